This design comes from an exercise in tuning for small area on the open sky130 flow, not from production work. RTL that was checked went through simulation tests only; none was proved equivalent to the original. Order is by start time. A run may have started before the one above it ended, and the first run may already hold edits. Some runs may be left out. An edit can pass the tests and still lose a function that they never use. The RTL of runs 4 to 8 was laid out without a check of its function. The clock cells of run 18 come from the design's own scripts or RTL, not from TritonCTS. The clock input has no modelled driver; a real chip could not lean on it and would need a root buffer or a full tree. No activity file was given, so power comes from the tool's default toggle rates.

$ cat design/flow/design.v
module SEQ0(
    input [3:0] address,
    output reg [3:0] output_reg
);
always @(address) begin
    case (address)
        4'b0000: output_reg = 4'b0001;
        4'b0001: output_reg = 4'b0001;
        4'b0010: output_reg = 4'b0001;
        4'b0011: output_reg = 4'b0001;
        4'b0100: output_reg = 4'b0001;
        4'b0101: output_reg = 4'b0001;
        4'b0110: output_reg = 4'b0001;
        4'b0111: output_reg = 4'b0001;
        4'b1000: output_reg = 4'b0001;
        4'b1001: output_reg = 4'b0001;
        4'b1010: output_reg = 4'b0001;
        4'b1011: output_reg = 4'b0001;
        4'b1100: output_reg = 4'b0001;
        4'b1101: output_reg = 4'b0001;
        4'b1110: output_reg = 4'b0001;
        4'b1111: output_reg = 4'b0001;
        default: output_reg = 4'b0000;   
    endcase
end
endmodule
module SEQ1(
    input [3:0] address,
    output reg [3:0] output_reg
);
always @(address) begin
    case (address)
        4'b0000: output_reg = 4'b0001;
        4'b0001: output_reg = 4'b0100;
        4'b0010: output_reg = 4'b0001;
        4'b0011: output_reg = 4'b1000;
        4'b0100: output_reg = 4'b0010;
        4'b0101: output_reg = 4'b0001;
        4'b0110: output_reg = 4'b1000;
        4'b0111: output_reg = 4'b0100;
        4'b1000: output_reg = 4'b0001;
        4'b1001: output_reg = 4'b0010;
        4'b1010: output_reg = 4'b0001;
        4'b1011: output_reg = 4'b1000;
        4'b1100: output_reg = 4'b0100;
        4'b1101: output_reg = 4'b0010;
        4'b1110: output_reg = 4'b1000;
        4'b1111: output_reg = 4'b0001;
        default: output_reg = 4'b0000;   
    endcase
end
endmodule
module SEQ2(
    input [3:0] address,
    output reg [3:0] output_reg
);
always @(address) begin
    case (address)
        4'b0000: output_reg = 4'b0001;
        4'b0001: output_reg = 4'b0100;
        4'b0010: output_reg = 4'b0010;
        4'b0011: output_reg = 4'b1000;
        4'b0100: output_reg = 4'b0001;
        4'b0101: output_reg = 4'b1000;
        4'b0110: output_reg = 4'b0100;
        4'b0111: output_reg = 4'b1000;
        4'b1000: output_reg = 4'b0010;
        4'b1001: output_reg = 4'b1000;
        4'b1010: output_reg = 4'b0001;
        4'b1011: output_reg = 4'b0010;
        4'b1100: output_reg = 4'b1000;
        4'b1101: output_reg = 4'b0001;
        4'b1110: output_reg = 4'b0100;
        4'b1111: output_reg = 4'b0010;
        default: output_reg = 4'b0000;   
    endcase
end
endmodule
module SEQ3(
    input [3:0] address,
    output reg [3:0] output_reg
);
always @(address) begin
    case (address)
        4'b0000: output_reg = 4'b0001;
        4'b0001: output_reg = 4'b1000;
        4'b0010: output_reg = 4'b0100;
        4'b0011: output_reg = 4'b1000;
        4'b0100: output_reg = 4'b0001;
        4'b0101: output_reg = 4'b0010;
        4'b0110: output_reg = 4'b0100;
        4'b0111: output_reg = 4'b1000;
        4'b1000: output_reg = 4'b0001;
        4'b1001: output_reg = 4'b0010;
        4'b1010: output_reg = 4'b1000;
        4'b1011: output_reg = 4'b0010;
        4'b1100: output_reg = 4'b0001;
        4'b1101: output_reg = 4'b1000;
        4'b1110: output_reg = 4'b0100;
        4'b1111: output_reg = 4'b0010;
        default: output_reg = 4'b0000;   
    endcase
end
endmodule
module dec7seg
(
bcd_i,
seg_o
);
localparam BCD_SIZE = 4;
localparam SEG_SIZE = 7;
input wire [BCD_SIZE - 1:0] bcd_i;
output reg [SEG_SIZE - 1:0] seg_o;
always @(bcd_i) begin
	case (bcd_i)
		4'h0 : seg_o = ~7'b011_1111;
		4'h1 : seg_o = ~7'b000_0110;
		4'h2 : seg_o = ~7'b110_1101;
		4'h3 : seg_o = ~7'b111_1001;
		4'h4 : seg_o = ~7'b011_0011;
		4'h5 : seg_o = ~7'b110_1101;
		4'h6 : seg_o = ~7'b111_1101;
		4'h7 : seg_o = ~7'b000_0111;
		4'h8 : seg_o = ~7'b111_1111;
		4'h9 : seg_o = ~7'b111_1011;
		4'hA : seg_o = ~7'b111_0111;
		4'hB : seg_o = ~7'b001_1111;
		4'hC : seg_o = ~7'b100_1110;
		4'hD : seg_o = ~7'b011_1101;
		4'hE : seg_o = ~7'b100_1111;
		4'hF : seg_o = ~7'b100_0111;
	endcase	
	end
endmodule 
module mux2x1
(
	a,
	b,
	sel,
	q
);
	input [6:0]a, b;
	input sel;
	output reg [6:0] q;
	always @(a or b or sel)
	begin
		if (sel==1'b1)
			q <= a;
		else
			q <= b;
	end
endmodule 
module MUX4X1
(
	level,
	CL1,
	CL2,
	CL3,
	CL4,
	CLKHZ
);
	localparam P_level = 2;
	input wire [P_level-1:0] level;
	input wire CL1;
	input wire CL2;
	input wire CL3;
	input wire CL4;
	output reg CLKHZ;
	always @(*) begin
		case (level)
			2'b00: CLKHZ = CL1;
			2'b01: CLKHZ = CL2;
			2'b10: CLKHZ = CL3;
			default: CLKHZ = CL4;
		endcase
	end
endmodule
module MUX4x1_4bits
(
	SEL,
	ENT0,
	ENT1,
	ENT2,
	ENT3,
	out
);
	localparam P_SEL = 2;
	localparam P_ENT = 4;
	localparam P_OUT = 4;
	input wire [P_SEL-1:0] SEL;
	input wire [P_ENT-1:0] ENT0;
	input wire [P_ENT-1:0] ENT1;
	input wire [P_ENT-1:0] ENT2;
	input wire [P_ENT-1:0] ENT3;
	output reg [P_OUT-1:0] out;
	always @(*) begin
		case (SEL)
			2'b00: out = ENT0;
			2'b01: out = ENT1;
			2'b10: out = ENT2;
			default: out = ENT3;
		endcase
	end
endmodule
module LOGICA (
    input wire [1:0] REG_SetupLEVEL,  
    input wire [3:0] ROUND,           
    input wire [1:0] REG_SetupMAPA,   
    output reg [7:0] POINTS          
);
    always @* begin
        POINTS = REG_SetupLEVEL * ROUND;
    end
endmodule
module buttonSync (
    input wire clk,
    input wire key,  
    output reg btn  
);
    parameter EsperaApertar = 2'b00;
    parameter SaidaAtiva = 2'b01;
    parameter EsperaSoltar = 2'b10;
    reg [1:0] current_state, next_state;
    always @(posedge clk) begin
        current_state <= next_state;
    end
    always @(*) begin
        case (current_state)
            EsperaApertar: begin
                if (key == 1'b0) 
                    next_state = SaidaAtiva;
                else 
                    next_state = EsperaApertar;
                btn = 1'b0;  
            end
            SaidaAtiva: begin
                if (key == 1'b0) 
                    next_state = EsperaSoltar;
                else 
                    next_state = EsperaApertar;
                btn = 1'b1;  
            end
            EsperaSoltar: begin
                if (key == 1'b0) 
                    next_state = EsperaSoltar;
                else 
                    next_state = EsperaApertar;
                btn = 1'b0;  
            end
            default: begin
                next_state = EsperaApertar;
                btn = 1'b0;  
            end
        endcase
    end
endmodule
module FMS_CLOCK (
    input wire clk,          
    input wire reset,        
    output reg clk_025Hz,    
    output reg clk_05Hz,     
    output reg clk_1Hz,      
    output reg clk_2Hz       
);
reg [15:0] c025;  
reg [14:0] c05;   
reg [13:0] c1;    
reg [12:0] c2;    
localparam C025_MAX = 65_535;
localparam C05_MAX  = 32_767;
localparam C1_MAX   = 16_383;
localparam C2_MAX   = 8_191;
always @(posedge clk) begin
    if (reset) begin
        c025 <= 0;
        c05 <= 0;
        c1 <= 0;
        c2 <= 0;
        clk_025Hz <= 0;
        clk_05Hz <= 0;
        clk_1Hz <= 0;
        clk_2Hz <= 0;
    end else begin
        if (c025 == C025_MAX) begin
            c025 <= 0;
            clk_025Hz <= ~clk_025Hz;
        end else begin
            c025 <= c025 + 1'b1;
        end
        if (c05 == C05_MAX) begin
            c05 <= 0;
            clk_05Hz <= ~clk_05Hz;
        end else begin
            c05 <= c05 + 1'b1;
        end
        if (c1 == C1_MAX) begin
            c1 <= 0;
            clk_1Hz <= ~clk_1Hz;
        end else begin
            c1 <= c1 + 1'b1;
        end
        if (c2 == C2_MAX) begin
            c2 <= 0;
            clk_2Hz <= ~clk_2Hz;
        end else begin
            c2 <= c2 + 1'b1;
        end
    end
end
endmodule
module counter_time
(
	CLKT, R, E,
	TEMPO, end_time
);
	input wire CLKT, R, E;
	output reg [3:0] TEMPO;
	output wire end_time;
	reg r_end_time;
	always @(posedge CLKT)
	begin
		if (R == 1'b1) begin
			TEMPO <= 4'h0;
			r_end_time <= 1'b0;
		end
		else begin
			if (E == 1'b1) begin
				if (TEMPO == 4'b1000) begin
					TEMPO <= 4'h0;
					r_end_time <= 1'b1;
				end
				else begin
					TEMPO <= TEMPO + 1'b1;
					r_end_time <= 1'b0;
				end
			end
		end
	end
	assign end_time = r_end_time;
endmodule
module counter_round (
    input wire [3:0] data,
    input wire clk,
    input wire R,
    input wire E,
    output reg tc,
    output reg [3:0] ROUND
);
reg [3:0] total;
always @(posedge clk) begin
    if (R) begin
        total <= 4'b0000;
        tc <= 1'b0;
    end else if (E) begin
        total <= total + 1'b1;
        if (total == data) begin
            tc <= 1'b1;
        end
    end
    ROUND <= total;
end
endmodule
module counter_FPGA (
    input wire clk,
    input wire R,
    input wire E,
    input wire [3:0] data,
    output reg tc,
    output reg [3:0] SEQFPGA
);
    reg [3:0] total;
    always @(posedge clk) begin
        if (R) begin
            total <= 4'b0000;
            tc <= 1'b0;
        end else if (E) begin
            total <= total + 4'b0001;
            if (total == data) begin
                tc <= 1'b1;
            end else begin
                tc <= 1'b0;
            end
        end
    end
    always @(*) begin
        SEQFPGA = total;
    end
endmodule
module counter_User (
    input wire clk,
    input wire R,
    input wire E,
    input wire [3:0] data,
    output reg tc
);
    reg [3:0] cnt;
    always @(posedge clk) begin
        if (R) begin
            cnt <= 4'b0000;
            tc <= 0;
        end else if (E) begin
            cnt <= cnt + 4'b0001;
            if (cnt == data) begin
                tc <= 1;
            end else begin
                tc <= 0;
            end
        end
    end
endmodule
module REG_Setup (
    input wire CLK,         
    input wire R,           
    input wire E,           
    input wire [7:0] SW,    
    output reg [7:0] setup  
);
    always @(posedge CLK) begin
        if (R) begin
            setup <= 8'b0;
        end else if (E) begin
            setup <= SW;
        end
    end
endmodule
module REG_FPGA (
    input wire CLK,           
    input wire R,             
    input wire E,             
    input wire [63:0] data,   
    output reg [63:4] q,      
    output reg [3:0] q3       
);
    always @(posedge CLK) begin
        if (R) begin
            q <= 60'b0;
            q3 <= 4'b0;
        end else if (E) begin
            q <= data[63:4];
            q3 <= data[3:0];
        end
    end
endmodule
module REG_USER (
    input wire CLK,           
    input wire R,             
    input wire E,             
    input wire [63:0] data,   
    output reg [63:4] q,      
    output reg [3:0] q3       
);
    always @(posedge CLK) begin
        if (R) begin
            q <= 60'b0;
            q3 <= 4'b0;
        end else if (E) begin
            q <= data[63:4];
            q3 <= data[3:0];
        end
    end
endmodule
	module datapath
(
	CLOCK_50,
	KEY,
	SWITCH,
	R1,
	R2,
	E1,
	E2,
	E3,
	E4,
	SEL,
	hex0,
	hex1,
	hex2,
	hex3,
	hex4,
	hex5,
	leds,
	ledr,
	end_FPGA,
	end_User,
	end_time,
	win,
	match	
	);
	localparam P_KEY		=4;
	localparam P_SWITCH	=8;
	localparam P_HEX		=7;
	localparam P_LEDS		=4;
	input wire CLOCK_50;
	input wire [P_KEY-1:0]KEY;
	input wire [P_SWITCH-1:0]SWITCH;
	input wire R1;
	input wire R2;
	input wire E1;
	input wire E2;
	input wire E3;
	input wire E4;
	input wire SEL;
	output wire [P_HEX-1:0]hex0;
	output wire [P_HEX-1:0]hex1;
	output wire [P_HEX-1:0]hex2;
	output wire [P_HEX-1:0]hex3;
	output wire [P_HEX-1:0]hex4;
	output wire [P_HEX-1:0]hex5;
	output wire [P_LEDS-1:0]leds;
	output wire [P_LEDS-1:0]ledr;
	output wire end_FPGA;
	output wire end_User;
	output wire end_time;
	output wire win;
	output wire match;
	wire [3:0] TIME;
	wire tick_1Hz;
	wire tick_HZ;
	counter_time U0_CT
	(
	.CLKT(CLOCK_50), .R(R2), .E(E2 & tick_1Hz),
	.TEMPO(TIME), .end_time(end_time)
	);
wire w_win;
assign w_win=win;
wire [6:0] w_mux0_mux1;
mux2x1 MUX0
(
	.a(7'b1000_111),  
	.b(7'b1011_011),  
	.sel(w_win),
	.q	(w_mux0_mux1)
);
mux2x1 MUX1
(
	.a(w_mux0_mux1),  
	.b(7'b0001_110),  
	.sel(SEL),
	.q	(hex5)
);
wire [7:0] SETUP;
wire [6:0] w_dec0_mux3;
wire [6:0] w_mux2_mux3;
dec7seg DEC0
(
	.bcd_i({2'b00,SETUP[7:6]}),
	.seg_o(w_dec0_mux3)
);
mux2x1 MUX2
(
	.a(7'b1011_011),  
	.b(7'b1100_111),  
	.sel(w_win),
	.q	(w_mux2_mux3)
);
mux2x1 MUX3
(
	.a(w_mux2_mux3),  
	.b(w_dec0_mux3),  
	.sel(SEL),
	.q	(hex4)
);
wire [6:0] w_mux4_mux5;
mux2x1 MUX4
(
	.a(7'b1001_111),  
	.b(7'b1111_011),  
	.sel(w_win),
	.q	(w_mux4_mux5)
);
mux2x1 MUX5
(
	.a(w_mux4_mux5),  
	.b(7'b0001_111),  
	.sel(SEL),
	.q	(hex3)
);
wire [6:0] w_dec1_mux7;
dec7seg DEC1
(
	.bcd_i(TIME),
	.seg_o(w_dec1_mux7)
);
wire [6:0] w_mux6_mux7;
mux2x1 MUX6
(
	.a(7'b1011_011),  
	.b(7'b1100_111),  
	.sel(w_win),
	.q	(w_mux6_mux7)
);
mux2x1 MUX7
(
	.a(w_mux6_mux7),  
	.b(w_dec1_mux7),  
	.sel(SEL),
	.q	(hex2)
);
wire [7:0] POINTS;
wire [6:0] w_dec2_mux8;
dec7seg DEC2
(
	.bcd_i(POINTS[7:4]),
	.seg_o(w_dec2_mux8)
);
mux2x1 MUX8
(
	.a(w_dec2_mux8),  
	.b(7'b1011_011),  
	.sel(SEL),
	.q	(hex1)
);
wire [3:0] ROUND;
wire [6:0] w_dec3_mux9;
dec7seg DEC3
(
	.bcd_i(ROUND),
	.seg_o(w_dec3_mux9)
);
wire [6:0] w_dec4_mux9;
dec7seg DEC4
(
	.bcd_i(POINTS[3:0]),
	.seg_o(w_dec4_mux9)
);
mux2x1 MUX9
(
	.a(w_dec4_mux9),  
	.b(w_dec3_mux9),  
	.sel(SEL),
	.q	(hex0)
);
counter_round CR1
(
	.data(SETUP[3:0]),
	.clk(CLOCK_50),
	.R(R1),														 
	.E(E4),
	.tc(win),
	.ROUND(ROUND)
);
wire clk_025Hz;
wire clk_05Hz;
wire clk_1Hz;
wire clk_2Hz;
wire CLKZ;
FMS_CLOCK fms01
(
	.clk(CLOCK_50),
	.reset(R1),
	.clk_025Hz(clk_025Hz), 	 
	.clk_05Hz(clk_05Hz),  	 
	.clk_1Hz(clk_1Hz),	  	 
	.clk_2Hz(clk_2Hz)			 
);
MUX4X1 MUX10 (
    .level(SETUP[7:6]),
    .CL1(clk_025Hz),
    .CL2(clk_05Hz),
    .CL3(clk_1Hz),
    .CL4(clk_2Hz),
    .CLKHZ(CLKZ)
);
reg r_CLKZ, r_clk_1Hz;
always @(posedge CLOCK_50) begin
	if (R1) begin
		r_CLKZ <= 1'b0;
		r_clk_1Hz <= 1'b0;
	end else begin
		r_CLKZ <= CLKZ;
		r_clk_1Hz <= clk_1Hz;
	end
end
assign tick_HZ  = CLKZ & ~r_CLKZ;
assign tick_1Hz = clk_1Hz & ~r_clk_1Hz;
wire [3:0]w_SEQFPGA;
counter_FPGA counter_fpga1 (
	.data(ROUND[3:0]),
	.clk(CLOCK_50),
	.R(R2),
	.E(E3 & tick_HZ),
	.tc(end_FPGA),
	.SEQFPGA(w_SEQFPGA[3:0])
);
wire [3:0] w_seq0_mux;
SEQ0 seq0 (
	.address(w_SEQFPGA[3:0]),            
   .output_reg(w_seq0_mux)
);
wire [3:0] w_seq1_mux;
SEQ1 seq1 (
	.address(w_SEQFPGA[3:0]),
   .output_reg(w_seq1_mux)
);
wire [3:0] w_seq2_mux;
SEQ2 seq2 (
	.address(w_SEQFPGA[3:0]),
   .output_reg(w_seq2_mux)
);
wire [3:0] w_seq3_mux;
SEQ3 seq3 (
	.address(w_SEQFPGA[3:0]),
   .output_reg(w_seq3_mux)
);
wire [3:0] SEQ_FPGA;
MUX4x1_4bits MUX11 (
    .SEL(SETUP[5:4]),
    .ENT0(w_seq0_mux),
    .ENT1(w_seq1_mux),
    .ENT2(w_seq2_mux),
    .ENT3(w_seq3_mux),
    .out(SEQ_FPGA)
);
    wire btn0, btn1, btn2, btn3;
    buttonSync sync0 (.clk(CLOCK_50), .key(~KEY[0]), .btn(btn0));
    buttonSync sync1 (.clk(CLOCK_50), .key(~KEY[1]), .btn(btn1));
    buttonSync sync2 (.clk(CLOCK_50), .key(~KEY[2]), .btn(btn2));
    buttonSync sync3 (.clk(CLOCK_50), .key(~KEY[3]), .btn(btn3));
    wire or_output;
    assign or_output = btn0 | btn1 | btn2 | btn3;
    wire counter_enable;
    assign counter_enable = or_output & E2;
    counter_User counter_user01 (
        .clk(CLOCK_50),
        .R(R2),
        .E(counter_enable),
        .data(ROUND),
        .tc(end_User)
    );
    LOGICA logica_inst (
        .REG_SetupLEVEL(SETUP[7:6]),   
        .ROUND(ROUND),                 
        .REG_SetupMAPA(SETUP[5:4]),   
        .POINTS(POINTS)                
    );
    REG_Setup reg_setup_inst (
        .CLK(CLOCK_50),                
        .R(R1),                       
        .E(E1),                       
        .SW(SWITCH),                  
        .setup(SETUP)       			 
    );
	 wire [63:4] q_output_regfpga;
    wire [3:0] q3_output_regfpga;
	 wire [63:0] OUT_FPGA;
    wire [63:0] and_output_regfpga;
	 assign and_output_regfpga = {SEQ_FPGA, q_output_regfpga};
	 assign OUT_FPGA = {q_output_regfpga, q3_output_regfpga};
    REG_FPGA reg_fpga_inst (
        .CLK(CLOCK_50),
        .R(R2),
        .E(E3 & tick_HZ),
        .data(and_output_regfpga),     
        .q(q_output_regfpga),          
        .q3(q3_output_regfpga)         
    );
	 wire [3:0] NBTN;
	 wire [63:4] q_output_reguser;
    wire [3:0] q3_output_reguser;
	 wire [63:0] OUT_User;
	 wire [63:0] and_NBTN_q_output;
	 assign NBTN = {btn3, btn2, btn1, btn0};
	 assign and_NBTN_q_output = {NBTN, q_output_reguser};
	 assign OUT_User = {q_output_reguser, q3_output_reguser};
    REG_USER reg_user_inst (
        .CLK(CLOCK_50),
        .R(R2),
        .E(counter_enable),
        .data(and_NBTN_q_output),     
        .q(q_output_reguser),          
        .q3(q3_output_reguser)         
    );
	assign ledr = OUT_FPGA[63:60];
	assign match = (OUT_User == OUT_FPGA);
	assign leds = ~KEY[3:0];
endmodule
module controle
(
	CLOCK, enter, reset,
	end_FPGA, end_User, end_time,
	win, match,
	R1, R2, E1, E2, E3, E4, SEL
);
	input wire CLOCK, enter, reset, end_FPGA, end_User, end_time, win, match;
	output reg R1, R2, E1, E2, E3, E4, SEL;
	localparam N_ESTADOS = 3;
	localparam [N_ESTADOS-1:0] Init       = 3'b000,  
	                           Setup      = 3'b001,  
	                           Play_FPGA  = 3'd2,    
	                           Play_User  = 3'h3,    
	                           Check      = 3'b100,  
	                           Next_Round = 3'b101,  
	                           Result     = 3'b110;  
	reg [N_ESTADOS-1:0] state, next_state;
	always @(posedge CLOCK) begin
		if (reset)
			state <= Init;
		else
			state <= next_state;
	end
	always @(*) begin
		next_state = state;
		case (state)
			Init: next_state = Setup;
			Setup: if (enter == 1'b1) next_state = Play_FPGA;
			Play_FPGA: if (end_FPGA == 1'b1) next_state = Play_User;
			Play_User:
			begin
				if (end_time == 1'b1) next_state = Result;
				else if (end_User == 1'b1) next_state = Check;
			end
			Check:
			begin
				if (match == 1'b1) next_state = Next_Round;
				else next_state = Result;
			end
			Next_Round:
			begin
				if (win == 1'b1) next_state = Result;
				else next_state = Play_FPGA;
			end
			Result: next_state = Result;
			default: next_state = state;
		endcase
	end
	always @(*) begin
		R1 = 1'b0; R2 = 1'b0;
		E1 = 1'b0; E2 = 1'b0; E3 = 1'b0; E4 = 1'b0;
		SEL = 1'b0;
		case (state)
			Init: begin
				R1 = 1'b1; R2 = 1'b1;
			end
			Setup:      E1 = 1'b1;
			Play_FPGA:  E3 = 1'b1;
			Play_User:  E2 = 1'b1;
			Check:      E4 = 1'b1;
			Next_Round: R2 = 1'b1;
			Result:     SEL = 1'b1;
			default: ;
		endcase
	end
endmodule
module Topo
(
	CLOCK_50, KEY, SW,
	LEDR, LEDS,
	HEX0, HEX1, HEX2, HEX3, HEX4, HEX5
);
	localparam P_KEY  = 4;
	localparam P_SW   = 10;
	localparam P_LEDR = 10;
	localparam P_HEX  = 7;
	input CLOCK_50;
	input wire [P_KEY-1:0] KEY;
	input wire [P_SW-1:0] SW;
	output wire [3:0] LEDR;
	output wire [9:6] LEDS;
	output wire [P_HEX-1:0] HEX0;
	output wire [P_HEX-1:0] HEX1;
	output wire [P_HEX-1:0] HEX2;
	output wire [P_HEX-1:0] HEX3;
	output wire [P_HEX-1:0] HEX4;
	output wire [P_HEX-1:0] HEX5;
	wire w_R1, w_R2, w_E1, w_E2, w_E3, w_E4, w_end_FPGA, w_end_User, w_end_time, w_win, w_match, w_SEL;
	datapath U0_DP
	(
		.CLOCK_50(CLOCK_50),
		.KEY(KEY),
		.SWITCH(SW[9:2]),
		.R1(w_R1), .R2(w_R2), .E1(w_E1), .E2(w_E2), .E3(w_E3), .E4(w_E4), .SEL(w_SEL),
		.hex0(HEX0), .hex1(HEX1), .hex2(HEX2), .hex3(HEX3), .hex4(HEX4), .hex5(HEX5),
		.ledr(LEDR[3:0]), .leds(LEDS[9:6]),
		.end_FPGA(w_end_FPGA), .end_User(w_end_User), .end_time(w_end_time), .win(w_win), .match(w_match)
	);
	controle U1_FSM
	(
		.CLOCK(CLOCK_50), .enter(SW[0]), .reset(SW[1]),
		.end_FPGA(w_end_FPGA), .end_User(w_end_User), .end_time(w_end_time),
		.win(w_win), .match(w_match),
		.R1(w_R1), .R2(w_R2), .E1(w_E1), .E2(w_E2), .E3(w_E3), .E4(w_E4), .SEL(w_SEL)
	);
endmodule
$ cat design/flow/run.sh
#!/bin/bash
# synth_recipe.tcl (not shown) runs the flow's synth.tcl, then flattens the netlist and writes it again
# the make line also repeats each setting of config.mk as NAME=value (left out here)
make -C /OpenROAD-flow-scripts/flow DESIGN_CONFIG=/design/flow/config.mk WORK_HOME=/design/flow/orfs CLKGATE_MAP_FILE= SYNTH_SCRIPT=/design/flow/synth_recipe.tcl finish
$ cat design/flow/config.mk
export PLATFORM = sky130hd
export DESIGN_NAME = Topo
export DESIGN_NICKNAME = Topo
export VERILOG_FILES = /design/flow/design.v
export SDC_FILE = /design/flow/constraint.sdc
export NUM_CORES = 4
export LEC_CHECK = 0
export CAP_MARGIN = 20
export CORE_MARGIN = 2
export CORE_UTILIZATION = 40
export PLACE_DENSITY = 0.6
export SLEW_MARGIN = 20
$ cat design/flow/constraint.sdc
create_clock -name core_clock -period 10.0 [get_ports {CLOCK_50}]
set_input_delay 2.0000 -clock core_clock [delete_from_list [all_inputs] [get_ports {CLOCK_50}]]
set_output_delay 2.0000 -clock core_clock [all_outputs]
set_load 0.01 [all_outputs]
==> impl_metrics.yaml, run 1 <==
status:
  outcome: "complete, no violations"
critical_path:
  crit_buf_inv: 2
  cp-end-kind: "output pin"
  critPathMaxFanout: 9
  worst_path_largest_cell_delay_ns: 0.58
  path_cells: "and2_1 -> ha_1 -> inv_1 -> fa_1 -> xor2_1 -> mux4_2 -> nand2_1 -> nand2_1 -> clkdlybuf4s50_1"
  cp_top_family: "adder cells"
  slowest_stage: "mux4_2"
  worstPathRequired_ns: 8.00
  arrival_ns: 3.54
  timing.critical_path.mode_cell: "nand2_1"
  crit_type: "reg -> out"
  startpoint_type: "register"
synthesis:
  synth_warnings: 20
  ys_seq_elements: 266
  netlist_top_cells_area: "dfxtp_1 44%, nand2_1 11%, xor2_1 7.7%, a21oi_1 6.3%, ha_1 4.3%"
  synth_async_sr_flop_share_pct: 0
  synthDistinctLibCells: 67
  synth_top_cell_by_area: "dfxtp_1"
  syn-cell-area_mm2: 0.0121
  synth_top_flop_cell: "dfxtp_1"
  ys_seq_area_share_pct: 43.9
  synth_edf_count: 0
  synth_top_area_share_pct: 43.9
  synthCells: 1462
  syn_avg_cell_area_um2: 8.29
clock_network:
  cts-buffers-inserted: 29
  cts_resized: 0
  post_cts_buffers: 0
  cts_tree: "built"
  clockBufferDepth: 3
  clk_pin_slew_ns: 0.06
  h-tree-depth: 1
  ctsHoldBuffers: 0
  clk_latency_ns: 0.54
  root_buffer: "clkbuf_16"
  cts.sinks: 266
layout:
  multi_input_area_mm2: 0.00616
  fin_nets: 1531
  final_cell_count_no_fill: 1883
  fill_cells: 2888
  drive_gt1_share_pct: 5.49
  final_core_util_pct: 46.5
  diodes: 0
  areaGrowthSynthToFinish_pct: 13.9
  register_area_mm2: 0.00533
sta:
  fin_skew_ns: 0.0153
  fin_setup_tns_ns: 0
  rsz0062_at_grt: "false"
  layout_min_cycle_time_ns: 5.54
  post-route-period-util_pct: 55.4
  slew_violations: 0
  worst_pin_slew_ns: 0.906
  slew_headroom_pct: 39.6
  finalSetupViolCount: 0
  fmax_ghz: 0.180
  hold_viol: 0
die:
  rows: 63
  start_util_pct: 40.8
  core_area_mm2: 0.0297
  die_x_um: 178
  die-area_mm2: 0.0317
  ios: 65
  die_h_um: 178
global_route:
  grt_use_total_pct: 16.4
  gr-total-overflow: 0
  antenna_found_initial: 0
  grt_pass1_vias: 8743
  grt_max_degree: 87
  grt_pass1_wl_um: 43300
route:
  num_vias: 9302
  drc: 0
  wl_um: 26100
  drt_iter0_drc: 605
  drtAntennaViolNets: 0
  vias_per_cell: 4.94
  wl_per_cell_um: 13.8
  detail_route.first_pass.iterations: 5
placement:
  dp_hpwl_um: 17300
  gp_congestion: 0.769
  dp.cells: 1832
  numPortBuffers: 59
power_and_ir_drop:
  p_per_area_mw_per_mm2: 174
  p_leak_nw: 5.45
  irDropWorstVdd_mv: 0.160
run:
  drv_cap: 0
hold_path:
  hold_path_class: "reg -> reg"
stage by stage:
step	power, mW	hold slack (ns)	setup slack, ns	instance area [µm²]
2_1_floorplan	1.28	0.329	5.67	12100
3_3_place_gp	1.34	0.441	4.97	12800
3_5_place_dp	1.34	0.450	4.97	12800
4_1_cts	2.44	0.462	4.41	13800
5_1_grt	2.51	0.484	4.18	13800
6_report	2.40	0.461	4.46	13800
cell usage after synthesis, types with 27 or more instances:
master and number:
a21oi_1 152, buf_4 27, clkbuf_1 35, dfxtp_1 266
ha_1 42, inv_1 50, nand2_1 347, nand3_1 29
nor2_1 97, o21ai_0 37, xnor2_1 34, xor2_1 107
worst register-to-register path: stages, from the launching register on:
cell	delay [ns]
dfxtp_1	0.43
mux4_2	0.72
nand2_2	0.11
buf_4	0.61
nand2_1	0.17
a21oi_1	0.34
ha_1	0.44
nor2b_1	0.18
o2111ai_1	0.15
nand2_1	0.16
a21oi_1	0.07
o31ai_1	0.27
cell families (layout without fill, tap and decap cells):
group / count (synthesis) / after routing / share of synthesized area, %
and+or+nand+nor: 604 / 604 / 22.1
xor gates and xnor gates: 141 / 141 / 10.2
DFF: 266 / 266 / 43.9
muxes: 23 / 23 / 2.26
adders and majority gates: 43 / 43 / 4.50
AOI/OAI and AO/OA: 242 / 242 / 11.4
buffers and inverters: 141 / 169 / 5.46
other: 2 / 5 / 0.0620
cells in the final DEF (no fill, tap or decap), types with 6 or more instances in the layout:
cell type / netlist / routed
and3_1: 22 / 22
a21o_1: 6 / 6
xor2_1: 107 / 107
dfxtp_1: 266 / 266
nor4_1: 19 / 19
ha_1: 42 / 42
nand3_1: 29 / 29
nor2_1: 97 / 97
o21ai_0: 37 / 37
nand2b_1: 16 / 16
clkdlybuf4s50_1: 0 / 59
a221oi_1: 6 / 6
nor3b_1: 10 / 10
nor3_1: 15 / 15
mux2i_1: 15 / 15
xnor2_1: 34 / 34
clkbuf_8: 0 / 8
a21oi_1: 152 / 151
nand2_1: 347 / 345
and2_1: 10 / 9
buf_4: 27 / 8
inv_1: 50 / 50
clkbuf_16: 0 / 29
nand4_1: 15 / 15
power by group:
part           switching [mW]  total, mW  internal (mW)
sequential             0.0303       1.12           1.09
clock                   0.425       1.09          0.666
combinational           0.124      0.190         0.0651
cell type report:
cell class	count	area share, %
clock buffers	42	6.19
clock inverters	9	0.933
inverters	51	1.42
multi-input cells	1058	44.6
flip-flops and latches	266	38.6
well taps	390	3.53
repair buffers	67	4.71
metal layers:
metal / wire [µm] / vias to the layer above / share of wire, % / track usage (%)
met2: 12300 / 100 / 47 / 27.6
met5: 0 / - / 0 / 0
met3: 800 / 34 / 3.1 / 2.24
li1: - / 4834 / - / -
met4: 383 / 0 / 1.5 / 3.52
met1: 12600 / 4334 / 48 / 22.5
sequential cells by signal, indices dropped and copies added, names as in the netlist, 3 cells and up:
| register | cells |
|---|---|
| U0_DP.counter_user01.cnt | 4 |
| U0_DP.CR1.ROUND | 4 |
| U0_DP.MUX3.b | 5 |
| U0_DP.MUX11.ENT1 | 4 |
| U0_DP.reg_user_inst.q | 60 |
| U0_DP.counter_fpga1.total | 4 |
| U0_DP.CR1.total | 4 |
| U0_DP.MUX11.ENT3 | 4 |
| U0_DP.reg_setup_inst.setup | 8 |
| U0_DP.fms01.c1 | 14 |
| U0_DP.reg_fpga_inst.q | 60 |
| U0_DP.MUX7.b | 7 |
| U0_DP.U0_CT.TEMPO | 4 |
| U1_FSM.state | 3 |
| U0_DP.reg_fpga_inst.q3 | 4 |
| U0_DP.fms01.c2 | 13 |
| U0_DP.reg_user_inst.q3 | 4 |
| U0_DP.MUX11.ENT2 | 4 |
| U0_DP.fms01.c025 | 16 |
| U0_DP.fms01.c05 | 15 |
| U0_DP.MUX9.b | 7 |
worst paths after layout:
| check | start | endpoint | slack, ns | cells past startpoint |
|---|---|---|---|---|
| setup reg to reg | U0_DP.reg_setup_inst.setup[7] | U0_DP.MUX11.ENT1[0] | 6.27 | 11 |
| hold reg to reg | U0_DP.fms01.c1[0] | U0_DP.fms01.c1[0] | 0.46 | 1 |
| hold / removal | U0_DP.fms01.c1[0] | U0_DP.fms01.c1[0] | 0.46 | 1 |
| setup / recovery | U0_DP.reg_setup_inst.setup[7] | HEX0[6] | 4.46 | 9 |
==> inputs of run 2 (changes only) <==
==> design/flow/design.v (replaced) <==
module Topo
(
	CLOCK_50, KEY, SW,
	LEDR, LEDS,
	HEX0, HEX1, HEX2, HEX3, HEX4, HEX5
);
	input CLOCK_50;
	input wire [3:0] KEY;
	input wire [9:0] SW;
	output wire [3:0] LEDR;
	output wire [9:6] LEDS;
	output wire [6:0] HEX0;
	output wire [6:0] HEX1;
	output wire [6:0] HEX2;
	output wire [6:0] HEX3;
	output wire [6:0] HEX4;
	output wire [6:0] HEX5;
	localparam [2:0] S_INIT   = 3'd0,
	                 S_SETUP  = 3'd1,
	                 S_FPGA   = 3'd2,
	                 S_USER   = 3'd3,
	                 S_CHECK  = 3'd4,
	                 S_NEXT   = 3'd5,
	                 S_RESULT = 3'd6;
	reg [2:0] state;
	wire R1  = (state == S_INIT);
	wire R2  = (state == S_INIT) | (state == S_NEXT);
	wire E1  = (state == S_SETUP);
	wire E2  = (state == S_USER);
	wire E3  = (state == S_FPGA);
	wire E4  = (state == S_CHECK);
	wire SEL = (state == S_RESULT);
	reg [1:0] level;      
	reg [1:0] map;        
	reg [3:0] last;       
	always @(posedge CLOCK_50) begin
		if (R1)
			level <= 2'd0;
		else if (E1)
			level <= SW[9:8];
		if (E1) begin
			map  <= SW[7:6];
			last <= SW[5:2];
		end
	end
	reg [16:0] presc;
	always @(posedge CLOCK_50) begin
		if (R1)
			presc <= 17'd0;
		else
			presc <= presc + 17'd1;
	end
	reg clkz;
	always @(*) begin
		case (level)
			2'd0: clkz = presc[16];
			2'd1: clkz = presc[15];
			2'd2: clkz = presc[14];
			default: clkz = presc[13];
		endcase
	end
	reg r_clkz, r_clk1;
	always @(posedge CLOCK_50) begin
		r_clkz <= clkz;
		r_clk1 <= presc[14];
	end
	wire tick_z = clkz & ~r_clkz;
	wire tick_1 = presc[14] & ~r_clk1;
	reg [3:0] key_d1, key_d2;
	always @(posedge CLOCK_50) begin
		key_d1 <= KEY;
		key_d2 <= key_d1;
	end
	wire [3:0] btn = key_d1 & ~key_d2;
	wire press = E2 & (|btn);
	reg [3:0] total;
	reg [3:0] round;
	reg       win;
	always @(posedge CLOCK_50) begin
		if (R1) begin
			total <= 4'd0;
			win   <= 1'b0;
		end else if (E4) begin
			total <= total + 4'd1;
			if (total == last)
				win <= 1'b1;
		end
		round <= total;
	end
	reg [3:0] tempo;
	always @(posedge CLOCK_50) begin
		if (R2)
			tempo <= 4'd0;
		else if (E2 & tick_1)
			tempo <= tempo + 4'd1;
	end
	wire end_time = tempo[3] & tempo[0];
	reg [3:0] cnt;
	reg       tc;
	wire show = E3 & tick_z;
	always @(posedge CLOCK_50) begin
		if (R2 | (E3 & tc)) begin
			cnt <= 4'd0;
			tc  <= 1'b0;
		end else if (show | press) begin
			cnt <= cnt + 4'd1;
			tc  <= (cnt == round);
		end
	end
	localparam [127:0] SEQ_TAB = 128'h6c74e4ec634decd836c4b1c800000000;
	wire [1:0] seq = SEQ_TAB[{map, cnt, 1'b0} +: 2];
	wire [3:0] seq_oh = 4'd1 << seq;
	reg       led_v;
	reg [1:0] led_i;
	always @(posedge CLOCK_50) begin
		if (R2)
			led_v <= 1'b0;
		else if (show)
			led_v <= 1'b1;
		if (show)
			led_i <= seq;
	end
	assign LEDR = led_v ? (4'd1 << led_i) : 4'd0;
	reg       okA, okB;
	reg [1:0] prev;
	wire first = ~(|cnt) & ~tc;
	always @(posedge CLOCK_50) begin
		if (R2) begin
			okA <= 1'b1;
			okB <= 1'b1;
		end else if (press) begin
			okA <= okA & (btn == seq_oh);
			okB <= okB & (first | (btn == (4'd1 << prev)));
		end
		if (press)
			prev <= seq;
	end
	wire match = tc ? okA : (okB & (&round));
	always @(posedge CLOCK_50) begin
		if (SW[1])
			state <= S_INIT;
		else begin
			case (state)
				S_INIT:   state <= S_SETUP;
				S_SETUP:  if (SW[0]) state <= S_FPGA;
				S_FPGA:   if (tc) state <= S_USER;
				S_USER:   if (end_time) state <= S_RESULT;
				          else if (tc) state <= S_CHECK;
				S_CHECK:  state <= match ? S_NEXT : S_RESULT;
				S_NEXT:   state <= win ? S_RESULT : S_FPGA;
				default:  state <= state;
			endcase
		end
	end
	localparam [111:0] SEG_TAB = 112'h70c2131c020200f00894c0c4bcc0;
	wire [7:0] points = level * round;
	wire [3:0] time_shown = end_time ? 4'd0 : tempo;
	assign HEX5 = SEL ? (win ? 7'b1000_111 : 7'b1011_011) : 7'b0001_110;
	assign HEX4 = SEL ? (win ? 7'b1011_011 : 7'b1100_111) : SEG_TAB[7*level +: 7];
	assign HEX3 = SEL ? (win ? 7'b1001_111 : 7'b1111_011) : 7'b0001_111;
	assign HEX2 = SEL ? (win ? 7'b1011_011 : 7'b1100_111) : SEG_TAB[7*time_shown +: 7];
	wire [3:0] hex0_v = SEL ? points[3:0] : round;
	assign HEX1 = SEL ? SEG_TAB[7*points[7:4] +: 7] : 7'b1011_011;
	assign HEX0 = SEG_TAB[7*hex0_v +: 7];
	assign LEDS = ~KEY;
endmodule
==> run 2 against run 1 <==
Effect of this change:
- non-clock buffer count decreased by 7
- via count shrank 66%
- clock skew shrank 0.0097 ns
- routed wire length is 68% lower
- synthesized area decreased by 68%
- critical path depth decreased by 1
- power down 66%
- worst hold slack got worse by 0.11 ns
- setup slack better by 0.016 ns
- fmax increased by 0.29%
- final cell count is 66% lower
- critical path type unchanged
- critical endpoint unchanged
- largest cell class unchanged
- largest power group unchanged
==> impl_metrics.yaml, run 2 <==
route:
  num_vias: 3208
  wl_met2_um: 3950
  top_layer_used: "met4"
  drt_iter0_drc: 88
  wl_per_cell_um: 13.2
  vias_per_cell: 5.05
  drtAntennaViolNets: 0
  met1_length_um: 4060
  wl_met3_um: 269
  detail_route.first_pass.iterations: 5
  wl_um: 8360
  drc: 0
synthesis:
  synth_top_area_share_pct: 27.5
  ys_seq_elements: 63
  synthDistinctLibCells: 58
  synth_edf_count: 10
  synth_warnings: 1
  netlist_top_cells_area: "dfxtp_1 28%, ha_1 8.4%, edfxtp_1 7.8%, nor2_1 5.6%, xor2_1 4.8%"
  synthCells: 456
  synth_top_flop_cell: "dfxtp_1"
  synth.most_common_cell: "nor2_1"
  ys_seq_area_share_pct: 35.3
  syn_avg_cell_area_um2: 8.45
  synth_top_cell_by_area: "dfxtp_1"
  synth_commonest_cells: "58 x nor2_1, 53 x dfxtp_1, 41 x nand2_1"
  synth_async_sr_flop_share_pct: 0
  syn-cell-area_mm2: 0.00385
layout:
  largest_reg_flops: 17
  areaGrowthSynthToFinish_pct: 21.3
  fin_nets: 543
  drive_gt1_share_pct: 5.73
  diodes: 0
  final_cell_mix: "59 x clkdlybuf4s50_1, 58 x nor2_1, 53 x dfxtp_1"
  top_register: "presc"
  final_core_util_pct: 50.4
  final_common_cell: "clkdlybuf4s50_1"
die:
  ios: 65
  die_h_um: 102
  die-area_mm2: 0.0104
  rows: 35
  die_x_um: 102
  start_util_pct: 41.5
  core_area_mm2: 0.00928
critical_path:
  startpoint_type: "register"
  cp-end-kind: "output pin"
  path_cells: "nand3b_1 -> o21ai_0 -> inv_1 -> ha_1 -> nor2b_1 -> a211oi_1 -> a21oi_1 -> clkdlybuf4s50_1"
  worstPathRequired_ns: 8.00
  slowest_stage: "dfxtp_1"
  critPathMaxFanout: 18
  worst_path_largest_cell_delay_ns: 0.67
  crit_type: "reg -> out"
  arrival_ns: 3.53
clock_network:
  post_cts_buffers: 0
  cts_tree: "built"
  clk_latency_ns: 0.34
  clockBufferDepth: 2
  clk_pin_slew_ns: 0.07
  h-tree-depth: 3
  cts-buffers-inserted: 9
  ctsHoldBuffers: 0
  cts_resized: 0
  cts.sinks: 63
  root_buffer: "clkbuf_8"
sta:
  worst_pin_slew_ns: 0.901
  post-route-period-util_pct: 55.3
  slew_headroom_pct: 40.0
  rsz0062_at_grt: "false"
  fin_setup_tns_ns: 0
  fin_skew_ns: 0.00557
  hold_viol: 0
  slew_violations: 0
  finalSetupViolCount: 0
  layout_min_cycle_time_ns: 5.53
  fmax_ghz: 0.181
power_and_ir_drop:
  clkPwrFrac_pct: 29.9
  comb_power_share_pct: 29.3
  p_leak_nw: 1.91
  irDropWorstVdd_mv: 0.148
  p_switching_uw: 286
  seqPwrFrac_pct: 40.8
  internal_power_uw: 535
  p_per_area_mw_per_mm2: 175
  switching_share_pct: 34.8
status:
  outcome: "complete, no violations"
global_route:
  grt_pass1_wl_um: 14000
  antenna_found_initial: 0
  grt_pass1_vias: 3000
  grt_use_total_pct: 16.9
  grt_max_degree: 21
  gr-total-overflow: 0
placement:
  numPortBuffers: 59
  dp_hpwl_um: 6280
  gp_congestion: 0.806
hold_path:
  hold_path_class: "reg -> reg"
run:
  drv_cap: 0
-- run 2: power groups by stage --
stage | Combinational (mW) | Clock, mW | Sequential [mW]
2_1_floorplan | 0.175 | 0 | 0.316
3_3_place_gp | 0.237 | 0 | 0.339
3_5_place_dp | 0.240 | 0 | 0.340
4_1_cts | 0.243 | 0.249 | 0.335
5_1_grt | 0.271 | 0.261 | 0.342
6_report | 0.240 | 0.245 | 0.335
-- run 2: path summary, 6_finish.rpt --
path	startpoint	endpoint	slack, ns	cells past startpoint
setup / recovery	state[2]	HEX0[6]	4.47	8
hold / removal	key_d1[0]	key_d2[0]	0.35	0
setup reg to reg	state[1]	cnt[3]	7.59	6
hold reg to reg	key_d1[0]	key_d2[0]	0.35	0
-- run 2: cell type report --
type                            count  area, µm²
Timing Repair Buffer               60        598
Multi-Input combinational cell    344       2250
Inverter                           23       86.3
Clock buffer                        9        124
Sequential cell                    63       1360
Fill cell                         906       4610
Tap cell                          129        161
Clock inverter                      7       96.3
-- run 2: cells by family (layout without fill, tap and decap cells) --
logic type      after synthesis  in the layout  share of synthesized area, %
compound gates               84             84                          14.1
xor+xnor                     32             32                          7.27
fa+ha+maj                    27             27                          8.96
buf+inv                      52             99                          6.62
flops                        63             63                          35.3
mux                          10             10                          3.05
other cells                   2              5                         0.195
simple gates                186            186                          24.5
-- run 2: routing by layer --
layer | up-vias | global-route usage [%]
li1 | 1637 | -
met3 | 9 | 3.56
met4 | 0 | 4.92
met5 | - | 0
met2 | 51 | 28.1
met1 | 1511 | 22.1
-- run 2: worst max-delay path: cells and delay by family (launching register included) --
| family | cells | cell delay, ns |
|---|---|---|
| buffers and inverters | 2 | 0.67 |
| adder cells (fa/ha/maj) | 1 | 0.25 |
| flip-flops | 1 | 0.67 |
| AO/OA/AOI/OAI | 3 | 0.86 |
| AND/OR/NAND/NOR | 2 | 0.74 |
-- run 2: through the flow --
step                std cells  total power, mW  instance area [µm²]  hold slack, ns  setup WS, ns
finish                    635            0.821                 4680           0.348          4.47
global route              635            0.874                 4680           0.361          4.03
CTS                       635            0.827                 4680           0.352          4.45
detailed placement        619            0.581                 4460           0.336          4.83
global placement          619            0.576                 4460           0.335          4.96
floorplan                 459            0.491                 3870           0.324          5.76
==> inputs of run 3 (changes only) <==
==> design/flow/flow/run.sh (new file) <==
#!/bin/bash
# Standard layout, with the port buffers made of the smallest buffer cell.
set -euo pipefail
export BUFFER_PORTS_ARGS="-buffer_cell sky130_fd_sc_hd__buf_1"
bash standard.sh > standard_flow.log 2>&1
==> design/flow/standard.sh (new file) <==
#!/bin/bash
# synth_recipe.tcl (not shown) runs the flow's synth.tcl, then flattens the netlist and writes it again
# the make line also repeats each setting of config.mk as NAME=value (left out here)
make -C /OpenROAD-flow-scripts/flow DESIGN_CONFIG=/design/flow/config.mk WORK_HOME=/design/flow/orfs CLKGATE_MAP_FILE= SYNTH_SCRIPT=/design/flow/synth_recipe.tcl "${@:-finish}"
removed: design/flow/run.sh
==> run 3 against run 2 <==
Effect of this change:
- still clean
- count of clock-buffer cells in the layout unchanged
- non-clock buffer count unchanged
- critical path depth unchanged
- clock skew rose by 0.0038 ns
- first-iteration DRC count grew 49%
- sequential share of layout area rose by 2.5 points
- global-route usage decreased by 0.55 points
- critical path type unchanged
==> impl_metrics.yaml, run 3 <==
die:
  ios: 65
  die_x_um: 102
  core_area_mm2: 0.00928
  die_h_um: 102
  rows: 35
  die-area_mm2: 0.0104
  start_util_pct: 41.5
critical_path:
  rr_startpoint: "state[1]"
  cp_num_cells: 8
  arrival_ns: 3.19
  cp-end-kind: "output pin"
  ff2ff_path_depth: 6
  path_cells: "nand3b_1 -> o21ai_0 -> inv_1 -> ha_1 -> nor2b_1 -> a211oi_1 -> a21oi_1 -> buf_1"
  crit_type: "reg -> out"
  r2r-end: "cnt[2]"
  rrSetupSlack_ns: 7.60
  worstPathRequired_ns: 8.00
  worst_path_largest_cell_delay_ns: 0.67
  cp_top_family: "compound AO/OA/AOI/OAI gates"
  startpoint_type: "register"
  crit_buf_inv: 2
  slowest_stage: "dfxtp_1"
  critPathMaxFanout: 18
placement:
  dp_hpwl_um: 6110
  dpl_worst_slack_ns: 5.19
  place_area_mm2: 0.00409
  dp.cells: 619
  numPortBuffers: 59
  gp_congestion: 0.862
clock_network:
  h-tree-depth: 3
  cts_tree: "built"
  clockBufferDepth: 2
  post_cts_buffers: 0
  clk_latency_ns: 0.34
  cts.sinks: 63
  root_buffer: "clkbuf_8"
  cts-buffers-inserted: 9
  ctsHoldBuffers: 0
  clk_pin_slew_ns: 0.08
  cts_resized: 0
sta:
  slew_headroom_pct: 41.3
  finalSetupViolCount: 0
  fin_skew_ns: 0.00933
  rsz0062_at_grt: "false"
  fmax_ghz: 0.193
  hold_viol: 0
  worst_pin_slew_ns: 0.881
  worst_slack_ns: 4.81
  layout_min_cycle_time_ns: 5.19
  fin_setup_tns_ns: 0
  whs_ns: 0.351
  slew_violations: 0
  post-route-period-util_pct: 51.9
run:
  drv_cap: 0
synthesis:
  synth_commonest_cells: "58 x nor2_1, 53 x dfxtp_1, 41 x nand2_1"
  synth_top_flop_cell: "dfxtp_1"
  synthCells: 456
  ys_seq_area_share_pct: 35.3
  syn-cell-area_mm2: 0.00385
  synth.most_common_cell: "nor2_1"
  synthDistinctLibCells: 58
  synth_warnings: 1
  ys_seq_elements: 63
  synth_top_area_share_pct: 27.5
  synth_edf_count: 10
  syn_avg_cell_area_um2: 8.45
  synth_top_cell_by_area: "dfxtp_1"
  synth_async_sr_flop_share_pct: 0
  netlist_top_cells_area: "dfxtp_1 28%, ha_1 8.4%, edfxtp_1 7.8%, nor2_1 5.6%, xor2_1 4.8%"
route:
  drtAntennaViolNets: 0
  wl_per_cell_um: 12.8
  drt_iter0_drc: 131
  wl_um: 8130
  drc: 0
  detail_route.first_pass.iterations: 6
  num_vias: 3191
  vias_per_cell: 5.03
layout:
  drive_gt1_share_pct: 5.93
  final_design_area_no_fill_mm2: 0.00431
  top_register: "presc"
  largest_reg_flops: 17
  fill_cells: 939
  diodes: 0
  final_core_util_pct: 46.4
  fin_nets: 543
  final_cell_count_no_fill: 635
  final_common_cell: "buf_1"
  areaGrowthSynthToFinish_pct: 11.8
  final_cell_mix: "59 x buf_1, 58 x nor2_1, 53 x dfxtp_1"
global_route:
  grt_use_total_pct: 16.3
  grt_pass1_vias: 2864
  grt_pass1_wl_um: 13400
  antenna_found_initial: 0
  grt_max_degree: 21
  gr-total-overflow: 0
hold_path:
  min_path_cells: 0
  hold_path_class: "reg -> reg"
  whs_endpoint: "key_d2[0]"
  hp-start: "key_d1[0]"
status:
  outcome: "complete, no violations"
power_and_ir_drop:
  p_leak_nw: 1.76
  p_per_area_mw_per_mm2: 183
  power_uw: 788
  irDropWorstVdd_mv: 0.0951
-- run 3: worst max path at each step --
stage / from / to / slack [ns]
global placement: state[2] / HEX0[6] / 5.33
floorplan: level[1] / HEX0[2] / 5.76
CTS: state[2] / HEX0[6] / 4.80
global route: state[2] / HEX0[1] / 4.48
finish: state[2] / HEX0[6] / 4.81
detailed placement: state[2] / HEX0[6] / 5.19
-- run 3: kinds of logic after synthesis --
logic type      Yosys count  synth area share [%]
compound gates           84                  14.1
xor+xnor                 32                  7.27
fa+ha+maj                27                  8.96
buf+inv                  52                  6.62
flops                    63                  35.3
mux                      10                  3.05
other cells               2                 0.195
simple gates            186                  24.5
-- run 3: power by group --
| group | internal [mW] | switching, mW |
|---|---|---|
| Sequential | 0.289 | 0.0455 |
| Clock | 0.140 | 0.103 |
| Combinational | 0.0779 | 0.132 |
| Total | 0.507 | 0.280 |
-- run 3: layout make-up --
class                           instances  area (µm²)  share of cell area, %
Multi-Input combinational cell        344        2250                   52.2
Sequential cell                        63        1360                   31.6
Timing Repair Buffer                   60         229                   5.31
Tap cell                              129         161                   3.75
Clock buffer                            9         124                   2.87
Clock inverter                          7        97.6                   2.26
Inverter                               23        86.3                   2.00
-- run 3: routing by layer --
layer / wire length [µm] / track usage, % / up-vias / share of wire, %
met4: 140 / 6.36 / 0 / 1.7
met2: 3760 / 26.1 / 66 / 46
met1: 3950 / 21.2 / 1472 / 49
met5: 0 / 0 / - / 0
met3: 284 / 4.04 / 14 / 3.5
li1: - / - / 1639 / -
==> inputs of run 4 (changes only) <==
--- a/design/flow/design.v
+++ b/design/flow/design.v
@@ -43,13 +43,33 @@
 			last <= SW[5:2];
 		end
 	end
-	reg [16:0] presc;
+	reg [12:0] q;
+	reg [3:0]  presc_hi;
+	wire nR1 = ~R1;
+	wire s_low0 = ~(q[0] | q[2] | q[4] | q[6] | q[8] | q[10]) &
+	              (q[1] & q[3] & q[5] & q[7] & q[9] & q[11]);    
+	wire s_wrap = s_low0 & ~q[12];                                 
+	wire s_fb   = ~(q[12] ^ q[3] ^ q[2] ^ q[0] ^ s_low0);         
 	always @(posedge CLOCK_50) begin
+		q[0]  <= R1 | s_fb;
+		q[1]  <= ~(nR1 & q[0]);
+		q[2]  <= ~(R1 | q[1]);
+		q[3]  <= ~(nR1 & q[2]);
+		q[4]  <= ~(R1 | q[3]);
+		q[5]  <= ~(nR1 & q[4]);
+		q[6]  <= ~(R1 | q[5]);
+		q[7]  <= ~(nR1 & q[6]);
+		q[8]  <= ~(R1 | q[7]);
+		q[9]  <= ~(nR1 & q[8]);
+		q[10] <= ~(R1 | q[9]);
+		q[11] <= ~(nR1 & q[10]);
+		q[12] <= ~(R1 | q[11]);
 		if (R1)
-			presc <= 17'd0;
+			presc_hi <= 4'd0;
 		else
-			presc <= presc + 17'd1;
+			presc_hi <= presc_hi + {3'd0, s_wrap};
 	end
+	wire [16:13] presc = presc_hi;
 	reg clkz;
 	always @(*) begin
 		case (level)
--- a/design/flow/config.mk
+++ b/design/flow/config.mk
@@ -5,8 +5,10 @@
 export SDC_FILE = /design/flow/constraint.sdc
 export NUM_CORES = 4
 export LEC_CHECK = 0
+export ABC_AREA = 1
 export CAP_MARGIN = 20
 export CORE_MARGIN = 2
 export CORE_UTILIZATION = 40
+export CTS_BUF_LIST = sky130_fd_sc_hd__clkbuf_4
 export PLACE_DENSITY = 0.6
 export SLEW_MARGIN = 20
==> run 4 against run 3 <==
Effect of this change:
- largest power group unchanged
- still clean on timing, DRC and antenna
- cell area shrank 6.7%
- sequential share of layout area grew 2.3 points
- fmax grew 6.8%
- first-iteration DRC count shrank 11%
- synthesized cell count grew 7.2%
- register-to-register slack lost 0.08 ns
- combinational power grew 59%
- die area shrank 6.1%
==> impl_metrics.yaml, run 4 <==
status:
  outcome: "complete, no violations"
critical_path:
  arrival_ns: 2.86
  timing.critical_path.mode_cell: "nand2_1"
  startpoint_type: "register"
  path_cells: "nand2_1 -> nor2_2 -> inv_2 -> o21ai_0 -> inv_1 -> ha_1 -> nand2_1 -> nand2_1 -> inv_1 -> a32oi_1 -> buf_1"
  worst_path_largest_cell_delay_ns: 0.49
  slowest_stage: "dfxtp_1"
  worstPathRequired_ns: 8.00
  crit_type: "reg -> out"
  cp_top_family: "simple AND/OR/NAND/NOR gates"
  cp-end-kind: "output pin"
  critPathMaxFanout: 18
  crit_buf_inv: 4
layout:
  top_register: "q"
  fin_nets: 587
  final_design_area_no_fill_mm2: 0.00402
  areaGrowthSynthToFinish_pct: 11.3
  largest_reg_flops: 13
  fill_cells: 860
  drive_gt1_share_pct: 8.38
  final_common_cell: "nand2_1"
  final_core_util_pct: 46.1
  final_cell_mix: "101 x nand2_1, 72 x inv_1, 59 x buf_1"
  diodes: 0
die:
  rows: 34
  start_util_pct: 41.4
  ios: 65
  die_h_um: 99.0
  core_area_mm2: 0.00872
  die_x_um: 99.0
  die-area_mm2: 0.00980
route:
  wl_per_cell_um: 11.3
  drc: 0
  detail_route.first_pass.iterations: 4
  drt_iter0_drc: 117
  drtAntennaViolNets: 0
  vias_per_cell: 4.80
  wl_um: 7400
  num_vias: 3153
global_route:
  grt_use_total_pct: 16.2
  grt_pass1_vias: 2896
  grt_max_degree: 19
  grt_pass1_wl_um: 12900
  antenna_found_initial: 0
  gr-total-overflow: 0
sta:
  rsz0062_at_grt: "false"
  worst_pin_slew_ns: 0.850
  layout_min_cycle_time_ns: 4.86
  slew_violations: 0
  slew_headroom_pct: 43.1
  hold_viol: 0
  finalSetupViolCount: 0
  fin_skew_ns: 0.0127
  fmax_ghz: 0.206
  fin_setup_tns_ns: 0
  post-route-period-util_pct: 48.6
synthesis:
  ys_seq_elements: 63
  synth_commonest_cells: "101 x nand2_1, 72 x inv_1, 53 x dfxtp_1"
  syn-cell-area_mm2: 0.00361
  netlist_top_cells_area: "dfxtp_1 29%, nand2_1 10%, ha_1 9.4%, edfxtp_1 8.3%, inv_1 7.5%"
  synth.most_common_cell: "nand2_1"
  synth_top_area_share_pct: 29.4
  synth_edf_count: 10
  synthDistinctLibCells: 43
  synth_async_sr_flop_share_pct: 0
  ys_seq_area_share_pct: 37.7
  synth_top_cell_by_area: "dfxtp_1"
  synthCells: 489
  syn_avg_cell_area_um2: 7.38
  synth_warnings: 1
  synth_top_flop_cell: "dfxtp_1"
power_and_ir_drop:
  clkPwrFrac_pct: 22.1
  irDropWorstVdd_mv: 0.117
  power_uw: 882
  p_leak_nw: 1.83
  switching_share_pct: 40.2
  comb_power_share_pct: 37.9
  internal_power_uw: 528
  p_switching_uw: 354
  seqPwrFrac_pct: 40.0
  p_per_area_mw_per_mm2: 219
clock_network:
  clk_latency_ns: 0.39
  root_buffer: "clkbuf_4"
  cts_resized: 0
  cts_tree: "built"
  ctsHoldBuffers: 0
  h-tree-depth: 3
  cts-buffers-inserted: 9
  post_cts_buffers: 0
  clk_pin_slew_ns: 0.09
  cts.sinks: 63
  clockBufferDepth: 2
placement:
  gp_congestion: 0.896
  place_area_mm2: 0.00386
  numPortBuffers: 59
  dp_hpwl_um: 5730
run:
  drv_cap: 0
hold_path:
  hold_path_class: "reg -> reg"
==> run 4: per-layer routing <==
metal	share of wire, %	GRT usage, %	vias to the layer above
met4	1.6	6.85	0
met2	46	25.9	82
li1	-	-	1671
met3	4.4	3.33	9
met1	48	21.1	1391
met5	0	0	-
==> run 4: worst reg2reg max path: stages (launching register included) <==
cell and delay (ns):
dfxtp_1 0.39, nor2_1 0.24, inv_1 0.11, nor2_1 0.66, inv_1 0.42, nand2_1 0.26, inv_1 0.14, o21ai_0 0.11
nor2_1 0.05
==> run 4: cells by family after synthesis <==
group / after synthesis / synth area share [%]
AOI/OAI and AO/OA: 75 / 12.4
xor gates and xnor gates: 11 / 2.67
DFF: 63 / 37.7
adders and majority gates: 28 / 9.91
and+or+nand+nor: 207 / 24.9
other: 2 / 0.208
buffers and inverters: 103 / 12.2
==> run 4: final timing paths <==
| kind | cells past startpoint | slack, ns | endpoint | startpoint |
|---|---|---|---|---|
| max | 11 | 5.14 | HEX0[3] | state[2] |
| min | 0 | 0.36 | key_d2[3] | key_d1[3] |
| max reg2reg | 8 | 7.52 | tempo[1] | state[0] |
| min reg2reg | 0 | 0.36 | key_d2[3] | key_d1[3] |
==> run 4: layout make-up <==
type                       count  area [µm²]  area share, %
multi-input combinational    326        1820           45.3
sequential                    63        1360           33.9
inverter                      85         319           7.94
timing repair buffer          59         221           5.51
tap                          108         135           3.36
clock buffer                  12        90.1           2.24
clock inverter                 4        70.1           1.74
==> run 4: through the flow <==
step           worst slack [ns]  hold WS (ns)  cells
2_1_floorplan              5.93         0.331    492
3_3_place_gp               5.66         0.338    641
3_5_place_dp               5.53         0.341    641
4_1_cts                    5.07         0.360    657
5_1_grt                    4.74         0.372    657
6_report                   5.14         0.357    657
==> run 4: power by group through the flow <==
stage | Sequential (mW) | Clock [mW] | Combinational [mW]
2_1_floorplan | 0.344 | 0 | 0.261
3_3_place_gp | 0.357 | 0 | 0.333
3_5_place_dp | 0.359 | 0 | 0.334
4_1_cts | 0.353 | 0.203 | 0.337
5_1_grt | 0.359 | 0.215 | 0.385
6_report | 0.353 | 0.195 | 0.334
==> inputs of run 5 (changes only) <==
--- a/design/flow/design.v
+++ b/design/flow/design.v
@@ -174,11 +174,11 @@
 	end
 	localparam [111:0] SEG_TAB = 112'h70c2131c020200f00894c0c4bcc0;
 	wire [7:0] points = level * round;
-	wire [3:0] time_shown = end_time ? 4'd0 : tempo;
+	localparam [111:0] TIME_TAB = 112'h80020008002000f00894c0c4bcc0;
 	assign HEX5 = SEL ? (win ? 7'b1000_111 : 7'b1011_011) : 7'b0001_110;
 	assign HEX4 = SEL ? (win ? 7'b1011_011 : 7'b1100_111) : SEG_TAB[7*level +: 7];
 	assign HEX3 = SEL ? (win ? 7'b1001_111 : 7'b1111_011) : 7'b0001_111;
-	assign HEX2 = SEL ? (win ? 7'b1011_011 : 7'b1100_111) : SEG_TAB[7*time_shown +: 7];
+	assign HEX2 = SEL ? (win ? 7'b1011_011 : 7'b1100_111) : TIME_TAB[7*tempo +: 7];
 	wire [3:0] hex0_v = SEL ? points[3:0] : round;
 	assign HEX1 = SEL ? SEG_TAB[7*points[7:4] +: 7] : 7'b1011_011;
 	assign HEX0 = SEG_TAB[7*hex0_v +: 7];
==> design/flow/flow/run.sh (replaced) <==
#!/bin/bash
# Standard layout, with the port buffers made of the smallest buffer cell
# and the buffers Yosys put on ports that share a net removed before placement.
set -euo pipefail
export BUFFER_PORTS_ARGS="-buffer_cell sky130_fd_sc_hd__buf_1"
export REMOVE_ABC_BUFFERS=1
bash standard.sh > standard_flow.log 2>&1
--- a/design/flow/config.mk
+++ b/design/flow/config.mk
@@ -8,7 +8,7 @@
 export ABC_AREA = 1
 export CAP_MARGIN = 20
 export CORE_MARGIN = 2
-export CORE_UTILIZATION = 40
+export CORE_UTILIZATION = 65
 export CTS_BUF_LIST = sky130_fd_sc_hd__clkbuf_4
-export PLACE_DENSITY = 0.6
+export PLACE_DENSITY = 0.75
 export SLEW_MARGIN = 20
==> run 5 against run 4 <==
Effect of this change:
- core utilization is 30 points higher
- via count is 1.9% lower
- synthesized area is 2.3% lower
- critical path depth is 2 lower
- critical path type unchanged
- largest power group unchanged
- highest routed layer unchanged
==> impl_metrics.yaml, run 5 <==
clock_network:
  clk_latency_ns: 0.40
  root_buffer: "clkbuf_4"
  cts.sinks: 63
  cts_resized: 0
  h-tree-depth: 3
  clockBufferDepth: 2
  ctsHoldBuffers: 0
  post_cts_buffers: 0
  cts_tree: "built"
  clk_pin_slew_ns: 0.12
  cts-buffers-inserted: 9
synthesis:
  netlist_top_cells_area: "dfxtp_1 30%, nand2_1 12%, ha_1 9.2%, edfxtp_1 8.5%, inv_1 7.0%"
  synth_top_cell_by_area: "dfxtp_1"
  syn-cell-area_mm2: 0.00353
  synth_async_sr_flop_share_pct: 0
  synth_commonest_cells: "109 x nand2_1, 66 x inv_1, 53 x dfxtp_1"
  synth_warnings: 1
  synthCells: 476
  synth.most_common_cell: "nand2_1"
  ys_seq_area_share_pct: 38.6
  synthDistinctLibCells: 39
  synth_top_flop_cell: "dfxtp_1"
  synth_edf_count: 10
  ys_seq_elements: 63
  syn_avg_cell_area_um2: 7.41
  synth_top_area_share_pct: 30.1
global_route:
  grt_pass1_wl_um: 12600
  grt_use_total_pct: 25.6
  grt_pass1_vias: 2946
  antenna_found_initial: 0
  gr-total-overflow: 0
  grt_max_degree: 18
die:
  rows: 26
  ios: 65
  die-area_mm2: 0.00603
  core_area_mm2: 0.00517
  start_util_pct: 68.2
  die_x_um: 77.7
  die_h_um: 77.7
layout:
  largest_reg_flops: 13
  fin_nets: 572
  diodes: 0
  top_register: "q"
  final_cell_count_no_fill: 605
  areaGrowthSynthToFinish_pct: 11.0
  final_common_cell: "nand2_1"
  final_cell_mix: "109 x nand2_1, 66 x inv_1, 59 x buf_1"
  drive_gt1_share_pct: 8.60
  final_design_area_no_fill_mm2: 0.00392
sta:
  fin_skew_ns: 0.0174
  worst_pin_slew_ns: 0.792
  slew_violations: 0
  finalSetupViolCount: 0
  post-route-period-util_pct: 47.5
  rsz0062_at_grt: "false"
  hold_viol: 0
  fmax_ghz: 0.211
  whs_ns: 0.362
  fin_setup_tns_ns: 0
  slew_headroom_pct: 47.0
  layout_min_cycle_time_ns: 4.75
critical_path:
  worst_path_largest_cell_delay_ns: 0.46
  rrSetupSlack_ns: 7.82
  crit_buf_inv: 2
  slowest_stage: "dfxtp_1"
  path_cells: "nand2_1 -> nor2_2 -> inv_2 -> o21ai_1 -> ha_1 -> nand2_1 -> o21ai_1 -> o21ai_1 -> buf_1"
  timing.critical_path.mode_cell: "o21ai_1"
  crit_type: "reg -> out"
  arrival_ns: 2.75
  worstPathRequired_ns: 8.00
  cp-end-kind: "output pin"
  startpoint_type: "register"
  cp_top_family: "simple AND/OR/NAND/NOR gates"
  critPathMaxFanout: 17
power_and_ir_drop:
  irDropWorstVdd_mv: 0.219
  p_per_area_mw_per_mm2: 219
  power_uw: 857
  p_leak_nw: 1.82
placement:
  numPortBuffers: 59
  gp_congestion: 0.866
  place_area_mm2: 0.00373
  dp_hpwl_um: 5510
  dp.cells: 589
run:
  drv_cap: 0
route:
  detail_route.first_pass.iterations: 5
  drc: 0
  drt_iter0_drc: 117
  vias_per_cell: 5.11
  num_vias: 3092
  wl_per_cell_um: 11.8
  drtAntennaViolNets: 0
  wl_um: 7130
hold_path:
  hold_path_class: "reg -> reg"
status:
  outcome: "complete, no violations"
run 5: changes by cell type in the layout (fill, tap and decap cells not counted), sizes merged, moves of 3 or more:
cell	change
a21oi	-3
xor2	+3
clkbuf	-3
nand2	+8
nor2	-7
run 5: metal layers:
metal / GRT usage (%) / part of all wire, %
met5: 0 / 0
met4: 8.57 / 1.0
met3: 4.19 / 4.6
met2: 43.4 / 48
met1: 33.1 / 47
run 5: cell type report:
type / instances / area [µm²]
Timing Repair Buffer: 59 / 221
Clock inverter: 7 / 120
Sequential cell: 63 / 1360
Tap cell: 70 / 87.6
Multi-Input combinational cell: 316 / 1750
Fill cell: 425 / 1260
Inverter: 81 / 304
Clock buffer: 9 / 67.6
run 5: final timing paths:
kind              from  depth (start not counted)   endpoint
max           state[2]                          9    HEX0[1]
min          key_d1[1]                          0  key_d2[1]
max reg2reg   state[0]                          8   tempo[0]
min reg2reg  key_d1[1]                          0  key_d2[1]
run 5: cell families (layout without fill, tap and decap cells):
family | count (synthesis) | after routing | share of synthesized area [%]
fa+ha+maj | 27 | 27 | 9.79
compound gates | 70 | 70 | 12.0
flops | 63 | 63 | 38.6
xor+xnor | 12 | 12 | 2.98
simple gates | 202 | 202 | 24.5
buf+inv | 100 | 156 | 12.0
other cells | 2 | 5 | 0.213
run 5: through the flow:
stage / worst slack, ns / util (%)
2_1_floorplan: 5.79 / -
3_3_place_gp: 5.74 / 72.1
3_5_place_dp: 5.70 / 72.1
4_1_cts: 5.25 / 75.7
5_1_grt: 4.95 / 75.7
6_report: 5.25 / 75.7
run 5: power by group:
group	switching [mW]	leakage [nW]	internal, mW
logic	0.194	1.20	0.102
clock network	0.0928	0.0981	0.127
registers	0.0391	0.526	0.302
total	0.326	1.82	0.531
==> inputs of run 6 (changes only) <==
--- a/design/flow/config.mk
+++ b/design/flow/config.mk
@@ -9,6 +9,6 @@
 export CAP_MARGIN = 20
 export CORE_MARGIN = 2
 export CORE_UTILIZATION = 65
-export CTS_BUF_LIST = sky130_fd_sc_hd__clkbuf_4
+export CTS_BUF_LIST = sky130_fd_sc_hd__clkbuf_2 sky130_fd_sc_hd__clkbuf_4
 export PLACE_DENSITY = 0.75
 export SLEW_MARGIN = 20
==> run 6 against run 5 <==
Effect of this change:
- via count is the same
- clock power about the same
- fmax stayed put
- critical endpoint unchanged
- core utilization is the same
- cell area did not move
- first-iteration DRC count stayed put
- flip-flop and latch count is the same
- combinational power hardly changed
- routed wire length unchanged
- worst hold slack stayed put
- highest routed layer unchanged
- synthesized area did not move
==> impl_metrics.yaml, run 6 <==
status:
  outcome: "complete, no violations"
sta:
  fin_setup_tns_ns: 0
  post-route-period-util_pct: 47.5
  rsz0062_at_grt: "false"
  worst_pin_slew_ns: 0.792
  finalSetupViolCount: 0
  whs_ns: 0.362
  fin_skew_ns: 0.0174
  slew_violations: 0
  fmax_ghz: 0.211
  hold_viol: 0
  slew_headroom_pct: 47.0
  layout_min_cycle_time_ns: 4.75
global_route:
  grt_pass1_wl_um: 12600
  grt_max_degree: 18
  antenna_found_initial: 0
  grt_use_total_pct: 25.6
  grt_pass1_vias: 2946
  gr-total-overflow: 0
layout:
  final_cell_mix: "109 x nand2_1, 66 x inv_1, 59 x buf_1"
  areaGrowthSynthToFinish_pct: 11.0
  fill_cells: 425
  drive_gt1_share_pct: 8.60
  largest_reg_flops: 13
  final_core_util_pct: 75.7
  fin_nets: 572
  final_cell_count_no_fill: 605
  diodes: 0
  final_common_cell: "nand2_1"
  top_register: "q"
synthesis:
  synth_commonest_cells: "109 x nand2_1, 66 x inv_1, 53 x dfxtp_1"
  yosys-mux-area-fraction_pct: 0
  synthDistinctLibCells: 39
  ys_seq_elements: 63
  netlist_top_cells_area: "dfxtp_1 30%, nand2_1 12%, ha_1 9.2%, edfxtp_1 8.5%, inv_1 7.0%"
  synth-simple-area-share_pct: 24.5
  synth-xor-area-share_pct: 2.98
  syn-cell-area_mm2: 0.00353
  synth_adder_area_share_pct: 9.79
  synthCells: 476
  syn_avg_cell_area_um2: 7.41
  synth_warnings: 1
  synth_top_cell_by_area: "dfxtp_1"
  synth_async_sr_flop_share_pct: 0
  synth_edf_count: 10
  synth_top_area_share_pct: 30.1
  synth-compound-area-share_pct: 12.0
  synth.most_common_cell: "nand2_1"
  ys_seq_area_share_pct: 38.6
  synth_top_flop_cell: "dfxtp_1"
  synth_top_family_by_area: "simple AND/OR/NAND/NOR gates"
critical_path:
  timing.critical_path.mode_cell: "o21ai_1"
  startpoint_type: "register"
  worstPathRequired_ns: 8.00
  slowest_stage: "dfxtp_1"
  crit_buf_inv: 2
  critPathMaxFanout: 17
  crit_type: "reg -> out"
  arrival_ns: 2.75
  path_cells: "nand2_1 -> nor2_2 -> inv_2 -> o21ai_1 -> ha_1 -> nand2_1 -> o21ai_1 -> o21ai_1 -> buf_1"
  cp-end-kind: "output pin"
  cp_top_family: "simple AND/OR/NAND/NOR gates"
  worst_path_largest_cell_delay_ns: 0.46
clock_network:
  clk_latency_ns: 0.40
  post_cts_buffers: 0
  cts_tree: "built"
  clockBufferDepth: 2
  cts_resized: 0
  ctsHoldBuffers: 0
  clk_pin_slew_ns: 0.12
  root_buffer: "clkbuf_4"
  cts.sinks: 63
  cts-buffers-inserted: 9
  h-tree-depth: 3
route:
  wl_um: 7130
  detail_route.first_pass.iterations: 5
  drt_iter0_drc: 117
  wl_per_cell_um: 11.8
  vias_per_cell: 5.11
  num_vias: 3092
  drc: 0
  drtAntennaViolNets: 0
hold_path:
  hold_path_class: "reg -> reg"
placement:
  dp_hpwl_um: 5510
  numPortBuffers: 59
  gp_congestion: 0.866
  dp.cells: 589
power_and_ir_drop:
  comb_power_share_pct: 34.5
  clkPwrFrac_pct: 25.7
  internal_power_uw: 531
  power_uw: 857
  irDropWorstVdd_mv: 0.219
  switching_share_pct: 38.0
  p_per_area_mw_per_mm2: 219
  p_switching_uw: 326
  seqPwrFrac_pct: 39.8
  p_leak_nw: 1.82
die:
  core_area_mm2: 0.00517
  die_x_um: 77.7
  die-area_mm2: 0.00603
  ios: 65
  die_h_um: 77.7
  rows: 26
  start_util_pct: 68.2
run:
  drv_cap: 0
==> run 6: worst paths after layout <==
| kind | slack (ns) | cells past startpoint | end | from |
|---|---|---|---|---|
| setup / recovery | 5.25 | 9 | HEX0[1] | state[2] |
| hold / removal | 0.36 | 0 | key_d2[1] | key_d1[1] |
| setup reg to reg | 7.82 | 8 | tempo[0] | state[0] |
| hold reg to reg | 0.36 | 0 | key_d2[1] | key_d1[1] |
==> run 6: final cells by class <==
| type | instances | area, µm² | share of cell area [%] |
|---|---|---|---|
| Clock buffer | 9 | 67.6 | 1.73 |
| Clock inverter | 7 | 120 | 3.07 |
| Inverter | 81 | 304 | 7.76 |
| Multi-Input combinational cell | 316 | 1750 | 44.8 |
| Sequential cell | 63 | 1360 | 34.8 |
| Tap cell | 70 | 87.6 | 2.24 |
| Timing Repair Buffer | 59 | 221 | 5.65 |
==> run 6: stage by stage <==
step	setup WS, ns	area (µm²)
2_1_floorplan	5.79	3420
3_3_place_gp	5.74	3730
3_5_place_dp	5.70	3730
4_1_cts	5.25	3920
5_1_grt	4.95	3920
6_report	5.25	3920
==> run 6: logic make-up (layout without fill, tap and decap cells) <==
group	after synthesis	count (layout)
and+or+nand+nor	202	202
buffers and inverters	100	156
AOI/OAI and AO/OA	70	70
DFF	63	63
adders and majority gates	27	27
xor gates and xnor gates	12	12
other	2	5
==> run 6: power groups by stage <==
stage               clock (mW)  combinational, mW  sequential [mW]
floorplan                    0              0.225            0.335
global placement             0              0.287            0.345
detailed placement           0              0.293            0.346
CTS                      0.224              0.296            0.340
global route             0.235              0.341            0.347
finish                   0.220              0.296            0.341
==> run 6: worst reg2reg max path, delay by kind of cell, from the launching register on <==
family          cells  cell delay (ns)
simple gates        3             1.05
compound gates      2             0.15
buf+inv             3             0.47
flops               1             0.39
==> run 6: metal layers <==
metal	part of all wire, %	wire (µm)	up-vias	GRT usage, %
met5	0	0	-	0
met4	1.0	73	0	8.57
met1	47	3320	1393	33.1
li1	-	-	1616	-
met3	4.6	330	9	4.19
met2	48	3410	74	43.4
==> inputs of run 7 (changes only) <==
==> design/flow/flow/run.sh (replaced) <==
#!/bin/bash
# Standard layout, with: the port buffers made of the smallest buffer cell;
# the buffers Yosys put on ports that share a net removed before placement;
# a clock tree of clkbuf_2 and clkbuf_4 cells without dummy balancing loads.
set -euo pipefail
export BUFFER_PORTS_ARGS="-buffer_cell sky130_fd_sc_hd__buf_1"
export REMOVE_ABC_BUFFERS=1
export CTS_ARGS="-sink_clustering_enable -repair_clock_nets -buf_list {sky130_fd_sc_hd__clkbuf_2 sky130_fd_sc_hd__clkbuf_4} -sink_clustering_size 8 -dont_use_dummy_load"
bash standard.sh > standard_flow.log 2>&1
--- a/design/flow/config.mk
+++ b/design/flow/config.mk
@@ -9,6 +9,5 @@
 export CAP_MARGIN = 20
 export CORE_MARGIN = 2
 export CORE_UTILIZATION = 65
-export CTS_BUF_LIST = sky130_fd_sc_hd__clkbuf_2 sky130_fd_sc_hd__clkbuf_4
 export PLACE_DENSITY = 0.75
 export SLEW_MARGIN = 20
==> run 7 against run 6 <==
Effect of this change:
- still clean
- critical path depth unchanged
- fmax increased by 0.50%
- synthesized cell count did not move
- global-route usage fell by 0.19 points
- largest power group unchanged
- highest routed layer unchanged
==> impl_metrics.yaml, run 7 <==
status:
  outcome: "complete, no violations"
critical_path:
  worstPathRequired_ns: 8.00
  critPathMaxFanout: 17
  path_cells: "nand2_1 -> nor2_2 -> inv_2 -> o21ai_1 -> ha_1 -> nand2_1 -> o21ai_1 -> o21ai_1 -> buf_1"
  timing.critical_path.mode_cell: "o21ai_1"
  arrival_ns: 2.72
  crit_type: "reg -> out"
  cp-end-kind: "output pin"
  worst_path_largest_cell_delay_ns: 0.45
  startpoint_type: "register"
  slowest_stage: "dfxtp_1"
clock_network:
  cts-buffers-inserted: 9
  cts_resized: 0
  h-tree-depth: 3
  clockBufferDepth: 2
  cts.sinks: 63
  root_buffer: "clkbuf_4"
  cts_tree: "built"
  ctsHoldBuffers: 0
  clk_pin_slew_ns: 0.11
  post_cts_buffers: 0
  clk_latency_ns: 0.41
placement:
  dp_hpwl_um: 5510
  gp_congestion: 0.866
  dp.cells: 589
  numPortBuffers: 59
synthesis:
  synthDistinctLibCells: 39
  synth_top_family_by_area: "simple AND/OR/NAND/NOR gates"
  ys_seq_elements: 63
  syn-cell-area_mm2: 0.00353
  synth_top_cell_by_area: "dfxtp_1"
  synth_top_flop_cell: "dfxtp_1"
  syn_avg_cell_area_um2: 7.41
  synth_commonest_cells: "109 x nand2_1, 66 x inv_1, 53 x dfxtp_1"
  synth_async_sr_flop_share_pct: 0
  synth_top_area_share_pct: 30.1
  synth.most_common_cell: "nand2_1"
  synth_warnings: 1
  yosys-mux-area-fraction_pct: 0
  synth-compound-area-share_pct: 12.0
  synth_adder_area_share_pct: 9.79
  synth_edf_count: 10
  synth-simple-area-share_pct: 24.5
  synthCells: 476
  synth-xor-area-share_pct: 2.98
  netlist_top_cells_area: "dfxtp_1 30%, nand2_1 12%, ha_1 9.2%, edfxtp_1 8.5%, inv_1 7.0%"
  ys_seq_area_share_pct: 38.6
route:
  wl_um: 7010
  vias_per_cell: 5.15
  drtAntennaViolNets: 0
  drc: 0
  num_vias: 3078
  drt_iter0_drc: 119
  detail_route.first_pass.iterations: 5
  wl_per_cell_um: 11.7
layout:
  top_register: "q"
  diodes: 0
  final_cell_mix: "109 x nand2_1, 66 x inv_1, 59 x buf_1"
  fin_nets: 572
  drive_gt1_share_pct: 7.58
  largest_reg_flops: 13
  final_common_cell: "nand2_1"
  areaGrowthSynthToFinish_pct: 7.59
  final_cell_count_no_fill: 598
sta:
  slew_headroom_pct: 46.9
  fin_setup_tns_ns: 0
  hold_viol: 0
  post-route-period-util_pct: 47.2
  rsz0062_at_grt: "false"
  finalSetupViolCount: 0
  worst_pin_slew_ns: 0.793
  fin_skew_ns: 0.0390
  slew_violations: 0
  layout_min_cycle_time_ns: 4.72
  fmax_ghz: 0.212
global_route:
  gr-total-overflow: 0
  grt_pass1_vias: 2894
  antenna_found_initial: 0
  grt_pass1_wl_um: 12400
  grt_max_degree: 18
  grt_use_total_pct: 25.4
power_and_ir_drop:
  irDropWorstVdd_mv: 0.146
  p_per_area_mw_per_mm2: 198
  p_leak_nw: 1.77
die:
  die_x_um: 77.7
  start_util_pct: 68.2
  rows: 26
  ios: 65
  die_h_um: 77.7
  core_area_mm2: 0.00517
  die-area_mm2: 0.00603
run:
  drv_cap: 0
hold_path:
  hold_path_class: "reg -> reg"
run 7: cell counts after synthesis:
Identical to the previous run, type by type.
run 7: final timing paths:
check | cells after the start | endpoint | slack, ns | start
hold reg to reg | 0 | key_d2[1] | 0.36 | key_d1[1]
setup / recovery | 9 | HEX0[1] | 5.28 | state[2]
hold / removal | 0 | key_d2[1] | 0.36 | key_d1[1]
setup reg to reg | 8 | tempo[0] | 7.83 | state[0]
run 7: power by group:
part           switching, mW  total [mW]  internal, mW
registers             0.0391       0.341         0.302
clock network         0.0740       0.116        0.0417
logic                  0.193       0.295         0.102
run 7: layer usage:
layer	share of wire (%)	global-route usage, %
met1	48	33.0
met2	47	41.6
met3	4.9	5.58
met4	0.56	8.75
met5	0	0
run 7: kinds of logic (layout without fill, tap and decap cells):
group                      after synthesis  in the layout
buffers and inverters                  100            149
xor gates and xnor gates                12             12
and+or+nand+nor                        202            202
adders and majority gates               27             27
other                                    2              5
AOI/OAI and AO/OA                       70             70
DFF                                     63             63
run 7: worst max-delay path, delay by kind of cell (launching register included):
| kind | cells | cell delay (ns) |
|---|---|---|
| fa+ha+maj | 1 | 0.31 |
| buf+inv | 2 | 0.42 |
| simple gates | 3 | 0.63 |
| compound gates | 3 | 0.54 |
| flops | 1 | 0.45 |
run 7: area by class of cell:
type                            count  area, µm²
Clock buffer                        9       67.6
Multi-Input combinational cell    316       1750
Tap cell                           70       87.6
Fill cell                         446       1380
Inverter                           81        304
Sequential cell                    63       1360
Timing Repair Buffer               59        221
run 7: through the flow:
stage | setup WS, ns | area, µm² | power [mW] | util [%] | hold slack (ns)
6_report | 5.28 | 3800 | 0.752 | 73.4 | 0.361
5_1_grt | 4.95 | 3800 | 0.819 | 73.4 | 0.373
4_1_cts | 5.28 | 3800 | 0.754 | 73.4 | 0.363
3_5_place_dp | 5.70 | 3730 | 0.639 | 72.1 | 0.337
3_3_place_gp | 5.74 | 3730 | 0.632 | 72.1 | 0.336
2_1_floorplan | 5.79 | 3420 | 0.560 | - | 0.331
==> inputs of run 8 (changes only) <==
==> design/flow/flow/run.sh (replaced) <==
#!/bin/bash
# Standard layout, with: the port buffers made of the smallest buffer cell;
# the buffers Yosys put on ports that share a net removed before placement;
# a clock tree of clkbuf_4 cells without dummy balancing loads.
set -euo pipefail
export BUFFER_PORTS_ARGS="-buffer_cell sky130_fd_sc_hd__buf_1"
export REMOVE_ABC_BUFFERS=1
export CTS_ARGS="-sink_clustering_enable -repair_clock_nets -buf_list sky130_fd_sc_hd__clkbuf_4 -dont_use_dummy_load"
bash standard.sh > standard_flow.log 2>&1
==> run 8 against run 7 <==
Effect of this change:
- flip-flop and latch count stayed put
- global-route usage stayed put
- routed wire length stayed put
- synthesized cell count stayed put
- via count stayed put
- non-clock buffer count stayed put
- first-iteration DRC count stayed put
- critical path type unchanged
==> impl_metrics.yaml, run 8 <==
status:
  outcome: "complete, no violations"
route:
  met1_length_um: 3330
  num_vias: 3078
  wl_met2_um: 3300
  wl_per_cell_um: 11.7
  top_layer_used: "met4"
  detail_route.first_pass.iterations: 5
  drc: 0
  drtAntennaViolNets: 0
  vias_per_cell: 5.15
  wl_um: 7010
  drt_iter0_drc: 119
  wl_met3_um: 342
synthesis:
  synth_top_cell_by_area: "dfxtp_1"
  synth-compound-area-share_pct: 12.0
  yosys-mux-area-fraction_pct: 0
  netlist_top_cells_area: "dfxtp_1 30%, nand2_1 12%, ha_1 9.2%, edfxtp_1 8.5%, inv_1 7.0%"
  synth_async_sr_flop_share_pct: 0
  syn-cell-area_mm2: 0.00353
  ys_seq_elements: 63
  synth_top_flop_cell: "dfxtp_1"
  synth-simple-area-share_pct: 24.5
  synthCells: 476
  synth_warnings: 1
  synth_adder_area_share_pct: 9.79
  ys_seq_area_share_pct: 38.6
  synthDistinctLibCells: 39
  synth.most_common_cell: "nand2_1"
  syn_avg_cell_area_um2: 7.41
  synth-xor-area-share_pct: 2.98
  synth_top_area_share_pct: 30.1
  synth_commonest_cells: "109 x nand2_1, 66 x inv_1, 53 x dfxtp_1"
  synth_edf_count: 10
  synth_top_family_by_area: "simple AND/OR/NAND/NOR gates"
sta:
  slew_headroom_pct: 46.9
  rsz0062_at_grt: "false"
  whs_ns: 0.361
  fin_skew_ns: 0.0390
  post-route-period-util_pct: 47.2
  worst_slack_ns: 5.28
  fin_setup_tns_ns: 0
  worst_pin_slew_ns: 0.793
  finalSetupViolCount: 0
  fmax_ghz: 0.212
  layout_min_cycle_time_ns: 4.72
  slew_violations: 0
  hold_viol: 0
clock_network:
  h-tree-depth: 3
  cts.sinks: 63
  clockBufferDepth: 2
  post_cts_buffers: 0
  cts_tree: "built"
  ctsHoldBuffers: 0
  clk_latency_ns: 0.41
  clk_pin_slew_ns: 0.11
  cts-buffers-inserted: 9
  cts_resized: 0
  root_buffer: "clkbuf_4"
layout:
  final_cell_count_no_fill: 598
  fin_nets: 572
  drive_gt1_share_pct: 7.58
  multi_input_area_mm2: 0.00175
  register_area_mm2: 0.00136
  largest_reg_flops: 13
  final_common_cell: "nand2_1"
  fill_cells: 446
  final_cell_mix: "109 x nand2_1, 66 x inv_1, 59 x buf_1"
  top_register: "q"
  diodes: 0
  areaGrowthSynthToFinish_pct: 7.59
critical_path:
  crit_buf_inv: 2
  cp-end-kind: "output pin"
  cp_top_family: "simple AND/OR/NAND/NOR gates"
  worstPathRequired_ns: 8.00
  timing.critical_path.mode_cell: "o21ai_1"
  crit_type: "reg -> out"
  startpoint_type: "register"
  r2r-end: "tempo[0]"
  critPathMaxFanout: 17
  ff2ff_path_depth: 8
  slowest_stage: "dfxtp_1"
  crit_start: "state[2]"
  worst_path_largest_cell_delay_ns: 0.45
  rrSetupSlack_ns: 7.83
  rr_startpoint: "state[0]"
  arrival_ns: 2.72
  path_cells: "nand2_1 -> nor2_2 -> inv_2 -> o21ai_1 -> ha_1 -> nand2_1 -> o21ai_1 -> o21ai_1 -> buf_1"
run:
  drv_cap: 0
power_and_ir_drop:
  p_per_area_mw_per_mm2: 198
  irDropWorstVdd_mv: 0.146
  p_leak_nw: 1.77
global_route:
  gr-total-overflow: 0
  grt_pass1_wl_um: 12400
  grt_pass1_vias: 2894
  antenna_found_initial: 0
  grt_max_degree: 18
  grt_use_total_pct: 25.4
die:
  die-area_mm2: 0.00603
  ios: 65
  core_area_mm2: 0.00517
  rows: 26
  die_x_um: 77.7
  start_util_pct: 68.2
  die_h_um: 77.7
hold_path:
  whs_endpoint: "key_d2[1]"
  min_path_cells: 0
  hold_path_class: "reg -> reg"
  hp-start: "key_d1[1]"
placement:
  numPortBuffers: 59
  dp_hpwl_um: 5510
  dp.cells: 589
  gp_congestion: 0.866
  dpl_worst_slack_ns: 5.70
==> run 8: final cells by class <==
class | count | share of cell area (%)
well taps | 70 | 2.31
inverters | 81 | 8.01
multi-input cells | 316 | 46.2
repair buffers | 59 | 5.83
flip-flops and latches | 63 | 35.9
clock buffers | 9 | 1.78
==> run 8: report_power, final <==
group	total, mW	switching (mW)	internal [mW]
sequential	0.341	0.0391	0.302
clock	0.116	0.0740	0.0417
combinational	0.295	0.193	0.102
total	0.752	0.307	0.445
==> run 8: metal layers <==
layer	global-route usage, %	up-vias
li1	-	1607
met3	5.58	5
met4	8.75	0
met2	41.6	87
met5	0	-
met1	33.0	1379
==> run 8: how the worst max path moves through the flow <==
stage,end,cells after the start
3_3_place_gp,LEDS[7],3
4_1_cts,HEX0[3],11
2_1_floorplan,HEX2[2],6
3_5_place_dp,HEX0[1],9
6_report,HEX0[1],9
5_1_grt,HEX0[3],11
==> run 8: through the flow <==
step                power (mW)  instance area [µm²]  util [%]
global route             0.819                 3800      73.4
global placement         0.632                 3730      72.1
CTS                      0.754                 3800      73.4
detailed placement       0.639                 3730      72.1
finish                   0.752                 3800      73.4
floorplan                0.560                 3420         -
==> run 8: cells by family after synthesis <==
kind of cell	Yosys count
simple gates	202
compound gates	70
fa+ha+maj	27
xor+xnor	12
flops	63
other cells	2
buf+inv	100
==> inputs of run 9 (changes only) <==
--- a/design/flow/design.v
+++ b/design/flow/design.v
@@ -93,19 +93,18 @@
 	end
 	wire [3:0] btn = key_d1 & ~key_d2;
 	wire press = E2 & (|btn);
-	reg [3:0] total;
 	reg [3:0] round;
 	reg       win;
+	reg       was_init, was_check;
+	wire [3:0] total = was_init ? 4'd0 : (round + {3'd0, was_check});
 	always @(posedge CLOCK_50) begin
-		if (R1) begin
-			total <= 4'd0;
-			win   <= 1'b0;
-		end else if (E4) begin
-			total <= total + 4'd1;
-			if (total == last)
-				win <= 1'b1;
-		end
-		round <= total;
+		was_init  <= R1;
+		was_check <= E4;
+		round     <= total;
+		if (R1)
+			win <= 1'b0;
+		else if (E4 & (round == last))
+			win <= 1'b1;
 	end
 	reg [3:0] tempo;
 	always @(posedge CLOCK_50) begin
==> run 9 against run 8 <==
Effect of this change:
- still clean
- first-iteration DRC count increased by 43%
- core utilization decreased by 0.95 points
- fmax increased by 2.5%
- worst hold slack got worse by 0.010 ns
- power decreased by 7.5%
- cell area decreased by 1.9%
- clock skew increased by 0.0074 ns
- routed wire length increased by 0.78%
- register-to-register slack improved by 0.13 ns
- combinational power decreased by 14%
- global-route usage about the same
- largest power group unchanged
==> impl_metrics.yaml, run 9 <==
layout:
  drive_gt1_share_pct: 6.84
  diodes: 0
  multi_input_area_mm2: 0.00173
  largest_reg_flops: 13
  final_common_cell: "nand2_1"
  top_register: "q"
  areaGrowthSynthToFinish_pct: 7.48
  fill_cells: 445
  final_cell_count_no_fill: 582
  final_cell_mix: "101 x nand2_1, 65 x inv_1, 59 x buf_1"
  register_area_mm2: 0.00132
  fin_nets: 556
synthesis:
  synth_warnings: 1
  synth_top_cell_by_area: "dfxtp_1"
  syn-cell-area_mm2: 0.00346
  ys_seq_elements: 61
  synthDistinctLibCells: 41
  synth_edf_count: 10
  syn_avg_cell_area_um2: 7.52
  synth_top_area_share_pct: 29.5
  netlist_top_cells_area: "dfxtp_1 29%, nand2_1 11%, ha_1 9.4%, edfxtp_1 8.7%, inv_1 7.0%"
  synth_async_sr_flop_share_pct: 0
  ys_seq_area_share_pct: 38.1
  synth_commonest_cells: "101 x nand2_1, 65 x inv_1, 51 x dfxtp_1"
  synth_top_flop_cell: "dfxtp_1"
  synth.most_common_cell: "nand2_1"
  synthCells: 461
power_and_ir_drop:
  p_per_area_mw_per_mm2: 187
  irDropWorstVdd_mv: 0.169
  internal_power_uw: 417
  clkPwrFrac_pct: 16.3
  comb_power_share_pct: 36.4
  seqPwrFrac_pct: 47.3
  p_switching_uw: 279
  switching_share_pct: 40.1
  power_uw: 695
  p_leak_nw: 1.71
route:
  vias_per_cell: 5.08
  wl_met2_um: 3350
  detail_route.first_pass.iterations: 5
  wl_met3_um: 268
  num_vias: 2954
  met1_length_um: 3380
  drt_iter0_drc: 170
  wl_per_cell_um: 12.1
  wl_um: 7070
  drc: 0
  drtAntennaViolNets: 0
  top_layer_used: "met4"
run:
  drv_cap: 0
die:
  start_util_pct: 67.4
  ios: 65
  rows: 26
  core_area_mm2: 0.00514
  die-area_mm2: 0.00593
  die_x_um: 77.0
  die_h_um: 77.0
clock_network:
  clk_pin_slew_ns: 0.08
  cts_tree: "built"
  clk_latency_ns: 0.41
  cts_resized: 0
  h-tree-depth: 3
  ctsHoldBuffers: 0
  clockBufferDepth: 2
  root_buffer: "clkbuf_4"
  cts.sinks: 61
  post_cts_buffers: 0
  cts-buffers-inserted: 9
placement:
  dp.cells: 573
  gp_congestion: 0.866
  numPortBuffers: 59
  dpl_worst_slack_ns: 5.73
  dp_hpwl_um: 5480
critical_path:
  worstPathRequired_ns: 8.00
  arrival_ns: 2.61
  cp-end-kind: "output pin"
  critPathMaxFanout: 16
  startpoint_type: "register"
  crit_type: "reg -> out"
global_route:
  grt_pass1_vias: 2701
  grt_use_total_pct: 25.4
  grt_pass1_wl_um: 12200
  grt_max_degree: 17
  gr-total-overflow: 0
  antenna_found_initial: 0
sta:
  fin_skew_ns: 0.0464
  post-route-period-util_pct: 46.1
  worst_pin_slew_ns: 0.697
  fin_setup_tns_ns: 0
  layout_min_cycle_time_ns: 4.61
  slew_violations: 0
  worst_slack_ns: 5.39
  finalSetupViolCount: 0
  hold_viol: 0
  rsz0062_at_grt: "false"
  slew_headroom_pct: 53.4
  fmax_ghz: 0.217
hold_path:
  hold_path_class: "reg -> reg"
status:
  outcome: "complete, no violations"
[run 9: critical path: stages, from the launching register on]
cell and delay, ns:
dfxtp_1 0.54, nand3_4 0.24, inv_2 0.28, or2_1 0.13, o21ai_0 0.15, ha_1 0.37, nand2_2 0.08, o21a_1 0.15
nand2_1 0.06, nand2_1 0.06, buf_1 0.15
[run 9: cell type report]
cell class	count	area share [%]
timing repair buffer	60	6.15
multi-input combinational	306	46.5
clock buffer	9	1.81
inverter	76	7.73
tap	70	2.35
sequential	61	35.5
[run 9: path summary, 6_finish.rpt]
kind          endpoint       from  depth (start not counted)  slack [ns]
max reg2reg        okA     cnt[0]                         14        7.96
max            HEX0[1]   state[2]                         10        5.39
min reg2reg  key_d2[2]  key_d1[2]                          0        0.35
min          key_d2[2]  key_d1[2]                          0        0.35
[run 9: per-layer routing]
layer,up-vias,global-route usage [%]
met4,0,5.89
met2,60,42.7
met5,-,0
li1,1559,-
met1,1328,32.3
met3,7,7.29
[run 9: cell families after synthesis]
| logic type | Yosys count | synth area share, % |
|---|---|---|
| other | 2 | 0.217 |
| AOI/OAI and AO/OA | 71 | 12.4 |
| buffers and inverters | 97 | 12.2 |
| adders and majority gates | 27 | 9.97 |
| and+or+nand+nor | 192 | 24.3 |
| DFF | 61 | 38.1 |
| xor gates and xnor gates | 11 | 2.78 |
[run 9: through the flow]
stage / util [%] / hold WS (ns) / area [µm²]
CTS: 72.4 / 0.353 / 3720
floorplan: - / 0.331 / 3340
detailed placement: 71.1 / 0.339 / 3660
global placement: 71.1 / 0.335 / 3660
global route: 72.4 / 0.362 / 3720
finish: 72.4 / 0.351 / 3720
[run 9: power by group through the flow]
stage | sequential, mW | combinational [mW] | clock (mW)
floorplan | 0.324 | 0.183 | 0
global placement | 0.332 | 0.242 | 0
detailed placement | 0.333 | 0.251 | 0
CTS | 0.328 | 0.251 | 0.119
global route | 0.335 | 0.286 | 0.129
finish | 0.329 | 0.253 | 0.113
==> inputs of run 10 (changes only) <==
==> design/flow/flow/run.sh (replaced) <==
#!/bin/bash
# Standard layout, with: the port buffers made of the smallest buffer cell;
# the buffers Yosys put on ports that share a net removed before placement;
# a clock tree of clkbuf_4 cells without dummy balancing loads;
# cells downsized where timing allows (power recovery).
set -euo pipefail
export BUFFER_PORTS_ARGS="-buffer_cell sky130_fd_sc_hd__buf_1"
export REMOVE_ABC_BUFFERS=1
export CTS_ARGS="-sink_clustering_enable -repair_clock_nets -buf_list sky130_fd_sc_hd__clkbuf_4 -dont_use_dummy_load"
export RECOVER_POWER=100
bash standard.sh > standard_flow.log 2>&1
==> run 10 against run 9 <==
Effect of this change:
- global-route usage unchanged
- largest power group unchanged
- largest cell class unchanged
- cell area decreased by 1.1%
- core utilization decreased by 0.83 points
- still clean on timing, DRC and antenna
==> impl_metrics.yaml, run 10 <==
synthesis:
  synth-compound-area-share_pct: 12.4
  synth_adder_area_share_pct: 9.97
  synth_top_area_share_pct: 29.5
  ys_seq_area_share_pct: 38.1
  synth_commonest_cells: "101 x nand2_1, 65 x inv_1, 51 x dfxtp_1"
  synthDistinctLibCells: 41
  synth-xor-area-share_pct: 2.78
  synth-simple-area-share_pct: 24.3
  synth_warnings: 1
  syn_avg_cell_area_um2: 7.52
  synth_top_flop_cell: "dfxtp_1"
  synth_top_family_by_area: "simple AND/OR/NAND/NOR gates"
  netlist_top_cells_area: "dfxtp_1 29%, nand2_1 11%, ha_1 9.4%, edfxtp_1 8.7%, inv_1 7.0%"
  yosys-mux-area-fraction_pct: 0
  synth.most_common_cell: "nand2_1"
  synth_top_cell_by_area: "dfxtp_1"
  synthCells: 461
  synth_edf_count: 10
  syn-cell-area_mm2: 0.00346
  ys_seq_elements: 61
  synth_async_sr_flop_share_pct: 0
placement:
  numPortBuffers: 59
  dp.cells: 573
  gp_congestion: 0.866
  dp_hpwl_um: 5480
  place_area_mm2: 0.00366
  dpl_worst_slack_ns: 5.73
power_and_ir_drop:
  p_switching_uw: 273
  irDropWorstVdd_mv: 0.169
  switching_share_pct: 39.8
  clkPwrFrac_pct: 16.6
  p_per_area_mw_per_mm2: 186
  p_leak_nw: 1.70
  power_uw: 685
  internal_power_uw: 413
  seqPwrFrac_pct: 47.7
  comb_power_share_pct: 35.7
sta:
  rsz0062_at_grt: "false"
  whs_ns: 0.351
  worst_slack_ns: 4.83
  fin_skew_ns: 0.0461
  hold_viol: 0
  slew_headroom_pct: 53.4
  finalSetupViolCount: 0
  fmax_ghz: 0.194
  post-route-period-util_pct: 51.7
  slew_violations: 0
  worst_pin_slew_ns: 0.696
  layout_min_cycle_time_ns: 5.17
  fin_setup_tns_ns: 0
critical_path:
  startpoint_type: "register"
  critPathMaxFanout: 16
  crit_type: "reg -> out"
  cp-end-kind: "output pin"
  cp_top_family: "simple AND/OR/NAND/NOR gates"
  worst_path_largest_cell_delay_ns: 0.47
  timing.critical_path.mode_cell: "nand2_1"
  worstPathRequired_ns: 8.00
  path_cells: "inv_1 -> nand3_1 -> inv_1 -> or2_1 -> o21ai_0 -> clkinv_1 -> ha_1 -> nand2_1 -> nand2_1 -> nand2_1 -> o211ai_1 -> buf_1"
  arrival_ns: 3.17
  crit_buf_inv: 4
  slowest_stage: "nand3_1"
clock_network:
  cts-buffers-inserted: 9
  clk_latency_ns: 0.41
  cts.sinks: 61
  h-tree-depth: 3
  cts_resized: 0
  root_buffer: "clkbuf_4"
  clk_pin_slew_ns: 0.09
  cts_tree: "built"
  ctsHoldBuffers: 0
  post_cts_buffers: 0
  clockBufferDepth: 2
route:
  drtAntennaViolNets: 0
  wl_per_cell_um: 12.1
  detail_route.first_pass.iterations: 5
  drc: 0
  vias_per_cell: 5.10
  drt_iter0_drc: 172
  num_vias: 2967
  wl_um: 7060
layout:
  final_cell_mix: "102 x nand2_1, 70 x inv_1, 59 x buf_1"
  final_core_util_pct: 71.6
  final_common_cell: "nand2_1"
  largest_reg_flops: 13
  top_register: "q"
  final_design_area_no_fill_mm2: 0.00368
  final_cell_count_no_fill: 582
  drive_gt1_share_pct: 3.91
  fill_cells: 452
  fin_nets: 556
  areaGrowthSynthToFinish_pct: 6.25
  diodes: 0
hold_path:
  hold_path_class: "reg -> reg"
die:
  start_util_pct: 67.4
  rows: 26
  ios: 65
  core_area_mm2: 0.00514
  die_x_um: 77.0
  die_h_um: 77.0
  die-area_mm2: 0.00593
run:
  drv_cap: 0
global_route:
  grt_max_degree: 17
  grt_pass1_vias: 2701
  grt_pass1_wl_um: 12200
  antenna_found_initial: 0
  gr-total-overflow: 0
  grt_use_total_pct: 25.4
status:
  outcome: "complete, no violations"
[run 10: changes by cell type in the layout (fill, tap and decap cells not counted), moves of 2 or more]
| cell | change |
|---|---|
| nor3_2 | -3 |
| nor3_1 | +3 |
| inv_1 | +5 |
| clkinv_1 | +2 |
| inv_2 | -7 |
[run 10: kinds of logic (layout without fill, tap and decap cells)]
| family | count (synthesis) | count (layout) |
|---|---|---|
| and+or+nand+nor | 192 | 192 |
| buffers and inverters | 97 | 145 |
| AOI/OAI and AO/OA | 71 | 71 |
| DFF | 61 | 61 |
| adders and majority gates | 27 | 27 |
| xor gates and xnor gates | 11 | 11 |
| other | 2 | 5 |
[run 10: power groups by stage]
stage | clock network (mW) | logic (mW) | registers (mW)
floorplan | 0 | 0.183 | 0.324
CTS | 0.119 | 0.251 | 0.328
detailed placement | 0 | 0.251 | 0.333
global route | 0.129 | 0.278 | 0.333
global placement | 0 | 0.242 | 0.332
finish | 0.114 | 0.245 | 0.327
[run 10: layer usage]
layer	wire length (µm)	global-route usage, %	part of all wire, %	vias up
li1	-	-	-	1557
met1	3340	32.3	47	1343
met2	3370	42.7	48	60
met3	267	7.29	3.8	7
met4	74	5.89	1.0	0
met5	0	0	0	-
[run 10: path summary, 6_finish.rpt]
check | from | end | slack, ns | cells after the start
worst max-delay path | state[0] | HEX0[3] | 4.83 | 12
worst min-delay path | key_d1[2] | key_d2[2] | 0.35 | 0
worst max register to register | state[0] | cnt[0] | 7.74 | 9
worst min register to register | key_d1[2] | key_d2[2] | 0.35 | 0
[run 10: area by class of cell]
type	count	area, µm²	area share (%)
Clock buffer	9	67.6	1.84
Inverter	76	288	7.82
Multi-Input combinational cell	306	1690	46.0
Sequential cell	61	1320	35.9
Tap cell	70	87.6	2.38
Timing Repair Buffer	60	225	6.12
[run 10: worst reg2reg max path, cell delays in order, from the launching register on]
cell,delay [ns]
dfxtp_1,0.44
inv_1,0.11
nor3_1,0.43
clkinv_1,0.24
a21oi_1,0.37
inv_2,0.04
nand2_1,0.15
inv_1,0.12
o21ai_0,0.17
a21oi_1,0.06
==> inputs of run 11 (changes only) <==
==> design/flow/flow/run.sh (replaced) <==
#!/bin/bash
# Standard layout, with: the port buffers made of the smallest buffer cell;
# the buffers Yosys put on ports that share a net removed before placement;
# a clock tree of clkbuf_8 cells, 16 registers each, without dummy balancing loads;
# cells downsized where timing allows (power recovery).
set -euo pipefail
export BUFFER_PORTS_ARGS="-buffer_cell sky130_fd_sc_hd__buf_1"
export REMOVE_ABC_BUFFERS=1
export CTS_ARGS="-sink_clustering_enable -repair_clock_nets -buf_list sky130_fd_sc_hd__clkbuf_8 -sink_clustering_size 16 -dont_use_dummy_load"
export RECOVER_POWER=100
bash standard.sh > standard_flow.log 2>&1
==> run 11 against run 10 <==
Effect of this change:
- register-to-register slack barely moved
- critical path depth did not move
- cell area rose by 1.5%
- combinational power barely moved
- non-clock buffer count did not move
- global-route usage did not move
- critical path type unchanged
- critical endpoint unchanged
- highest routed layer unchanged
==> impl_metrics.yaml, run 11 <==
layout:
  areaGrowthSynthToFinish_pct: 7.87
  top_register: "q"
  fin_nets: 556
  drive_gt1_share_pct: 3.91
  diodes: 0
  largest_reg_flops: 13
  final_cell_mix: "102 x nand2_1, 70 x inv_1, 59 x buf_1"
  final_common_cell: "nand2_1"
synthesis:
  synth_async_sr_flop_share_pct: 0
  synth_top_area_share_pct: 29.5
  synthCells: 461
  ys_seq_elements: 61
  syn-cell-area_mm2: 0.00346
  synth_commonest_cells: "101 x nand2_1, 65 x inv_1, 51 x dfxtp_1"
  synth_warnings: 1
  synth.most_common_cell: "nand2_1"
  netlist_top_cells_area: "dfxtp_1 29%, nand2_1 11%, ha_1 9.4%, edfxtp_1 8.7%, inv_1 7.0%"
  ys_seq_area_share_pct: 38.1
  synth_top_cell_by_area: "dfxtp_1"
  syn_avg_cell_area_um2: 7.52
  synth_edf_count: 10
  synthDistinctLibCells: 41
  synth_top_flop_cell: "dfxtp_1"
critical_path:
  cp_top_family: "simple AND/OR/NAND/NOR gates"
  slowest_stage: "nand3_1"
  timing.critical_path.mode_cell: "nand2_1"
  crit_type: "reg -> out"
  path_cells: "inv_1 -> nand3_1 -> inv_1 -> or2_1 -> o21ai_0 -> clkinv_1 -> ha_1 -> nand2_1 -> nand2_1 -> nand2_1 -> o211ai_1 -> buf_1"
  critPathMaxFanout: 16
  worstPathRequired_ns: 8.00
  r2r-end: "tc"
  rrSetupSlack_ns: 7.75
  arrival_ns: 3.05
  cp-end-kind: "output pin"
  rr_startpoint: "state[0]"
  crit_buf_inv: 4
  startpoint_type: "register"
  ff2ff_path_depth: 9
  worst_path_largest_cell_delay_ns: 0.46
route:
  wl_um: 7030
  wl_per_cell_um: 12.1
  drtAntennaViolNets: 0
  drt_iter0_drc: 181
  drc: 0
  vias_per_cell: 5.04
  detail_route.first_pass.iterations: 4
  num_vias: 2931
clock_network:
  cts.sinks: 61
  cts-buffers-inserted: 9
  clk_pin_slew_ns: 0.06
  post_cts_buffers: 0
  clk_latency_ns: 0.34
  h-tree-depth: 3
  ctsHoldBuffers: 0
  cts_resized: 0
  cts_tree: "built"
  root_buffer: "clkbuf_8"
  clockBufferDepth: 2
placement:
  gp_congestion: 0.866
  dpl_worst_slack_ns: 5.73
  numPortBuffers: 59
  dp_hpwl_um: 5480
die:
  die_h_um: 77.0
  die_x_um: 77.0
  start_util_pct: 67.4
  die-area_mm2: 0.00593
  rows: 26
  core_area_mm2: 0.00514
  ios: 65
run:
  drv_cap: 0
sta:
  fin_skew_ns: 0.0266
  slew_violations: 0
  worst_slack_ns: 4.95
  fmax_ghz: 0.198
  layout_min_cycle_time_ns: 5.05
  slew_headroom_pct: 52.2
  hold_viol: 0
  worst_pin_slew_ns: 0.714
  post-route-period-util_pct: 50.5
  rsz0062_at_grt: "false"
  finalSetupViolCount: 0
  fin_setup_tns_ns: 0
global_route:
  grt_pass1_wl_um: 12200
  antenna_found_initial: 0
  grt_max_degree: 17
  grt_use_total_pct: 25.4
  gr-total-overflow: 0
  grt_pass1_vias: 2720
power_and_ir_drop:
  p_per_area_mw_per_mm2: 195
  power_uw: 728
  p_leak_nw: 1.73
  irDropWorstVdd_mv: 0.144
hold_path:
  hp-start: "key_d1[2]"
  whs_endpoint: "key_d2[2]"
  min_path_cells: 0
  hold_path_class: "reg -> reg"
status:
  outcome: "complete, no violations"
-- run 11: cell counts after synthesis --
No cell type changed its count.
-- run 11: stage by stage --
step	instance area (µm²)	utilization (%)	cells	hold WS [ns]
2_1_floorplan	3340	-	443	0.331
3_3_place_gp	3660	71.1	573	0.335
3_5_place_dp	3660	71.1	573	0.339
4_1_cts	3780	73.5	582	0.350
5_1_grt	3740	72.7	582	0.358
6_report	3740	72.7	582	0.347
-- run 11: routing by layer --
metal | vias to the layer above | GRT usage [%] | share of wire [%]
met5 | - | 0 | 0
met4 | 0 | 6.79 | 0.30
met3 | 2 | 6.59 | 3.3
met2 | 41 | 42.7 | 49
met1 | 1325 | 32.4 | 47
li1 | 1563 | - | -
-- run 11: area by class of cell --
type                            instances  area, µm²
Sequential cell                        61       1320
Fill cell                             458       1400
Clock buffer                            9        124
Multi-Input combinational cell        306       1690
Timing Repair Buffer                   60        225
Inverter                               76        288
Tap cell                               70       87.6
-- run 11: worst max path at each step --
stage	slack, ns	to	depth (start not counted)	from
floorplan	5.93	LEDS[6]	1	KEY[0]
CTS	5.45	HEX0[1]	10	state[2]
finish	4.95	HEX0[3]	12	state[0]
global placement	5.74	LEDS[6]	3	KEY[0]
global route	4.57	HEX0[3]	12	state[0]
detailed placement	5.73	LEDS[7]	3	KEY[1]
-- run 11: cell families after synthesis --
kind of cell | after synthesis | synth area share (%)
buffers and inverters | 97 | 12.2
flip-flops | 61 | 38.1
XOR/XNOR | 11 | 2.78
adder cells (fa/ha/maj) | 27 | 9.97
AND/OR/NAND/NOR | 192 | 24.3
AO/OA/AOI/OAI | 71 | 12.4
other | 2 | 0.217
-- run 11: report_power, final --
group | total (mW) | switching, mW | internal [mW] | leakage, nW
Sequential | 0.327 | 0.0344 | 0.292 | 0.510
Clock | 0.156 | 0.0759 | 0.0796 | 0.0647
Combinational | 0.245 | 0.166 | 0.0790 | 1.15
==> inputs of run 12 (changes only) <==
==> design/flow/flow/run.sh (replaced) <==
#!/bin/bash
# Standard layout (standard.sh), with these changes:
#  - adders are left to ABC as plain gates (no half/full-adder cells);
#    the registers are the same as the standard synthesis's;
#  - the port buffers are the smallest buffer cell (buf_1);
#  - the buffers Yosys put on ports that share a net are removed before placement;
#  - the clock tree is built of clkbuf_4 cells, without dummy balancing loads;
#  - cells off the critical paths are downsized (power recovery).
set -euo pipefail
export ADDER_MAP_FILE=
export BUFFER_PORTS_ARGS="-buffer_cell sky130_fd_sc_hd__buf_1"
export REMOVE_ABC_BUFFERS=1
export CTS_ARGS="-sink_clustering_enable -repair_clock_nets -buf_list sky130_fd_sc_hd__clkbuf_4 -dont_use_dummy_load"
export RECOVER_POWER=100
bash standard.sh > standard_flow.log 2>&1
==> run 12 against run 11 <==
Effect of this change:
- fmax down 3.6%
- non-clock buffer count shrank 2
- first-iteration DRC count rose by 49%
- critical endpoint unchanged
- clock power shrank 26%
- largest cell class unchanged
- combinational power decreased by 13%
- worst hold slack gained 0.0076 ns
- via count increased by 2.3%
- clock skew down 0.0035 ns
- count of clock-buffer cells in the layout stayed put
==> impl_metrics.yaml, run 12 <==
synthesis:
  synth_async_sr_flop_share_pct: 0
  synth_top_cell_by_area: "dfxtp_1"
  synth_warnings: 1
  netlist_top_cells_area: "dfxtp_1 32%, nand2_1 14%, edfxtp_1 9.3%, inv_1 7.4%, nor2_1 5.5%"
  ys_seq_area_share_pct: 40.8
  ys_seq_elements: 61
  synth.most_common_cell: "nand2_1"
  synth_top_flop_cell: "dfxtp_1"
  synth_commonest_cells: "121 x nand2_1, 64 x inv_1, 51 x dfxtp_1"
  syn-cell-area_mm2: 0.00324
  synth_edf_count: 10
  synthDistinctLibCells: 43
  syn_avg_cell_area_um2: 6.98
  synth_top_area_share_pct: 31.5
  synthCells: 464
placement:
  place_area_mm2: 0.00338
  gp_congestion: 0.861
  dp_hpwl_um: 5170
  numPortBuffers: 58
route:
  detail_route.first_pass.iterations: 5
  wl_per_cell_um: 11.7
  vias_per_cell: 5.21
  drtAntennaViolNets: 0
  wl_um: 6730
  drc: 0
  drt_iter0_drc: 269
  num_vias: 2999
layout:
  areaGrowthSynthToFinish_pct: 5.26
  fill_cells: 440
  final_common_cell: "nand2_1"
  final_design_area_no_fill_mm2: 0.00341
  diodes: 0
  register_area_mm2: 0.00132
  fin_nets: 526
  multi_input_area_mm2: 0.00146
  drive_gt1_share_pct: 3.54
  top_register: "q"
  final_cell_mix: "121 x nand2_1, 64 x inv_1, 58 x buf_1"
  largest_reg_flops: 13
power_and_ir_drop:
  p_per_area_mw_per_mm2: 192
  irDropWorstVdd_mv: 0.158
  power_uw: 655
  p_leak_nw: 1.55
critical_path:
  worstPathRequired_ns: 8.00
  startpoint_type: "register"
  rr_startpoint: "state[0]"
  crit_start: "state[0]"
  cp-end-kind: "output pin"
  cp_top_family: "simple AND/OR/NAND/NOR gates"
  crit_type: "reg -> out"
  path_cells: "clkinvlp_2 -> nand3_1 -> clkinvlp_2 -> nand3_1 -> o21ai_0 -> nor2_1 -> clkinv_1 -> nor2_1 -> inv_1 -> nand2_1 -> nand2_1 -> nand2_1 -> buf_1"
  slowest_stage: "clkinvlp_2"
  worst_path_largest_cell_delay_ns: 0.50
  timing.critical_path.mode_cell: "nand2_1"
  critPathMaxFanout: 14
  crit_buf_inv: 5
  arrival_ns: 3.24
clock_network:
  h-tree-depth: 3
  clk_pin_slew_ns: 0.09
  cts_tree: "built"
  cts_resized: 0
  cts-buffers-inserted: 9
  ctsHoldBuffers: 0
  root_buffer: "clkbuf_4"
  clk_latency_ns: 0.40
  post_cts_buffers: 0
  cts.sinks: 61
  clockBufferDepth: 2
sta:
  post-route-period-util_pct: 52.4
  fin_skew_ns: 0.0231
  rsz0062_at_grt: "false"
  layout_min_cycle_time_ns: 5.24
  fin_setup_tns_ns: 0
  slew_violations: 0
  slew_headroom_pct: 49.0
  worst_pin_slew_ns: 0.762
  whs_ns: 0.355
  fmax_ghz: 0.191
  finalSetupViolCount: 0
  hold_viol: 0
die:
  ios: 65
  core_area_mm2: 0.00475
  start_util_pct: 68.1
  die_x_um: 74.6
  die-area_mm2: 0.00556
  die_h_um: 74.6
  rows: 25
global_route:
  grt_max_degree: 15
  grt_use_total_pct: 25.4
  gr-total-overflow: 0
  antenna_found_initial: 0
  grt_pass1_wl_um: 10800
  grt_pass1_vias: 2573
hold_path:
  hp-start: "key_d1[3]"
  hold_path_class: "reg -> reg"
status:
  outcome: "complete, no violations"
run:
  drv_cap: 0
==> run 12: cell count changes in the layout (fill, tap and decap cells not counted), sizes merged, moves of 4 or more <==
cell,delta
o211ai,-4
a21oi,+4
or2,-5
ha,-26
nor2,+12
nand2,+21
inv,-9
==> run 12: layout make-up <==
| cell class | instances | area share (%) |
|---|---|---|
| Multi-Input combinational cell | 313 | 42.8 |
| Sequential cell | 61 | 38.8 |
| Inverter | 68 | 7.57 |
| Timing Repair Buffer | 58 | 6.39 |
| Tap cell | 67 | 2.46 |
| Clock buffer | 9 | 1.98 |
==> run 12: worst paths after layout <==
check | end | slack, ns | cells past startpoint
worst max-delay path | HEX0[3] | 4.76 | 13
worst min-delay path | key_d2[3] | 0.35 | 0
worst max register to register | cnt[3] | 7.75 | 8
worst min register to register | key_d2[3] | 0.35 | 0
==> run 12: report_power, final <==
part / internal (mW) / total (mW) / switching, mW
Clock: 0.0418 / 0.116 / 0.0738
Sequential: 0.290 / 0.326 / 0.0362
Combinational: 0.0679 / 0.214 / 0.146
==> run 12: logic make-up after synthesis <==
family                    after synthesis  synth area share (%)
xor gates and xnor gates               10                  2.71
AOI/OAI and AO/OA                      71                  12.3
and+or+nand+nor                       226                  30.5
other                                   2                 0.232
DFF                                    61                  40.8
buffers and inverters                  94                  13.5
==> run 12: worst register-to-register path: cells and delay by family (launching register included) <==
family,cells,cell delay [ns]
DFF,1,0.39
buffers and inverters,2,0.45
AOI/OAI and AO/OA,3,0.29
and+or+nand+nor,3,0.97
==> run 12: layer usage <==
| metal | track usage, % | part of all wire, % |
|---|---|---|
| met2 | 41.6 | 48 |
| met5 | 0 | 0 |
| met3 | 5.56 | 5.3 |
| met1 | 32.7 | 46 |
| met4 | 9.92 | 1.2 |
==> run 12: per-stage QoR <==
stage | utilization, % | std cells | setup slack, ns
CTS | 72.5 | 576 | 5.61
finish | 71.7 | 576 | 4.76
detailed placement | 71.1 | 567 | 5.73
global placement | 71.1 | 567 | 5.74
global route | 71.7 | 576 | 4.37
floorplan | - | 442 | 5.93
==> inputs of run 13 (changes only) <==
==> design/flow/flow/run.sh (replaced) <==
#!/bin/bash
# Standard layout (standard.sh), with these changes:
#  - synthesis: adders are left to ABC as plain gates (no half/full-adder
#    cells), and ABC's one mapping call uses flow/abc_deep.script (deeper
#    area optimisation and area-oriented mapping). Everything else in the
#    synthesis is synth_recipe.tcl unchanged, so the registers are the same
#    as the standard synthesis's;
#  - the port buffers are the smallest buffer cell (buf_1);
#  - the buffers Yosys put on ports that share a net are removed before placement;
#  - the clock tree is built of clkbuf_4 cells, without dummy balancing loads;
#  - cells off the critical paths are downsized (power recovery).
set -euo pipefail
here=$(pwd)
{
  echo "proc abc {args} {"
  echo "  set i [lsearch \$args -script]"
  echo "  if {\$i >= 0} { lset args [expr {\$i + 1}] $here/flow/abc_deep.script }"
  echo "  yosys abc {*}\$args"
  echo "}"
  cat synth_recipe.tcl
} > synth_deep.tcl
sed "s#SYNTH_SCRIPT=[^ ]*#SYNTH_SCRIPT=$here/synth_deep.tcl#" standard.sh > standard_deep.sh
grep -q "SYNTH_SCRIPT=$here/synth_deep.tcl" standard_deep.sh
export ADDER_MAP_FILE=
export BUFFER_PORTS_ARGS="-buffer_cell sky130_fd_sc_hd__buf_1"
export REMOVE_ABC_BUFFERS=1
export CTS_ARGS="-sink_clustering_enable -repair_clock_nets -buf_list sky130_fd_sc_hd__clkbuf_4 -dont_use_dummy_load"
export RECOVER_POWER=100
bash standard_deep.sh > standard_flow.log 2>&1
==> design/flow/flow/abc_deep.script (new file) <==
strash
&get -n
&deepsyn -T 30
&put
dch
amap
mfs2
strash
dch
amap
topo
==> run 13 against run 12 <==
Effect of this change:
- still clean on timing, DRC and antenna
- final cell count is 20% lower
- global-route usage is 1.6 points higher
- first-iteration DRC count is 36% lower
- worst hold slack worse by 0.0068 ns
- routed wire length is 11% lower
- critical path type unchanged
- critical endpoint is now HEX0[6]
- largest cell class is now flip-flops and latches
- largest power group unchanged
==> impl_metrics.yaml, run 13 <==
status:
  outcome: "complete, no violations"
power_and_ir_drop:
  p_per_area_mw_per_mm2: 145
  irDropWorstVdd_mv: 0.144
  p_leak_nw: 1.04
  power_uw: 436
synthesis:
  netlist_top_cells_area: "dfxtp_1 37%, edfxtp_1 11%, nor2_1 11%, clkinv_1 7.2%, nand2_1 4.8%"
  synth_top_area_share_pct: 37.2
  synth_commonest_cells: "78 x nor2_1, 53 x clkinv_1, 51 x dfxtp_1"
  ys_seq_area_share_pct: 48.1
  synth_async_sr_flop_share_pct: 0
  syn-cell-area_mm2: 0.00275
  synthDistinctLibCells: 34
  synth_top_flop_cell: "dfxtp_1"
  syn_avg_cell_area_um2: 7.81
  synthCells: 352
  synth_edf_count: 10
  synth_warnings: 1
  ys_seq_elements: 61
  synth.most_common_cell: "nor2_1"
  synth_top_cell_by_area: "dfxtp_1"
route:
  num_vias: 2554
  detail_route.first_pass.iterations: 4
  vias_per_cell: 5.55
  drt_iter0_drc: 172
  wl_um: 5970
  drc: 0
  drtAntennaViolNets: 0
  wl_per_cell_um: 13.0
global_route:
  antenna_found_initial: 0
  grt_pass1_vias: 2418
  grt_pass1_wl_um: 10600
  grt_max_degree: 13
  grt_use_total_pct: 27.0
  gr-total-overflow: 0
critical_path:
  rr_startpoint: "state[1]"
  arrival_ns: 4.60
  critPathMaxFanout: 10
  startpoint_type: "register"
  r2r-end: "tc"
  worstPathRequired_ns: 8.00
  rrSetupSlack_ns: 7.06
  cp-end-kind: "output pin"
  crit_type: "reg -> out"
  ff2ff_path_depth: 8
hold_path:
  min_path_cells: 0
  hold_path_class: "reg -> reg"
  whs_endpoint: "key_d2[1]"
  hp-start: "key_d1[1]"
layout:
  final_common_cell: "nor2_1"
  areaGrowthSynthToFinish_pct: 9.65
  fin_nets: 427
  top_register: "q"
  final_cell_mix: "78 x nor2_1, 58 x buf_1, 53 x clkinv_1"
  largest_reg_flops: 13
  final_cell_count_no_fill: 460
  diodes: 0
  drive_gt1_share_pct: 2.20
clock_network:
  ctsHoldBuffers: 0
  clockBufferDepth: 2
  cts-buffers-inserted: 9
  post_cts_buffers: 0
  root_buffer: "clkbuf_4"
  cts_resized: 0
  cts_tree: "built"
  h-tree-depth: 3
  clk_latency_ns: 0.39
  clk_pin_slew_ns: 0.10
  cts.sinks: 61
sta:
  rsz0062_at_grt: "false"
  slew_violations: 0
  hold_viol: 0
  post-route-period-util_pct: 66.0
  fin_skew_ns: 0.0315
  whs_ns: 0.348
  layout_min_cycle_time_ns: 6.60
  slew_headroom_pct: 40.6
  finalSetupViolCount: 0
  fin_setup_tns_ns: 0
  worst_pin_slew_ns: 0.884
  fmax_ghz: 0.152
  worst_slack_ns: 3.40
die:
  core_area_mm2: 0.00403
  start_util_pct: 68.2
  die-area_mm2: 0.00476
  rows: 23
  ios: 65
  die_x_um: 69.0
  die_h_um: 69.0
placement:
  gp_congestion: 0.859
  dp.cells: 451
  dp_hpwl_um: 4620
  dpl_worst_slack_ns: 3.95
  numPortBuffers: 58
run:
  drv_cap: 0
-- run 13: cell types whose count changed after synthesis, moves of 7 or more --
cell      delta
nand2_1     -86
inv_1       -64
clkinv_1    +53
nor2_1      +31
nand3_1     -29
a21oi_1     -15
nor3_1      +11
o22ai_1      +9
o21ai_0      -8
a211oi_1     +7
buf_2        -7
-- run 13: cells by family (layout without fill, tap and decap cells) --
logic type	count (synthesis)	in the layout	synth area share, %
other	2	6	0.273
flip-flops	61	61	48.1
buffers and inverters	66	120	10.8
AND/OR/NAND/NOR	145	145	22.0
AO/OA/AOI/OAI	78	78	18.9
-- run 13: metal layers --
metal	wire length, µm	GRT usage, %
met5	0	0
met4	86	9.59
met3	318	7.02
met2	2890	45.0
met1	2680	33.8
-- run 13: critical path: stages (launching register included) --
cell and delay (ns):
dfxtp_1 0.44, clkinv_1 0.18, nor3_1 0.70, clkinv_1 0.48, nor2_1 0.25, o21ai_0 0.15, nor2_1 0.16, nor2_1 0.06
a21oi_1 0.34, a21oi_1 0.17, nor2_1 0.20, nor2_1 0.08, o21ai_0 0.12, clkinv_1 0.09, o21ai_0 0.24, o21ai_0 0.20
o22ai_1 0.16, buf_1 0.18
-- run 13: final cells by class --
class                           count  area, µm²
Multi-Input combinational cell    229       1140
Timing Repair Buffer               58        218
Clock buffer                        9       67.6
Inverter                           53        199
Fill cell                         332       1020
Tap cell                           50       62.6
Sequential cell                    61       1320
-- run 13: worst max-delay path by stage --
stage | startpoint | cells after the start | end
after detailed placement | state[2] | 17 | HEX0[6]
after CTS | state[2] | 17 | HEX0[6]
final | state[2] | 17 | HEX0[6]
after floorplan | state[2] | 16 | HEX0[6]
after global placement | state[2] | 17 | HEX0[6]
after global routing | state[2] | 17 | HEX0[6]
-- run 13: stage by stage --
step	area, µm²	utilization, %
6_report	3010	74.8
5_1_grt	3010	74.8
4_1_cts	3010	74.8
3_5_place_dp	2950	73.1
3_3_place_gp	2950	73.1
2_1_floorplan	2670	-
-- run 13: power breakdown --
group | internal, mW | total [mW] | switching [mW]
Sequential | 0.262 | 0.272 | 0.00957
Clock | 0.0417 | 0.116 | 0.0741
Combinational | 0.0159 | 0.0482 | 0.0322
==> inputs of run 14 (changes only) <==
--- a/design/flow/flow/run.sh
+++ b/design/flow/flow/run.sh
@@ -24,6 +24,6 @@
 export ADDER_MAP_FILE=
 export BUFFER_PORTS_ARGS="-buffer_cell sky130_fd_sc_hd__buf_1"
 export REMOVE_ABC_BUFFERS=1
-export CTS_ARGS="-sink_clustering_enable -repair_clock_nets -buf_list sky130_fd_sc_hd__clkbuf_4 -dont_use_dummy_load"
+export CTS_ARGS="-sink_clustering_enable -repair_clock_nets -buf_list sky130_fd_sc_hd__clkbuf_16 -sink_clustering_size 64 -sink_clustering_max_diameter 500 -dont_use_dummy_load"
 export RECOVER_POWER=100
 bash standard_deep.sh > standard_flow.log 2>&1
==> run 14 against run 13 <==
Effect of this change:
- still clean
- routed wire length increased by 8.3%
- synthesized cell count unchanged
- register-to-register slack got worse by 0.04 ns
- clock skew decreased by 0.013 ns
- sequential share of layout area decreased by 2.2 points
- sequential power about the same
- combinational power increased by 2%
- worst hold slack improved by 0.0040 ns
- flip-flop and latch count unchanged
- fmax decreased by 0.23%
- cell area increased by 5.2%
- critical path type unchanged
- critical endpoint unchanged
- highest routed layer unchanged
==> impl_metrics.yaml, run 14 <==
clock_network:
  post_cts_buffers: 0
  clockBufferDepth: 2
  clk_latency_ns: 0.32
  cts-buffers-inserted: 9
  h-tree-depth: 3
  cts_tree: "built"
  root_buffer: "clkbuf_16"
  cts_resized: 0
  clk_pin_slew_ns: 0.05
  ctsHoldBuffers: 0
  cts.sinks: 61
placement:
  gp_congestion: 0.859
  dp_hpwl_um: 4620
  numPortBuffers: 58
layout:
  drive_gt1_share_pct: 2.20
  final_common_cell: "nor2_1"
  register_area_mm2: 0.00132
  multi_input_area_mm2: 0.00114
  top_register: "q"
  fin_nets: 427
  final_cell_mix: "78 x nor2_1, 58 x buf_1, 53 x clkinv_1"
  largest_reg_flops: 13
  final_core_util_pct: 78.7
  fill_cells: 294
  diodes: 0
  areaGrowthSynthToFinish_pct: 15.4
route:
  detail_route.first_pass.iterations: 4
  num_vias: 2672
  wl_per_cell_um: 14.1
  drt_iter0_drc: 167
  drc: 0
  drtAntennaViolNets: 0
  vias_per_cell: 5.81
  wl_um: 6470
critical_path:
  crit_type: "reg -> out"
  worstPathRequired_ns: 8.00
  slowest_stage: "nor3_1"
  startpoint_type: "register"
  path_cells: "clkinv_1 -> nor3_1 -> clkinv_1 -> nor2_1 -> o21ai_0 -> nor2_1 -> nor2_1 -> a21oi_1 -> a21oi_1 -> nor2_1 -> nor2_1 -> o21ai_0 -> clkinv_1 -> o21ai_0 -> o21ai_0 -> o22ai_1 -> buf_1"
  critPathMaxFanout: 10
  timing.critical_path.mode_cell: "nor2_1"
  cp-end-kind: "output pin"
  worst_path_largest_cell_delay_ns: 0.72
  arrival_ns: 4.61
die:
  core_area_mm2: 0.00403
  die_h_um: 69.0
  ios: 65
  die_x_um: 69.0
  die-area_mm2: 0.00476
  rows: 23
  start_util_pct: 68.2
power_and_ir_drop:
  switching_share_pct: 23.7
  comb_power_share_pct: 8.7
  p_leak_nw: 1.11
  internal_power_uw: 435
  clkPwrFrac_pct: 43.6
  irDropWorstVdd_mv: 0.162
  p_per_area_mw_per_mm2: 180
  seqPwrFrac_pct: 47.8
  p_switching_uw: 135
sta:
  fmax_ghz: 0.151
  fin_setup_tns_ns: 0
  post-route-period-util_pct: 66.1
  rsz0062_at_grt: "false"
  layout_min_cycle_time_ns: 6.61
  hold_viol: 0
  fin_skew_ns: 0.0186
  finalSetupViolCount: 0
  slew_violations: 0
  worst_pin_slew_ns: 0.918
  slew_headroom_pct: 38.3
synthesis:
  syn-cell-area_mm2: 0.00275
  synth.most_common_cell: "nor2_1"
  synth_top_flop_cell: "dfxtp_1"
  ys_seq_area_share_pct: 48.1
  synth_edf_count: 10
  synth_commonest_cells: "78 x nor2_1, 53 x clkinv_1, 51 x dfxtp_1"
  synth_top_cell_by_area: "dfxtp_1"
  synth_warnings: 1
  synthDistinctLibCells: 34
  netlist_top_cells_area: "dfxtp_1 37%, edfxtp_1 11%, nor2_1 11%, clkinv_1 7.2%, nand2_1 4.8%"
  syn_avg_cell_area_um2: 7.81
  ys_seq_elements: 61
  synth_top_area_share_pct: 37.2
  synthCells: 352
  synth_async_sr_flop_share_pct: 0
global_route:
  antenna_found_initial: 0
  grt_pass1_wl_um: 11200
  grt_use_total_pct: 29.0
  grt_pass1_vias: 2506
  grt_max_degree: 13
  gr-total-overflow: 0
run:
  drv_cap: 0
status:
  outcome: "complete, no violations"
hold_path:
  hold_path_class: "reg -> reg"
[run 14: power groups by stage]
stage	sequential (mW)	combinational [mW]	clock, mW
after global placement	0.277	0.0465	0
after floorplan	0.274	0.0344	0
after detailed placement	0.277	0.0479	0
after CTS	0.272	0.0489	0.251
after global routing	0.274	0.0555	0.260
final	0.273	0.0494	0.249
[run 14: final cells by class]
cell class	instances	share of cell area, %
sequential	61	41.7
inverter	53	6.27
multi-input combinational	229	36.1
timing repair buffer	58	6.87
tap	50	1.97
clock buffer	9	7.10
[run 14: final timing paths]
check	slack, ns	to	depth (start not counted)	start
worst min-delay path	0.35	key_d2[1]	0	key_d1[1]
worst max-delay path	3.39	HEX0[6]	17	state[2]
worst min register to register	0.35	key_d2[1]	0	key_d1[1]
worst max register to register	7.02	tc	8	state[1]
[run 14: logic make-up (layout without fill, tap and decap cells)]
logic type | count (synthesis) | after routing | synth area share [%]
simple gates | 145 | 145 | 22.0
other cells | 2 | 6 | 0.273
compound gates | 78 | 78 | 18.9
flops | 61 | 61 | 48.1
buf+inv | 66 | 120 | 10.8
[run 14: stage by stage]
step                total power [mW]  cell area [µm²]  hold WS, ns  cells  setup slack (ns)
floorplan                      0.308             2670        0.338    343              3.74
global placement               0.323             2950        0.340    451              4.26
detailed placement             0.325             2950        0.348    451              3.95
CTS                            0.572             3170        0.350    460              3.58
global route                   0.589             3170        0.363    460              2.94
finish                         0.571             3170        0.352    460              3.39
[run 14: layer usage]
layer | global-route usage, % | up-vias | wire length (µm)
met5 | 0 | - | 0
met4 | 14.8 | 0 | 138
met3 | 5.85 | 15 | 391
met2 | 49.4 | 104 | 3260
met1 | 34.6 | 1240 | 2680
li1 | - | 1313 | -
[run 14: worst max-delay path, delay by kind of cell, from the launching register on]
| kind | cells | cell delay [ns] |
|---|---|---|
| AOI/OAI and AO/OA | 7 | 1.42 |
| and+or+nand+nor | 6 | 1.47 |
| buffers and inverters | 4 | 0.94 |
| DFF | 1 | 0.45 |
==> inputs of run 15 (changes only) <==
--- a/design/flow/flow/run.sh
+++ b/design/flow/flow/run.sh
@@ -24,6 +24,6 @@
 export ADDER_MAP_FILE=
 export BUFFER_PORTS_ARGS="-buffer_cell sky130_fd_sc_hd__buf_1"
 export REMOVE_ABC_BUFFERS=1
-export CTS_ARGS="-sink_clustering_enable -repair_clock_nets -buf_list sky130_fd_sc_hd__clkbuf_16 -sink_clustering_size 64 -sink_clustering_max_diameter 500 -dont_use_dummy_load"
+export CTS_ARGS="-sink_clustering_enable -repair_clock_nets -buf_list sky130_fd_sc_hd__clkbuf_8 -sink_clustering_size 32 -sink_clustering_max_diameter 500 -dont_use_dummy_load"
 export RECOVER_POWER=100
 bash standard_deep.sh > standard_flow.log 2>&1
==> run 15 against run 14 <==
Effect of this change:
- first-iteration DRC count down 9.6%
- synthesized area did not move
- setup slack gained 0.098 ns
- non-clock buffer count unchanged
- sequential power is essentially flat
- fmax grew 1.5%
- core utilization fell by 2.5 points
- sequential share of layout area up 1.4 points
- critical endpoint unchanged
==> impl_metrics.yaml, run 15 <==
sta:
  finalSetupViolCount: 0
  post-route-period-util_pct: 65.1
  layout_min_cycle_time_ns: 6.51
  fmax_ghz: 0.154
  fin_setup_tns_ns: 0
  rsz0062_at_grt: "false"
  slew_violations: 0
  worst_pin_slew_ns: 0.839
  slew_headroom_pct: 43.6
  fin_skew_ns: 0.0207
  worst_slack_ns: 3.49
  hold_viol: 0
die:
  ios: 65
  die-area_mm2: 0.00476
  start_util_pct: 68.2
  die_h_um: 69.0
  rows: 23
  core_area_mm2: 0.00403
  die_x_um: 69.0
route:
  drtAntennaViolNets: 0
  met1_length_um: 2690
  vias_per_cell: 5.68
  top_layer_used: "met4"
  wl_um: 6120
  drt_iter0_drc: 151
  wl_met3_um: 306
  detail_route.first_pass.iterations: 4
  wl_met2_um: 3000
  drc: 0
  num_vias: 2611
  wl_per_cell_um: 13.3
hold_path:
  min_path_cells: 0
  hold_path_class: "reg -> reg"
  hp-start: "key_d1[1]"
synthesis:
  synthDistinctLibCells: 34
  synth_edf_count: 10
  synth_top_area_share_pct: 37.2
  synth_top_cell_by_area: "dfxtp_1"
  ys_seq_elements: 61
  synth_top_flop_cell: "dfxtp_1"
  netlist_top_cells_area: "dfxtp_1 37%, edfxtp_1 11%, nor2_1 11%, clkinv_1 7.2%, nand2_1 4.8%"
  synth_async_sr_flop_share_pct: 0
  syn_avg_cell_area_um2: 7.81
  syn-cell-area_mm2: 0.00275
  synth_commonest_cells: "78 x nor2_1, 53 x clkinv_1, 51 x dfxtp_1"
  synthCells: 352
  synth_warnings: 1
  ys_seq_area_share_pct: 48.1
  synth.most_common_cell: "nor2_1"
critical_path:
  rrSetupSlack_ns: 7.06
  crit_buf_inv: 4
  cp_num_cells: 17
  ff2ff_path_depth: 8
  r2r-end: "tc"
  crit_type: "reg -> out"
  startpoint_type: "register"
  path_cells: "clkinv_1 -> nor3_1 -> clkinv_1 -> nor2_1 -> o21ai_0 -> nor2_1 -> nor2_1 -> a21oi_1 -> a21oi_1 -> nor2_1 -> nor2_1 -> o21ai_0 -> clkinv_1 -> o21ai_0 -> o21ai_0 -> o22ai_1 -> buf_1"
  crit_end: "HEX0[6]"
  worstPathRequired_ns: 8.00
  arrival_ns: 4.51
  rr_startpoint: "state[1]"
  critPathMaxFanout: 10
  crit_start: "state[2]"
  cp_top_family: "simple AND/OR/NAND/NOR gates"
  slowest_stage: "nor3_1"
  timing.critical_path.mode_cell: "nor2_1"
  cp-end-kind: "output pin"
  worst_path_largest_cell_delay_ns: 0.67
layout:
  final_cell_mix: "78 x nor2_1, 58 x buf_1, 53 x clkinv_1"
  drive_gt1_share_pct: 2.20
  final_common_cell: "nor2_1"
  diodes: 0
  fin_nets: 427
  fill_cells: 327
  areaGrowthSynthToFinish_pct: 11.7
  largest_reg_flops: 13
  final_core_util_pct: 76.2
  top_register: "q"
power_and_ir_drop:
  switching_share_pct: 25.7
  internal_power_uw: 358
  comb_power_share_pct: 10.1
  irDropWorstVdd_mv: 0.166
  p_leak_nw: 1.07
  seqPwrFrac_pct: 56.5
  p_per_area_mw_per_mm2: 157
  p_switching_uw: 124
  clkPwrFrac_pct: 33.5
global_route:
  gr-total-overflow: 0
  grt_pass1_wl_um: 10700
  grt_max_degree: 13
  antenna_found_initial: 0
  grt_pass1_vias: 2431
  grt_use_total_pct: 27.4
placement:
  numPortBuffers: 58
  dpl_worst_slack_ns: 3.95
  dp_hpwl_um: 4620
  gp_congestion: 0.859
clock_network:
  clk_pin_slew_ns: 0.07
  clockBufferDepth: 2
  cts.sinks: 61
  ctsHoldBuffers: 0
  root_buffer: "clkbuf_8"
  cts-buffers-inserted: 9
  cts_tree: "built"
  h-tree-depth: 3
  post_cts_buffers: 0
  clk_latency_ns: 0.33
  cts_resized: 0
status:
  outcome: "complete, no violations"
run:
  drv_cap: 0
## run 15: power groups by stage
stage | logic (mW) | registers [mW] | clock network (mW)
global placement | 0.0465 | 0.277 | 0
detailed placement | 0.0479 | 0.277 | 0
finish | 0.0484 | 0.272 | 0.161
CTS | 0.0483 | 0.272 | 0.163
floorplan | 0.0344 | 0.274 | 0
global route | 0.0546 | 0.273 | 0.174
## run 15: worst reg2reg max path, stage by stage (launching register included)
cell	delay (ns)
dfxtp_1	0.33
clkinv_1	0.10
nand2_1	0.12
nor2_1	0.66
clkinv_1	0.47
o21ai_0	0.39
clkinv_1	0.30
o21ai_0	0.33
a211oi_1	0.10
## run 15: kinds of logic after synthesis
kind of cell / count (synthesis) / share of synthesized area [%]
simple gates: 145 / 22.0
other cells: 2 / 0.273
compound gates: 78 / 18.9
flops: 61 / 48.1
buf+inv: 66 / 10.8
## run 15: final cells by class
| class | instances | area (µm²) | share of cell area (%) |
|---|---|---|---|
| multi-input cells | 229 | 1140 | 37.3 |
| flip-flops and latches | 61 | 1320 | 43.0 |
| repair buffers | 58 | 218 | 7.09 |
| inverters | 53 | 199 | 6.48 |
| clock buffers | 9 | 124 | 4.04 |
| well taps | 50 | 62.6 | 2.04 |
## run 15: worst min-delay path by stage
stage,to,slack (ns)
finish,key_d2[1],0.35
global route,key_d2[0],0.36
CTS,key_d2[1],0.35
detailed placement,key_d2[1],0.35
global placement,r_clk1,0.34
floorplan,key_d2[0],0.34
## run 15: per-layer routing
| layer | track usage [%] | vias up |
|---|---|---|
| met3 | 5.70 | 11 |
| met1 | 33.9 | 1214 |
| met5 | 0 | - |
| met4 | 12.6 | 0 |
| li1 | - | 1308 |
| met2 | 45.7 | 78 |
## run 15: metrics by stage
stage          total power [mW]  hold WS, ns  cells  area, µm²
2_1_floorplan             0.308        0.338    343       2670
3_3_place_gp              0.323        0.340    451       2950
5_1_grt                   0.502        0.357    460       3070
3_5_place_dp              0.325        0.348    451       2950
4_1_cts                   0.483        0.348    460       3070
6_report                  0.482        0.350    460       3070
==> inputs of run 16 (changes only) <==
--- a/design/flow/flow/run.sh
+++ b/design/flow/flow/run.sh
@@ -24,6 +24,6 @@
 export ADDER_MAP_FILE=
 export BUFFER_PORTS_ARGS="-buffer_cell sky130_fd_sc_hd__buf_1"
 export REMOVE_ABC_BUFFERS=1
-export CTS_ARGS="-sink_clustering_enable -repair_clock_nets -buf_list sky130_fd_sc_hd__clkbuf_8 -sink_clustering_size 32 -sink_clustering_max_diameter 500 -dont_use_dummy_load"
+export CTS_ARGS="-sink_clustering_enable -repair_clock_nets -buf_list sky130_fd_sc_hd__clkbuf_4 -dont_use_dummy_load"
 export RECOVER_POWER=100
 bash standard_deep.sh > standard_flow.log 2>&1
--- a/design/flow/config.mk
+++ b/design/flow/config.mk
@@ -8,6 +8,6 @@
 export ABC_AREA = 1
 export CAP_MARGIN = 20
 export CORE_MARGIN = 2
-export CORE_UTILIZATION = 65
-export PLACE_DENSITY = 0.75
+export CORE_UTILIZATION = 85
+export PLACE_DENSITY = 0.92
 export SLEW_MARGIN = 20
==> run 16 against run 15 <==
Effect of this change:
- the run now fails in global placement without I/O
- synthesized cell count is the same
- synthesized area is the same
==> impl_metrics.yaml, run 16 <==
status:
  outcome: "stopped before the end"
  stop_stage: "global placement without I/O"
  error: "[ERROR GPL-0301] Utilization 100.392 % exceeds 100%."
synthesis:
  synth_top_cell_by_area: "dfxtp_1"
  synth_commonest_cells: "78 x nor2_1, 53 x clkinv_1, 51 x dfxtp_1"
  synthDistinctLibCells: 34
  ys_seq_elements: 61
  synth_top_area_share_pct: 37.2
  syn_avg_cell_area_um2: 7.81
  synth_top_flop_cell: "dfxtp_1"
  synth_edf_count: 10
  syn-cell-area_mm2: 0.00275
  synth.most_common_cell: "nor2_1"
  synth_async_sr_flop_share_pct: 0
  synthCells: 352
  ys_seq_area_share_pct: 48.1
  synth_warnings: 1
  netlist_top_cells_area: "dfxtp_1 37%, edfxtp_1 11%, nor2_1 11%, clkinv_1 7.2%, nand2_1 4.8%"
die:
  start_util_pct: 90.0
  die_h_um: 60.9
  rows: 20
  die_x_um: 60.9
## run 16: cell counts after synthesis
Identical to the previous run, type by type.
## run 16: logic make-up after synthesis
kind of cell / after synthesis / share of synthesized area [%]
other: 2 / 0.273
DFF: 61 / 48.1
buffers and inverters: 66 / 10.8
and+or+nand+nor: 145 / 22.0
AOI/OAI and AO/OA: 78 / 18.9
==> inputs of run 17 (changes only) <==
--- a/design/flow/flow/run.sh
+++ b/design/flow/flow/run.sh
@@ -6,6 +6,7 @@
 #    synthesis is synth_recipe.tcl unchanged, so the registers are the same
 #    as the standard synthesis's;
 #  - the port buffers are the smallest buffer cell (buf_1);
+#  - the synthesis's tie cells are kept (no separate tie cell per load);
 #  - the buffers Yosys put on ports that share a net are removed before placement;
 #  - the clock tree is built of clkbuf_4 cells, without dummy balancing loads;
 #  - cells off the critical paths are downsized (power recovery).
@@ -24,6 +25,7 @@
 export ADDER_MAP_FILE=
 export BUFFER_PORTS_ARGS="-buffer_cell sky130_fd_sc_hd__buf_1"
 export REMOVE_ABC_BUFFERS=1
+export SKIP_REPAIR_TIE_FANOUT=1
 export CTS_ARGS="-sink_clustering_enable -repair_clock_nets -buf_list sky130_fd_sc_hd__clkbuf_4 -dont_use_dummy_load"
 export RECOVER_POWER=100
 bash standard_deep.sh > standard_flow.log 2>&1
--- a/design/flow/config.mk
+++ b/design/flow/config.mk
@@ -8,6 +8,6 @@
 export ABC_AREA = 1
 export CAP_MARGIN = 20
 export CORE_MARGIN = 2
-export CORE_UTILIZATION = 85
-export PLACE_DENSITY = 0.92
+export CORE_UTILIZATION = 65
+export PLACE_DENSITY = 0.75
 export SLEW_MARGIN = 20
==> run 17 against run 16 <==
Effect of this change:
- now clean on timing, DRC and antenna
- synthesized cell count stayed put
- synthesized area did not move
==> impl_metrics.yaml, run 17 <==
status:
  outcome: "complete, no violations"
die:
  start_util_pct: 68.2
  die_x_um: 69.0
  ios: 65
  die_h_um: 69.0
  core_area_mm2: 0.00403
  die-area_mm2: 0.00476
  rows: 23
hold_path:
  hold_path_class: "reg -> reg"
  whs_endpoint: "key_d2[0]"
  hp-start: "key_d1[0]"
  min_path_cells: 0
route:
  detail_route.first_pass.iterations: 5
  top_layer_used: "met4"
  drtAntennaViolNets: 0
  num_vias: 2511
  drc: 0
  wl_met3_um: 353
  drt_iter0_drc: 119
  wl_met2_um: 2740
  vias_per_cell: 5.51
  wl_per_cell_um: 13.1
  wl_um: 5990
  met1_length_um: 2810
power_and_ir_drop:
  p_per_area_mw_per_mm2: 146
  irDropWorstVdd_mv: 0.143
  p_leak_nw: 1.03
clock_network:
  clockBufferDepth: 2
  ctsHoldBuffers: 0
  cts_tree: "built"
  clk_pin_slew_ns: 0.11
  cts_resized: 0
  h-tree-depth: 3
  post_cts_buffers: 0
  clk_latency_ns: 0.40
  root_buffer: "clkbuf_4"
  cts-buffers-inserted: 9
  cts.sinks: 61
synthesis:
  synth_top_cell_by_area: "dfxtp_1"
  syn_avg_cell_area_um2: 7.81
  ys_seq_area_share_pct: 48.1
  synth_commonest_cells: "78 x nor2_1, 53 x clkinv_1, 51 x dfxtp_1"
  synth_edf_count: 10
  synth_top_flop_cell: "dfxtp_1"
  netlist_top_cells_area: "dfxtp_1 37%, edfxtp_1 11%, nor2_1 11%, clkinv_1 7.2%, nand2_1 4.8%"
  synthCells: 352
  synth_top_area_share_pct: 37.2
  synth_async_sr_flop_share_pct: 0
  synthDistinctLibCells: 34
  synth.most_common_cell: "nor2_1"
  synth_warnings: 1
  ys_seq_elements: 61
  syn-cell-area_mm2: 0.00275
sta:
  slew_headroom_pct: 45.2
  fin_setup_tns_ns: 0
  post-route-period-util_pct: 64.9
  worst_pin_slew_ns: 0.819
  fin_skew_ns: 0.0291
  layout_min_cycle_time_ns: 6.49
  hold_viol: 0
  whs_ns: 0.332
  fmax_ghz: 0.154
  slew_violations: 0
  finalSetupViolCount: 0
  rsz0062_at_grt: "false"
layout:
  final_common_cell: "nor2_1"
  register_area_mm2: 0.00132
  drive_gt1_share_pct: 2.22
  areaGrowthSynthToFinish_pct: 9.11
  top_register: "q"
  multi_input_area_mm2: 0.00113
  final_cell_mix: "78 x nor2_1, 58 x buf_1, 53 x clkinv_1"
  fin_nets: 423
  diodes: 0
  fill_cells: 338
  largest_reg_flops: 13
  final_core_util_pct: 74.4
run:
  drv_cap: 0
critical_path:
  rrSetupSlack_ns: 7.04
  worstPathRequired_ns: 8.00
  ff2ff_path_depth: 8
  path_cells: "clkinv_1 -> nor3_1 -> clkinv_1 -> nor2_1 -> o21ai_0 -> nor2_1 -> nor2_1 -> a21oi_1 -> a21oi_1 -> nor2_1 -> nor2_1 -> o21ai_0 -> clkinv_1 -> o21ai_0 -> o21ai_0 -> o22ai_1 -> buf_1"
  crit_buf_inv: 4
  r2r-end: "tc"
  slowest_stage: "nor3_1"
  startpoint_type: "register"
  crit_type: "reg -> out"
  timing.critical_path.mode_cell: "nor2_1"
  cp-end-kind: "output pin"
  worst_path_largest_cell_delay_ns: 0.64
  cp_top_family: "simple AND/OR/NAND/NOR gates"
  arrival_ns: 4.49
  rr_startpoint: "state[0]"
  critPathMaxFanout: 10
global_route:
  grt_use_total_pct: 27.2
  antenna_found_initial: 0
  grt_pass1_wl_um: 10500
  gr-total-overflow: 0
  grt_pass1_vias: 2407
  grt_max_degree: 13
placement:
  gp_congestion: 0.864
  numPortBuffers: 58
  dp_hpwl_um: 4640
-- run 17: cell counts after synthesis --
Identical to the previous run, type by type.
-- run 17: logic make-up after synthesis --
logic type / count (synthesis) / share of synthesized area, %
and+or+nand+nor: 145 / 22.0
DFF: 61 / 48.1
other: 2 / 0.273
buffers and inverters: 66 / 10.8
AOI/OAI and AO/OA: 78 / 18.9
-- run 17: stage by stage --
| stage | std cells | power (mW) | worst slack, ns | area, µm² |
|---|---|---|---|---|
| floorplan | 339 | 0.308 | 3.74 | 2650 |
| global placement | 447 | 0.323 | 4.25 | 2930 |
| detailed placement | 447 | 0.324 | 3.95 | 2930 |
| CTS | 456 | 0.438 | 3.52 | 3000 |
| global route | 456 | 0.458 | 2.89 | 3000 |
| finish | 456 | 0.437 | 3.51 | 3000 |
-- run 17: layout make-up --
class                   instances  area share (%)
well taps                      50            2.09
multi-input cells             225            37.7
flip-flops and latches         61            44.1
clock buffers                   9            2.25
inverters                      53            6.64
repair buffers                 58            7.26
-- run 17: worst register-to-register path, cell delays in order (launching register included) --
cell and delay [ns]:
dfxtp_1 0.35, clkinv_1 0.08, nand2_1 0.11, nor2_1 0.65
clkinv_1 0.47, o21ai_0 0.41, clkinv_1 0.31, o21ai_0 0.32
a211oi_1 0.11
-- run 17: how the worst max path moves through the flow --
stage / from / slack, ns / cells after the start / endpoint
after floorplan: state[2] / 3.74 / 16 / HEX0[6]
after global placement: state[2] / 4.25 / 17 / HEX0[6]
after detailed placement: state[2] / 3.95 / 17 / HEX0[6]
after CTS: state[2] / 3.52 / 17 / HEX0[6]
after global routing: state[2] / 2.89 / 17 / HEX0[6]
final: state[2] / 3.51 / 17 / HEX0[6]
-- run 17: power by group --
| group | internal (mW) | switching (mW) |
|---|---|---|
| clock network | 0.0418 | 0.0764 |
| registers | 0.262 | 0.00945 |
| logic | 0.0159 | 0.0319 |
-- run 17: layer usage --
layer	up-vias	global-route usage, %
li1	1291	-
met1	1132	35.3
met2	79	43.5
met3	9	5.85
met4	0	12.2
met5	-	0
==> inputs of run 18 (changes only) <==
--- a/design/flow/flow/run.sh
+++ b/design/flow/flow/run.sh
@@ -6,9 +6,9 @@
 #    synthesis is synth_recipe.tcl unchanged, so the registers are the same
 #    as the standard synthesis's;
 #  - the port buffers are the smallest buffer cell (buf_1);
-#  - the synthesis's tie cells are kept (no separate tie cell per load);
 #  - the buffers Yosys put on ports that share a net are removed before placement;
-#  - the clock tree is built of clkbuf_4 cells, without dummy balancing loads;
+#  - the clock: flow/pre_cts.tcl, run before CTS, builds a two-level tree
+#    (one root and six leaf clkbuf_4 cells) in place of the one CTS would build;
 #  - cells off the critical paths are downsized (power recovery).
 set -euo pipefail
 here=$(pwd)
@@ -25,7 +25,6 @@
 export ADDER_MAP_FILE=
 export BUFFER_PORTS_ARGS="-buffer_cell sky130_fd_sc_hd__buf_1"
 export REMOVE_ABC_BUFFERS=1
-export SKIP_REPAIR_TIE_FANOUT=1
-export CTS_ARGS="-sink_clustering_enable -repair_clock_nets -buf_list sky130_fd_sc_hd__clkbuf_4 -dont_use_dummy_load"
+export PRE_CTS_TCL=$here/flow/pre_cts.tcl
 export RECOVER_POWER=100
 bash standard_deep.sh > standard_flow.log 2>&1
==> design/flow/flow/pre_cts.tcl (new file) <==
# Clock distribution, in place of the tree CTS would build (CTS is skipped):
# the registers are split into six groups by position (halves by x, then
# thirds by y); each group's clock pins are driven by one leaf clock buffer
# at the group's centre, and one root clock buffer drives the six leaves.
set leaf_master sky130_fd_sc_hd__clkbuf_4
set root_master sky130_fd_sc_hd__clkbuf_4
set db [ord::get_db]
set block [[$db getChip] getBlock]
set clk [$block findNet CLOCK_50]
$clk setSigType CLOCK

proc pin_xy {it} {
  set bb [[$it getInst] getBBox]
  return [list [expr {([$bb xMin] + [$bb xMax]) / 2}] [expr {([$bb yMin] + [$bb yMax]) / 2}]]
}
# split a list of {iterm x y} in n parts by coordinate k (1: x, 2: y)
proc parts {items k n} {
  set s [lsort -integer -index $k $items]
  set len [llength $s]
  set out {}
  for {set i 0} {$i < $n} {incr i} {
    lappend out [lrange $s [expr {$i * $len / $n}] [expr {($i + 1) * $len / $n - 1}]]
  }
  return $out
}
proc centre {items} {
  set sx 0; set sy 0
  foreach i $items { set sx [expr {$sx + [lindex $i 1]}]; set sy [expr {$sy + [lindex $i 2]}] }
  set n [llength $items]
  return [list [expr {$sx / $n}] [expr {$sy / $n}]]
}

set sinks {}
foreach it [$clk getITerms] { lappend sinks [concat [list $it] [pin_xy $it]] }
set groups {}
foreach h [parts $sinks 1 2] { foreach q [parts $h 2 3] { lappend groups $q } }

set root [odb::dbInst_create $block [$db findMaster $root_master] clkbuf_root]
set trunk [odb::dbNet_create $block clknet_trunk]
$trunk setSigType CLOCK
set leaves {}
set g 0
foreach grp $groups {
  set buf [odb::dbInst_create $block [$db findMaster $leaf_master] clkbuf_leaf_$g]
  set net [odb::dbNet_create $block clknet_leaf_$g]
  $net setSigType CLOCK
  foreach i $grp {
    set it [lindex $i 0]
    $it disconnect
    $it connect $net
  }
  [$buf findITerm A] connect $trunk
  [$buf findITerm X] connect $net
  set c [centre $grp]
  $buf setLocation [lindex $c 0] [lindex $c 1]
  $buf setPlacementStatus PLACED
  lappend leaves [list $buf {*}$c]
  puts "clock: leaf $g ($leaf_master) drives [llength $grp] clock pins"
  incr g
}
[$root findITerm A] connect $clk
[$root findITerm X] connect $trunk
set c [centre $leaves]
$root setLocation [lindex $c 0] [lindex $c 1]
$root setPlacementStatus PLACED
proc clock_tree_synthesis {args} { puts "clock_tree_synthesis skipped: $args" }
==> run 18 against run 17 <==
Effect of this change:
- worst hold slack better by 0.033 ns
- critical endpoint unchanged
- synthesized cell count unchanged
- highest routed layer unchanged
- synthesized area stayed put
- sequential share of layout area unchanged
- routed wire length is 2.0% lower
- clock skew fell by 0.017 ns
- combinational power is essentially flat
- die area stayed put
- via count grew 1.8%
==> impl_metrics.yaml, run 18 <==
synthesis:
  synth-xor-area-share_pct: 0
  synth_warnings: 1
  synth_edf_count: 10
  synthCells: 352
  yosys-mux-area-fraction_pct: 0
  synth_top_family_by_area: "simple AND/OR/NAND/NOR gates"
  synth-compound-area-share_pct: 18.9
  syn_avg_cell_area_um2: 7.81
  ys_seq_elements: 61
  netlist_top_cells_area: "dfxtp_1 37%, edfxtp_1 11%, nor2_1 11%, clkinv_1 7.2%, nand2_1 4.8%"
  synth_top_area_share_pct: 37.2
  synthDistinctLibCells: 34
  synth_commonest_cells: "78 x nor2_1, 53 x clkinv_1, 51 x dfxtp_1"
  synth.most_common_cell: "nor2_1"
  synth_top_flop_cell: "dfxtp_1"
  syn-cell-area_mm2: 0.00275
  synth-simple-area-share_pct: 22.0
  synth_async_sr_flop_share_pct: 0
  synth_adder_area_share_pct: 0
  ys_seq_area_share_pct: 48.1
  synth_top_cell_by_area: "dfxtp_1"
sta:
  finalSetupViolCount: 0
  worst_pin_slew_ns: 0.871
  slew_violations: 0
  fin_setup_tns_ns: 0
  fmax_ghz: 0.153
  worst_slack_ns: 3.45
  layout_min_cycle_time_ns: 6.55
  fin_skew_ns: 0.0117
  hold_viol: 0
  post-route-period-util_pct: 65.5
  rsz0062_at_grt: "false"
  slew_headroom_pct: 41.5
clock_network:
  ctsHoldBuffers: 0
  post_cts_buffers: 0
  cts_resized: 0
  clk_latency_ns: 0.37
  clk_pin_slew_ns: 0.11
die:
  die-area_mm2: 0.00476
  die_h_um: 69.0
  start_util_pct: 68.2
  ios: 65
  rows: 23
  core_area_mm2: 0.00403
  die_x_um: 69.0
layout:
  multi_input_area_mm2: 0.00114
  diodes: 0
  final_core_util_pct: 74.4
  fill_cells: 336
  register_area_mm2: 0.00132
  final_common_cell: "nor2_1"
  final_cell_mix: "78 x nor2_1, 58 x buf_1, 53 x clkinv_1"
  final_cell_count_no_fill: 458
  largest_reg_flops: 13
  drive_gt1_share_pct: 1.72
  top_register: "q"
  fin_nets: 425
  areaGrowthSynthToFinish_pct: 9.11
power_and_ir_drop:
  p_per_area_mw_per_mm2: 141
  p_leak_nw: 1.04
  irDropWorstVdd_mv: 0.128
  power_uw: 422
critical_path:
  arrival_ns: 4.55
  startpoint_type: "register"
  crit_type: "reg -> out"
  critPathMaxFanout: 10
  worstPathRequired_ns: 8.00
  cp-end-kind: "output pin"
placement:
  gp_congestion: 0.859
  dpl_worst_slack_ns: 3.95
  numPortBuffers: 58
  dp.cells: 451
  dp_hpwl_um: 4620
global_route:
  grt_pass1_wl_um: 10400
  grt_pass1_vias: 2399
  grt_max_degree: 13
  gr-total-overflow: 0
  grt_use_total_pct: 25.0
  antenna_found_initial: 0
route:
  wl_um: 5870
  vias_per_cell: 5.58
  drtAntennaViolNets: 0
  drc: 0
  num_vias: 2557
  wl_per_cell_um: 12.8
  drt_iter0_drc: 134
  detail_route.first_pass.iterations: 4
run:
  drv_cap: 0
hold_path:
  hold_path_class: "reg -> reg"
status:
  outcome: "complete, no violations"
-- run 18: cell count changes in the layout (fill, tap and decap cells not counted), sizes merged --
| cell | change |
|---|---|
| conb | +4 |
| clkbuf | -2 |
-- run 18: final cells by class --
class / count / share of cell area (%)
Buffer: 7 / 1.75
Inverter: 53 / 6.64
Multi-Input combinational cell: 229 / 38.2
Sequential cell: 61 / 44.1
Tap cell: 50 / 2.09
Timing Repair Buffer: 58 / 7.26
-- run 18: cell families (layout without fill, tap and decap cells) --
logic type      after synthesis  count (layout)
compound gates               78              78
flops                        61              61
other cells                   2               6
simple gates                145             145
buf+inv                      66             118
-- run 18: per-layer routing --
metal  vias up  wire [µm]  track usage [%]
li1       1310          -                -
met1      1163       2560             33.7
met2        72       2890             44.0
met3        12        313             1.61
met4         0        101             5.45
met5         -          0                0
-- run 18: final timing paths --
| kind | from | endpoint | slack, ns | cells past startpoint |
|---|---|---|---|---|
| max | state[2] | HEX0[6] | 3.45 | 17 |
| min | presc_hi[1] | r_clk1 | 0.36 | 0 |
| max reg2reg | state[1] | tc | 7.10 | 8 |
| min reg2reg | presc_hi[1] | r_clk1 | 0.36 | 0 |
-- run 18: critical path, cell delays in order, from the launching register on --
cell,delay (ns)
dfxtp_1,0.45
clkinv_1,0.18
nor3_1,0.69
clkinv_1,0.48
nor2_1,0.25
o21ai_0,0.15
nor2_1,0.16
nor2_1,0.06
a21oi_1,0.34
a21oi_1,0.17
nor2_1,0.20
nor2_1,0.08
o21ai_0,0.12
clkinv_1,0.09
o21ai_0,0.24
o21ai_0,0.19
o22ai_1,0.16
buf_1,0.17
-- run 18: where the power goes --
group          total [mW]  switching (mW)  leakage, nW  internal (mW)
Sequential          0.272         0.00958        0.512          0.262
Combinational      0.0480          0.0320        0.491         0.0159
Clock               0.102          0.0697       0.0322         0.0328
-- run 18: stage by stage --
step / hold WS, ns / cell area (µm²)
after CTS: 0.348 / 3000
after detailed placement: 0.348 / 2950
final: 0.365 / 3000
after global placement: 0.340 / 2950
after floorplan: 0.338 / 2670
after global routing: 0.378 / 3000

[port drivers added, routing unchanged]
The flow's constraints put no driver on any port. The routed layouts listed below were extracted and timed again, unchanged, in two steps. Step 1 assumes that a clkbuf_16 drives the clock port and a buf_2 every other input. Step 2, shift: input delay + t, output delay - t, t = (earliest + latest rising clock arrival at the registers) / 2. This alone moves slack from input paths to output paths. Slacks: ideal / step 1 / step 2; pairs: ideal / step 1.
run | t, ns | setup slack, ns | latest minus earliest clock arrival (ns) | cell pins on the clock port's net
run 1 | 0.587 | 4.457 / 4.408 / 4.954 | 0.016 / 0.015 | 1
run 2 | 0.364 | 4.473 / 4.443 / 4.807 | 0.007 / 0.007 | 1
run 3 | 0.365 | 4.805 / 4.777 / 5.142 | 0.010 / 0.011 | 1
run 4 | 0.409 | 5.136 / 5.109 / 5.518 | 0.013 / 0.013 | 1
run 5 | 0.417 | 5.253 / 5.225 / 5.642 | 0.018 / 0.018 | 1
run 6 | 0.417 | 5.253 / 5.225 / 5.642 | 0.018 / 0.018 | 1
run 7 | 0.414 | 5.276 / 5.249 / 5.664 | 0.040 / 0.039 | 1
run 8 | 0.414 | 5.276 / 5.249 / 5.664 | 0.040 / 0.039 | 1
run 9 | 0.414 | 5.391 / 5.368 / 5.713 | 0.047 / 0.047 | 1
run 10 | 0.416 | 4.834 / 4.810 / 5.226 | 0.046 / 0.046 | 1
run 11 | 0.350 | 4.950 / 4.926 / 5.276 | 0.026 / 0.026 | 1
run 12 | 0.410 | 4.759 / 4.732 / 5.143 | 0.024 / 0.023 | 1
run 13 | 0.403 | 3.404 / 3.378 / 3.781 | 0.033 / 0.033 | 1
run 14 | 0.349 | 3.388 / 3.356 / 3.704 | 0.019 / 0.019 | 1
run 15 | 0.352 | 3.486 / 3.458 / 3.810 | 0.024 / 0.024 | 1
run 17 | 0.414 | 3.514 / 3.489 / 3.903 | 0.029 / 0.029 | 1
run 18 | 0.390 | 3.449 / 3.422 / 3.812 | 0.012 / 0.012 | 1
After both steps every run listed still meets setup and hold.
